Background: an optimization exercise with open tools, aiming at small area. Do not read the settings as production practice. RTL that was checked went through simulation tests only; none was proved equivalent to the original. Order is by start time. A run may have started before the one above it ended, and the first run may already hold edits. Not every run is shown, and edits may drop behaviour that the tests do not exercise. Function not checked in runs 3, 4 and 6: the RTL went through the layout flow alone.

$ cat config.mk
export PLATFORM = sky130hd
export DESIGN_NAME = inp_handler
export DESIGN_NICKNAME = inp_handler
export VERILOG_FILES = /design/flow/design.v
export SDC_FILE = /design/flow/constraint.sdc
export NUM_CORES = 8
export LEC_CHECK = 0
export CAP_MARGIN = 20
export CORE_MARGIN = 2
export CORE_UTILIZATION = 40
export SLEW_MARGIN = 20
$ cat constraint.sdc
create_clock -name core_clock -period 80.0 [get_ports {clk}]
set_input_delay 16.0000 -clock core_clock [delete_from_list [all_inputs] [get_ports {clk}]]
set_output_delay 16.0000 -clock core_clock [all_outputs]
set_load 0.01 [all_outputs]
$ cat design.v
`timescale 1ns / 1ps
module hvsync(clk, reset, data_enable, hsync, vsync, hpos, vpos);
input clk;
input reset;
output data_enable;
output reg hsync;
output reg vsync;
output reg [11:0] hpos;
output reg [11:0] vpos;
parameter HDISPLAY = 800;
parameter HFRONT = 210;
parameter HSPULSE = 23;
parameter HTOTAL = 1056;
parameter HBACK = HTOTAL - HDISPLAY - HFRONT - HSPULSE;  
parameter VDISPLAY = 480;
parameter VBOTTOM = 22;
parameter VSPULSE = 5;
parameter VTOTAL = 525;
parameter VTOP =  VTOTAL - VSPULSE - VBOTTOM - VDISPLAY;  
parameter HA_END = HDISPLAY - 1;
parameter HS_STA = HA_END + HFRONT;  
parameter HS_END = HS_STA + HSPULSE;  
parameter LINE = HTOTAL - 1;
parameter VA_END = VDISPLAY - 1;
parameter VS_STA = VA_END + VBOTTOM;  
parameter VS_END = VS_STA + VSPULSE;  
parameter SCREEN = VTOTAL - 1; 
always @(posedge clk)
begin
	hsync <= (hpos>= HS_STA && hpos< HS_END) ? 0 : 1;
	vsync <= (vpos>= VS_STA && vpos< VS_END) ? 0 : 1;
if(hpos >= LINE)
begin
	hpos<= 12'd0;
	vpos<= (vpos == SCREEN) ? 12'd0 : vpos + 12'd1;
end
else 
begin
	hpos <= hpos + 12'd1;
end
if(reset) begin
	hpos <= 12'd0;
	vpos <= 12'd0;
	hsync <= 1'b1;
	vsync <= 1'b1;
end
end
	assign data_enable = (hpos<= HA_END && vpos<= VA_END) ? 1 : 0;
endmodule
module PushButton_Debouncer(
    input clk,
    input reset,  
    input PB,   
    output reg PB_state,   
    output PB_down,   
    output PB_up    
);
parameter CNT_W = 8;
reg PB_sync_0;  always @(posedge clk) PB_sync_0 <= reset ? 1'b0 : ~PB;   
reg PB_sync_1;  always @(posedge clk) PB_sync_1 <= reset ? 1'b0 : PB_sync_0;
reg [CNT_W-1:0] PB_cnt;
wire PB_idle = (PB_state==PB_sync_1);
wire PB_cnt_max = &PB_cnt;	 
always @(posedge clk)
if(reset)
begin
    PB_cnt <= 0;
    PB_state <= 1'b0;
end
else if(PB_idle)
    PB_cnt <= 0;   
else
begin
    PB_cnt <= PB_cnt + 1'b1;   
    if(PB_cnt_max) PB_state <= ~PB_state;   
end
assign PB_down = ~PB_idle & PB_cnt_max & ~PB_state;
assign PB_up   = ~PB_idle & PB_cnt_max &  PB_state;
endmodule
module dec_to_7seg (out, in);
output [6:0] out;
input [11:0] in;
reg [6:0] out;
always @(*)
	case (in)
		0: out = 7'b1000000;
		1: out = 7'b1111001;
		2: out = 7'b0100100;
		3: out = 7'b0110000;
		4: out = 7'b0011001;
		5: out = 7'b0010010;
		6: out = 7'b0000010;
		7: out = 7'b1111000;
		8: out = 7'b0000000;
		9: out = 7'b0011000;
		default: out = 7'b1111111;
	endcase
endmodule
module sign_to_7seg (out, in);
output [6:0] out;
input [7:0] in;
reg [6:0] out;
always @(*)
	case (in)
		0: out = 7'b0111111;
		1: out = 7'b1111111;
		default: out = 7'b1111111;
	endcase
endmodule
module inp_handler(SW, GPIO_0, HEX0, HEX1, HEX2, HEX3, HEX4, HEX5, clk, reset, MTL2_R, MTL2_G, MTL2_B, MTL2_HSD,
MTL2_VSD);
input [3:0] SW;
input [35:0] GPIO_0;
output [6:0] HEX0;
output [6:0] HEX1;
output [6:0] HEX2;
output [6:0] HEX3;
output [6:0] HEX4;
output [6:0] HEX5;
input clk;
input reset;
output [7:0] MTL2_R;
output [7:0] MTL2_G;
output [7:0] MTL2_B;
output MTL2_HSD;
output MTL2_VSD;
reg [7:0] red, green, blue;
wire res=~reset;  
wire display_on;
wire [11:0] hpos;
wire [11:0] vpos;
wire clk25 = clk;
hvsync test(
	.clk(clk25),
	.reset(res),
	.data_enable(display_on),
	.hsync(MTL2_HSD),
	.vsync(MTL2_VSD),
	.hpos(hpos),
	.vpos(vpos)
);
reg graph;
integer curCoef;
integer shiftX;
localparam integer shiftY = 240;
localparam [11:0] t = 500;
reg signed [16:0] x;
reg signed [36:0] y;
reg signed [16:0] coefs [4:0];
integer i, j;
reg [11:0] nums [0:4];
wire pressed [35:0];
genvar gen;
reg signed [4:0] zoom;
reg [7:0] plus;  
generate
   for (gen = 0; gen < 36; gen = gen + 1) begin : debounce_loop
      PushButton_Debouncer dber(
			.clk(clk25),
			.reset(res),
			.PB(GPIO_0[gen]),
			.PB_up(pressed[gen])
		);
   end
	dec_to_7seg conv0 (
		.out(HEX0), 
		.in(nums[0])
	);
	dec_to_7seg conv1 (
		.out(HEX1), 
		.in(nums[1])
	);
	dec_to_7seg conv2 (
		.out(HEX2), 
		.in(nums[2])
	);
	dec_to_7seg conv3 (
		.out(HEX3), 
		.in(nums[3])
	);
	dec_to_7seg conv4 (
		.out(HEX4), 
		.in(nums[4])
	);
	sign_to_7seg sign_conv (
		.out(HEX5),
		.in(plus)
	);
endgenerate
reg signed [16:0] buff;
function reg signed [36:0] poly(input reg signed [16:0] x, a4, a3, a2, a1, a0);
    begin
        poly = ((((a4 * x + a3) * x) + a2) * x + a1)*x + a0; 
    end
endfunction
always @(posedge clk25) begin
	if (res) begin
	graph = 0;
	curCoef = 0;
	shiftX = 400;
	zoom = 1;
	plus <= 1;
	for (j = 0; j < 5; j=j+1) begin
		coefs[j] = 0;
		nums[j] = 0;
	end
	buff = 0;
	x <= 0;
	y <= 0;
	red <= 8'h00;
	green <= 8'h00;
	blue <= 8'h00;
	end
	else begin
	x <= (hpos - shiftX) / zoom;
	y <= shiftY - vpos;
	red <= 8'hcc;
	green <= 8'hcc;
	blue <= 8'hcc;
	if (pressed[33]) begin  
		coefs[curCoef] = nums[0] + nums[1] * 10 + nums[2] * 100 + nums[3] * 1000 + nums[4] * 10000;
		if (plus == 0) coefs[curCoef] = coefs[curCoef] * -1;
		graph = ~graph;
	end
	if (graph) begin
		if (pressed[34])  
			shiftX = shiftX + 10;
		if (pressed[35])  
			shiftX = shiftX - 10;	
		if ((x === 0 || y === 0) && display_on) begin
			red <= 8'h00;
			green <= 8'h00;
			blue <= 8'h00;
		end
		if (pressed[29] && zoom < 5)
			zoom = zoom * 2;
		else if (pressed[31] && zoom > 1)
			zoom = zoom / 2;
		if ((x % 10 === 0 && y > -4 && 4 > y))begin
			red <= 8'h00;
			green <= 8'h00;
			blue <= 8'h00;
		end
		if ((x % 100 === 0 && y > -10 && 10 > y))begin
			red <= 8'h00;
			green <= 8'h00;
			blue <= 8'h00;
		end
		if ((y % 10 === 0 && x > -4 && 4 > x))begin
			red <= 8'h00;
			green <= 8'h00;
			blue <= 8'h00;
		end
		if ((y % 100 === 0 && x > -10 && 10 > x))begin
			red <= 8'h00;
			green <= 8'h00;
			blue <= 8'h00;
		end
		if ((y >= poly(x, coefs[4], coefs[3], coefs[2], coefs[1], coefs[0]) 
				&& poly(x + 1, coefs[4], coefs[3], coefs[2], coefs[1], coefs[0]) >= y)
				||	 (poly(x, coefs[4], coefs[3], coefs[2], coefs[1], coefs[0]) >= y 
				&& y >= poly(x + 1, coefs[4], coefs[3], coefs[2], coefs[1], coefs[0]))) begin
					red <= 8'hcc;
					green <= 8'h00;
					blue <= 8'h00;
		end
	end
	else begin
		if (pressed[30]) begin  
			if (plus == 0) begin plus <= 1; end
			else begin plus <= 0; end
		end
		if (pressed[34] && curCoef > 0) begin  
			coefs[curCoef] = nums[0] + nums[1] * 10 + nums[2] * 100 + nums[3] * 1000 + nums[4] * 10000;  
			if (plus == 0) coefs[curCoef] = coefs[curCoef] * -1;  
			curCoef = curCoef - 1;  
			buff = coefs[curCoef];
			if (buff < 0) begin
				plus <= 0;
				buff = buff * -1;
			end
			else begin  
				plus <= 1;
			end
			nums[0] = buff % 10;
			buff = buff / 10;
			nums[1] = buff % 10;
			buff = buff / 10;
			nums[2] = buff % 10;
			buff = buff / 10;
			nums[3] = buff % 10;
			buff = buff / 10;
			nums[4] = buff % 10;
		end
		else if (pressed[35] && curCoef < 4) begin  
			coefs[curCoef] = nums[0] + nums[1] * 10 + nums[2] * 100 + nums[3] * 1000 + nums[4] * 10000;
			if (plus == 0) coefs[curCoef] = coefs[curCoef] * -1;
			curCoef = curCoef + 1;
			buff = coefs[curCoef];
			if (buff < 0) begin
				plus <= 0;
				buff = buff * -1;
			end
			else begin  
				plus <= 1;
			end
			nums[0] = buff % 10;
			buff = buff / 10;
			nums[1] = buff % 10;
			buff = buff / 10;
			nums[2] = buff % 10;
			buff = buff / 10;
			nums[3] = buff % 10;
			buff = buff / 10;
			nums[4] = buff % 10;
		end
		else if (hpos < t) begin
			red <= 8'h00;
			green <= 8'hcc;
			blue <= 8'h00;
		end
		else begin
			red <= 8'hcc;
			green <= 8'hcc;
			blue <= 8'hcc;
		end
		for (i = 0; i < 5; i=i+1) begin  
			if (hpos >= 20 + i*80 && vpos >= 20 &&
				56 + i*80 >= hpos && 80 >= vpos && display_on) begin
				red <= 8'h00;
				green <= 8'h00;
				blue <= 8'h00;
			end
		end
		if (hpos >= 20 + curCoef*80 && vpos >= 20 &&  
			56 + curCoef*80 >= hpos && 80 >= vpos && display_on) begin
			red <= 8'hcc;
			green <= 8'h00;
			blue <= 8'h00;
		end
		for (i = 0; i < 5; i=i+1) begin  
			if (i == 0) begin  
				if (hpos >= 32 + i*80 && vpos >= 32 &&
					44 + i*80 >= hpos && 68 >= vpos && display_on) begin
					red <= 8'h00;
					green <= 8'hcc;
					blue <= 8'h00;
				end
			end
			if (i == 1) begin  
				if (hpos >= 20 + i*80 && vpos >= 20 &&
					32 + i*80 >= hpos && 80 >= vpos && display_on) begin
					red <= 8'h00;
					green <= 8'hcc;
					blue <= 8'h00;
				end
				if (hpos >= 44 + i*80 && vpos >= 20 &&
					56 + i*80 >= hpos && 80 >= vpos && display_on) begin
					red <= 8'h00;
					green <= 8'hcc;
					blue <= 8'h00;
				end
			end
			if (i == 2) begin  
				if (hpos >= 20 + i*80 && vpos >= 32 &&
					44 + i*80 >= hpos && 44 >= vpos && display_on) begin
					red <= 8'h00;
					green <= 8'hcc;
					blue <= 8'h00;
				end
				if (hpos >= 32 + i*80 && vpos >= 56 &&
					68 + i*80 >= hpos && 68 >= vpos && display_on) begin
					red <= 8'h00;
					green <= 8'hcc;
					blue <= 8'h00;
				end
			end
			if (i == 3) begin  
				if (hpos >= 20 + i*80 && vpos >= 32 &&
					44 + i*80 >= hpos && 44 >= vpos && display_on) begin
					red <= 8'h00;
					green <= 8'hcc;
					blue <= 8'h00;
				end
				if (hpos >= 20 + i*80 && vpos >= 56 &&
					44 + i*80 >= hpos && 68 >= vpos && display_on) begin
					red <= 8'h00;
					green <= 8'hcc;
					blue <= 8'h00;
				end
			end
			if (i == 4) begin  
				if (hpos >= 32 + i*80 && vpos >= 20 &&
					44 + i*80 >= hpos && 44 >= vpos && display_on) begin
					red <= 8'h00;
					green <= 8'hcc;
					blue <= 8'h00;
				end
				if (hpos >= 20 + i*80 && vpos >= 56 &&
					44 + i*80 >= hpos && 80 >= vpos && display_on) begin
					red <= 8'h00;
					green <= 8'hcc;
					blue <= 8'h00;
				end
			end
		end
		if (pressed[32]) begin  
			nums[0] = nums[1];
			nums[1] = nums[2];
			nums[2] = nums[3];
			nums[3] = nums[4];
			nums[4] = 0;
		end
		if (nums[4] != 0) begin
		end
		else begin  
			if (pressed[0]) begin
				nums[4] = nums[3];
				nums[3] = nums[2];
				nums[2] = nums[1];
				nums[1] = nums[0];
				nums[0] = 0;
			end
			else if (pressed[1]) begin
				nums[4] = nums[3];
				nums[3] = nums[2];
				nums[2] = nums[1];
				nums[1] = nums[0];
				nums[0] = 1;
			end
			else if (pressed[2]) begin
				nums[4] = nums[3];
				nums[3] = nums[2];
				nums[2] = nums[1];
				nums[1] = nums[0];
				nums[0] = 2;
			end
			else if (pressed[3]) begin
				nums[4] = nums[3];
				nums[3] = nums[2];
				nums[2] = nums[1];
				nums[1] = nums[0];
				nums[0] = 3;
			end
			else if (pressed[4]) begin
				nums[4] = nums[3];
				nums[3] = nums[2];
				nums[2] = nums[1];
				nums[1] = nums[0];
				nums[0] = 4;
			end
			else if (pressed[5]) begin
				nums[4] = nums[3];
				nums[3] = nums[2];
				nums[2] = nums[1];
				nums[1] = nums[0];
				nums[0] = 5;
			end
			else if (pressed[6]) begin
				nums[4] = nums[3];
				nums[3] = nums[2];
				nums[2] = nums[1];
				nums[1] = nums[0];
				nums[0] = 6;
			end
			else if (pressed[7]) begin
				nums[4] = nums[3];
				nums[3] = nums[2];
				nums[2] = nums[1];
				nums[1] = nums[0];
				nums[0] = 7;
			end
			else if (pressed[8]) begin
				nums[4] = nums[3];
				nums[3] = nums[2];
				nums[2] = nums[1];
				nums[1] = nums[0];
				nums[0] = 8;
			end
			else if (pressed[9]) begin
				nums[4] = nums[3];
				nums[3] = nums[2];
				nums[2] = nums[1];
				nums[1] = nums[0];
				nums[0] = 9;
			end
		end
	end
	end
end
assign MTL2_R=red;
assign MTL2_G=green;
assign MTL2_B=blue;
endmodule
$ cat run.sh
#!/bin/bash
# synth_recipe.tcl (not shown) runs the flow's synth.tcl, then flattens the netlist and writes it again
# the make line also repeats each setting of config.mk as NAME=value (left out here)
make -C /OpenROAD-flow-scripts/flow DESIGN_CONFIG=/design/flow/config.mk WORK_HOME=/design/flow/orfs CLKGATE_MAP_FILE= SYNTH_SCRIPT=/design/flow/synth_recipe.tcl finish
==> metrics.csv, run 1 <==
metric;value;unit
r2r setup slk;6580;ps
Worst Path Class, Setup;reg -> reg;
mean routed wirelength per cell;19.7;µm
Cell Area, Synth;190000;µm²
Worst Setup End Kind;flip-flop;
routability cong.;0.941;
crit path max fanout;17;
Primary FF master, synth;dfxtp_1;
area share of the largest cell type after synthesis;0.347;
number of remaining DRC errors;0;
WP buf/inv;15;
Max-cap violations;0;
Die Y;693;µm
CTS root buf;clkbuf_16;
CTS Buf Count;67;
RR Endpoint;x[0];
die width;693;µm
WP depth;343;
WP data arrival;73980;ps
slew of the pin with the lowest slew margin;1240;ps
initial antenna violation count;23;
Area contributors post-synth;fa_1, ha_1, inv_1, dfxtp_1, and2_1;
total length of routed wires;580000;µm
worst setup path start;test.hpos[1];
Core Area;474000;µm²
Fin Clk Skew;44.7;ps
Tcrit/Tclk final;0.918;
CTS tree;done;
CP dominant cell by count;o21a_1;
post-placement cell area;199000;µm²
first drt pass iteration count;9;
Syn Inst Count;23597;
post-route cell area;202000;µm²
final core utilization;0.426;
cts hold-fix bufs;0;
EDFF count, synth;0;
remaining antenna violation count;0;
final setup fails;0;
row count;253;
worst reg2reg path depth;343;
Congestion Overflow GR;0;
vias in the first global route;161610;
Syn-to-layout area delta;6.29;%
layout cells sized above 1;0.0491;
Rel. slew slack;0.170;
Final Hold Viols;0;
synth cell count leaders;inv_1, fa_1, nand2_1;
CP required;80560;ps
count leader, synth;inv_1;
H-Tree Depth;3;
largest net degree at the start of global routing;106;
crit path max-delay cell type;or4_4;
final net count;27955;
port bufs;68;
Via density;5.41;
Initial Util;0.401;
Synth Warn #;9;
GRT Util Overall;0.241;
Synth area leader;fa_1;
CTS Buffer Depth;3;
Worst path top cell family by delay;compound AO/OA/AOI/OAI gates;
Hold Crit Class;reg -> reg;
DR iter-0 viols;11479;
crit start category;flip-flop;
I/O pins;110;
Pins Over Slew Limit;0;
DIE AREA;481000;µm²
clock latency (worst-skew pair);720;ps
CP max stage delay;620;ps
dpl hpwl;460000;µm
syn_area_per_cell;8.05;µm²
r2r startpoint;test.hpos[1];
Clk pin slew, worst setup/hold paths;80;ps
Yosys cell types;136;
Min Clock Period, post-route;73420;ps
Synth async-reset ratio;0;
first-pass GRT wire length;924000;µm
vias;159732;
Fmax;0.0136;GHz
flop and latch count out of synthesis;496;
CTS sink count;496;
sequential element share of the synthesized area;0.0522;
status;complete, no violations;
worst setup path endpoint;x[0];
[layout make-up]
cell class / count / area, µm²
Fill cell: 47752 / 272000
Multi-Input combinational cell: 17829 / 161000
Inverter: 4239 / 15900
Sequential cell: 496 / 9990
Tap cell: 6247 / 7820
Timing Repair Buffer: 572 / 4480
Clock buffer: 85 / 1800
Clock inverter: 37 / 504
Antenna cell: 4 / 10.0
[sequential cells by signal, indices dropped and copies added, names as in the netlist, named ones only]
register and flops:
debounce_loop.dber.PB_state 17, test.hsync 1, y 13, test.vsync 1
red 1, green 1, coefs 85, debounce_loop.dber.PB_sync_1 17
x 17, curCoef 32, test.vpos 12, graph 1
debounce_loop.dber.PB_cnt 136, plus 1, debounce_loop.dber.PB_sync_0 17, blue 1
test.hpos 12, nums 60, shiftX 31, zoom 5
[worst min-delay path by stage]
stage / from / end / slack (ps) / cells past startpoint
CTS: debounce_loop[1].dber.PB_sync_0 / debounce_loop[1].dber.PB_sync_1 / 430 / 1
floorplan: debounce_loop[0].dber.PB_sync_0 / debounce_loop[0].dber.PB_sync_1 / 410 / 1
detailed placement: debounce_loop[1].dber.PB_sync_0 / debounce_loop[1].dber.PB_sync_1 / 420 / 1
global route: debounce_loop[32].dber.PB_sync_0 / debounce_loop[32].dber.PB_sync_1 / 450 / 1
finish: debounce_loop[1].dber.PB_sync_0 / debounce_loop[1].dber.PB_sync_1 / 430 / 1
global placement: debounce_loop[2].dber.PB_sync_0 / debounce_loop[2].dber.PB_sync_1 / 420 / 1
[metal layers]
| layer | part of all wire | vias to the layer above | global-route usage |
|---|---|---|---|
| met2 | 0.47 | 4396 | 0.400 |
| met4 | 0.043 | 4 | 0.0888 |
| li1 | - | 74215 | - |
| met1 | 0.43 | 80233 | 0.324 |
| met5 | 0.000038 | - | 0 |
| met3 | 0.059 | 884 | 0.0281 |
[cell families (layout without fill, tap and decap cells)]
kind of cell,Yosys count,in the layout,synth area share
xor gates and xnor gates,1306,1306,0.0603
and+or+nand+nor,7836,7836,0.199
DFF,496,496,0.0522
buffers and inverters,5289,4933,0.105
muxes,299,299,0.0165
adders and majority gates,4732,4732,0.441
other,2,23,0.0000395
AOI/OAI and AO/OA,3637,3637,0.126
[placed cells by master, fill, tap and decap left out, drive strengths merged, types with 40 or more instances in the layout]
| cell type | count |
|---|---|
| a21oi | 1052 |
| clkbuf | 86 |
| fa | 3298 |
| or4 | 57 |
| nand2 | 2231 |
| nor2 | 2209 |
| or3 | 147 |
| and2 | 1407 |
| a221oi | 40 |
| and4 | 49 |
| o21ai | 683 |
| a2111oi | 47 |
| ha | 1410 |
| o21bai | 280 |
| a211oi | 153 |
| and3 | 142 |
| inv | 4232 |
| nand4 | 141 |
| nor2b | 199 |
| mux2 | 104 |
| nor3 | 334 |
| xnor2 | 966 |
| nor4 | 117 |
| o21a | 174 |
| a31oi | 159 |
| nand3 | 398 |
| o22ai | 81 |
| a22oi | 61 |
| mux2i | 195 |
| clkdlybuf4s50 | 67 |
| o31ai | 104 |
| o211ai | 149 |
| buf | 504 |
| a21o | 124 |
| xor2 | 339 |
| or2 | 117 |
| dfxtp | 496 |
| nand2b | 181 |
[metrics by stage]
step | instances | TNS, ps | hold slack [ps] | setup WS (ps)
final | 29509 | 0 | 430 | 6580
after global routing | 29506 | -180 | 446 | -180
after CTS | 29479 | 0 | 432 | 1140
after detailed placement | 29357 | 0 | 421 | 1570
after global placement | 29355 | 0 | 415 | 2020
after floorplan | 23614 | 0 | 412 | 9060
[repair_timing]
action                                  CTS  global route
endpoints found under the hold margin     0             0
resized for setup                         0            66
endpoints found under the setup margin    0             3
setup buffers                             0            25
Power of run 1 is left out: the tool's default activity adds up to more than one toggle a clock period on the data nets, which glitch-free logic cannot reach.
## Run 2: large edit since run 1, in outline
design.v: 494 -> 5586 lines; modules unchanged: 0
  hvsync: edited, 48 -> 24 lines
  PushButton_Debouncer: edited, 30 -> 20 lines
  dec_to_7seg: edited, 19 -> 19 lines
  sign_to_7seg: edited, 11 -> 5 lines
  inp_handler: edited, 385 -> 241 lines
  polyeval: new, 5277 lines, shown in part
  code outside the modules changed too, not shown
==> module hvsync as of run 2 <==
module hvsync(
    input clk,
    input rst,
    output reg [10:0] hpos,
    output reg [9:0] vd,
    output [9:0] vpos,
    output hsync,
    output vsync
);
wire hz = (hpos == 11'd0);
wire [9:0] vinc = (vd == 10'd524) ? 10'd0 : vd + 10'd1;
assign vpos = hz ? vinc : vd;
always @(posedge clk) begin
    if (rst) begin
        hpos <= 11'd0;
        vd <= 10'd524;
    end else begin
        hpos <= (hpos == 11'd1055) ? 11'd0 : hpos + 11'd1;
        vd <= vpos;
    end
end
assign hsync = ~(hpos >= 11'd1010 && hpos < 11'd1033);
assign vsync = ~(vd >= 10'd501 && vd < 10'd506);
endmodule
==> module PushButton_Debouncer as of run 2 <==
module PushButton_Debouncer(
    input clk,
    input rst,       
    input PB,        
    output PB_up     
);
reg s0, s1, st;
reg [7:0] q;
wire idle = (st == s1);
wire last = (q == 8'h80);
wire fb = q[7] ^ q[5] ^ q[4] ^ q[3] ^ ~|q[6:0];
always @(posedge clk) begin
    s0 <= ~(rst | PB);
    s1 <= ~rst & s0;
    q <= (rst | idle) ? 8'd0 : {q[6:0], fb};
    if (rst) st <= 1'b0;
    else if (~idle & last) st <= ~st;
end
assign PB_up = ~idle & last & st;
endmodule
==> module dec_to_7seg, changes in run 2 <==
@@ -1,6 +1,6 @@
 module dec_to_7seg (out, in);
 output [6:0] out;
-input [11:0] in;
+input [3:0] in;
 reg [6:0] out;
 always @(*)
 	case (in)
==> module sign_to_7seg as of run 2 <==
module sign_to_7seg (out, in);
output [6:0] out;
input in;
assign out = {in, 6'b111111};
endmodule
==> module inp_handler as of run 2 <==
module inp_handler(SW, GPIO_0, HEX0, HEX1, HEX2, HEX3, HEX4, HEX5, clk, reset, MTL2_R, MTL2_G, MTL2_B, MTL2_HSD,
MTL2_VSD);
input [3:0] SW;
input [35:0] GPIO_0;
output [6:0] HEX0;
output [6:0] HEX1;
output [6:0] HEX2;
output [6:0] HEX3;
output [6:0] HEX4;
output [6:0] HEX5;
input clk;
input reset;
output [7:0] MTL2_R;
output [7:0] MTL2_G;
output [7:0] MTL2_B;
output MTL2_HSD;
output MTL2_VSD;
wire rst = ~reset;  
wire [10:0] hpos;
wire [9:0] vd, vpos;
hvsync raster(.clk(clk), .rst(rst), .hpos(hpos), .vd(vd), .vpos(vpos),
	.hsync(MTL2_HSD), .vsync(MTL2_VSD));
wire display_on = (hpos <= 11'd799) && (vpos <= 10'd479);
wire [35:0] pressed;
genvar gk;
generate
	for (gk = 0; gk < 36; gk = gk + 1) begin : debounce_loop
		if (gk <= 9 || gk >= 29) begin : used
			PushButton_Debouncer dber(.clk(clk), .rst(rst), .PB(GPIO_0[gk]), .PB_up(pressed[gk]));
		end else begin : unused
			assign pressed[gk] = 1'b0;
		end
	end
endgenerate
reg graph;
reg [2:0] cur;
reg plus;
reg [3:0] n0, n1, n2, n3, n4;         
reg [16:0] C0, C1, C2, C3, C4;         
reg [1:0] zs;                          
reg [1:0] zsd;                         
reg [19:0] dd;                         
reg evL, evR;                          
reg rr, gg;                            
function [4:0] sdig(input [3:0] c);
	sdig = (c[3] & (c[2] | c[1])) ? {1'b1, c} : {1'b0, c};
endfunction
function ext(input [3:0] c);
	ext = c[3] & (c[2] | c[1]);
endfunction
function [16:0] storeval(input [3:0] c0, input [3:0] c1, input [3:0] c2, input [3:0] c3,
	input [3:0] c4, input p);
	reg [16:0] s, v0, v1, v2, v3, v4;
	reg [4:0] e;
	begin
		e = {4'd0, ext(c0)} + (ext(c1) ? 5'd10 : 5'd0) + (ext(c2) ? 5'd4 : 5'd0)
			+ (ext(c3) ? 5'd8 : 5'd0) + (ext(c4) ? 5'd16 : 5'd0);
		v0 = {{12{ext(c0)}}, sdig(c0)};
		v1 = {{12{ext(c1)}}, sdig(c1)};
		v2 = {{12{ext(c2)}}, sdig(c2)};
		v3 = {{12{ext(c3)}}, sdig(c3)};
		v4 = {{12{ext(c4)}}, sdig(c4)};
		s = v0 + v1 * 17'd10 + v2 * 17'd100 + v3 * 17'd1000 + v4 * 17'd10000 + {e, 12'd0};
		storeval = p ? s : 17'd0 - s;
	end
endfunction
wire gp = graph ^ pressed[33];         
wire mvL = ~gp & pressed[34] & (cur != 3'd0);
wire mvR = ~gp & ~mvL & pressed[35] & (cur != 3'd4);
wire mv = mvL | mvR;
wire [2:0] curN = mvL ? cur - 3'd1 : mvR ? cur + 3'd1 : cur;
reg [16:0] rc;
always @(*)
	case (curN)
		3'd0: rc = C0;
		3'd1: rc = C1;
		3'd2: rc = C2;
		3'd3: rc = C3;
		default: rc = C4;
	endcase
wire rneg = rc[16];
wire [16:0] rabs = rneg ? 17'd0 - rc : rc;
reg [3:0] b0, b1, b2, b3, b4;
reg [35:0] dab;
integer k;
always @(*) begin
	dab = {20'd0, rabs[15:0]};
	for (k = 0; k < 16; k = k + 1) begin
		if (dab[19:16] >= 5) dab[19:16] = dab[19:16] + 4'd3;
		if (dab[23:20] >= 5) dab[23:20] = dab[23:20] + 4'd3;
		if (dab[27:24] >= 5) dab[27:24] = dab[27:24] + 4'd3;
		if (dab[31:28] >= 5) dab[31:28] = dab[31:28] + 4'd3;
		dab = dab << 1;
	end
	if (rc == 17'h10000) begin
		b0 = 4'd10; b1 = 4'd13; b2 = 4'd11; b3 = 4'd11; b4 = 4'd10;
	end else begin
		b0 = dab[19:16]; b1 = dab[23:20]; b2 = dab[27:24]; b3 = dab[31:28]; b4 = dab[35:32];
	end
end
reg plusN;
reg [3:0] d0, d1, d2, d3, d4;
always @(*) begin
	if (gp) begin
		plusN = plus;
		{d4, d3, d2, d1, d0} = {n4, n3, n2, n1, n0};
	end else begin
		if (mv) begin
			plusN = ~rneg;
			{d4, d3, d2, d1, d0} = {b4, b3, b2, b1, b0};
		end else begin
			plusN = pressed[30] ? ~plus : plus;
			{d4, d3, d2, d1, d0} = {n4, n3, n2, n1, n0};
		end
		if (pressed[32])
			{d4, d3, d2, d1, d0} = {4'd0, d4, d3, d2, d1};
		if (d4 == 4'd0) begin
			if (pressed[0]) {d4, d3, d2, d1, d0} = {d3, d2, d1, d0, 4'd0};
			else if (pressed[1]) {d4, d3, d2, d1, d0} = {d3, d2, d1, d0, 4'd1};
			else if (pressed[2]) {d4, d3, d2, d1, d0} = {d3, d2, d1, d0, 4'd2};
			else if (pressed[3]) {d4, d3, d2, d1, d0} = {d3, d2, d1, d0, 4'd3};
			else if (pressed[4]) {d4, d3, d2, d1, d0} = {d3, d2, d1, d0, 4'd4};
			else if (pressed[5]) {d4, d3, d2, d1, d0} = {d3, d2, d1, d0, 4'd5};
			else if (pressed[6]) {d4, d3, d2, d1, d0} = {d3, d2, d1, d0, 4'd6};
			else if (pressed[7]) {d4, d3, d2, d1, d0} = {d3, d2, d1, d0, 4'd7};
			else if (pressed[8]) {d4, d3, d2, d1, d0} = {d3, d2, d1, d0, 4'd8};
			else if (pressed[9]) {d4, d3, d2, d1, d0} = {d3, d2, d1, d0, 4'd9};
		end
	end
end
wire [16:0] sv = storeval(d0, d1, d2, d3, d4, plusN);
always @(posedge clk) begin
	if (rst) begin
		graph <= 1'b0;
		cur <= 3'd0;
		plus <= 1'b1;
		{n4, n3, n2, n1, n0} <= 20'd0;
		C0 <= 17'd0; C1 <= 17'd0; C2 <= 17'd0; C3 <= 17'd0; C4 <= 17'd0;
	end else begin
		graph <= gp;
		cur <= curN;
		plus <= plusN;
		{n4, n3, n2, n1, n0} <= {d4, d3, d2, d1, d0};
		if (curN == 3'd0) C0 <= sv;
		if (curN == 3'd1) C1 <= sv;
		if (curN == 3'd2) C2 <= sv;
		if (curN == 3'd3) C3 <= sv;
		if (curN == 3'd4) C4 <= sv;
	end
end
always @(posedge clk) begin
	if (rst) begin
		zs <= 2'd0;
		dd <= 20'd655;    
		evL <= 1'b0;
		evR <= 1'b0;
	end else begin
		if (gp) begin
			if (pressed[29] && zs != 2'd3) zs <= zs + 2'd1;
			else if (pressed[31] && zs != 2'd0) zs <= zs - 2'd1;
		end
		dd <= dd + ((hpos == 11'd0) ? -20'd1055 : 20'd1) + (evR ? 20'd10 : 20'd0) - (evL ? 20'd10 : 20'd0);
		evL <= gp & pressed[34];
		evR <= gp & pressed[35];
	end
	zsd <= zs;
end
wire [16:0] x = (zsd == 2'd0) ? dd[16:0] : (zsd == 2'd1) ? dd[17:1] : (zsd == 2'd2) ? dd[18:2] : dd[19:3];
wire [9:0] y = 10'd240 - vd;
wire [36:0] P, Q;
polyeval poly(.x(x), .a0(C0), .a1(C1), .a2(C2), .a3(C3), .a4(C4), .P(P), .Q(Q));
function [1:0] cmpy(input [36:0] p, input [9:0] yy);   
	reg inr;
	begin
		inr = (p[36:9] == 28'd0) || (p[36:9] == {28{1'b1}});
		if (inr) cmpy = {{~p[9], p[8:0]} > {~yy[9], yy[8:0]}, {~p[9], p[8:0]} < {~yy[9], yy[8:0]}};
		else cmpy = {~p[36], p[36]};
	end
endfunction
wire [1:0] cp = cmpy(P, y);
wire [1:0] cq = cmpy(Q, y);
wire curve = ~(cp[1] & cq[1]) & ~(cp[0] & cq[0]);
wire signed [16:0] xs = x;
wire [7:0] xr = (x[0] ? 8'd1 : 8'd0) + (x[1] ? 8'd2 : 8'd0) + (x[2] ? 8'd4 : 8'd0) + (x[3] ? 8'd8 : 8'd0)
	+ (x[4] ? 8'd16 : 8'd0) + (x[5] ? 8'd7 : 8'd0) + (x[6] ? 8'd14 : 8'd0) + (x[7] ? 8'd3 : 8'd0)
	+ (x[8] ? 8'd6 : 8'd0) + (x[9] ? 8'd12 : 8'd0) + (x[10] ? 8'd24 : 8'd0) + (x[11] ? 8'd23 : 8'd0)
	+ (x[12] ? 8'd21 : 8'd0) + (x[13] ? 8'd17 : 8'd0) + (x[14] ? 8'd9 : 8'd0) + (x[15] ? 8'd18 : 8'd0)
	+ (x[16] ? 8'd14 : 8'd0);    
wire x25 = (xr % 25) == 0;
wire x5 = (xr % 5) == 0;
wire xm10 = ~x[0] & x5;
wire xm100 = (x[1:0] == 2'b00) & x25;
wire xa4 = (xs > -17'sd4) && (xs < 17'sd4);
wire xa10 = (xs > -17'sd10) && (xs < 17'sd10);
wire [5:0] vr = (vd[0] ? 6'd1 : 6'd0) + (vd[1] ? 6'd2 : 6'd0) + (vd[2] ? 6'd4 : 6'd0) + (vd[3] ? 6'd3 : 6'd0)
	+ (vd[4] ? 6'd1 : 6'd0) + (vd[5] ? 6'd2 : 6'd0) + (vd[6] ? 6'd4 : 6'd0) + (vd[7] ? 6'd3 : 6'd0)
	+ (vd[8] ? 6'd1 : 6'd0) + (vd[9] ? 6'd2 : 6'd0);    
wire ym10 = ~vd[0] & ((vr % 5) == 0);      
wire ym100 = (vd == 10'd40) || (vd == 10'd140) || (vd == 10'd240) || (vd == 10'd340) || (vd == 10'd440);
wire ya4 = (vd >= 10'd237) && (vd <= 10'd243);
wire ya10 = (vd >= 10'd231) && (vd <= 10'd249);
wire axis = ((x == 17'd0) || (vd == 10'd240)) && display_on;
wire tick = (xm10 & ya4) | (xm100 & ya10) | (ym10 & xa4) | (ym100 & xa10);
wire blk = axis | tick;
function inr(input [10:0] v, input [10:0] lo, input [10:0] hi);
	inr = (v >= lo) && (v <= hi);
endfunction
wire [10:0] vv = {1'b0, vd};    
wire vb = inr(vv, 20, 80);
wire box_any = vb & (inr(hpos, 20, 56) | inr(hpos, 100, 136) | inr(hpos, 180, 216)
	| inr(hpos, 260, 296) | inr(hpos, 340, 376));
wire box_cur = vb & inr(hpos, 11'd20 + {curN, 4'd0} * 5, 11'd56 + {curN, 4'd0} * 5);
wire glyph = (inr(hpos, 32, 44) & inr(vv, 32, 68))
	| (inr(hpos, 100, 112) & vb) | (inr(hpos, 124, 136) & vb)
	| (inr(hpos, 180, 204) & inr(vv, 32, 44)) | (inr(hpos, 192, 228) & inr(vv, 56, 68))
	| (inr(hpos, 260, 284) & inr(vv, 32, 44)) | (inr(hpos, 260, 284) & inr(vv, 56, 68))
	| (inr(hpos, 352, 364) & inr(vv, 20, 44)) | (inr(hpos, 340, 364) & inr(vv, 56, 80));
wire base_r = mv | (hpos >= 11'd500);
always @(posedge clk) begin
	if (rst) begin
		rr <= 1'b0;
		gg <= 1'b0;
	end else if (gp) begin
		rr <= curve | ~blk;
		gg <= ~curve & ~blk;
	end else begin
		rr <= ~glyph & (box_cur | (~box_any & base_r));
		gg <= glyph | (~box_cur & ~box_any);
	end
end
wire bb = rr & gg;
assign MTL2_R = {rr, rr, 2'b00, rr, rr, 2'b00};
assign MTL2_G = {gg, gg, 2'b00, gg, gg, 2'b00};
assign MTL2_B = {bb, bb, 2'b00, bb, bb, 2'b00};
dec_to_7seg conv0(.out(HEX0), .in(n0));
dec_to_7seg conv1(.out(HEX1), .in(n1));
dec_to_7seg conv2(.out(HEX2), .in(n2));
dec_to_7seg conv3(.out(HEX3), .in(n3));
dec_to_7seg conv4(.out(HEX4), .in(n4));
sign_to_7seg sign_conv(.out(HEX5), .in(plus));
endmodule
==> module polyeval as of run 2, first 51 of 5277 lines <==
module polyeval(input [16:0] x, input [16:0] a0, input [16:0] a1, input [16:0] a2,
  input [16:0] a3, input [16:0] a4, output [36:0] P, output [36:0] Q);
  wire xp1 = ~x[0];
  wire xp2 = x[1] ^ x[0];
  wire xpc3 = x[1] & x[0];
  wire xp4 = x[2] ^ xpc3;
  wire xpc5 = x[2] & xpc3;
  wire xp6 = x[3] ^ xpc5;
  wire xpc7 = x[3] & xpc5;
  wire xp8 = x[4] ^ xpc7;
  wire xpc9 = x[4] & xpc7;
  wire xp10 = x[5] ^ xpc9;
  wire xpc11 = x[5] & xpc9;
  wire xp12 = x[6] ^ xpc11;
  wire xpc13 = x[6] & xpc11;
  wire xp14 = x[7] ^ xpc13;
  wire xpc15 = x[7] & xpc13;
  wire xp16 = x[8] ^ xpc15;
  wire xpc17 = x[8] & xpc15;
  wire xp18 = x[9] ^ xpc17;
  wire xpc19 = x[9] & xpc17;
  wire xp20 = x[10] ^ xpc19;
  wire xpc21 = x[10] & xpc19;
  wire xp22 = x[11] ^ xpc21;
  wire xpc23 = x[11] & xpc21;
  wire xp24 = x[12] ^ xpc23;
  wire xpc25 = x[12] & xpc23;
  wire xp26 = x[13] ^ xpc25;
  wire xpc27 = x[13] & xpc25;
  wire xp28 = x[14] ^ xpc27;
  wire xpc29 = x[14] & xpc27;
  wire xp30 = x[15] ^ xpc29;
  wire xpc31 = x[15] & xpc29;
  wire xp32 = x[16] ^ xpc31;
  wire xpc33 = x[16] & xpc31;
  wire xp34 = x[16] ^ xpc33;
  wire bxone35 = 1'b0 ^ x[0];
  wire bxtwo36 = (x[1] & ~x[0] & ~1'b0) | (~x[1] & x[0] & 1'b0);
  wire bxneg37 = x[1] & ~(x[0] & 1'b0);
  wire bxone38 = x[1] ^ x[2];
  wire bxtwo39 = (x[3] & ~x[2] & ~x[1]) | (~x[3] & x[2] & x[1]);
  wire bxneg40 = x[3] & ~(x[2] & x[1]);
  wire bxone41 = x[3] ^ x[4];
  wire bxtwo42 = (x[5] & ~x[4] & ~x[3]) | (~x[5] & x[4] & x[3]);
  wire bxneg43 = x[5] & ~(x[4] & x[3]);
  wire bxone44 = x[5] ^ x[6];
  wire bxtwo45 = (x[7] & ~x[6] & ~x[5]) | (~x[7] & x[6] & x[5]);
  wire bxneg46 = x[7] & ~(x[6] & x[5]);
  wire bxone47 = x[7] ^ x[8];
  wire bxtwo48 = (x[9] & ~x[8] & ~x[7]) | (~x[9] & x[8] & x[7]);
  wire bxneg49 = x[9] & ~(x[8] & x[7]);
==> run 2 against run 1 <==
  * Still clean
  * Area after synthesis decreased by 47%
  * Global-route usage increased by 2.6 points
  * Setup slack improved by 38000 ps
  * Utilization decreased by 0.17 points
  * Design area decreased by 48%
  * Clock skew decreased by 9.6 ps
  * Synthesized cell count decreased by 51%
  * Sequential share of layout area increased by 2.3 points
  * Clock-buffer cell count decreased by 31
  * Routed wire length decreased by 40%
  * Non-clock buffer count decreased by 214
  * Die area decreased by 47%
  * Highest routed layer unchanged
==> metrics.csv, run 2 <==
metric;value;unit
Worst Setup End Kind;flip-flop;
I/O pins;110;
Area contributors post-synth;fa_1, xnor2_1, a22oi_1, inv_1, ha_1;
Via density;5.81;
number of remaining DRC errors;0;
r2r setup slk;44600;ps
multi-input logic area;81000;µm²
Die Y;504;µm
EDFF count, synth;0;
row count;183;
area share of the largest cell type after synthesis;0.307;
syn_area_per_cell;8.65;µm²
register area;7630;µm²
sequential element share of the synthesized area;0.0762;
Max-cap violations;0;
vias;83966;
crit path max-delay cell type;fa_1;
GRT Util Overall;0.267;
Final Hold Viols;0;
Fmax;0.0283;GHz
status;complete, no violations;
Filler Cell Count;24410;
synth cell count leaders;inv_1, fa_1, xnor2_1;
Top reg by flops;debounce_loop.used.dber.q;
CTS Buffer Depth;3;
Congestion Overflow GR;0;
remaining antenna violation count;0;
flop and latch count out of synthesis;381;
Cell Area, Synth;100000;µm²
routability cong.;0.954;
CTS root buf;clkbuf_16;
CP max stage delay;1280;ps
Clk pin slew, worst setup/hold paths;60;ps
Initial Util;0.402;
Hold Crit Class;reg -> reg;
CTS sink count;381;
first drt pass iteration count;9;
Syn-to-layout area delta;5.54;%
final setup fails;0;
Worst Path Class, Setup;reg -> reg;
Synth Warn #;4;
Primary FF master, synth;dfxtp_1;
Syn Inst Count;11571;
port bufs;68;
mean routed wirelength per cell;24.2;µm
vias in the first global route;87880;
WP data arrival;35840;ps
crit start category;flip-flop;
dpl hpwl;254000;µm
CP required;80440;ps
Post-CTS Resized;0;
CTS Buf Count;41;
Min Clock Period, post-route;35400;ps
Tcrit/Tclk final;0.442;
clock latency (worst-skew pair);600;ps
# Post-CTS Setup Buffers;0;
Synth area leader;fa_1;
Yosys cell types;120;
cts hold-fix bufs;0;
first-pass GRT wire length;532000;µm
CP dominant cell by count;fa_1;
leading cell types in the layout, fill and taps excluded;inv_1, fa_1, xnor2_1;
slew of the pin with the lowest slew margin;1290;ps
die width;504;µm
Rel. slew slack;0.136;
total length of routed wires;349000;µm
count leader, synth;inv_1;
CTS tree;done;
H-Tree Depth;2;
DR iter-0 viols;9405;
most common cell after layout, fill and taps aside;inv_1;
Synth async-reset ratio;0;
setup TNS;0;ps
final net count;13305;
Core Area;249000;µm²
DIE AREA;254000;µm²
initial antenna violation count;5;
crit path max fanout;33;
RSZ-0062 raised after global routing;false;
layout cells sized above 1;0.0524;
max reg flops;136;
Fin Clk Skew;35.1;ps
largest net degree at the start of global routing;94;
Pins Over Slew Limit;0;
==> run 2: changes by cell type after synthesis, sizes merged, moves of 811 or more <==
cell,delta
a22oi,+1088
nor2,-1844
fa,-1762
nand2,-1765
inv,-1991
and2,-1333
a21oi,-811
==> run 2: cells by family (layout without fill, tap and decap cells) <==
family / count (synthesis) / count (layout) / share of synthesized area
buffers and inverters: 3156 / 2686 / 0.121
muxes: 145 / 145 / 0.0153
DFF: 381 / 381 / 0.0762
other: 2 / 20 / 0.0000750
and+or+nand+nor: 1582 / 1582 / 0.0789
xor gates and xnor gates: 1818 / 1818 / 0.160
AOI/OAI and AO/OA: 2307 / 2307 / 0.162
adders and majority gates: 2180 / 2180 / 0.388
==> run 2: final cells by class <==
class / count / area share
multi-input cells: 8050 / 0.766
inverters: 2252 / 0.0802
flip-flops and latches: 381 / 0.0722
well taps: 3330 / 0.0394
repair buffers: 358 / 0.0276
clock buffers: 54 / 0.0109
clock inverters: 22 / 0.00360
diodes: 2 / 0.0000474
==> run 2: metrics by stage <==
| step | std cells | hold slack, ps | utilization | worst slack, ps | instance area [µm²] |
|---|---|---|---|---|---|
| final | 14449 | 417 | 0.425 | 44600 | 106000 |
| after detailed placement | 14371 | 410 | 0.418 | 45150 | 104000 |
| after floorplan | 11587 | 364 | - | 47600 | 100000 |
| after global placement | 14371 | 398 | 0.418 | 45330 | 104000 |
| after global routing | 14447 | 410 | 0.425 | 43650 | 106000 |
| after CTS | 14447 | 404 | 0.425 | 45100 | 106000 |
==> run 2: metal layers <==
metal / wire length (µm) / part of all wire / track usage / up-vias
met5: 27 / 0.000077 / 0 / -
met4: 19300 / 0.055 / 0.127 / 4
met3: 37300 / 0.11 / 0.0528 / 1129
met2: 156000 / 0.45 / 0.430 / 4863
met1: 136000 / 0.39 / 0.344 / 41746
li1: - / - / - / 36224
==> run 2: critical path: cells and delay by family (launching register included) <==
family,cells,cell delay [ps]
buf+inv,15,1910
xor+xnor,11,3240
compound gates,9,2430
simple gates,3,530
fa+ha+maj,56,26020
flops,1,1020
==> run 2: path summary, 6_finish.rpt <==
check,start,end,depth (start not counted)
hold / removal,zs[0],zsd[0],0
hold reg to reg,zs[0],zsd[0],0
setup / recovery,zsd[0],gg,94
setup reg to reg,zsd[0],gg,94
Power of run 2 is left out for the same reason.
## Run 3: large edit since run 2, in outline
design.v: 5586 -> 10516 lines; modules unchanged: 4
  inp_handler: edited, 241 -> 226 lines
  polyeval: edited, 5277 -> 9832 lines, shown in part
  storeval: new, 284 lines, not shown
  xres: new, 80 lines
  cfa: new, 4 lines
  cha: new, 4 lines
  caoi22: new, 3 lines
  cxnor2: new, 3 lines
  cxor2: new, 3 lines
  cnand2: new, 3 lines
  cor2: new, 3 lines
  cinv: new, 3 lines
==> module inp_handler, changes in run 3 <==
@@ -42,27 +42,11 @@
 reg [19:0] dd;                         
 reg evL, evR;                          
 reg rr, gg;                            
-function [4:0] sdig(input [3:0] c);
-	sdig = (c[3] & (c[2] | c[1])) ? {1'b1, c} : {1'b0, c};
-endfunction
-function ext(input [3:0] c);
-	ext = c[3] & (c[2] | c[1]);
-endfunction
-function [16:0] storeval(input [3:0] c0, input [3:0] c1, input [3:0] c2, input [3:0] c3,
-	input [3:0] c4, input p);
-	reg [16:0] s, v0, v1, v2, v3, v4;
-	reg [4:0] e;
-	begin
-		e = {4'd0, ext(c0)} + (ext(c1) ? 5'd10 : 5'd0) + (ext(c2) ? 5'd4 : 5'd0)
-			+ (ext(c3) ? 5'd8 : 5'd0) + (ext(c4) ? 5'd16 : 5'd0);
-		v0 = {{12{ext(c0)}}, sdig(c0)};
-		v1 = {{12{ext(c1)}}, sdig(c1)};
-		v2 = {{12{ext(c2)}}, sdig(c2)};
-		v3 = {{12{ext(c3)}}, sdig(c3)};
-		v4 = {{12{ext(c4)}}, sdig(c4)};
-		s = v0 + v1 * 17'd10 + v2 * 17'd100 + v3 * 17'd1000 + v4 * 17'd10000 + {e, 12'd0};
-		storeval = p ? s : 17'd0 - s;
-	end
+function [3:0] add3(input [3:0] d);
+	add3 = {d[3] | (d[2] & d[0]) | (d[2] & d[1]),
+		(d[3] & d[0]) | (d[2] & ~d[1] & ~d[0]),
+		(d[3] & ~d[0]) | (~d[2] & d[1]) | (d[1] & d[0]),
+		(d[3] & ~d[0]) | (~d[3] & ~d[2] & d[0]) | (d[2] & d[1] & ~d[0])};
 endfunction
 wire gp = graph ^ pressed[33];         
 wire mvL = ~gp & pressed[34] & (cur != 3'd0);
@@ -86,10 +70,10 @@
 always @(*) begin
 	dab = {20'd0, rabs[15:0]};
 	for (k = 0; k < 16; k = k + 1) begin
-		if (dab[19:16] >= 5) dab[19:16] = dab[19:16] + 4'd3;
-		if (dab[23:20] >= 5) dab[23:20] = dab[23:20] + 4'd3;
-		if (dab[27:24] >= 5) dab[27:24] = dab[27:24] + 4'd3;
-		if (dab[31:28] >= 5) dab[31:28] = dab[31:28] + 4'd3;
+		dab[19:16] = add3(dab[19:16]);
+		dab[23:20] = add3(dab[23:20]);
+		dab[27:24] = add3(dab[27:24]);
+		dab[31:28] = add3(dab[31:28]);
 		dab = dab << 1;
 	end
 	if (rc == 17'h10000) begin
@@ -128,7 +112,8 @@
 		end
 	end
 end
-wire [16:0] sv = storeval(d0, d1, d2, d3, d4, plusN);
+wire [16:0] sv;
+storeval store(.c0(d0), .c1(d1), .c2(d2), .c3(d3), .c4(d4), .p(plusN), .sv(sv));
 always @(posedge clk) begin
 	if (rst) begin
 		graph <= 1'b0;
@@ -181,13 +166,13 @@
 wire [1:0] cq = cmpy(Q, y);
 wire curve = ~(cp[1] & cq[1]) & ~(cp[0] & cq[0]);
 wire signed [16:0] xs = x;
-wire [7:0] xr = (x[0] ? 8'd1 : 8'd0) + (x[1] ? 8'd2 : 8'd0) + (x[2] ? 8'd4 : 8'd0) + (x[3] ? 8'd8 : 8'd0)
-	+ (x[4] ? 8'd16 : 8'd0) + (x[5] ? 8'd7 : 8'd0) + (x[6] ? 8'd14 : 8'd0) + (x[7] ? 8'd3 : 8'd0)
-	+ (x[8] ? 8'd6 : 8'd0) + (x[9] ? 8'd12 : 8'd0) + (x[10] ? 8'd24 : 8'd0) + (x[11] ? 8'd23 : 8'd0)
-	+ (x[12] ? 8'd21 : 8'd0) + (x[13] ? 8'd17 : 8'd0) + (x[14] ? 8'd9 : 8'd0) + (x[15] ? 8'd18 : 8'd0)
-	+ (x[16] ? 8'd14 : 8'd0);    
-wire x25 = (xr % 25) == 0;
-wire x5 = (xr % 5) == 0;
+wire [7:0] xr;       
+xres xmod(.x(x), .s(xr));
+wire x25 = (xr == 8'd0) || (xr == 8'd25) || (xr == 8'd50) || (xr == 8'd75) || (xr == 8'd100)
+	|| (xr == 8'd125) || (xr == 8'd150) || (xr == 8'd175);
+wire [4:0] xr5 = {4'd0, xr[0]} + {3'd0, xr[1], 1'b0} + {2'd0, xr[2], 2'b0} + {3'd0, xr[3], xr[3]}
+	+ {4'd0, xr[4]} + {3'd0, xr[5], 1'b0} + {2'd0, xr[6], 2'b0} + {3'd0, xr[7], xr[7]};
+wire x5 = (xr5 == 5'd0) || (xr5 == 5'd5) || (xr5 == 5'd10) || (xr5 == 5'd15) || (xr5 == 5'd20);
 wire xm10 = ~x[0] & x5;
 wire xm100 = (x[1:0] == 2'b00) & x25;
 wire xa4 = (xs > -17'sd4) && (xs < 17'sd4);
@@ -195,7 +180,7 @@
 wire [5:0] vr = (vd[0] ? 6'd1 : 6'd0) + (vd[1] ? 6'd2 : 6'd0) + (vd[2] ? 6'd4 : 6'd0) + (vd[3] ? 6'd3 : 6'd0)
 	+ (vd[4] ? 6'd1 : 6'd0) + (vd[5] ? 6'd2 : 6'd0) + (vd[6] ? 6'd4 : 6'd0) + (vd[7] ? 6'd3 : 6'd0)
 	+ (vd[8] ? 6'd1 : 6'd0) + (vd[9] ? 6'd2 : 6'd0);    
-wire ym10 = ~vd[0] & ((vr % 5) == 0);      
+wire ym10 = ~vd[0] & ((vr == 6'd0) || (vr == 6'd5) || (vr == 6'd10) || (vr == 6'd15) || (vr == 6'd20));      
 wire ym100 = (vd == 10'd40) || (vd == 10'd140) || (vd == 10'd240) || (vd == 10'd340) || (vd == 10'd440);
 wire ya4 = (vd >= 10'd237) && (vd <= 10'd243);
 wire ya10 = (vd >= 10'd231) && (vd <= 10'd249);
==> module polyeval as of run 3, first 51 of 9832 lines <==
module polyeval(input [16:0] x, input [16:0] a0, input [16:0] a1, input [16:0] a2,
  input [16:0] a3, input [16:0] a4, output [36:0] P, output [36:0] Q);
  wire xp1 = ~x[0];
  wire xp2 = x[1] ^ x[0];
  wire xpc3 = x[1] & x[0];
  wire xp4 = x[2] ^ xpc3;
  wire xpc5 = x[2] & xpc3;
  wire xp6 = x[3] ^ xpc5;
  wire xpc7 = x[3] & xpc5;
  wire xp8 = x[4] ^ xpc7;
  wire xpc9 = x[4] & xpc7;
  wire xp10 = x[5] ^ xpc9;
  wire xpc11 = x[5] & xpc9;
  wire xp12 = x[6] ^ xpc11;
  wire xpc13 = x[6] & xpc11;
  wire xp14 = x[7] ^ xpc13;
  wire xpc15 = x[7] & xpc13;
  wire xp16 = x[8] ^ xpc15;
  wire xpc17 = x[8] & xpc15;
  wire xp18 = x[9] ^ xpc17;
  wire xpc19 = x[9] & xpc17;
  wire xp20 = x[10] ^ xpc19;
  wire xpc21 = x[10] & xpc19;
  wire xp22 = x[11] ^ xpc21;
  wire xpc23 = x[11] & xpc21;
  wire xp24 = x[12] ^ xpc23;
  wire xpc25 = x[12] & xpc23;
  wire xp26 = x[13] ^ xpc25;
  wire xpc27 = x[13] & xpc25;
  wire xp28 = x[14] ^ xpc27;
  wire xpc29 = x[14] & xpc27;
  wire xp30 = x[15] ^ xpc29;
  wire xpc31 = x[15] & xpc29;
  wire xp32 = x[16] ^ xpc31;
  wire xpc33 = x[16] & xpc31;
  wire xp34 = x[16] ^ xpc33;
  wire bxone35 = 1'b0 ^ x[0];
  wire bxtwo36 = (x[1] & ~x[0] & ~1'b0) | (~x[1] & x[0] & 1'b0);
  wire bxneg37 = x[1] & ~(x[0] & 1'b0);
  wire bxone38 = x[1] ^ x[2];
  wire bxtwo39 = (x[3] & ~x[2] & ~x[1]) | (~x[3] & x[2] & x[1]);
  wire bxneg40 = x[3] & ~(x[2] & x[1]);
  wire bxone41 = x[3] ^ x[4];
  wire bxtwo42 = (x[5] & ~x[4] & ~x[3]) | (~x[5] & x[4] & x[3]);
  wire bxneg43 = x[5] & ~(x[4] & x[3]);
  wire bxone44 = x[5] ^ x[6];
  wire bxtwo45 = (x[7] & ~x[6] & ~x[5]) | (~x[7] & x[6] & x[5]);
  wire bxneg46 = x[7] & ~(x[6] & x[5]);
  wire bxone47 = x[7] ^ x[8];
  wire bxtwo48 = (x[9] & ~x[8] & ~x[7]) | (~x[9] & x[8] & x[7]);
  wire bxneg49 = x[9] & ~(x[8] & x[7]);
==> module xres as of run 3 <==
module xres(input [16:0] x, output [7:0] s);
  wire n6836, n6837;
  cha cn6836 (.A(x[0]), .B(x[5]), .COUT(n6836), .SUM(n6837));
  wire n6838, n6839;
  cfa cn6838 (.A(x[1]), .B(x[5]), .CIN(x[6]), .COUT(n6838), .SUM(n6839));
  wire n6840, n6841;
  cha cn6840 (.A(x[7]), .B(x[8]), .COUT(n6840), .SUM(n6841));
  wire n6842, n6843;
  cfa cn6842 (.A(x[2]), .B(x[5]), .CIN(x[6]), .COUT(n6842), .SUM(n6843));
  wire n6844, n6845;
  cfa cn6844 (.A(x[8]), .B(x[9]), .CIN(x[11]), .COUT(n6844), .SUM(n6845));
  wire n6846, n6847;
  cfa cn6846 (.A(x[3]), .B(x[6]), .CIN(x[9]), .COUT(n6846), .SUM(n6847));
  wire n6848, n6849;
  cha cn6848 (.A(x[4]), .B(x[10]), .COUT(n6848), .SUM(n6849));
  wire n6850, n6851;
  cfa cn6850 (.A(x[7]), .B(x[11]), .CIN(x[12]), .COUT(n6850), .SUM(n6851));
  wire n6852, n6853;
  cfa cn6852 (.A(x[11]), .B(x[15]), .CIN(x[16]), .COUT(n6852), .SUM(n6853));
  wire n6854, n6855;
  cha cn6854 (.A(n6836), .B(n6839), .COUT(n6854), .SUM(n6855));
  wire n6856, n6857;
  cfa cn6856 (.A(x[12]), .B(x[16]), .CIN(n6838), .COUT(n6856), .SUM(n6857));
  wire n6858, n6859;
  cfa cn6858 (.A(n6840), .B(n6843), .CIN(n6845), .COUT(n6858), .SUM(n6859));
  wire n6860, n6861;
  cfa cn6860 (.A(x[10]), .B(x[14]), .CIN(x[16]), .COUT(n6860), .SUM(n6861));
  wire n6862, n6863;
  cfa cn6862 (.A(n6842), .B(n6844), .CIN(n6847), .COUT(n6862), .SUM(n6863));
  wire n6864, n6865;
  cfa cn6864 (.A(x[11]), .B(x[12]), .CIN(x[13]), .COUT(n6864), .SUM(n6865));
  wire n6866, n6867;
  cfa cn6866 (.A(x[15]), .B(n6846), .CIN(n6849), .COUT(n6866), .SUM(n6867));
  wire n6868, n6869;
  cha cn6868 (.A(x[13]), .B(x[14]), .COUT(n6868), .SUM(n6869));
  wire n6870, n6871;
  cfa cn6870 (.A(n6841), .B(n6850), .CIN(n6853), .COUT(n6870), .SUM(n6871));
  wire n6872, n6873;
  cfa cn6872 (.A(n6852), .B(n6854), .CIN(n6857), .COUT(n6872), .SUM(n6873));
  wire n6874, n6875;
  cfa cn6874 (.A(n6856), .B(n6858), .CIN(n6861), .COUT(n6874), .SUM(n6875));
  wire n6876, n6877;
  cfa cn6876 (.A(n6860), .B(n6862), .CIN(n6865), .COUT(n6876), .SUM(n6877));
  wire n6878, n6879;
  cha cn6878 (.A(n6848), .B(n6864), .COUT(n6878), .SUM(n6879));
  wire n6880, n6881;
  cha cn6880 (.A(n6837), .B(n6851), .COUT(n6880), .SUM(n6881));
  wire n6882, n6883;
  cfa cn6882 (.A(n6855), .B(n6868), .CIN(n6871), .COUT(n6882), .SUM(n6883));
  wire n6884, n6885;
  cfa cn6884 (.A(n6859), .B(n6870), .CIN(n6873), .COUT(n6884), .SUM(n6885));
  wire n6886, n6887;
  cfa cn6886 (.A(n6863), .B(n6872), .CIN(n6875), .COUT(n6886), .SUM(n6887));
  wire n6888, n6889;
  cfa cn6888 (.A(n6867), .B(n6874), .CIN(n6877), .COUT(n6888), .SUM(n6889));
  wire n6890, n6891;
  cfa cn6890 (.A(n6866), .B(n6876), .CIN(n6879), .COUT(n6890), .SUM(n6891));
  wire n6892, n6893;
  cha cn6892 (.A(n6869), .B(n6881), .COUT(n6892), .SUM(n6893));
  wire n6894, n6895;
  cfa cn6894 (.A(n6880), .B(n6883), .CIN(n6892), .COUT(n6894), .SUM(n6895));
  wire n6896, n6897;
  cfa cn6896 (.A(n6882), .B(n6885), .CIN(n6894), .COUT(n6896), .SUM(n6897));
  wire n6898, n6899;
  cfa cn6898 (.A(n6884), .B(n6887), .CIN(n6896), .COUT(n6898), .SUM(n6899));
  wire n6900, n6901;
  cfa cn6900 (.A(n6886), .B(n6889), .CIN(n6898), .COUT(n6900), .SUM(n6901));
  wire n6902, n6903;
  cfa cn6902 (.A(n6888), .B(n6891), .CIN(n6900), .COUT(n6902), .SUM(n6903));
  wire n6904, n6905;
  cfa cn6904 (.A(n6878), .B(n6890), .CIN(n6902), .COUT(n6904), .SUM(n6905));
  assign s[0] = n6893;
  assign s[1] = n6895;
  assign s[2] = n6897;
  assign s[3] = n6899;
  assign s[4] = n6901;
  assign s[5] = n6903;
  assign s[6] = n6905;
  assign s[7] = n6904;
endmodule
==> module cfa as of run 3 <==
module cfa(input A, input B, input CIN, output COUT, output SUM);
	assign SUM = A ^ B ^ CIN;
	assign COUT = (A & B) | (A & CIN) | (B & CIN);
endmodule
==> module cha as of run 3 <==
module cha(input A, input B, output COUT, output SUM);
	assign SUM = A ^ B;
	assign COUT = A & B;
endmodule
==> module caoi22 as of run 3 <==
module caoi22(input A1, input A2, input B1, input B2, output Y);
	assign Y = ~((A1 & A2) | (B1 & B2));
endmodule
==> module cxnor2 as of run 3 <==
module cxnor2(input A, input B, output Y);
	assign Y = ~(A ^ B);
endmodule
==> module cxor2 as of run 3 <==
module cxor2(input A, input B, output X);
	assign X = A ^ B;
endmodule
==> module cnand2 as of run 3 <==
module cnand2(input A, input B, output Y);
	assign Y = ~(A & B);
endmodule
==> module cor2 as of run 3 <==
module cor2(input A, input B, output X);
	assign X = A | B;
endmodule
==> module cinv as of run 3 <==
module cinv(input A, output Y);
	assign Y = ~A;
endmodule
removed: run.sh
==> flow/run.sh (new file) <==
#!/bin/bash
# Layout flow: the standard layout (standard.sh), run on the design with
# the stand-in cell modules of the RTL (cfa, cha, ...) replaced by the
# sky130_fd_sc_hd cells they model (flow/cells.py), so that synthesis keeps
# the hand-built arithmetic instead of restructuring it. Everything else
# (synthesis script, settings, floorplan, placement, CTS, routing) is the
# standard flow's.
set -euo pipefail
here=$(pwd)
python3 flow/cells.py design.v design_cells.v > cells.log 2>&1
sed "s#^export VERILOG_FILES = .*#export VERILOG_FILES = $here/design_cells.v#" config.mk > config_cells.mk
grep -q "design_cells.v" config_cells.mk
sed "s#$here/config.mk#$here/config_cells.mk#g" standard.sh > standard_cells.sh
grep -q "config_cells.mk" standard_cells.sh
bash standard_cells.sh > flow.log 2>&1
==> flow/cells.py (new file) <==
#!/usr/bin/env python3
"""Map the RTL's stand-in cell modules to the sky130_fd_sc_hd cells they model.

The RTL builds its arithmetic from small modules (cfa, cha, ...), each the
exact function of one library cell with the same port names. This drops
their definitions and instantiates the library cells instead, so synthesis
keeps that structure. Usage: cells.py IN.v OUT.v"""
import re
import sys

CELLS = {'cfa': 'fa_1', 'cha': 'ha_1', 'caoi22': 'a22oi_1', 'cxnor2': 'xnor2_1',
         'cxor2': 'xor2_1', 'cnand2': 'nand2_1', 'cor2': 'or2_1', 'cinv': 'inv_1'}

src = open(sys.argv[1]).read()
names = '|'.join(CELLS)
defs = re.compile(r'^\s*module\s+(' + names + r')\b.*?^\s*endmodule\b[^\n]*\n', re.S | re.M)
src, ndef = defs.subn('', src)
inst = re.compile(r'^(\s*)(' + names + r')(\s+\w+\s*\()', re.M)
counts = {}
def ren(m):
    counts[m.group(2)] = counts.get(m.group(2), 0) + 1
    return m.group(1) + 'sky130_fd_sc_hd__' + CELLS[m.group(2)] + m.group(3)
src = inst.sub(ren, src)
open(sys.argv[2], 'w').write(src)
print(f'removed {ndef} stand-in module definitions')
for k, v in sorted(counts.items()):
    print(f'{k} -> sky130_fd_sc_hd__{CELLS[k]}: {v} instances')
==> standard.sh (new file) <==
#!/bin/bash
# synth_recipe.tcl (not shown) runs the flow's synth.tcl, then flattens the netlist and writes it again
# the make line also repeats each setting of config.mk as NAME=value (left out here)
make -C /OpenROAD-flow-scripts/flow DESIGN_CONFIG=/design/flow/config.mk WORK_HOME=/design/flow/orfs CLKGATE_MAP_FILE= SYNTH_SCRIPT=/design/flow/synth_recipe.tcl "${@:-finish}"
--- a/config.mk
+++ b/config.mk
@@ -5,6 +5,7 @@
 export SDC_FILE = /design/flow/constraint.sdc
 export NUM_CORES = 8
 export LEC_CHECK = 0
+export ABC_AREA = 1
 export CAP_MARGIN = 20
 export CORE_MARGIN = 2
 export CORE_UTILIZATION = 40
==> run 3 against run 2 <==
  * Register-to-register slack better by 390 ps
  * Largest cell class unchanged
  * Flip-flop and latch count stayed put
  * Hold slack got worse by 20 ps
  * Utilization rose by 1.5 points
  * Die area down 16%
  * Non-clock buffer count fell by 42
  * Still clean
==> metrics.csv, run 3 <==
metric;value;unit
status;complete, no violations;
routability cong.;0.931;
I/O pins;110;
count leader, synth;xnor2_1;
crit path max-delay cell type;fa_1;
metal2 WL;138000;µm
final setup fails;0;
vias in the first global route;76594;
Fin Clk Skew;36.8;ps
Min Clock Period, post-route;35010;ps
Syn Inst Count;8691;
number of remaining DRC errors;0;
max layer used;met5;
Syn-to-layout area delta;9.17;%
Top reg by flops;debounce_loop.used.dber.q;
vias;72261;
flop and latch count out of synthesis;381;
cts hold-fix bufs;0;
Worst Path Class, Setup;reg -> reg;
Die Y;463;µm
CTS tree;done;
Worst Setup End Kind;flip-flop;
Primary FF master, synth;dfxtp_1;
routed length on met3;33100;µm
first drt pass iteration count;9;
most common cell after layout, fill and taps aside;xnor2_1;
Synth area leader;fa_1;
max reg flops;136;
Tcrit/Tclk final;0.438;
dpl hpwl;205000;µm
total length of routed wires;300000;µm
CP max stage delay;1310;ps
Hold Crit Class;reg -> reg;
CTS sink count;381;
slew of the pin with the lowest slew margin;1240;ps
area share of the largest cell type after synthesis;0.374;
final net count;11036;
CTS Buffer Depth;3;
syn_area_per_cell;9.71;µm²
Max-cap violations;0;
row count;168;
sequential element share of the synthesized area;0.0904;
initial antenna violation count;7;
leading cell types in the layout, fill and taps excluded;xnor2_1, fa_1, a22oi_1;
Fmax;0.0286;GHz
Initial Util;0.403;
synth cell count leaders;xnor2_1, fa_1, a22oi_1;
clock latency (worst-skew pair);600;ps
GRT Util Overall;0.273;
Congestion Overflow GR;0;
setup TNS;0;ps
Synth async-reset ratio;0;
Core Area;210000;µm²
Clk pin slew, worst setup/hold paths;60;ps
CP dominant cell by count;fa_1;
Synth Warn #;4;
EDFF count, synth;0;
die width;463;µm
crit start category;flip-flop;
Final Hold Viols;0;
Yosys cell types;74;
Rel. slew slack;0.174;
DR iter-0 viols;8015;
mean routed wirelength per cell;25.3;µm
Via density;6.09;
Area contributors post-synth;fa_1, xnor2_1, a22oi_1, dfxtp_1, ha_1;
CP required;80420;ps
diodes inserted;0;
r2r setup slk;44990;ps
# Post-CTS Setup Buffers;0;
remaining antenna violation count;0;
crit path max fanout;41;
largest net degree at the start of global routing;93;
Cell Area, Synth;84400;µm²
CTS root buf;clkbuf_16;
met1 wire length;119000;µm
layout cells sized above 1;0.0635;
H-Tree Depth;2;
DIE AREA;215000;µm²
CTS Buf Count;43;
Pins Over Slew Limit;0;
first-pass GRT wire length;460000;µm
port bufs;68;
RSZ-0062 raised after global routing;false;
Post-CTS Resized;0;
WP data arrival;35430;ps
run 3: metrics by stage:
step           instances  area, µm²  hold slack, ps   util  setup WS [ps]
2_1_floorplan       8784      84700             361      -          29460
3_3_place_gp       11790      90600             369  0.432          45040
3_5_place_dp       11790      90600             386  0.432          45150
4_1_cts            11865      92100             395  0.439          45020
5_1_grt            11865      92100             410  0.439          43840
6_report           11865      92100             396  0.439          44990
run 3: worst paths after layout:
path | from | end | cells after the start
max reg2reg | zsd[1] | gg | 86
min reg2reg | zs[1] | zsd[1] | 0
min | zs[1] | zsd[1] | 0
max | zsd[1] | gg | 86
run 3: cells by family after synthesis:
logic type / count (synthesis) / share of synthesized area
adder cells (fa/ha/maj): 1964 / 0.431
buffers and inverters: 792 / 0.0381
AND/OR/NAND/NOR: 1938 / 0.103
AO/OA/AOI/OAI: 1929 / 0.162
other: 2 / 0.0000890
XOR/XNOR: 1685 / 0.175
flip-flops: 381 / 0.0904
run 3: worst max-delay path: cells and delay by family (launching register included):
family                   cells  cell delay (ps)
AND/OR/NAND/NOR              8             1340
AO/OA/AOI/OAI               12             3460
flip-flops                   1              680
buffers and inverters        6             2050
adder cells (fa/ha/maj)     54            25540
XOR/XNOR                     6             1630
run 3: cell type report:
type                            instances  area (µm²)
Multi-Input combinational cell       7611       74300
Tap cell                             2805        3510
Clock inverter                         18         267
Sequential cell                       381        7630
Inverter                              677        2550
Timing Repair Buffer                  316        2580
Fill cell                           20023      117000
Clock buffer                           57        1220
run 3: routing by layer:
metal | vias to the layer above | track usage
met4 | 8 | 0.0969
met3 | 809 | 0.0630
li1 | 30352 | -
met5 | - | 0
met1 | 36733 | 0.355
met2 | 4359 | 0.442
Power of run 3 is left out for the same reason.
--- run 4: outline of the changes from run 3 ---
design.v: 10516 -> 10510 lines; modules unchanged: 12
  dec_to_7seg: edited, 19 -> 14 lines
  polyeval: edited, 9832 -> 9831 lines, shown in part
  storeval: edited, 284 -> 284 lines, not shown
  xres: edited, 80 -> 80 lines
==> module dec_to_7seg as of run 4 <==
module dec_to_7seg (out, in);
output [6:0] out;
input [3:0] in;
assign out = (in == 4'd0) ? 7'b1000000 :
	(in == 4'd1) ? 7'b1111001 :
	(in == 4'd2) ? 7'b0100100 :
	(in == 4'd3) ? 7'b0110000 :
	(in == 4'd4) ? 7'b0011001 :
	(in == 4'd5) ? 7'b0010010 :
	(in == 4'd6) ? 7'b0000010 :
	(in == 4'd7) ? 7'b1111000 :
	(in == 4'd8) ? 7'b0000000 :
	(in == 4'd9) ? 7'b0011000 : 7'b1111111;
endmodule
==> module polyeval, changes in run 4, first 39 of 16445 lines <==
@@ -59,9061 +59,9062 @@
   wire bxtwo57 = (x[15] & ~x[14] & ~x[13]) | (~x[15] & x[14] & x[13]);
   wire bxneg58 = x[15] & ~(x[14] & x[13]);
   wire bxone59 = x[15] ^ x[16];
-  wire bxtwo60 = (x[16] & ~x[16] & ~x[15]) | (~x[16] & x[16] & x[15]);
-  wire bxneg61 = x[16] & ~(x[16] & x[15]);
-  wire bpone62 = 1'b0 ^ xp1;
-  wire bptwo63 = (xp2 & ~xp1 & ~1'b0) | (~xp2 & xp1 & 1'b0);
-  wire bpneg64 = xp2 & ~(xp1 & 1'b0);
-  wire bpone65 = xp2 ^ xp4;
-  wire bptwo66 = (xp6 & ~xp4 & ~xp2) | (~xp6 & xp4 & xp2);
-  wire bpneg67 = xp6 & ~(xp4 & xp2);
-  wire bpone68 = xp6 ^ xp8;
-  wire bptwo69 = (xp10 & ~xp8 & ~xp6) | (~xp10 & xp8 & xp6);
-  wire bpneg70 = xp10 & ~(xp8 & xp6);
-  wire bpone71 = xp10 ^ xp12;
-  wire bptwo72 = (xp14 & ~xp12 & ~xp10) | (~xp14 & xp12 & xp10);
-  wire bpneg73 = xp14 & ~(xp12 & xp10);
-  wire bpone74 = xp14 ^ xp16;
-  wire bptwo75 = (xp18 & ~xp16 & ~xp14) | (~xp18 & xp16 & xp14);
-  wire bpneg76 = xp18 & ~(xp16 & xp14);
-  wire bpone77 = xp18 ^ xp20;
-  wire bptwo78 = (xp22 & ~xp20 & ~xp18) | (~xp22 & xp20 & xp18);
-  wire bpneg79 = xp22 & ~(xp20 & xp18);
-  wire bpone80 = xp22 ^ xp24;
-  wire bptwo81 = (xp26 & ~xp24 & ~xp22) | (~xp26 & xp24 & xp22);
-  wire bpneg82 = xp26 & ~(xp24 & xp22);
-  wire bpone83 = xp26 ^ xp28;
-  wire bptwo84 = (xp30 & ~xp28 & ~xp26) | (~xp30 & xp28 & xp26);
-  wire bpneg85 = xp30 & ~(xp28 & xp26);
-  wire bpone86 = xp30 ^ xp32;
-  wire bptwo87 = (xp34 & ~xp32 & ~xp30) | (~xp34 & xp32 & xp30);
-  wire bpneg88 = xp34 & ~(xp32 & xp30);
+  wire bxneg60 = x[16] & ~(x[16] & x[15]);
+  wire bpone61 = 1'b0 ^ xp1;
+  wire bptwo62 = (xp2 & ~xp1 & ~1'b0) | (~xp2 & xp1 & 1'b0);
+  wire bpneg63 = xp2 & ~(xp1 & 1'b0);
+  wire bpone64 = xp2 ^ xp4;
+  wire bptwo65 = (xp6 & ~xp4 & ~xp2) | (~xp6 & xp4 & xp2);
==> module xres as of run 4 <==
module xres(input [16:0] x, output [7:0] s);
  wire n6835, n6836;
  cha cn6835 (.A(x[0]), .B(x[5]), .COUT(n6835), .SUM(n6836));
  wire n6837, n6838;
  cfa cn6837 (.A(x[1]), .B(x[5]), .CIN(x[6]), .COUT(n6837), .SUM(n6838));
  wire n6839, n6840;
  cha cn6839 (.A(x[7]), .B(x[8]), .COUT(n6839), .SUM(n6840));
  wire n6841, n6842;
  cfa cn6841 (.A(x[2]), .B(x[5]), .CIN(x[6]), .COUT(n6841), .SUM(n6842));
  wire n6843, n6844;
  cfa cn6843 (.A(x[8]), .B(x[9]), .CIN(x[11]), .COUT(n6843), .SUM(n6844));
  wire n6845, n6846;
  cfa cn6845 (.A(x[3]), .B(x[6]), .CIN(x[9]), .COUT(n6845), .SUM(n6846));
  wire n6847, n6848;
  cha cn6847 (.A(x[4]), .B(x[10]), .COUT(n6847), .SUM(n6848));
  wire n6849, n6850;
  cfa cn6849 (.A(x[7]), .B(x[11]), .CIN(x[12]), .COUT(n6849), .SUM(n6850));
  wire n6851, n6852;
  cfa cn6851 (.A(x[11]), .B(x[15]), .CIN(x[16]), .COUT(n6851), .SUM(n6852));
  wire n6853, n6854;
  cha cn6853 (.A(n6835), .B(n6838), .COUT(n6853), .SUM(n6854));
  wire n6855, n6856;
  cfa cn6855 (.A(x[12]), .B(x[16]), .CIN(n6837), .COUT(n6855), .SUM(n6856));
  wire n6857, n6858;
  cfa cn6857 (.A(n6839), .B(n6842), .CIN(n6844), .COUT(n6857), .SUM(n6858));
  wire n6859, n6860;
  cfa cn6859 (.A(x[10]), .B(x[14]), .CIN(x[16]), .COUT(n6859), .SUM(n6860));
  wire n6861, n6862;
  cfa cn6861 (.A(n6841), .B(n6843), .CIN(n6846), .COUT(n6861), .SUM(n6862));
  wire n6863, n6864;
  cfa cn6863 (.A(x[11]), .B(x[12]), .CIN(x[13]), .COUT(n6863), .SUM(n6864));
  wire n6865, n6866;
  cfa cn6865 (.A(x[15]), .B(n6845), .CIN(n6848), .COUT(n6865), .SUM(n6866));
  wire n6867, n6868;
  cha cn6867 (.A(x[13]), .B(x[14]), .COUT(n6867), .SUM(n6868));
  wire n6869, n6870;
  cfa cn6869 (.A(n6840), .B(n6849), .CIN(n6852), .COUT(n6869), .SUM(n6870));
  wire n6871, n6872;
  cfa cn6871 (.A(n6851), .B(n6853), .CIN(n6856), .COUT(n6871), .SUM(n6872));
  wire n6873, n6874;
  cfa cn6873 (.A(n6855), .B(n6857), .CIN(n6860), .COUT(n6873), .SUM(n6874));
  wire n6875, n6876;
  cfa cn6875 (.A(n6859), .B(n6861), .CIN(n6864), .COUT(n6875), .SUM(n6876));
  wire n6877, n6878;
  cha cn6877 (.A(n6847), .B(n6863), .COUT(n6877), .SUM(n6878));
  wire n6879, n6880;
  cha cn6879 (.A(n6836), .B(n6850), .COUT(n6879), .SUM(n6880));
  wire n6881, n6882;
  cfa cn6881 (.A(n6854), .B(n6867), .CIN(n6870), .COUT(n6881), .SUM(n6882));
  wire n6883, n6884;
  cfa cn6883 (.A(n6858), .B(n6869), .CIN(n6872), .COUT(n6883), .SUM(n6884));
  wire n6885, n6886;
  cfa cn6885 (.A(n6862), .B(n6871), .CIN(n6874), .COUT(n6885), .SUM(n6886));
  wire n6887, n6888;
  cfa cn6887 (.A(n6866), .B(n6873), .CIN(n6876), .COUT(n6887), .SUM(n6888));
  wire n6889, n6890;
  cfa cn6889 (.A(n6865), .B(n6875), .CIN(n6878), .COUT(n6889), .SUM(n6890));
  wire n6891, n6892;
  cha cn6891 (.A(n6868), .B(n6880), .COUT(n6891), .SUM(n6892));
  wire n6893, n6894;
  cfa cn6893 (.A(n6879), .B(n6882), .CIN(n6891), .COUT(n6893), .SUM(n6894));
  wire n6895, n6896;
  cfa cn6895 (.A(n6881), .B(n6884), .CIN(n6893), .COUT(n6895), .SUM(n6896));
  wire n6897, n6898;
  cfa cn6897 (.A(n6883), .B(n6886), .CIN(n6895), .COUT(n6897), .SUM(n6898));
  wire n6899, n6900;
  cfa cn6899 (.A(n6885), .B(n6888), .CIN(n6897), .COUT(n6899), .SUM(n6900));
  wire n6901, n6902;
  cfa cn6901 (.A(n6887), .B(n6890), .CIN(n6899), .COUT(n6901), .SUM(n6902));
  wire n6903, n6904;
  cfa cn6903 (.A(n6877), .B(n6889), .CIN(n6901), .COUT(n6903), .SUM(n6904));
  assign s[0] = n6892;
  assign s[1] = n6894;
  assign s[2] = n6896;
  assign s[3] = n6898;
  assign s[4] = n6900;
  assign s[5] = n6902;
  assign s[6] = n6904;
  assign s[7] = n6903;
endmodule
--- a/config.mk
+++ b/config.mk
@@ -9,4 +9,5 @@
 export CAP_MARGIN = 20
 export CORE_MARGIN = 2
 export CORE_UTILIZATION = 40
+export CTS_BUF_LIST = sky130_fd_sc_hd__clkbuf_4 sky130_fd_sc_hd__clkbuf_8
 export SLEW_MARGIN = 20
==> run 4 against run 3 <==
  * Still clean on timing, DRC and antenna
  * Register-to-register slack improved by 310 ps
  * Flip-flop and latch count is 35 lower
  * Design area decreased by 2.1%
  * Global-route usage grew 0.62 points
  * Routed wire length up 0.14%
  * Area after synthesis fell by 1.6%
  * Largest cell class unchanged
==> metrics.csv, run 4 <==
metric;value;unit
first drt pass iteration count;7;
Primary FF master, synth;dfxtp_1;
status;complete, no violations;
Clk pin slew, worst setup/hold paths;70;ps
Fmax;0.0288;GHz
EDFF count, synth;0;
I/O pins;110;
vias in the first global route;75146;
crit path max-delay cell type;fa_1;
row count;167;
crit start category;flip-flop;
CTS root buf;clkbuf_8;
Synth area leader;fa_1;
routability cong.;0.940;
crit path max fanout;78;
post-route cell area;90100;µm²
first-pass GRT wire length;458000;µm
port bufs;68;
Hold Path Cell Cnt;0;
Syn-to-layout area delta;8.52;%
Pins Over Slew Limit;0;
mean routed wirelength per cell;25.7;µm
Area contributors post-synth;fa_1, xnor2_1, a22oi_1, dfxtp_1, ha_1;
post-placement cell area;88900;µm²
area share of the largest cell type after synthesis;0.380;
CP max stage delay;1160;ps
Hold Path Sink;zsd[1];
# Post-CTS Setup Buffers;0;
dpl hpwl;208000;µm
Fin Clk Skew;58.2;ps
CTS Buffer Depth;3;
Min Clock Period, post-route;34700;ps
synth cell count leaders;xnor2_1, fa_1, a22oi_1;
die width;460;µm
cts hold-fix bufs;0;
number of remaining DRC errors;0;
max reg flops;136;
Synth async-reset ratio;0;
RR Endpoint;gg;
DR iter-0 viols;8856;
GRT Util Overall;0.279;
largest net degree at the start of global routing;99;
CP required;80500;ps
initial antenna violation count;10;
Filler Cell Count;19744;
final core utilization;0.436;
Die Y;460;µm
CTS sink count;346;
count leader, synth;xnor2_1;
Hold WS;407;ps
Worst path top cell family by delay;adder cells;
Worst Path Class, Setup;reg -> reg;
Via density;6.10;
Tcrit/Tclk final;0.434;
CTS Buf Count;58;
worst reg2reg path depth;82;
RSZ-0062 raised after global routing;false;
Top reg by flops;debounce_loop.used.dber.q;
WP data arrival;35200;ps
final setup fails;0;
most common cell after layout, fill and taps aside;xnor2_1;
Syn Inst Count;8675;
r2r setup slk;45300;ps
Initial Util;0.402;
r2r startpoint;zsd[1];
register area;6930;µm²
CTS tree;done;
Worst Setup End Kind;flip-flop;
Yosys cell types;72;
H-Tree Depth;2;
sequential element share of the synthesized area;0.0834;
CP dominant cell by count;fa_1;
Rel. slew slack;0.209;
Post-CTS Resized;0;
Max-cap violations;0;
Final Hold Viols;0;
layout cells sized above 1;0.0607;
flop and latch count out of synthesis;346;
Cell Area, Synth;83000;µm²
multi-input logic area;73400;µm²
Core Area;207000;µm²
syn_area_per_cell;9.57;µm²
WP buf/inv;5;
DIE AREA;211000;µm²
Synth Warn #;3;
Congestion Overflow GR;0;
remaining antenna violation count;0;
leading cell types in the layout, fill and taps excluded;xnor2_1, fa_1, a22oi_1;
clock latency (worst-skew pair);700;ps
Hold Crit Class;reg -> reg;
total length of routed wires;300000;µm
slew of the pin with the lowest slew margin;1190;ps
setup TNS;0;ps
vias;71319;
final net count;10931;
hold_sp;zs[1];
==> run 4: cell types whose count changed in the layout (fill, tap and decap cells not counted), sizes merged, moves of 31 or more <==
cell / previous run / this run
a21oi: 145 / 204
a22oi: 1417 / 1345
clkbuf: 57 / 88
conb: 95 / 18
dfxtp: 381 / 346
nand2: 819 / 891
nor2: 587 / 618
==> run 4: worst max path at each step <==
stage	slack, ps	cells past startpoint	from	endpoint
2_1_floorplan	30610	81	zsd[1]	rr
3_3_place_gp	45700	82	zsd[1]	gg
3_5_place_dp	45520	82	zsd[1]	gg
4_1_cts	45460	82	zsd[1]	gg
5_1_grt	44270	82	zsd[1]	gg
6_report	45300	82	zsd[1]	gg
==> run 4: cell type report <==
cell class              instances  area share
diodes                          2   0.0000555
multi-input cells            7550       0.815
clock buffers                  88      0.0120
flip-flops and latches        346      0.0769
well taps                    2704      0.0375
inverters                     670      0.0279
clock inverters                12     0.00139
repair buffers                324      0.0295
==> run 4: cells by family after synthesis <==
| logic type | Yosys count | share of synthesized area |
|---|---|---|
| and+or+nand+nor | 2008 | 0.105 |
| adders and majority gates | 1939 | 0.435 |
| AOI/OAI and AO/OA | 1896 | 0.160 |
| xor gates and xnor gates | 1687 | 0.178 |
| buffers and inverters | 795 | 0.0386 |
| DFF | 346 | 0.0834 |
| other | 2 | 0.0000904 |
| muxes | 2 | 0.000256 |
==> run 4: routing by layer <==
metal  track usage  vias up  routed length, µm
met1         0.371    36117             121000
met4         0.108       14              11600
met2         0.437     4323             134000
met3        0.0672      769              33400
met5             0        -                 98
li1              -    30096                  -
==> run 4: metrics by stage <==
stage	setup slack, ps	instances
2_1_floorplan	30610	8691
3_3_place_gp	45700	11594
3_5_place_dp	45520	11594
4_1_cts	45460	11694
5_1_grt	44270	11694
6_report	45300	11696
Power of run 4 is left out for the same reason.
--- run 5: outline of the changes from run 4 ---
design.v: 10510 -> 11747 lines; modules unchanged: 12
  inp_handler: edited, 226 -> 210 lines
  polyeval: edited, 9831 -> 10888 lines, shown in part
  storeval: edited, 284 -> 284 lines, not shown
  xres: edited, 80 -> 80 lines
  bin2bcd: new, 162 lines, not shown
  cand2: new, 3 lines
  ca222oi: new, 3 lines
  co21ai: new, 3 lines
  cnand2b: new, 3 lines
  ca22o: new, 3 lines
  ca21oi: new, 3 lines
  co21a: new, 3 lines
  cadd3: new, 13 lines
==> module inp_handler, changes in run 5 <==
@@ -42,12 +42,6 @@
 reg [19:0] dd;                         
 reg evL, evR;                          
 reg rr, gg;                            
-function [3:0] add3(input [3:0] d);
-	add3 = {d[3] | (d[2] & d[0]) | (d[2] & d[1]),
-		(d[3] & d[0]) | (d[2] & ~d[1] & ~d[0]),
-		(d[3] & ~d[0]) | (~d[2] & d[1]) | (d[1] & d[0]),
-		(d[3] & ~d[0]) | (~d[3] & ~d[2] & d[0]) | (d[2] & d[1] & ~d[0])};
-endfunction
 wire gp = graph ^ pressed[33];         
 wire mvL = ~gp & pressed[34] & (cur != 3'd0);
 wire mvR = ~gp & ~mvL & pressed[35] & (cur != 3'd4);
@@ -63,25 +57,14 @@
 		default: rc = C4;
 	endcase
 wire rneg = rc[16];
-wire [16:0] rabs = rneg ? 17'd0 - rc : rc;
-reg [3:0] b0, b1, b2, b3, b4;
-reg [35:0] dab;
-integer k;
-always @(*) begin
-	dab = {20'd0, rabs[15:0]};
-	for (k = 0; k < 16; k = k + 1) begin
-		dab[19:16] = add3(dab[19:16]);
-		dab[23:20] = add3(dab[23:20]);
-		dab[27:24] = add3(dab[27:24]);
-		dab[31:28] = add3(dab[31:28]);
-		dab = dab << 1;
-	end
-	if (rc == 17'h10000) begin
-		b0 = 4'd10; b1 = 4'd13; b2 = 4'd11; b3 = 4'd11; b4 = 4'd10;
-	end else begin
-		b0 = dab[19:16]; b1 = dab[23:20]; b2 = dab[27:24]; b3 = dab[31:28]; b4 = dab[35:32];
-	end
-end
+wire [19:0] rdig;       
+bin2bcd recall_digits(.r(rc), .d(rdig));
+wire rmin = (rc == 17'h10000);
+wire [3:0] b0 = rmin ? 4'd10 : rdig[3:0];
+wire [3:0] b1 = rmin ? 4'd13 : rdig[7:4];
+wire [3:0] b2 = rmin ? 4'd11 : rdig[11:8];
+wire [3:0] b3 = rmin ? 4'd11 : rdig[15:12];
+wire [3:0] b4 = rmin ? 4'd10 : rdig[19:16];
 reg plusN;
 reg [3:0] d0, d1, d2, d3, d4;
 always @(*) begin
@@ -192,9 +175,10 @@
 endfunction
 wire [10:0] vv = {1'b0, vd};    
 wire vb = inr(vv, 20, 80);
-wire box_any = vb & (inr(hpos, 20, 56) | inr(hpos, 100, 136) | inr(hpos, 180, 216)
-	| inr(hpos, 260, 296) | inr(hpos, 340, 376));
-wire box_cur = vb & inr(hpos, 11'd20 + {curN, 4'd0} * 5, 11'd56 + {curN, 4'd0} * 5);
+wire [4:0] boxh = {inr(hpos, 340, 376), inr(hpos, 260, 296), inr(hpos, 180, 216),
+	inr(hpos, 100, 136), inr(hpos, 20, 56)};
+wire box_any = vb & (|boxh);
+wire box_cur = vb & boxh[curN];
 wire glyph = (inr(hpos, 32, 44) & inr(vv, 32, 68))
 	| (inr(hpos, 100, 112) & vb) | (inr(hpos, 124, 136) & vb)
 	| (inr(hpos, 180, 204) & inr(vv, 32, 44)) | (inr(hpos, 192, 228) & inr(vv, 56, 68))
==> module polyeval as of run 5, first 54 of 10888 lines <==
module polyeval(input [16:0] x, input [16:0] a0, input [16:0] a1, input [16:0] a2,
  input [16:0] a3, input [16:0] a4, output [36:0] P, output [36:0] Q);
  wire xp1 = ~x[0];
  wire xp2 = x[1] ^ x[0];
  wire xpc3 = x[1] & x[0];
  wire xp4 = x[2] ^ xpc3;
  wire xpc5 = x[2] & xpc3;
  wire xp6 = x[3] ^ xpc5;
  wire xpc7 = x[3] & xpc5;
  wire xp8 = x[4] ^ xpc7;
  wire xpc9 = x[4] & xpc7;
  wire xp10 = x[5] ^ xpc9;
  wire xpc11 = x[5] & xpc9;
  wire xp12 = x[6] ^ xpc11;
  wire xpc13 = x[6] & xpc11;
  wire xp14 = x[7] ^ xpc13;
  wire xpc15 = x[7] & xpc13;
  wire xp16 = x[8] ^ xpc15;
  wire xpc17 = x[8] & xpc15;
  wire xp18 = x[9] ^ xpc17;
  wire xpc19 = x[9] & xpc17;
  wire xp20 = x[10] ^ xpc19;
  wire xpc21 = x[10] & xpc19;
  wire xp22 = x[11] ^ xpc21;
  wire xpc23 = x[11] & xpc21;
  wire xp24 = x[12] ^ xpc23;
  wire xpc25 = x[12] & xpc23;
  wire xp26 = x[13] ^ xpc25;
  wire xpc27 = x[13] & xpc25;
  wire xp28 = x[14] ^ xpc27;
  wire xpc29 = x[14] & xpc27;
  wire xp30 = x[15] ^ xpc29;
  wire xpc31 = x[15] & xpc29;
  wire xp32 = x[16] ^ xpc31;
  wire xpc33 = x[16] & xpc31;
  wire xp34 = x[16] ^ xpc33;
  wire bxbc35 = x[0] ^ 1'b0;
  wire bxas36 = x[1] ^ x[2];
  wire bxone37 = bxbc35 & ~bxas36;
  wire bxthr38 = bxbc35 & bxas36;
  wire bxtwo39 = ~bxbc35 & (x[1] ^ x[0]);
  wire bxfour40 = ~bxbc35 & ~(x[1] ^ x[0]) & bxas36;
  wire bxneg41 = x[2] & ~(x[1] & x[0] & 1'b0);
  wire bxbc42 = x[3] ^ x[2];
  wire bxas43 = x[4] ^ x[5];
  wire bxone44 = bxbc42 & ~bxas43;
  wire bxthr45 = bxbc42 & bxas43;
  wire bxtwo46 = ~bxbc42 & (x[4] ^ x[3]);
  wire bxfour47 = ~bxbc42 & ~(x[4] ^ x[3]) & bxas43;
  wire bxneg48 = x[5] & ~(x[4] & x[3] & x[2]);
  wire bxbc49 = x[6] ^ x[5];
  wire bxas50 = x[7] ^ x[8];
  wire bxone51 = bxbc49 & ~bxas50;
  wire bxthr52 = bxbc49 & bxas50;
==> module xres as of run 5 <==
module xres(input [16:0] x, output [7:0] s);
  wire n7108, n7109;
  cha cn7108 (.A(x[0]), .B(x[5]), .COUT(n7108), .SUM(n7109));
  wire n7110, n7111;
  cfa cn7110 (.A(x[1]), .B(x[5]), .CIN(x[6]), .COUT(n7110), .SUM(n7111));
  wire n7112, n7113;
  cha cn7112 (.A(x[7]), .B(x[8]), .COUT(n7112), .SUM(n7113));
  wire n7114, n7115;
  cfa cn7114 (.A(x[2]), .B(x[5]), .CIN(x[6]), .COUT(n7114), .SUM(n7115));
  wire n7116, n7117;
  cfa cn7116 (.A(x[8]), .B(x[9]), .CIN(x[11]), .COUT(n7116), .SUM(n7117));
  wire n7118, n7119;
  cfa cn7118 (.A(x[3]), .B(x[6]), .CIN(x[9]), .COUT(n7118), .SUM(n7119));
  wire n7120, n7121;
  cha cn7120 (.A(x[4]), .B(x[10]), .COUT(n7120), .SUM(n7121));
  wire n7122, n7123;
  cfa cn7122 (.A(x[7]), .B(x[11]), .CIN(x[12]), .COUT(n7122), .SUM(n7123));
  wire n7124, n7125;
  cfa cn7124 (.A(x[11]), .B(x[15]), .CIN(x[16]), .COUT(n7124), .SUM(n7125));
  wire n7126, n7127;
  cha cn7126 (.A(n7108), .B(n7111), .COUT(n7126), .SUM(n7127));
  wire n7128, n7129;
  cfa cn7128 (.A(x[12]), .B(x[16]), .CIN(n7110), .COUT(n7128), .SUM(n7129));
  wire n7130, n7131;
  cfa cn7130 (.A(n7112), .B(n7115), .CIN(n7117), .COUT(n7130), .SUM(n7131));
  wire n7132, n7133;
  cfa cn7132 (.A(x[10]), .B(x[14]), .CIN(x[16]), .COUT(n7132), .SUM(n7133));
  wire n7134, n7135;
  cfa cn7134 (.A(n7114), .B(n7116), .CIN(n7119), .COUT(n7134), .SUM(n7135));
  wire n7136, n7137;
  cfa cn7136 (.A(x[11]), .B(x[12]), .CIN(x[13]), .COUT(n7136), .SUM(n7137));
  wire n7138, n7139;
  cfa cn7138 (.A(x[15]), .B(n7118), .CIN(n7121), .COUT(n7138), .SUM(n7139));
  wire n7140, n7141;
  cha cn7140 (.A(x[13]), .B(x[14]), .COUT(n7140), .SUM(n7141));
  wire n7142, n7143;
  cfa cn7142 (.A(n7113), .B(n7122), .CIN(n7125), .COUT(n7142), .SUM(n7143));
  wire n7144, n7145;
  cfa cn7144 (.A(n7124), .B(n7126), .CIN(n7129), .COUT(n7144), .SUM(n7145));
  wire n7146, n7147;
  cfa cn7146 (.A(n7128), .B(n7130), .CIN(n7133), .COUT(n7146), .SUM(n7147));
  wire n7148, n7149;
  cfa cn7148 (.A(n7132), .B(n7134), .CIN(n7137), .COUT(n7148), .SUM(n7149));
  wire n7150, n7151;
  cha cn7150 (.A(n7120), .B(n7136), .COUT(n7150), .SUM(n7151));
  wire n7152, n7153;
  cha cn7152 (.A(n7109), .B(n7123), .COUT(n7152), .SUM(n7153));
  wire n7154, n7155;
  cfa cn7154 (.A(n7127), .B(n7140), .CIN(n7143), .COUT(n7154), .SUM(n7155));
  wire n7156, n7157;
  cfa cn7156 (.A(n7131), .B(n7142), .CIN(n7145), .COUT(n7156), .SUM(n7157));
  wire n7158, n7159;
  cfa cn7158 (.A(n7135), .B(n7144), .CIN(n7147), .COUT(n7158), .SUM(n7159));
  wire n7160, n7161;
  cfa cn7160 (.A(n7139), .B(n7146), .CIN(n7149), .COUT(n7160), .SUM(n7161));
  wire n7162, n7163;
  cfa cn7162 (.A(n7138), .B(n7148), .CIN(n7151), .COUT(n7162), .SUM(n7163));
  wire n7164, n7165;
  cha cn7164 (.A(n7141), .B(n7153), .COUT(n7164), .SUM(n7165));
  wire n7166, n7167;
  cfa cn7166 (.A(n7152), .B(n7155), .CIN(n7164), .COUT(n7166), .SUM(n7167));
  wire n7168, n7169;
  cfa cn7168 (.A(n7154), .B(n7157), .CIN(n7166), .COUT(n7168), .SUM(n7169));
  wire n7170, n7171;
  cfa cn7170 (.A(n7156), .B(n7159), .CIN(n7168), .COUT(n7170), .SUM(n7171));
  wire n7172, n7173;
  cfa cn7172 (.A(n7158), .B(n7161), .CIN(n7170), .COUT(n7172), .SUM(n7173));
  wire n7174, n7175;
  cfa cn7174 (.A(n7160), .B(n7163), .CIN(n7172), .COUT(n7174), .SUM(n7175));
  wire n7176, n7177;
  cfa cn7176 (.A(n7150), .B(n7162), .CIN(n7174), .COUT(n7176), .SUM(n7177));
  assign s[0] = n7165;
  assign s[1] = n7167;
  assign s[2] = n7169;
  assign s[3] = n7171;
  assign s[4] = n7173;
  assign s[5] = n7175;
  assign s[6] = n7177;
  assign s[7] = n7176;
endmodule
==> module cand2 as of run 5 <==
module cand2(input A, input B, output X);
	assign X = A & B;
endmodule
==> module ca222oi as of run 5 <==
module ca222oi(input A1, input A2, input B1, input B2, input C1, input C2, output Y);
	assign Y = ~((A1 & A2) | (B1 & B2) | (C1 & C2));
endmodule
==> module co21ai as of run 5 <==
module co21ai(input A1, input A2, input B1, output Y);
	assign Y = ~((A1 | A2) & B1);
endmodule
==> module cnand2b as of run 5 <==
module cnand2b(input A_N, input B, output Y);
	assign Y = ~(~A_N & B);
endmodule
==> module ca22o as of run 5 <==
module ca22o(input A1, input A2, input B1, input B2, output X);
	assign X = (A1 & A2) | (B1 & B2);
endmodule
==> module ca21oi as of run 5 <==
module ca21oi(input A1, input A2, input B1, output Y);
	assign Y = ~((A1 & A2) | B1);
endmodule
==> module co21a as of run 5 <==
module co21a(input A1, input A2, input B1, output X);
	assign X = (A1 | A2) & B1;
endmodule
==> module cadd3 as of run 5 <==
module cadd3(input [3:0] d, output [3:0] o);
	wire t5, t0, t1, nd0, t3, t4;
	co21ai u0 (.A1(d[0]), .A2(d[1]), .B1(d[2]), .Y(t5));
	cnand2b u1 (.A_N(d[3]), .B(t5), .Y(o[3]));
	cnand2b u2 (.A_N(d[0]), .B(d[2]), .Y(t0));
	cnand2 u3 (.A(d[0]), .B(d[3]), .Y(t1));
	co21ai u4 (.A1(d[1]), .A2(t0), .B1(t1), .Y(o[2]));
	cinv u5 (.A(d[0]), .Y(nd0));
	ca22o u6 (.A1(nd0), .A2(d[3]), .B1(t0), .B2(d[1]), .X(o[1]));
	ca21oi u7 (.A1(d[2]), .A2(d[1]), .B1(d[3]), .Y(t3));
	co21a u8 (.A1(d[2]), .A2(d[3]), .B1(d[0]), .X(t4));
	ca21oi u9 (.A1(nd0), .A2(t3), .B1(t4), .Y(o[0]));
endmodule
--- a/flow/cells.py
+++ b/flow/cells.py
@@ -8,7 +8,8 @@
 import re
 import sys
 
-CELLS = {'cfa': 'fa_1', 'cha': 'ha_1', 'caoi22': 'a22oi_1', 'cxnor2': 'xnor2_1',
+CELLS = {'co21ai': 'o21ai_0', 'cnand2b': 'nand2b_1', 'ca22o': 'a22o_1', 'ca21oi': 'a21oi_1',
+         'co21a': 'o21a_1', 'ca222oi': 'a222oi_1', 'cand2': 'and2_1', 'cfa': 'fa_1', 'cha': 'ha_1', 'caoi22': 'a22oi_1', 'cxnor2': 'xnor2_1',
          'cxor2': 'xor2_1', 'cnand2': 'nand2_1', 'cor2': 'or2_1', 'cinv': 'inv_1'}
 
 src = open(sys.argv[1]).read()
--- a/config.mk
+++ b/config.mk
@@ -9,5 +9,4 @@
 export CAP_MARGIN = 20
 export CORE_MARGIN = 2
 export CORE_UTILIZATION = 40
-export CTS_BUF_LIST = sky130_fd_sc_hd__clkbuf_4 sky130_fd_sc_hd__clkbuf_8
 export SLEW_MARGIN = 20
==> run 5 against run 4 <==
  * Routed wire length is 3.0% lower
  * Sequential share of layout area is 0.46 points higher
  * Setup slack worse by 2000 ps
  * Design area is 5.6% lower
  * Maximum frequency is 5.4% lower
  * Die area is 6.1% lower
  * Critical path type unchanged
  * Hold slack hardly changed
  * Utilization is 0.15 points higher
  * Area after synthesis is 6.1% lower
  * Flip-flop and latch count stayed put
==> metrics.csv, run 5 <==
metric;value;unit
H-Tree Depth;2;
WP buf/inv;6;
multi-input logic area;68400;µm²
GR Util met1;0.374;
I/O pins;110;
status;complete, no violations;
Worst path top cell family by delay;adder cells;
area share of the largest cell type after synthesis;0.330;
Clk pin slew, worst setup/hold paths;60;ps
dpl hpwl;201000;µm
max reg flops;136;
synth cell count leaders;nand2_1, fa_1, xor2_1;
count leader, synth;nand2_1;
Hold Crit Class;reg -> reg;
routability cong.;0.917;
Syn-to-layout area delta;9.12;%
Syn Inst Count;8850;
CP required;80440;ps
# Post-CTS Setup Buffers;0;
crit start category;flip-flop;
remaining antenna violation count;0;
Synth Warn #;3;
GRT Max-Usage Layer;met2;
Tcrit/Tclk final;0.459;
initial antenna violation count;5;
Via density;6.36;
CTS Buffer Depth;3;
RSZ-0062 raised after global routing;false;
cts hold-fix bufs;0;
first-pass GRT wire length;444000;µm
most common cell after layout, fill and taps aside;nand2_1;
sequential element share of the synthesized area;0.0889;
register area;6930;µm²
Pins Over Slew Limit;0;
syn_area_per_cell;8.81;µm²
final net count;10826;
CTS Buf Count;42;
CP max stage delay;1140;ps
Primary FF master, synth;dfxtp_1;
Core Area;194000;µm²
Cell Area, Synth;78000;µm²
Fmax;0.0273;GHz
port bufs;68;
Fin Clk Skew;58.8;ps
Min Clock Period, post-route;36700;ps
final setup fails;0;
layout cells sized above 1;0.0479;
Initial Util;0.401;
clock latency (worst-skew pair);600;ps
first drt pass iteration count;17;
Yosys cell types;68;
Synth area leader;fa_1;
number of remaining DRC errors;0;
Post-CTS Resized;0;
Worst Setup End Kind;flip-flop;
largest net degree at the start of global routing;107;
setup TNS;0;ps
vias in the first global route;74820;
met2 global-route usage;0.456;
flop and latch count out of synthesis;346;
Filler Cell Count;18888;
leading cell types in the layout, fill and taps excluded;nand2_1, fa_1, xor2_1;
WP data arrival;37130;ps
Rel. slew slack;0.230;
GRT Util Overall;0.284;
EDFF count, synth;0;
Area contributors post-synth;fa_1, a222oi_1, nand2_1, xor2_1, dfxtp_1;
CP dominant cell by count;fa_1;
Congestion Overflow GR;0;
r2r setup slk;43300;ps
CTS root buf;clkbuf_16;
Top reg by flops;debounce_loop.used.dber.q;
row count;162;
crit path max fanout;50;
DIE AREA;198000;µm²
Worst Path Class, Setup;reg -> reg;
met3 GRT Util;0.0647;
Synth async-reset ratio;0;
slew of the pin with the lowest slew margin;1150;ps
Final Hold Viols;0;
die width;445;µm
vias;74242;
crit path max-delay cell type;fa_1;
Die Y;445;µm
mean routed wirelength per cell;24.9;µm
CTS sink count;346;
total length of routed wires;291000;µm
CTS tree;done;
DR iter-0 viols;14050;
Max-cap violations;0;
==> run 5: cell count changes in the layout (fill, tap and decap cells not counted), sizes merged, moves of 33 or more <==
cell,delta
fa,-288
xor2,+829
o21a,+33
a222oi,+881
nand2b,+60
nand3,-95
a22oi,-1218
o21ai,+52
clkbuf,-34
nor2,-82
xnor2,-1283
nand2,+1271
==> run 5: worst paths after layout <==
check,start,to,cells past startpoint
max reg2reg,zsd[1],rr,88
min,debounce_loop[6].used.dber.s0,debounce_loop[6].used.dber.s1,2
max,zsd[1],rr,88
min reg2reg,debounce_loop[6].used.dber.s0,debounce_loop[6].used.dber.s1,2
==> run 5: cell type report <==
class / instances / area share
Sequential cell: 346 / 0.0814
Multi-Input combinational cell: 7750 / 0.805
Clock inverter: 18 / 0.00337
Antenna cell: 1 / 0.0000294
Timing Repair Buffer: 314 / 0.0304
Tap cell: 2542 / 0.0374
Inverter: 654 / 0.0291
Clock buffer: 54 / 0.0137
==> run 5: through the flow <==
| step | cells | hold WS (ps) | area (µm²) | utilization | setup WS (ps) |
|---|---|---|---|---|---|
| after floorplan | 8866 | 385 | 78000 | - | 40880 |
| after global placement | 11606 | 400 | 83600 | 0.430 | 43700 |
| after detailed placement | 11606 | 397 | 83600 | 0.430 | 43510 |
| after CTS | 11678 | 410 | 85100 | 0.438 | 43480 |
| after global routing | 11678 | 432 | 85100 | 0.438 | 42050 |
| final | 11679 | 407 | 85100 | 0.438 | 43300 |
==> run 5: cells by family after synthesis <==
logic type / after synthesis / synth area share
AND/OR/NAND/NOR: 3127 / 0.163
AO/OA/AOI/OAI: 1695 / 0.177
adder cells (fa/ha/maj): 1676 / 0.393
XOR/XNOR: 1233 / 0.139
buffers and inverters: 770 / 0.0393
flip-flops: 346 / 0.0889
other: 2 / 0.0000963
multiplexers: 1 / 0.000144
==> run 5: per-layer routing <==
| layer | up-vias | part of all wire |
|---|---|---|
| met2 | 5040 | 0.45 |
| met5 | - | 0.00014 |
| li1 | 31767 | - |
| met4 | 6 | 0.034 |
| met1 | 36686 | 0.39 |
| met3 | 743 | 0.13 |
==> run 5: worst register-to-register path, delay by kind of cell, from the launching register on <==
family | cells | cell delay, ps
buf+inv | 6 | 2420
simple gates | 8 | 1550
xor+xnor | 6 | 1250
flops | 1 | 400
fa+ha+maj | 57 | 27190
compound gates | 10 | 3420
mux | 1 | 320
Power of run 5 is left out for the same reason.
==> run 6: too many edits to list; what changed since run 5 <==
design.v: 11747 -> 11104 lines; modules unchanged: 21
  polyeval: edited, 10888 -> 10255 lines, shown in part
  storeval: edited, 284 -> 284 lines, not shown
  xres: edited, 80 -> 70 lines
  bin2bcd: edited, 162 -> 162 lines
==> module polyeval as of run 6, first 53 of 10255 lines <==
module polyeval(input [16:0] x, input [16:0] a0, input [16:0] a1, input [16:0] a2,
  input [16:0] a3, input [16:0] a4, output [36:0] P, output [36:0] Q);
  wire xp1 = ~x[0];
  wire xp2 = x[1] ^ x[0];
  wire xpc3 = x[1] & x[0];
  wire xp4 = x[2] ^ xpc3;
  wire xpc5 = x[2] & xpc3;
  wire xp6 = x[3] ^ xpc5;
  wire xpc7 = x[3] & xpc5;
  wire xp8 = x[4] ^ xpc7;
  wire xpc9 = x[4] & xpc7;
  wire xp10 = x[5] ^ xpc9;
  wire xpc11 = x[5] & xpc9;
  wire xp12 = x[6] ^ xpc11;
  wire xpc13 = x[6] & xpc11;
  wire xp14 = x[7] ^ xpc13;
  wire xpc15 = x[7] & xpc13;
  wire xp16 = x[8] ^ xpc15;
  wire xpc17 = x[8] & xpc15;
  wire xp18 = x[9] ^ xpc17;
  wire xpc19 = x[9] & xpc17;
  wire xp20 = x[10] ^ xpc19;
  wire xpc21 = x[10] & xpc19;
  wire xp22 = x[11] ^ xpc21;
  wire xpc23 = x[11] & xpc21;
  wire xp24 = x[12] ^ xpc23;
  wire xpc25 = x[12] & xpc23;
  wire xp26 = x[13] ^ xpc25;
  wire xpc27 = x[13] & xpc25;
  wire xp28 = x[14] ^ xpc27;
  wire xpc29 = x[14] & xpc27;
  wire xp30 = x[15] ^ xpc29;
  wire xpc31 = x[15] & xpc29;
  wire xp32 = x[16] ^ xpc31;
  wire xpc33 = x[16] & xpc31;
  wire xp34 = x[16] ^ xpc33;
  wire b1xbc35 = x[0] ^ 1'b0;
  wire b1xas36 = x[1] ^ x[2];
  wire b1xone37 = b1xbc35 & ~b1xas36;
  wire b1xthr38 = b1xbc35 & b1xas36;
  wire b1xtwo39 = ~b1xbc35 & (x[1] ^ x[0]);
  wire b1xfour40 = ~b1xbc35 & ~(x[1] ^ x[0]) & b1xas36;
  wire b1xneg41 = x[2] & ~(x[1] & x[0] & 1'b0);
  wire b1xbc42 = x[3] ^ x[2];
  wire b1xas43 = x[4] ^ x[5];
  wire b1xone44 = b1xbc42 & ~b1xas43;
  wire b1xthr45 = b1xbc42 & b1xas43;
  wire b1xtwo46 = ~b1xbc42 & (x[4] ^ x[3]);
  wire b1xfour47 = ~b1xbc42 & ~(x[4] ^ x[3]) & b1xas43;
  wire b1xneg48 = x[5] & ~(x[4] & x[3] & x[2]);
  wire b1xbc49 = x[6] ^ x[5];
  wire b1xas50 = x[7] ^ x[8];
  wire b1xone51 = b1xbc49 & ~b1xas50;
==> module xres as of run 6 <==
module xres(input [16:0] x, output [7:0] s);
  wire n6720, n6721;
  cfa cn6720 (.A(x[0]), .B(x[5]), .CIN(x[7]), .COUT(n6720), .SUM(n6721));
  wire n6722, n6723;
  cfa cn6722 (.A(x[11]), .B(x[12]), .CIN(x[13]), .COUT(n6722), .SUM(n6723));
  wire n6724, n6725;
  cfa cn6724 (.A(x[1]), .B(x[5]), .CIN(x[6]), .COUT(n6724), .SUM(n6725));
  wire n6726, n6727;
  cfa cn6726 (.A(x[7]), .B(x[8]), .CIN(x[11]), .COUT(n6726), .SUM(n6727));
  wire n6728, n6729;
  cfa cn6728 (.A(x[2]), .B(x[5]), .CIN(x[6]), .COUT(n6728), .SUM(n6729));
  wire n6730, n6731;
  cfa cn6730 (.A(x[8]), .B(x[9]), .CIN(x[11]), .COUT(n6730), .SUM(n6731));
  wire n6732, n6733;
  cfa cn6732 (.A(x[3]), .B(x[6]), .CIN(x[9]), .COUT(n6732), .SUM(n6733));
  wire n6734, n6735;
  cfa cn6734 (.A(x[10]), .B(x[14]), .CIN(x[16]), .COUT(n6734), .SUM(n6735));
  wire n6736, n6737;
  cfa cn6736 (.A(x[4]), .B(x[10]), .CIN(x[11]), .COUT(n6736), .SUM(n6737));
  wire n6738, n6739;
  cfa cn6738 (.A(x[12]), .B(x[13]), .CIN(x[15]), .COUT(n6738), .SUM(n6739));
  wire n6740, n6741;
  cfa cn6740 (.A(n6721), .B(n6723), .CIN(x[14]), .COUT(n6740), .SUM(n6741));
  wire n6742, n6743;
  cfa cn6742 (.A(n6720), .B(n6722), .CIN(n6725), .COUT(n6742), .SUM(n6743));
  wire n6744, n6745;
  cfa cn6744 (.A(n6727), .B(x[15]), .CIN(x[16]), .COUT(n6744), .SUM(n6745));
  wire n6746, n6747;
  cfa cn6746 (.A(n6724), .B(n6726), .CIN(n6729), .COUT(n6746), .SUM(n6747));
  wire n6748, n6749;
  cfa cn6748 (.A(n6731), .B(x[12]), .CIN(x[16]), .COUT(n6748), .SUM(n6749));
  wire n6750, n6751;
  cfa cn6750 (.A(n6728), .B(n6730), .CIN(n6733), .COUT(n6750), .SUM(n6751));
  wire n6752, n6753;
  cfa cn6752 (.A(n6732), .B(n6734), .CIN(n6737), .COUT(n6752), .SUM(n6753));
  wire n6754, n6755;
  cfa cn6754 (.A(n6740), .B(n6743), .CIN(n6745), .COUT(n6754), .SUM(n6755));
  wire n6756, n6757;
  cfa cn6756 (.A(n6742), .B(n6744), .CIN(n6747), .COUT(n6756), .SUM(n6757));
  wire n6758, n6759;
  cfa cn6758 (.A(n6746), .B(n6748), .CIN(n6751), .COUT(n6758), .SUM(n6759));
  wire n6760, n6761;
  cfa cn6760 (.A(n6750), .B(n6753), .CIN(n6739), .COUT(n6760), .SUM(n6761));
  wire n6762, n6763;
  cfa cn6762 (.A(n6752), .B(n6736), .CIN(n6738), .COUT(n6762), .SUM(n6763));
  wire n6764, n6765;
  cfa cn6764 (.A(n6754), .B(n6757), .CIN(n6749), .COUT(n6764), .SUM(n6765));
  wire n6766, n6767;
  cfa cn6766 (.A(n6756), .B(n6759), .CIN(n6735), .COUT(n6766), .SUM(n6767));
  wire n6768, n6769;
  cfa cn6768 (.A(n6766), .B(n6758), .CIN(n6761), .COUT(n6768), .SUM(n6769));
  wire n6770, n6771;
  cfa cn6770 (.A(n6768), .B(n6760), .CIN(n6763), .COUT(n6770), .SUM(n6771));
  wire n6772, n6773;
  cha cn6772 (.A(n6764), .B(n6767), .COUT(n6772), .SUM(n6773));
  wire n6774, n6775;
  cha cn6774 (.A(n6769), .B(n6772), .COUT(n6774), .SUM(n6775));
  wire n6776, n6777;
  cha cn6776 (.A(n6771), .B(n6774), .COUT(n6776), .SUM(n6777));
  wire n6778, n6779;
  cfa cn6778 (.A(n6770), .B(n6762), .CIN(n6776), .COUT(n6778), .SUM(n6779));
  assign s[0] = n6741;
  assign s[1] = n6755;
  assign s[2] = n6765;
  assign s[3] = n6773;
  assign s[4] = n6775;
  assign s[5] = n6777;
  assign s[6] = n6779;
  assign s[7] = n6778;
endmodule
==> module bin2bcd as of run 6 <==
module bin2bcd(input [16:0] r, output [19:0] d);
  wire n6780;
  cxor2 cn6780 (.A(r[0]), .B(r[16]), .X(n6780));
  wire n6781;
  cxor2 cn6781 (.A(r[1]), .B(r[16]), .X(n6781));
  wire n6782;
  cxor2 cn6782 (.A(r[2]), .B(r[16]), .X(n6782));
  wire n6783;
  cxor2 cn6783 (.A(r[3]), .B(r[16]), .X(n6783));
  wire n6784;
  cxor2 cn6784 (.A(r[4]), .B(r[16]), .X(n6784));
  wire n6785;
  cxor2 cn6785 (.A(r[5]), .B(r[16]), .X(n6785));
  wire n6786;
  cxor2 cn6786 (.A(r[6]), .B(r[16]), .X(n6786));
  wire n6787;
  cxor2 cn6787 (.A(r[7]), .B(r[16]), .X(n6787));
  wire n6788;
  cxor2 cn6788 (.A(r[8]), .B(r[16]), .X(n6788));
  wire n6789;
  cxor2 cn6789 (.A(r[9]), .B(r[16]), .X(n6789));
  wire n6790;
  cxor2 cn6790 (.A(r[10]), .B(r[16]), .X(n6790));
  wire n6791;
  cxor2 cn6791 (.A(r[11]), .B(r[16]), .X(n6791));
  wire n6792;
  cxor2 cn6792 (.A(r[12]), .B(r[16]), .X(n6792));
  wire n6793;
  cxor2 cn6793 (.A(r[13]), .B(r[16]), .X(n6793));
  wire n6794;
  cxor2 cn6794 (.A(r[14]), .B(r[16]), .X(n6794));
  wire n6795;
  cxor2 cn6795 (.A(r[15]), .B(r[16]), .X(n6795));
  wire n6796, n6797;
  cha cn6796 (.A(n6780), .B(r[16]), .COUT(n6796), .SUM(n6797));
  wire n6798, n6799;
  cha cn6798 (.A(n6781), .B(n6796), .COUT(n6798), .SUM(n6799));
  wire n6800, n6801;
  cha cn6800 (.A(n6782), .B(n6798), .COUT(n6800), .SUM(n6801));
  wire n6802, n6803;
  cha cn6802 (.A(n6783), .B(n6800), .COUT(n6802), .SUM(n6803));
  wire n6804, n6805;
  cha cn6804 (.A(n6784), .B(n6802), .COUT(n6804), .SUM(n6805));
  wire n6806, n6807;
  cha cn6806 (.A(n6785), .B(n6804), .COUT(n6806), .SUM(n6807));
  wire n6808, n6809;
  cha cn6808 (.A(n6786), .B(n6806), .COUT(n6808), .SUM(n6809));
  wire n6810, n6811;
  cha cn6810 (.A(n6787), .B(n6808), .COUT(n6810), .SUM(n6811));
  wire n6812, n6813;
  cha cn6812 (.A(n6788), .B(n6810), .COUT(n6812), .SUM(n6813));
  wire n6814, n6815;
  cha cn6814 (.A(n6789), .B(n6812), .COUT(n6814), .SUM(n6815));
  wire n6816, n6817;
  cha cn6816 (.A(n6790), .B(n6814), .COUT(n6816), .SUM(n6817));
  wire n6818, n6819;
  cha cn6818 (.A(n6791), .B(n6816), .COUT(n6818), .SUM(n6819));
  wire n6820, n6821;
  cha cn6820 (.A(n6792), .B(n6818), .COUT(n6820), .SUM(n6821));
  wire n6822, n6823;
  cha cn6822 (.A(n6793), .B(n6820), .COUT(n6822), .SUM(n6823));
  wire n6824, n6825;
  cha cn6824 (.A(n6794), .B(n6822), .COUT(n6824), .SUM(n6825));
  wire n6826;
  cxor2 cn6826 (.A(n6795), .B(n6824), .X(n6826));
  wire bc6827 = n6826 & (n6825 | n6823);
  wire bc6828 = n6826 & ~n6825 & ~n6823;
  wire bc6829 = n6825 & (~n6826 | n6823);
  wire bc6830 = (~n6826 & n6823) | (n6826 & n6825 & ~n6823);
  wire n6831, n6832, n6833, n6834;
  cadd3 an6831 (.d({bc6828, bc6829, bc6830, n6821}), .o({n6834, n6833, n6832, n6831}));
  wire n6835, n6836, n6837, n6838;
  cadd3 an6835 (.d({n6833, n6832, n6831, n6819}), .o({n6838, n6837, n6836, n6835}));
  wire n6839, n6840, n6841, n6842;
  cadd3 an6839 (.d({n6837, n6836, n6835, n6817}), .o({n6842, n6841, n6840, n6839}));
  wire bc6843 = bc6827 & (n6834 | n6838);
  wire bc6844 = bc6827 & ~n6834 & ~n6838;
  wire bc6845 = n6834 & (~bc6827 | n6838);
  wire bc6846 = (~bc6827 & n6838) | (bc6827 & n6834 & ~n6838);
  wire n6847, n6848, n6849, n6850;
  cadd3 an6847 (.d({n6841, n6840, n6839, n6815}), .o({n6850, n6849, n6848, n6847}));
  wire n6851, n6852, n6853, n6854;
  cadd3 an6851 (.d({bc6844, bc6845, bc6846, n6842}), .o({n6854, n6853, n6852, n6851}));
  wire n6855, n6856, n6857, n6858;
  cadd3 an6855 (.d({n6849, n6848, n6847, n6813}), .o({n6858, n6857, n6856, n6855}));
  wire n6859, n6860, n6861, n6862;
  cadd3 an6859 (.d({n6853, n6852, n6851, n6850}), .o({n6862, n6861, n6860, n6859}));
  wire n6863, n6864, n6865, n6866;
  cadd3 an6863 (.d({n6857, n6856, n6855, n6811}), .o({n6866, n6865, n6864, n6863}));
  wire n6867, n6868, n6869, n6870;
  cadd3 an6867 (.d({n6861, n6860, n6859, n6858}), .o({n6870, n6869, n6868, n6867}));
  wire bc6871 = bc6843 & (n6854 | n6862);
  wire bc6872 = bc6843 & ~n6854 & ~n6862;
  wire bc6873 = n6854 & (~bc6843 | n6862);
  wire bc6874 = (~bc6843 & n6862) | (bc6843 & n6854 & ~n6862);
  wire n6875, n6876, n6877, n6878;
  cadd3 an6875 (.d({n6865, n6864, n6863, n6809}), .o({n6878, n6877, n6876, n6875}));
  wire n6879, n6880, n6881, n6882;
  cadd3 an6879 (.d({n6869, n6868, n6867, n6866}), .o({n6882, n6881, n6880, n6879}));
  wire n6883, n6884, n6885, n6886;
  cadd3 an6883 (.d({bc6872, bc6873, bc6874, n6870}), .o({n6886, n6885, n6884, n6883}));
  wire n6887, n6888, n6889, n6890;
  cadd3 an6887 (.d({n6877, n6876, n6875, n6807}), .o({n6890, n6889, n6888, n6887}));
  wire n6891, n6892, n6893, n6894;
  cadd3 an6891 (.d({n6881, n6880, n6879, n6878}), .o({n6894, n6893, n6892, n6891}));
  wire n6895, n6896, n6897, n6898;
  cadd3 an6895 (.d({n6885, n6884, n6883, n6882}), .o({n6898, n6897, n6896, n6895}));
  wire n6899, n6900, n6901, n6902;
  cadd3 an6899 (.d({n6889, n6888, n6887, n6805}), .o({n6902, n6901, n6900, n6899}));
  wire n6903, n6904, n6905, n6906;
  cadd3 an6903 (.d({n6893, n6892, n6891, n6890}), .o({n6906, n6905, n6904, n6903}));
  wire n6907, n6908, n6909, n6910;
  cadd3 an6907 (.d({n6897, n6896, n6895, n6894}), .o({n6910, n6909, n6908, n6907}));
  wire bc6911 = bc6871 & (n6886 | n6898);
  wire bc6912 = bc6871 & ~n6886 & ~n6898;
  wire bc6913 = n6886 & (~bc6871 | n6898);
  wire bc6914 = (~bc6871 & n6898) | (bc6871 & n6886 & ~n6898);
  wire n6915, n6916, n6917, n6918;
  cadd3 an6915 (.d({n6901, n6900, n6899, n6803}), .o({n6918, n6917, n6916, n6915}));
  wire n6919, n6920, n6921, n6922;
  cadd3 an6919 (.d({n6905, n6904, n6903, n6902}), .o({n6922, n6921, n6920, n6919}));
  wire n6923, n6924, n6925, n6926;
  cadd3 an6923 (.d({n6909, n6908, n6907, n6906}), .o({n6926, n6925, n6924, n6923}));
  wire n6927, n6928, n6929, n6930;
  cadd3 an6927 (.d({bc6912, bc6913, bc6914, n6910}), .o({n6930, n6929, n6928, n6927}));
  wire n6931, n6932, n6933, n6934;
  cadd3 an6931 (.d({n6917, n6916, n6915, n6801}), .o({n6934, n6933, n6932, n6931}));
  wire n6935, n6936, n6937, n6938;
  cadd3 an6935 (.d({n6921, n6920, n6919, n6918}), .o({n6938, n6937, n6936, n6935}));
  wire n6939, n6940, n6941, n6942;
  cadd3 an6939 (.d({n6925, n6924, n6923, n6922}), .o({n6942, n6941, n6940, n6939}));
  wire n6943, n6944, n6945, n6946;
  cadd3 an6943 (.d({n6929, n6928, n6927, n6926}), .o({n6946, n6945, n6944, n6943}));
  wire n6947, n6948, n6949, n6950;
  cadd3 an6947 (.d({n6933, n6932, n6931, n6799}), .o({n6950, n6949, n6948, n6947}));
  wire n6951, n6952, n6953, n6954;
  cadd3 an6951 (.d({n6937, n6936, n6935, n6934}), .o({n6954, n6953, n6952, n6951}));
  wire n6955, n6956, n6957, n6958;
  cadd3 an6955 (.d({n6941, n6940, n6939, n6938}), .o({n6958, n6957, n6956, n6955}));
  wire n6959, n6960, n6961, n6962;
  cadd3 an6959 (.d({n6945, n6944, n6943, n6942}), .o({n6962, n6961, n6960, n6959}));
  assign d[0] = n6797;
  assign d[1] = n6947;
  assign d[2] = n6948;
  assign d[3] = n6949;
  assign d[4] = n6950;
  assign d[5] = n6951;
  assign d[6] = n6952;
  assign d[7] = n6953;
  assign d[8] = n6954;
  assign d[9] = n6955;
  assign d[10] = n6956;
  assign d[11] = n6957;
  assign d[12] = n6958;
  assign d[13] = n6959;
  assign d[14] = n6960;
  assign d[15] = n6961;
  assign d[16] = n6962;
  assign d[17] = n6946;
  assign d[18] = n6930;
  assign d[19] = bc6911;
endmodule
--- a/flow/run.sh
+++ b/flow/run.sh
@@ -10,6 +10,8 @@
 python3 flow/cells.py design.v design_cells.v > cells.log 2>&1
 sed "s#^export VERILOG_FILES = .*#export VERILOG_FILES = $here/design_cells.v#" config.mk > config_cells.mk
 grep -q "design_cells.v" config_cells.mk
+# port buffers: the smallest buffer cell (the ports drive or see light loads)
+echo "export BUFFER_PORTS_ARGS = -buffer_cell sky130_fd_sc_hd__buf_1" >> config_cells.mk
 sed "s#$here/config.mk#$here/config_cells.mk#g" standard.sh > standard_cells.sh
 grep -q "config_cells.mk" standard_cells.sh
 bash standard_cells.sh > flow.log 2>&1
--- a/config.mk
+++ b/config.mk
@@ -8,5 +8,7 @@
 export ABC_AREA = 1
 export CAP_MARGIN = 20
 export CORE_MARGIN = 2
-export CORE_UTILIZATION = 40
+export CORE_UTILIZATION = 60
+export CTS_BUF_LIST = sky130_fd_sc_hd__clkbuf_4 sky130_fd_sc_hd__clkbuf_8
+export PLACE_DENSITY = 0.7
 export SLEW_MARGIN = 20
==> run 6 against run 5 <==
  * Design area decreased by 6.4%
  * Routed wire length decreased by 6.4%
  * Clock-buffer cell count increased by 32
  * Clock skew decreased by 4.2 ps
  * Area after synthesis decreased by 4.6%
  * Die area decreased by 36%
==> metrics.csv, run 6 <==
metric;value;unit
dpl hpwl;189000;µm
Synth async-reset ratio;0;
die width;356;µm
EDFF count, synth;0;
status;complete, no violations;
syn_area_per_cell;8.76;µm²
CTS tree;done;
leading cell types in the layout, fill and taps excluded;nand2_1, fa_1, xor2_1;
CTS Buffer Depth;3;
Clk pin slew, worst setup/hold paths;60;ps
worst setup path start;zsd[1];
first drt pass iteration count;23;
Top reg by flops;debounce_loop.used.dber.q;
WP data arrival;39790;ps
Filler Cell Count;10629;
flop and latch count out of synthesis;346;
row count;129;
CP max stage delay;900;ps
crit path max-delay cell type;o21ai_0;
sequential element share of the synthesized area;0.0931;
post-route cell area;79600;µm²
Yosys cell types;69;
# Post-CTS Setup Buffers;0;
Core Area;123000;µm²
H-Tree Depth;2;
RSZ-0062 raised after global routing;false;
CTS root buf;clkbuf_8;
Min Clock Period, post-route;39290;ps
vias in the first global route;71812;
DIE AREA;127000;µm²
max reg flops;136;
Fmax;0.0255;GHz
CP required;80510;ps
vias;71963;
Syn Inst Count;8491;
Area contributors post-synth;fa_1, a222oi_1, nand2_1, xor2_1, dfxtp_1;
Primary FF master, synth;dfxtp_1;
slew of the pin with the lowest slew margin;1280;ps
Max-cap violations;0;
count leader, synth;nand2_1;
I/O pins;110;
remaining antenna violation count;0;
initial antenna violation count;2;
Initial Util;0.603;
Worst path top cell family by delay;adder cells;
Pins Over Slew Limit;0;
largest net degree at the start of global routing;148;
dpl cells;10306;
crit path max fanout;147;
Rel. slew slack;0.141;
WP buf/inv;6;
Post-CTS Resized;0;
DR iter-0 viols;14590;
post-placement cell area;78200;µm²
Via density;6.91;
routability cong.;0.975;
Synth area leader;fa_1;
Finished Layout Cells;10412;
synth cell count leaders;nand2_1, fa_1, xor2_1;
Cell Area, Synth;74400;µm²
Final Hold Viols;0;
most common cell after layout, fill and taps aside;nand2_1;
number of remaining DRC errors;0;
Fin Clk Skew;54.7;ps
Die Y;356;µm
r2r startpoint;zsd[1];
final net count;10294;
Congestion Overflow GR;0;
port bufs;68;
cts hold-fix bufs;0;
Tcrit/Tclk final;0.491;
CTS Buf Count;56;
total length of routed wires;273000;µm
first-pass GRT wire length;422000;µm
area share of the largest cell type after synthesis;0.336;
Synth Warn #;3;
setup TNS;0;ps
crit start category;flip-flop;
CTS sink count;346;
layout cells sized above 1;0.0492;
Worst Setup End Kind;flip-flop;
GRT Util Overall;0.426;
clock latency (worst-skew pair);700;ps
Worst Path Class, Setup;reg -> reg;
mean routed wirelength per cell;26.2;µm
Hold Crit Class;reg -> reg;
hold_sp;debounce_loop[6].used.dber.s0;
CP dominant cell by count;fa_1;
Syn-to-layout area delta;6.99;%
final setup fails;0;
run 6: changes by cell type in the layout (fill, tap and decap cells not counted), moves of 40 or more:
cell and change:
nand2_1 -138, ha_1 -113, a222oi_1 -81, xor2_1 -77, clkbuf_8 +70, buf_1 +67, clkdlybuf4s50_1 -67, clkbuf_16 -42
fa_1 -40
run 6: worst min-delay path, delay by kind of cell, from the launching register on:
kind,cells,cell delay [ps]
DFF,1,300
and+or+nand+nor,1,40
buffers and inverters,1,40
run 6: kinds of logic (layout without fill, tap and decap cells):
group | count (synthesis) | in the layout | share of synthesized area
flip-flops | 346 | 346 | 0.0931
buffers and inverters | 773 | 1039 | 0.0416
other | 2 | 20 | 0.000101
multiplexers | 2 | 2 | 0.000269
adder cells (fa/ha/maj) | 1525 | 1525 | 0.383
AO/OA/AOI/OAI | 1609 | 1609 | 0.174
XOR/XNOR | 1188 | 1188 | 0.140
AND/OR/NAND/NOR | 3046 | 3046 | 0.169
run 6: area by class of cell:
| cell class | instances | area [µm²] | share of cell area |
|---|---|---|---|
| tap | 1637 | 2050 | 0.0257 |
| timing repair buffer | 284 | 1940 | 0.0244 |
| sequential | 346 | 6930 | 0.0870 |
| clock buffer | 86 | 1130 | 0.0142 |
| clock inverter | 18 | 294 | 0.00369 |
| antenna | 2 | 5.00 | 0.0000629 |
| inverter | 651 | 2460 | 0.0310 |
| multi-input combinational | 7388 | 64800 | 0.814 |
run 6: worst paths after layout:
check                                        to  slack, ps  depth (start not counted)
setup / recovery                             gg      40710                         91
hold / removal    debounce_loop[6].used.dber.s1        410                          2
setup reg to reg                             gg      40710                         91
hold reg to reg   debounce_loop[6].used.dber.s1        410                          2
run 6: per-stage QoR:
| step | setup WS [ps] | hold slack, ps | utilization |
|---|---|---|---|
| floorplan | 31500 | 356 | - |
| global placement | 41370 | 396 | 0.634 |
| detailed placement | 41220 | 396 | 0.634 |
| CTS | 41120 | 408 | 0.645 |
| global route | 39780 | 425 | 0.645 |
| finish | 40710 | 409 | 0.645 |
run 6: per-layer routing:
| layer | vias up | GRT usage | share of wire |
|---|---|---|---|
| met5 | - | 0 | 0.00077 |
| met4 | 2 | 0.264 | 0.075 |
| met3 | 1201 | 0.113 | 0.14 |
| met2 | 5817 | 0.646 | 0.43 |
| met1 | 34667 | 0.545 | 0.35 |
| li1 | 30276 | - | - |
Power of run 6 is left out for the same reason.
==> inputs of run 7 (changes only) <==
--- a/design.v
+++ b/design.v
@@ -28,19 +28,43 @@
     input PB,        
     output PB_up     
 );
-reg s0, s1, st;
-reg [7:0] q;
-wire idle = (st == s1);
-wire last = (q == 8'h80);
-wire fb = q[7] ^ q[5] ^ q[4] ^ q[3] ^ ~|q[6:0];
+reg s0n, s1, st;     
+reg q0, qn1, q2, qn3, q4, qn5, q6, qn7;    
+wire s0n_d, s1_d, idle, go, ngo, n02, n46, z4, z3, z, last, t1, t2, t3, fbn, f, gn, st_d;
+wire q0_d, qn1_d, q2_d, qn3_d, q4_d, qn5_d, q6_d, qn7_d;
+cor2 u0 (.A(rst), .B(PB), .X(s0n_d));
+cnor2 u1 (.A(rst), .B(s0n), .Y(s1_d));
+cxnor2 u2 (.A(st), .B(s1), .Y(idle));
+cnor2 u3 (.A(rst), .B(idle), .Y(go));                 
+cinv u4 (.A(go), .Y(ngo));
+cnor2 u5 (.A(ngo), .B(fbn), .Y(q0_d));
+cnand2 u6 (.A(go), .B(q0), .Y(qn1_d));
+cnor2 u7 (.A(ngo), .B(qn1), .Y(q2_d));
+cnand2 u8 (.A(go), .B(q2), .Y(qn3_d));
+cnor2 u9 (.A(ngo), .B(qn3), .Y(q4_d));
+cnand2 u10 (.A(go), .B(q4), .Y(qn5_d));
+cnor2 u11 (.A(ngo), .B(qn5), .Y(q6_d));
+cnand2 u12 (.A(go), .B(q6), .Y(qn7_d));
+cnor2 u13 (.A(q0), .B(q2), .Y(n02));
+cand3 u14 (.A(n02), .B(qn1), .C(qn3), .X(z4));       
+cnor2 u25 (.A(q4), .B(q6), .Y(n46));
+cand2 u26 (.A(n46), .B(qn5), .X(z3));                
+cand2 u15 (.A(z4), .B(z3), .X(z));
+cand3b u16 (.A_N(qn7), .B(z4), .C(z3), .X(last));
+cxor2 u17 (.A(qn7), .B(qn5), .X(t1));
+cxor2 u18 (.A(q4), .B(qn3), .X(t2));
+cxor2 u19 (.A(t1), .B(t2), .X(t3));
+cxor2 u20 (.A(t3), .B(z), .X(fbn));                   
+cand2 u21 (.A(go), .B(last), .X(f));                  
+cxnor2 u22 (.A(st), .B(f), .Y(gn));
+cnor2 u23 (.A(rst), .B(gn), .Y(st_d));
+cand2 u24 (.A(f), .B(st), .X(PB_up));
 always @(posedge clk) begin
-    s0 <= ~(rst | PB);
-    s1 <= ~rst & s0;
-    q <= (rst | idle) ? 8'd0 : {q[6:0], fb};
-    if (rst) st <= 1'b0;
-    else if (~idle & last) st <= ~st;
+    s0n <= s0n_d;
+    s1 <= s1_d;
+    {qn7, q6, qn5, q4, qn3, q2, qn1, q0} <= {qn7_d, q6_d, qn5_d, q4_d, qn3_d, q2_d, qn1_d, q0_d};
+    st <= st_d;
 end
-assign PB_up = ~idle & last & st;
 endmodule
 module dec_to_7seg (out, in);
 output [6:0] out;
@@ -389,9 +413,9 @@
   cfa cn109 (.A(n76), .B(n74), .CIN(n107), .COUT(n109), .SUM(n110));
   wire n111 = ~n109;
   wire n112;
-  caoi22 cn112 (.A1(b1xone37), .A2(a4[0]), .B1(b1xthr38), .B2(a4[0]), .Y(n112));
+  ca22o cn112 (.A1(b1xone37), .A2(a4[0]), .B1(b1xthr38), .B2(a4[0]), .X(n112));
   wire n113;
-  cxnor2 cn113 (.A(n112), .B(b1xneg41), .Y(n113));
+  cxor2 cn113 (.A(n112), .B(b1xneg41), .X(n113));
   wire n114;
   ca222oi cn114 (.A1(b1xone37), .A2(a4[1]), .B1(b1xtwo39), .B2(a4[0]), .C1(b1xthr38), .C2(n78), .Y(n114));
   wire n115;
@@ -533,9 +557,9 @@
   wire n183;
   cxnor2 cn183 (.A(n182), .B(b1xneg41), .Y(n183));
   wire n184;
-  caoi22 cn184 (.A1(b1xone44), .A2(a4[0]), .B1(b1xthr45), .B2(a4[0]), .Y(n184));
+  ca22o cn184 (.A1(b1xone44), .A2(a4[0]), .B1(b1xthr45), .B2(a4[0]), .X(n184));
   wire n185;
-  cxnor2 cn185 (.A(n184), .B(b1xneg48), .Y(n185));
+  cxor2 cn185 (.A(n184), .B(b1xneg48), .X(n185));
   wire n186;
   ca222oi cn186 (.A1(b1xone44), .A2(a4[1]), .B1(b1xtwo46), .B2(a4[0]), .C1(b1xthr45), .C2(n78), .Y(n186));
   wire n187;
@@ -677,9 +701,9 @@
   wire n255;
   cxnor2 cn255 (.A(n254), .B(b1xneg48), .Y(n255));
   wire n256;
-  caoi22 cn256 (.A1(b1xone51), .A2(a4[0]), .B1(b1xthr52), .B2(a4[0]), .Y(n256));
+  ca22o cn256 (.A1(b1xone51), .A2(a4[0]), .B1(b1xthr52), .B2(a4[0]), .X(n256));
   wire n257;
-  cxnor2 cn257 (.A(n256), .B(b1xneg55), .Y(n257));
+  cxor2 cn257 (.A(n256), .B(b1xneg55), .X(n257));
   wire n258;
   ca222oi cn258 (.A1(b1xone51), .A2(a4[1]), .B1(b1xtwo53), .B2(a4[0]), .C1(b1xthr52), .C2(n78), .Y(n258));
   wire n259;
@@ -821,9 +845,9 @@
   wire n327;
   cxnor2 cn327 (.A(n326), .B(b1xneg55), .Y(n327));
   wire n328;
-  caoi22 cn328 (.A1(b1xone58), .A2(a4[0]), .B1(b1xthr59), .B2(a4[0]), .Y(n328));
+  ca22o cn328 (.A1(b1xone58), .A2(a4[0]), .B1(b1xthr59), .B2(a4[0]), .X(n328));
   wire n329;
-  cxnor2 cn329 (.A(n328), .B(b1xneg62), .Y(n329));
+  cxor2 cn329 (.A(n328), .B(b1xneg62), .X(n329));
   wire n330;
   ca222oi cn330 (.A1(b1xone58), .A2(a4[1]), .B1(b1xtwo60), .B2(a4[0]), .C1(b1xthr59), .C2(n78), .Y(n330));
   wire n331;
@@ -965,9 +989,9 @@
   wire n399;
   cxnor2 cn399 (.A(n398), .B(b1xneg62), .Y(n399));
   wire n400;
-  caoi22 cn400 (.A1(b1xone65), .A2(a4[0]), .B1(b1xthr66), .B2(a4[0]), .Y(n400));
+  ca22o cn400 (.A1(b1xone65), .A2(a4[0]), .B1(b1xthr66), .B2(a4[0]), .X(n400));
   wire n401;
-  cxnor2 cn401 (.A(n400), .B(b1xneg69), .Y(n401));
+  cxor2 cn401 (.A(n400), .B(b1xneg69), .X(n401));
   wire n402;
   ca222oi cn402 (.A1(b1xone65), .A2(a4[1]), .B1(b1xtwo67), .B2(a4[0]), .C1(b1xthr66), .C2(n78), .Y(n402));
   wire n403;
@@ -1113,77 +1137,77 @@
   wire n473;
   cxnor2 cn473 (.A(n472), .B(b1xneg72), .Y(n473));
   wire n474;
-  caoi22 cn474 (.A1(b1xbc70), .A2(a4[1]), .B1(b1xtwo71), .B2(a4[0]), .Y(n474));
+  ca22o cn474 (.A1(b1xbc70), .A2(a4[1]), .B1(b1xtwo71), .B2(a4[0]), .X(n474));
   wire n475;
-  cxnor2 cn475 (.A(n474), .B(b1xneg72), .Y(n475));
+  cxor2 cn475 (.A(n474), .B(b1xneg72), .X(n475));
   wire n476;
-  caoi22 cn476 (.A1(b1xbc70), .A2(a4[2]), .B1(b1xtwo71), .B2(a4[1]), .Y(n476));
+  ca22o cn476 (.A1(b1xbc70), .A2(a4[2]), .B1(b1xtwo71), .B2(a4[1]), .X(n476));
   wire n477;
-  cxnor2 cn477 (.A(n476), .B(b1xneg72), .Y(n477));
+  cxor2 cn477 (.A(n476), .B(b1xneg72), .X(n477));
   wire n478;
-  caoi22 cn478 (.A1(b1xbc70), .A2(a4[3]), .B1(b1xtwo71), .B2(a4[2]), .Y(n478));
+  ca22o cn478 (.A1(b1xbc70), .A2(a4[3]), .B1(b1xtwo71), .B2(a4[2]), .X(n478));
   wire n479;
-  cxnor2 cn479 (.A(n478), .B(b1xneg72), .Y(n479));
+  cxor2 cn479 (.A(n478), .B(b1xneg72), .X(n479));
   wire n480;
-  caoi22 cn480 (.A1(b1xbc70), .A2(a4[4]), .B1(b1xtwo71), .B2(a4[3]), .Y(n480));
+  ca22o cn480 (.A1(b1xbc70), .A2(a4[4]), .B1(b1xtwo71), .B2(a4[3]), .X(n480));
   wire n481;
-  cxnor2 cn481 (.A(n480), .B(b1xneg72), .Y(n481));
+  cxor2 cn481 (.A(n480), .B(b1xneg72), .X(n481));
   wire n482;
-  caoi22 cn482 (.A1(b1xbc70), .A2(a4[5]), .B1(b1xtwo71), .B2(a4[4]), .Y(n482));
+  ca22o cn482 (.A1(b1xbc70), .A2(a4[5]), .B1(b1xtwo71), .B2(a4[4]), .X(n482));
   wire n483;
-  cxnor2 cn483 (.A(n482), .B(b1xneg72), .Y(n483));
+  cxor2 cn483 (.A(n482), .B(b1xneg72), .X(n483));
   wire n484;
-  caoi22 cn484 (.A1(b1xbc70), .A2(a4[6]), .B1(b1xtwo71), .B2(a4[5]), .Y(n484));
+  ca22o cn484 (.A1(b1xbc70), .A2(a4[6]), .B1(b1xtwo71), .B2(a4[5]), .X(n484));
   wire n485;
-  cxnor2 cn485 (.A(n484), .B(b1xneg72), .Y(n485));
+  cxor2 cn485 (.A(n484), .B(b1xneg72), .X(n485));
   wire n486;
-  caoi22 cn486 (.A1(b1xbc70), .A2(a4[7]), .B1(b1xtwo71), .B2(a4[6]), .Y(n486));
+  ca22o cn486 (.A1(b1xbc70), .A2(a4[7]), .B1(b1xtwo71), .B2(a4[6]), .X(n486));
   wire n487;
-  cxnor2 cn487 (.A(n486), .B(b1xneg72), .Y(n487));
+  cxor2 cn487 (.A(n486), .B(b1xneg72), .X(n487));
   wire n488;
-  caoi22 cn488 (.A1(b1xbc70), .A2(a4[8]), .B1(b1xtwo71), .B2(a4[7]), .Y(n488));
+  ca22o cn488 (.A1(b1xbc70), .A2(a4[8]), .B1(b1xtwo71), .B2(a4[7]), .X(n488));
   wire n489;
-  cxnor2 cn489 (.A(n488), .B(b1xneg72), .Y(n489));
+  cxor2 cn489 (.A(n488), .B(b1xneg72), .X(n489));
   wire n490;
-  caoi22 cn490 (.A1(b1xbc70), .A2(a4[9]), .B1(b1xtwo71), .B2(a4[8]), .Y(n490));
+  ca22o cn490 (.A1(b1xbc70), .A2(a4[9]), .B1(b1xtwo71), .B2(a4[8]), .X(n490));
   wire n491;
-  cxnor2 cn491 (.A(n490), .B(b1xneg72), .Y(n491));
+  cxor2 cn491 (.A(n490), .B(b1xneg72), .X(n491));
   wire n492;
-  caoi22 cn492 (.A1(b1xbc70), .A2(a4[10]), .B1(b1xtwo71), .B2(a4[9]), .Y(n492));
+  ca22o cn492 (.A1(b1xbc70), .A2(a4[10]), .B1(b1xtwo71), .B2(a4[9]), .X(n492));
   wire n493;
-  cxnor2 cn493 (.A(n492), .B(b1xneg72), .Y(n493));
+  cxor2 cn493 (.A(n492), .B(b1xneg72), .X(n493));
   wire n494;
-  caoi22 cn494 (.A1(b1xbc70), .A2(a4[11]), .B1(b1xtwo71), .B2(a4[10]), .Y(n494));
+  ca22o cn494 (.A1(b1xbc70), .A2(a4[11]), .B1(b1xtwo71), .B2(a4[10]), .X(n494));
   wire n495;
-  cxnor2 cn495 (.A(n494), .B(b1xneg72), .Y(n495));
+  cxor2 cn495 (.A(n494), .B(b1xneg72), .X(n495));
   wire n496;
-  caoi22 cn496 (.A1(b1xbc70), .A2(a4[12]), .B1(b1xtwo71), .B2(a4[11]), .Y(n496));
+  ca22o cn496 (.A1(b1xbc70), .A2(a4[12]), .B1(b1xtwo71), .B2(a4[11]), .X(n496));
   wire n497;
-  cxnor2 cn497 (.A(n496), .B(b1xneg72), .Y(n497));
+  cxor2 cn497 (.A(n496), .B(b1xneg72), .X(n497));
   wire n498;
-  caoi22 cn498 (.A1(b1xbc70), .A2(a4[13]), .B1(b1xtwo71), .B2(a4[12]), .Y(n498));
+  ca22o cn498 (.A1(b1xbc70), .A2(a4[13]), .B1(b1xtwo71), .B2(a4[12]), .X(n498));
   wire n499;
-  cxnor2 cn499 (.A(n498), .B(b1xneg72), .Y(n499));
+  cxor2 cn499 (.A(n498), .B(b1xneg72), .X(n499));
   wire n500;
-  caoi22 cn500 (.A1(b1xbc70), .A2(a4[14]), .B1(b1xtwo71), .B2(a4[13]), .Y(n500));
+  ca22o cn500 (.A1(b1xbc70), .A2(a4[14]), .B1(b1xtwo71), .B2(a4[13]), .X(n500));
   wire n501;
-  cxnor2 cn501 (.A(n500), .B(b1xneg72), .Y(n501));
+  cxor2 cn501 (.A(n500), .B(b1xneg72), .X(n501));
   wire n502;
-  caoi22 cn502 (.A1(b1xbc70), .A2(a4[15]), .B1(b1xtwo71), .B2(a4[14]), .Y(n502));
+  ca22o cn502 (.A1(b1xbc70), .A2(a4[15]), .B1(b1xtwo71), .B2(a4[14]), .X(n502));
   wire n503;
-  cxnor2 cn503 (.A(n502), .B(b1xneg72), .Y(n503));
+  cxor2 cn503 (.A(n502), .B(b1xneg72), .X(n503));
   wire n504;
-  caoi22 cn504 (.A1(b1xbc70), .A2(a4[16]), .B1(b1xtwo71), .B2(a4[15]), .Y(n504));
+  ca22o cn504 (.A1(b1xbc70), .A2(a4[16]), .B1(b1xtwo71), .B2(a4[15]), .X(n504));
   wire n505;
-  cxnor2 cn505 (.A(n504), .B(b1xneg72), .Y(n505));
+  cxor2 cn505 (.A(n504), .B(b1xneg72), .X(n505));
   wire n506;
-  caoi22 cn506 (.A1(b1xbc70), .A2(a4[16]), .B1(b1xtwo71), .B2(a4[16]), .Y(n506));
+  ca22o cn506 (.A1(b1xbc70), .A2(a4[16]), .B1(b1xtwo71), .B2(a4[16]), .X(n506));
   wire n507;
-  cxnor2 cn507 (.A(n506), .B(b1xneg72), .Y(n507));
+  cxor2 cn507 (.A(n506), .B(b1xneg72), .X(n507));
   wire n508;
-  caoi22 cn508 (.A1(b1xbc70), .A2(a4[16]), .B1(b1xtwo71), .B2(a4[16]), .Y(n508));
+  ca22o cn508 (.A1(b1xbc70), .A2(a4[16]), .B1(b1xtwo71), .B2(a4[16]), .X(n508));
   wire n509;
-  cxor2 cn509 (.A(n508), .B(b1xneg72), .X(n509));
+  cxnor2 cn509 (.A(n508), .B(b1xneg72), .Y(n509));
   wire n510;
   cinv cn510 (.A(a3[16]), .Y(n510));
   wire n511, n512;
@@ -1577,9 +1601,9 @@
   wire b2xtwo871 = ~b2xbc870 & (x[16] ^ x[15]);
   wire b2xneg872 = x[16] & ~(x[16] & x[15] & x[14]);
   wire n873;
-  caoi22 cn873 (.A1(b2xone837), .A2(n512), .B1(b2xthr838), .B2(n512), .Y(n873));
+  ca22o cn873 (.A1(b2xone837), .A2(n512), .B1(b2xthr838), .B2(n512), .X(n873));
   wire n874;
-  cxnor2 cn874 (.A(n873), .B(b2xneg841), .Y(n874));
+  cxor2 cn874 (.A(n873), .B(b2xneg841), .X(n874));
   wire n875;
   ca222oi cn875 (.A1(b2xone837), .A2(n588), .B1(b2xtwo839), .B2(n512), .C1(b2xthr838), .C2(n767), .Y(n875));
   wire n876;
@@ -1857,9 +1881,9 @@
   wire n1012;
   cxnor2 cn1012 (.A(n1011), .B(b2xneg841), .Y(n1012));
   wire n1013;
-  caoi22 cn1013 (.A1(b2xone844), .A2(n512), .B1(b2xthr845), .B2(n512), .Y(n1013));
+  ca22o cn1013 (.A1(b2xone844), .A2(n512), .B1(b2xthr845), .B2(n512), .X(n1013));
   wire n1014;
-  cxnor2 cn1014 (.A(n1013), .B(b2xneg848), .Y(n1014));
+  cxor2 cn1014 (.A(n1013), .B(b2xneg848), .X(n1014));
   wire n1015;
   ca222oi cn1015 (.A1(b2xone844), .A2(n588), .B1(b2xtwo846), .B2(n512), .C1(b2xthr845), .C2(n767), .Y(n1015));
   wire n1016;
@@ -2121,9 +2145,9 @@
   wire n1144;
   cxor2 cn1144 (.A(n1143), .B(b2xneg848), .X(n1144));
   wire n1145;
-  caoi22 cn1145 (.A1(b2xone851), .A2(n512), .B1(b2xthr852), .B2(n512), .Y(n1145));
+  ca22o cn1145 (.A1(b2xone851), .A2(n512), .B1(b2xthr852), .B2(n512), .X(n1145));
   wire n1146;
-  cxnor2 cn1146 (.A(n1145), .B(b2xneg855), .Y(n1146));
+  cxor2 cn1146 (.A(n1145), .B(b2xneg855), .X(n1146));
   wire n1147;
   ca222oi cn1147 (.A1(b2xone851), .A2(n588), .B1(b2xtwo853), .B2(n512), .C1(b2xthr852), .C2(n767), .Y(n1147));
   wire n1148;
@@ -2361,9 +2385,9 @@
   wire n1264;
   cxor2 cn1264 (.A(n1263), .B(b2xneg855), .X(n1264));
   wire n1265;
-  caoi22 cn1265 (.A1(b2xone858), .A2(n512), .B1(b2xthr859), .B2(n512), .Y(n1265));
+  ca22o cn1265 (.A1(b2xone858), .A2(n512), .B1(b2xthr859), .B2(n512), .X(n1265));
   wire n1266;
-  cxnor2 cn1266 (.A(n1265), .B(b2xneg862), .Y(n1266));
+  cxor2 cn1266 (.A(n1265), .B(b2xneg862), .X(n1266));
   wire n1267;
   ca222oi cn1267 (.A1(b2xone858), .A2(n588), .B1(b2xtwo860), .B2(n512), .C1(b2xthr859), .C2(n767), .Y(n1267));
   wire n1268;
@@ -2577,9 +2601,9 @@
   wire n1372;
   cxor2 cn1372 (.A(n1371), .B(b2xneg862), .X(n1372));
   wire n1373;
-  caoi22 cn1373 (.A1(b2xone865), .A2(n512), .B1(b2xthr866), .B2(n512), .Y(n1373));
+  ca22o cn1373 (.A1(b2xone865), .A2(n512), .B1(b2xthr866), .B2(n512), .X(n1373));
   wire n1374;
-  cxnor2 cn1374 (.A(n1373), .B(b2xneg869), .Y(n1374));
+  cxor2 cn1374 (.A(n1373), .B(b2xneg869), .X(n1374));
   wire n1375;
   ca222oi cn1375 (.A1(b2xone865), .A2(n588), .B1(b2xtwo867), .B2(n512), .C1(b2xthr866), .C2(n767), .Y(n1375));
   wire n1376;
@@ -2773,89 +2797,89 @@
   wire n1470;
   cxnor2 cn1470 (.A(n1469), .B(b2xneg872), .Y(n1470));
   wire n1471;
-  caoi22 cn1471 (.A1(b2xbc870), .A2(n588), .B1(b2xtwo871), .B2(n512), .Y(n1471));
+  ca22o cn1471 (.A1(b2xbc870), .A2(n588), .B1(b2xtwo871), .B2(n512), .X(n1471));
   wire n1472;
-  cxnor2 cn1472 (.A(n1471), .B(b2xneg872), .Y(n1472));
+  cxor2 cn1472 (.A(n1471), .B(b2xneg872), .X(n1472));
   wire n1473;
-  caoi22 cn1473 (.A1(b2xbc870), .A2(n638), .B1(b2xtwo871), .B2(n588), .Y(n1473));
+  ca22o cn1473 (.A1(b2xbc870), .A2(n638), .B1(b2xtwo871), .B2(n588), .X(n1473));
   wire n1474;
-  cxnor2 cn1474 (.A(n1473), .B(b2xneg872), .Y(n1474));
+  cxor2 cn1474 (.A(n1473), .B(b2xneg872), .X(n1474));
   wire n1475;
-  caoi22 cn1475 (.A1(b2xbc870), .A2(n672), .B1(b2xtwo871), .B2(n638), .Y(n1475));
+  ca22o cn1475 (.A1(b2xbc870), .A2(n672), .B1(b2xtwo871), .B2(n638), .X(n1475));
   wire n1476;
-  cxnor2 cn1476 (.A(n1475), .B(b2xneg872), .Y(n1476));
+  cxor2 cn1476 (.A(n1475), .B(b2xneg872), .X(n1476));
   wire n1477;
-  caoi22 cn1477 (.A1(b2xbc870), .A2(n686), .B1(b2xtwo871), .B2(n672), .Y(n1477));
+  ca22o cn1477 (.A1(b2xbc870), .A2(n686), .B1(b2xtwo871), .B2(n672), .X(n1477));
   wire n1478;
-  cxnor2 cn1478 (.A(n1477), .B(b2xneg872), .Y(n1478));
+  cxor2 cn1478 (.A(n1477), .B(b2xneg872), .X(n1478));
   wire n1479;
-  caoi22 cn1479 (.A1(b2xbc870), .A2(n698), .B1(b2xtwo871), .B2(n686), .Y(n1479));
+  ca22o cn1479 (.A1(b2xbc870), .A2(n698), .B1(b2xtwo871), .B2(n686), .X(n1479));
   wire n1480;
-  cxnor2 cn1480 (.A(n1479), .B(b2xneg872), .Y(n1480));
+  cxor2 cn1480 (.A(n1479), .B(b2xneg872), .X(n1480));
   wire n1481;
-  caoi22 cn1481 (.A1(b2xbc870), .A2(n706), .B1(b2xtwo871), .B2(n698), .Y(n1481));
+  ca22o cn1481 (.A1(b2xbc870), .A2(n706), .B1(b2xtwo871), .B2(n698), .X(n1481));
   wire n1482;
-  cxnor2 cn1482 (.A(n1481), .B(b2xneg872), .Y(n1482));
+  cxor2 cn1482 (.A(n1481), .B(b2xneg872), .X(n1482));
   wire n1483;
-  caoi22 cn1483 (.A1(b2xbc870), .A2(n710), .B1(b2xtwo871), .B2(n706), .Y(n1483));
+  ca22o cn1483 (.A1(b2xbc870), .A2(n710), .B1(b2xtwo871), .B2(n706), .X(n1483));
   wire n1484;
-  cxnor2 cn1484 (.A(n1483), .B(b2xneg872), .Y(n1484));
+  cxor2 cn1484 (.A(n1483), .B(b2xneg872), .X(n1484));
   wire n1485;
-  caoi22 cn1485 (.A1(b2xbc870), .A2(n712), .B1(b2xtwo871), .B2(n710), .Y(n1485));
+  ca22o cn1485 (.A1(b2xbc870), .A2(n712), .B1(b2xtwo871), .B2(n710), .X(n1485));
   wire n1486;
-  cxnor2 cn1486 (.A(n1485), .B(b2xneg872), .Y(n1486));
+  cxor2 cn1486 (.A(n1485), .B(b2xneg872), .X(n1486));
   wire n1487;
-  caoi22 cn1487 (.A1(b2xbc870), .A2(n714), .B1(b2xtwo871), .B2(n712), .Y(n1487));
+  ca22o cn1487 (.A1(b2xbc870), .A2(n714), .B1(b2xtwo871), .B2(n712), .X(n1487));
   wire n1488;
-  cxnor2 cn1488 (.A(n1487), .B(b2xneg872), .Y(n1488));
+  cxor2 cn1488 (.A(n1487), .B(b2xneg872), .X(n1488));
   wire n1489;
-  caoi22 cn1489 (.A1(b2xbc870), .A2(n716), .B1(b2xtwo871), .B2(n714), .Y(n1489));
+  ca22o cn1489 (.A1(b2xbc870), .A2(n716), .B1(b2xtwo871), .B2(n714), .X(n1489));
   wire n1490;
-  cxnor2 cn1490 (.A(n1489), .B(b2xneg872), .Y(n1490));
+  cxor2 cn1490 (.A(n1489), .B(b2xneg872), .X(n1490));
   wire n1491;
-  caoi22 cn1491 (.A1(b2xbc870), .A2(n718), .B1(b2xtwo871), .B2(n716), .Y(n1491));
+  ca22o cn1491 (.A1(b2xbc870), .A2(n718), .B1(b2xtwo871), .B2(n716), .X(n1491));
   wire n1492;
-  cxnor2 cn1492 (.A(n1491), .B(b2xneg872), .Y(n1492));
+  cxor2 cn1492 (.A(n1491), .B(b2xneg872), .X(n1492));
   wire n1493;
-  caoi22 cn1493 (.A1(b2xbc870), .A2(n720), .B1(b2xtwo871), .B2(n718), .Y(n1493));
+  ca22o cn1493 (.A1(b2xbc870), .A2(n720), .B1(b2xtwo871), .B2(n718), .X(n1493));
   wire n1494;
-  cxnor2 cn1494 (.A(n1493), .B(b2xneg872), .Y(n1494));
+  cxor2 cn1494 (.A(n1493), .B(b2xneg872), .X(n1494));
   wire n1495;
-  caoi22 cn1495 (.A1(b2xbc870), .A2(n722), .B1(b2xtwo871), .B2(n720), .Y(n1495));
+  ca22o cn1495 (.A1(b2xbc870), .A2(n722), .B1(b2xtwo871), .B2(n720), .X(n1495));
   wire n1496;
-  cxnor2 cn1496 (.A(n1495), .B(b2xneg872), .Y(n1496));
+  cxor2 cn1496 (.A(n1495), .B(b2xneg872), .X(n1496));
   wire n1497;
-  caoi22 cn1497 (.A1(b2xbc870), .A2(n724), .B1(b2xtwo871), .B2(n722), .Y(n1497));
+  ca22o cn1497 (.A1(b2xbc870), .A2(n724), .B1(b2xtwo871), .B2(n722), .X(n1497));
   wire n1498;
-  cxnor2 cn1498 (.A(n1497), .B(b2xneg872), .Y(n1498));
+  cxor2 cn1498 (.A(n1497), .B(b2xneg872), .X(n1498));
   wire n1499;
-  caoi22 cn1499 (.A1(b2xbc870), .A2(n726), .B1(b2xtwo871), .B2(n724), .Y(n1499));
+  ca22o cn1499 (.A1(b2xbc870), .A2(n726), .B1(b2xtwo871), .B2(n724), .X(n1499));
   wire n1500;
-  cxnor2 cn1500 (.A(n1499), .B(b2xneg872), .Y(n1500));
+  cxor2 cn1500 (.A(n1499), .B(b2xneg872), .X(n1500));
   wire n1501;
-  caoi22 cn1501 (.A1(b2xbc870), .A2(n728), .B1(b2xtwo871), .B2(n726), .Y(n1501));
+  ca22o cn1501 (.A1(b2xbc870), .A2(n728), .B1(b2xtwo871), .B2(n726), .X(n1501));
   wire n1502;
-  cxnor2 cn1502 (.A(n1501), .B(b2xneg872), .Y(n1502));
+  cxor2 cn1502 (.A(n1501), .B(b2xneg872), .X(n1502));
   wire n1503;
-  caoi22 cn1503 (.A1(b2xbc870), .A2(n730), .B1(b2xtwo871), .B2(n728), .Y(n1503));
+  ca22o cn1503 (.A1(b2xbc870), .A2(n730), .B1(b2xtwo871), .B2(n728), .X(n1503));
   wire n1504;
-  cxnor2 cn1504 (.A(n1503), .B(b2xneg872), .Y(n1504));
+  cxor2 cn1504 (.A(n1503), .B(b2xneg872), .X(n1504));
   wire n1505;
-  caoi22 cn1505 (.A1(b2xbc870), .A2(n732), .B1(b2xtwo871), .B2(n730), .Y(n1505));
+  ca22o cn1505 (.A1(b2xbc870), .A2(n732), .B1(b2xtwo871), .B2(n730), .X(n1505));
   wire n1506;
-  cxnor2 cn1506 (.A(n1505), .B(b2xneg872), .Y(n1506));
+  cxor2 cn1506 (.A(n1505), .B(b2xneg872), .X(n1506));
   wire n1507;
-  caoi22 cn1507 (.A1(b2xbc870), .A2(n734), .B1(b2xtwo871), .B2(n732), .Y(n1507));
+  ca22o cn1507 (.A1(b2xbc870), .A2(n734), .B1(b2xtwo871), .B2(n732), .X(n1507));
   wire n1508;
-  cxnor2 cn1508 (.A(n1507), .B(b2xneg872), .Y(n1508));
+  cxor2 cn1508 (.A(n1507), .B(b2xneg872), .X(n1508));
   wire n1509;
-  caoi22 cn1509 (.A1(b2xbc870), .A2(n736), .B1(b2xtwo871), .B2(n734), .Y(n1509));
+  ca22o cn1509 (.A1(b2xbc870), .A2(n736), .B1(b2xtwo871), .B2(n734), .X(n1509));
   wire n1510;
-  cxnor2 cn1510 (.A(n1509), .B(b2xneg872), .Y(n1510));
+  cxor2 cn1510 (.A(n1509), .B(b2xneg872), .X(n1510));
   wire n1511;
-  caoi22 cn1511 (.A1(b2xbc870), .A2(n738), .B1(b2xtwo871), .B2(n736), .Y(n1511));
+  ca22o cn1511 (.A1(b2xbc870), .A2(n738), .B1(b2xtwo871), .B2(n736), .X(n1511));
   wire n1512;
-  cxnor2 cn1512 (.A(n1511), .B(b2xneg872), .Y(n1512));
+  cxor2 cn1512 (.A(n1511), .B(b2xneg872), .X(n1512));
   wire n1513;
   cinv cn1513 (.A(a2[16]), .Y(n1513));
   wire n1514, n1515;
@@ -3405,9 +3429,9 @@
   wire b3xtwo2015 = ~b3xbc2014 & (x[16] ^ x[15]);
   wire b3xneg2016 = x[16] & ~(x[16] & x[15] & x[14]);
   wire n2017;
-  caoi22 cn2017 (.A1(b3xone1981), .A2(n1515), .B1(b3xthr1982), .B2(n1515), .Y(n2017));
+  ca22o cn2017 (.A1(b3xone1981), .A2(n1515), .B1(b3xthr1982), .B2(n1515), .X(n2017));
   wire n2018;
-  cxnor2 cn2018 (.A(n2017), .B(b3xneg1985), .Y(n2018));
+  cxor2 cn2018 (.A(n2017), .B(b3xneg1985), .X(n2018));
   wire n2019;
   ca222oi cn2019 (.A1(b3xone1981), .A2(n1637), .B1(b3xtwo1983), .B2(n1515), .C1(b3xthr1982), .C2(n1909), .Y(n2019));
   wire n2020;
@@ -3693,9 +3717,9 @@
   wire n2160;
   cxor2 cn2160 (.A(n2159), .B(b3xneg1985), .X(n2160));
   wire n2161;
-  caoi22 cn2161 (.A1(b3xone1988), .A2(n1515), .B1(b3xthr1989), .B2(n1515), .Y(n2161));
+  ca22o cn2161 (.A1(b3xone1988), .A2(n1515), .B1(b3xthr1989), .B2(n1515), .X(n2161));
   wire n2162;
-  cxnor2 cn2162 (.A(n2161), .B(b3xneg1992), .Y(n2162));
+  cxor2 cn2162 (.A(n2161), .B(b3xneg1992), .X(n2162));
   wire n2163;
   ca222oi cn2163 (.A1(b3xone1988), .A2(n1637), .B1(b3xtwo1990), .B2(n1515), .C1(b3xthr1989), .C2(n1909), .Y(n2163));
   wire n2164;
@@ -3957,9 +3981,9 @@
   wire n2292;
   cxor2 cn2292 (.A(n2291), .B(b3xneg1992), .X(n2292));
   wire n2293;
-  caoi22 cn2293 (.A1(b3xone1995), .A2(n1515), .B1(b3xthr1996), .B2(n1515), .Y(n2293));
+  ca22o cn2293 (.A1(b3xone1995), .A2(n1515), .B1(b3xthr1996), .B2(n1515), .X(n2293));
   wire n2294;
-  cxnor2 cn2294 (.A(n2293), .B(b3xneg1999), .Y(n2294));
+  cxor2 cn2294 (.A(n2293), .B(b3xneg1999), .X(n2294));
   wire n2295;
   ca222oi cn2295 (.A1(b3xone1995), .A2(n1637), .B1(b3xtwo1997), .B2(n1515), .C1(b3xthr1996), .C2(n1909), .Y(n2295));
   wire n2296;
@@ -4197,9 +4221,9 @@
   wire n2412;
   cxor2 cn2412 (.A(n2411), .B(b3xneg1999), .X(n2412));
   wire n2413;
-  caoi22 cn2413 (.A1(b3xone2002), .A2(n1515), .B1(b3xthr2003), .B2(n1515), .Y(n2413));
+  ca22o cn2413 (.A1(b3xone2002), .A2(n1515), .B1(b3xthr2003), .B2(n1515), .X(n2413));
   wire n2414;
-  cxnor2 cn2414 (.A(n2413), .B(b3xneg2006), .Y(n2414));
+  cxor2 cn2414 (.A(n2413), .B(b3xneg2006), .X(n2414));
   wire n2415;
   ca222oi cn2415 (.A1(b3xone2002), .A2(n1637), .B1(b3xtwo2004), .B2(n1515), .C1(b3xthr2003), .C2(n1909), .Y(n2415));
   wire n2416;
@@ -4413,9 +4437,9 @@
   wire n2520;
   cxor2 cn2520 (.A(n2519), .B(b3xneg2006), .X(n2520));
   wire n2521;
-  caoi22 cn2521 (.A1(b3xone2009), .A2(n1515), .B1(b3xthr2010), .B2(n1515), .Y(n2521));
+  ca22o cn2521 (.A1(b3xone2009), .A2(n1515), .B1(b3xthr2010), .B2(n1515), .X(n2521));
   wire n2522;
-  cxnor2 cn2522 (.A(n2521), .B(b3xneg2013), .Y(n2522));
+  cxor2 cn2522 (.A(n2521), .B(b3xneg2013), .X(n2522));
   wire n2523;
   ca222oi cn2523 (.A1(b3xone2009), .A2(n1637), .B1(b3xtwo2011), .B2(n1515), .C1(b3xthr2010), .C2(n1909), .Y(n2523));
   wire n2524;
@@ -4609,89 +4633,89 @@
   wire n2618;
   cxnor2 cn2618 (.A(n2617), .B(b3xneg2016), .Y(n2618));
   wire n2619;
-  caoi22 cn2619 (.A1(b3xbc2014), .A2(n1637), .B1(b3xtwo2015), .B2(n1515), .Y(n2619));
+  ca22o cn2619 (.A1(b3xbc2014), .A2(n1637), .B1(b3xtwo2015), .B2(n1515), .X(n2619));
   wire n2620;
-  cxnor2 cn2620 (.A(n2619), .B(b3xneg2016), .Y(n2620));
+  cxor2 cn2620 (.A(n2619), .B(b3xneg2016), .X(n2620));
   wire n2621;
-  caoi22 cn2621 (.A1(b3xbc2014), .A2(n1705), .B1(b3xtwo2015), .B2(n1637), .Y(n2621));
+  ca22o cn2621 (.A1(b3xbc2014), .A2(n1705), .B1(b3xtwo2015), .B2(n1637), .X(n2621));
   wire n2622;
-  cxnor2 cn2622 (.A(n2621), .B(b3xneg2016), .Y(n2622));
+  cxor2 cn2622 (.A(n2621), .B(b3xneg2016), .X(n2622));
   wire n2623;
-  caoi22 cn2623 (.A1(b3xbc2014), .A2(n1761), .B1(b3xtwo2015), .B2(n1705), .Y(n2623));
+  ca22o cn2623 (.A1(b3xbc2014), .A2(n1761), .B1(b3xtwo2015), .B2(n1705), .X(n2623));
   wire n2624;
-  cxnor2 cn2624 (.A(n2623), .B(b3xneg2016), .Y(n2624));
+  cxor2 cn2624 (.A(n2623), .B(b3xneg2016), .X(n2624));
   wire n2625;
-  caoi22 cn2625 (.A1(b3xbc2014), .A2(n1801), .B1(b3xtwo2015), .B2(n1761), .Y(n2625));
+  ca22o cn2625 (.A1(b3xbc2014), .A2(n1801), .B1(b3xtwo2015), .B2(n1761), .X(n2625));
   wire n2626;
-  cxnor2 cn2626 (.A(n2625), .B(b3xneg2016), .Y(n2626));
+  cxor2 cn2626 (.A(n2625), .B(b3xneg2016), .X(n2626));
   wire n2627;
-  caoi22 cn2627 (.A1(b3xbc2014), .A2(n1807), .B1(b3xtwo2015), .B2(n1801), .Y(n2627));
+  ca22o cn2627 (.A1(b3xbc2014), .A2(n1807), .B1(b3xtwo2015), .B2(n1801), .X(n2627));
   wire n2628;
-  cxnor2 cn2628 (.A(n2627), .B(b3xneg2016), .Y(n2628));
+  cxor2 cn2628 (.A(n2627), .B(b3xneg2016), .X(n2628));
   wire n2629;
-  caoi22 cn2629 (.A1(b3xbc2014), .A2(n1813), .B1(b3xtwo2015), .B2(n1807), .Y(n2629));
+  ca22o cn2629 (.A1(b3xbc2014), .A2(n1813), .B1(b3xtwo2015), .B2(n1807), .X(n2629));
   wire n2630;
-  cxnor2 cn2630 (.A(n2629), .B(b3xneg2016), .Y(n2630));
+  cxor2 cn2630 (.A(n2629), .B(b3xneg2016), .X(n2630));
   wire n2631;
-  caoi22 cn2631 (.A1(b3xbc2014), .A2(n1817), .B1(b3xtwo2015), .B2(n1813), .Y(n2631));
+  ca22o cn2631 (.A1(b3xbc2014), .A2(n1817), .B1(b3xtwo2015), .B2(n1813), .X(n2631));
   wire n2632;
-  cxnor2 cn2632 (.A(n2631), .B(b3xneg2016), .Y(n2632));
+  cxor2 cn2632 (.A(n2631), .B(b3xneg2016), .X(n2632));
   wire n2633;
-  caoi22 cn2633 (.A1(b3xbc2014), .A2(n1821), .B1(b3xtwo2015), .B2(n1817), .Y(n2633));
+  ca22o cn2633 (.A1(b3xbc2014), .A2(n1821), .B1(b3xtwo2015), .B2(n1817), .X(n2633));
   wire n2634;
-  cxnor2 cn2634 (.A(n2633), .B(b3xneg2016), .Y(n2634));
+  cxor2 cn2634 (.A(n2633), .B(b3xneg2016), .X(n2634));
   wire n2635;
-  caoi22 cn2635 (.A1(b3xbc2014), .A2(n1825), .B1(b3xtwo2015), .B2(n1821), .Y(n2635));
+  ca22o cn2635 (.A1(b3xbc2014), .A2(n1825), .B1(b3xtwo2015), .B2(n1821), .X(n2635));
   wire n2636;
-  cxnor2 cn2636 (.A(n2635), .B(b3xneg2016), .Y(n2636));
+  cxor2 cn2636 (.A(n2635), .B(b3xneg2016), .X(n2636));
   wire n2637;
-  caoi22 cn2637 (.A1(b3xbc2014), .A2(n1829), .B1(b3xtwo2015), .B2(n1825), .Y(n2637));
+  ca22o cn2637 (.A1(b3xbc2014), .A2(n1829), .B1(b3xtwo2015), .B2(n1825), .X(n2637));
   wire n2638;
-  cxnor2 cn2638 (.A(n2637), .B(b3xneg2016), .Y(n2638));
+  cxor2 cn2638 (.A(n2637), .B(b3xneg2016), .X(n2638));
   wire n2639;
-  caoi22 cn2639 (.A1(b3xbc2014), .A2(n1833), .B1(b3xtwo2015), .B2(n1829), .Y(n2639));
+  ca22o cn2639 (.A1(b3xbc2014), .A2(n1833), .B1(b3xtwo2015), .B2(n1829), .X(n2639));
   wire n2640;
-  cxnor2 cn2640 (.A(n2639), .B(b3xneg2016), .Y(n2640));
+  cxor2 cn2640 (.A(n2639), .B(b3xneg2016), .X(n2640));
   wire n2641;
-  caoi22 cn2641 (.A1(b3xbc2014), .A2(n1837), .B1(b3xtwo2015), .B2(n1833), .Y(n2641));
+  ca22o cn2641 (.A1(b3xbc2014), .A2(n1837), .B1(b3xtwo2015), .B2(n1833), .X(n2641));
   wire n2642;
-  cxnor2 cn2642 (.A(n2641), .B(b3xneg2016), .Y(n2642));
+  cxor2 cn2642 (.A(n2641), .B(b3xneg2016), .X(n2642));
   wire n2643;
-  caoi22 cn2643 (.A1(b3xbc2014), .A2(n1841), .B1(b3xtwo2015), .B2(n1837), .Y(n2643));
+  ca22o cn2643 (.A1(b3xbc2014), .A2(n1841), .B1(b3xtwo2015), .B2(n1837), .X(n2643));
   wire n2644;
-  cxnor2 cn2644 (.A(n2643), .B(b3xneg2016), .Y(n2644));
+  cxor2 cn2644 (.A(n2643), .B(b3xneg2016), .X(n2644));
   wire n2645;
-  caoi22 cn2645 (.A1(b3xbc2014), .A2(n1845), .B1(b3xtwo2015), .B2(n1841), .Y(n2645));
+  ca22o cn2645 (.A1(b3xbc2014), .A2(n1845), .B1(b3xtwo2015), .B2(n1841), .X(n2645));
   wire n2646;
-  cxnor2 cn2646 (.A(n2645), .B(b3xneg2016), .Y(n2646));
+  cxor2 cn2646 (.A(n2645), .B(b3xneg2016), .X(n2646));
   wire n2647;
-  caoi22 cn2647 (.A1(b3xbc2014), .A2(n1849), .B1(b3xtwo2015), .B2(n1845), .Y(n2647));
+  ca22o cn2647 (.A1(b3xbc2014), .A2(n1849), .B1(b3xtwo2015), .B2(n1845), .X(n2647));
   wire n2648;
-  cxnor2 cn2648 (.A(n2647), .B(b3xneg2016), .Y(n2648));
+  cxor2 cn2648 (.A(n2647), .B(b3xneg2016), .X(n2648));
   wire n2649;
-  caoi22 cn2649 (.A1(b3xbc2014), .A2(n1865), .B1(b3xtwo2015), .B2(n1849), .Y(n2649));
+  ca22o cn2649 (.A1(b3xbc2014), .A2(n1865), .B1(b3xtwo2015), .B2(n1849), .X(n2649));
   wire n2650;
-  cxnor2 cn2650 (.A(n2649), .B(b3xneg2016), .Y(n2650));
+  cxor2 cn2650 (.A(n2649), .B(b3xneg2016), .X(n2650));
   wire n2651;
-  caoi22 cn2651 (.A1(b3xbc2014), .A2(n1867), .B1(b3xtwo2015), .B2(n1865), .Y(n2651));
+  ca22o cn2651 (.A1(b3xbc2014), .A2(n1867), .B1(b3xtwo2015), .B2(n1865), .X(n2651));
   wire n2652;
-  cxnor2 cn2652 (.A(n2651), .B(b3xneg2016), .Y(n2652));
+  cxor2 cn2652 (.A(n2651), .B(b3xneg2016), .X(n2652));
   wire n2653;
-  caoi22 cn2653 (.A1(b3xbc2014), .A2(n1869), .B1(b3xtwo2015), .B2(n1867), .Y(n2653));
+  ca22o cn2653 (.A1(b3xbc2014), .A2(n1869), .B1(b3xtwo2015), .B2(n1867), .X(n2653));
   wire n2654;
-  cxnor2 cn2654 (.A(n2653), .B(b3xneg2016), .Y(n2654));
+  cxor2 cn2654 (.A(n2653), .B(b3xneg2016), .X(n2654));
   wire n2655;
-  caoi22 cn2655 (.A1(b3xbc2014), .A2(n1871), .B1(b3xtwo2015), .B2(n1869), .Y(n2655));
+  ca22o cn2655 (.A1(b3xbc2014), .A2(n1871), .B1(b3xtwo2015), .B2(n1869), .X(n2655));
   wire n2656;
-  cxnor2 cn2656 (.A(n2655), .B(b3xneg2016), .Y(n2656));
+  cxor2 cn2656 (.A(n2655), .B(b3xneg2016), .X(n2656));
   wire n2657;
-  caoi22 cn2657 (.A1(b3xbc2014), .A2(n1873), .B1(b3xtwo2015), .B2(n1871), .Y(n2657));
+  ca22o cn2657 (.A1(b3xbc2014), .A2(n1873), .B1(b3xtwo2015), .B2(n1871), .X(n2657));
   wire n2658;
-  cxnor2 cn2658 (.A(n2657), .B(b3xneg2016), .Y(n2658));
+  cxor2 cn2658 (.A(n2657), .B(b3xneg2016), .X(n2658));
   wire n2659;
-  caoi22 cn2659 (.A1(b3xbc2014), .A2(n1875), .B1(b3xtwo2015), .B2(n1873), .Y(n2659));
+  ca22o cn2659 (.A1(b3xbc2014), .A2(n1875), .B1(b3xtwo2015), .B2(n1873), .X(n2659));
   wire n2660;
-  cxnor2 cn2660 (.A(n2659), .B(b3xneg2016), .Y(n2660));
+  cxor2 cn2660 (.A(n2659), .B(b3xneg2016), .X(n2660));
   wire n2661;
   cinv cn2661 (.A(a1[16]), .Y(n2661));
   wire n2662, n2663;
@@ -5247,9 +5271,9 @@
   cfa cn3166 (.A(n3055), .B(n3053), .CIN(n3164), .COUT(n3166), .SUM(n3167));
   wire n3168 = n3096 ^ n3166;
   wire n3169;
-  caoi22 cn3169 (.A1(b4xone3059), .A2(n2663), .B1(b4xthr3060), .B2(n2663), .Y(n3169));
+  ca22o cn3169 (.A1(b4xone3059), .A2(n2663), .B1(b4xthr3060), .B2(n2663), .X(n3169));
   wire n3170;
-  cxnor2 cn3170 (.A(n3169), .B(b4xneg3063), .Y(n3170));
+  cxor2 cn3170 (.A(n3169), .B(b4xneg3063), .X(n3170));
   wire n3171;
   ca222oi cn3171 (.A1(b4xone3059), .A2(n2785), .B1(b4xtwo3061), .B2(n2663), .C1(b4xthr3060), .C2(n3099), .Y(n3171));
   wire n3172;
@@ -5535,9 +5559,9 @@
   wire n3312;
   cxor2 cn3312 (.A(n3311), .B(b4xneg3063), .X(n3312));
   wire n3313;
-  caoi22 cn3313 (.A1(b4xone3066), .A2(n2663), .B1(b4xthr3067), .B2(n2663), .Y(n3313));
+  ca22o cn3313 (.A1(b4xone3066), .A2(n2663), .B1(b4xthr3067), .B2(n2663), .X(n3313));
   wire n3314;
-  cxnor2 cn3314 (.A(n3313), .B(b4xneg3070), .Y(n3314));
+  cxor2 cn3314 (.A(n3313), .B(b4xneg3070), .X(n3314));
   wire n3315;
   ca222oi cn3315 (.A1(b4xone3066), .A2(n2785), .B1(b4xtwo3068), .B2(n2663), .C1(b4xthr3067), .C2(n3099), .Y(n3315));
   wire n3316;
@@ -5799,9 +5823,9 @@
   wire n3444;
   cxor2 cn3444 (.A(n3443), .B(b4xneg3070), .X(n3444));
   wire n3445;
-  caoi22 cn3445 (.A1(b4xone3073), .A2(n2663), .B1(b4xthr3074), .B2(n2663), .Y(n3445));
+  ca22o cn3445 (.A1(b4xone3073), .A2(n2663), .B1(b4xthr3074), .B2(n2663), .X(n3445));
   wire n3446;
-  cxnor2 cn3446 (.A(n3445), .B(b4xneg3077), .Y(n3446));
+  cxor2 cn3446 (.A(n3445), .B(b4xneg3077), .X(n3446));
   wire n3447;
   ca222oi cn3447 (.A1(b4xone3073), .A2(n2785), .B1(b4xtwo3075), .B2(n2663), .C1(b4xthr3074), .C2(n3099), .Y(n3447));
   wire n3448;
@@ -6039,9 +6063,9 @@
   wire n3564;
   cxor2 cn3564 (.A(n3563), .B(b4xneg3077), .X(n3564));
   wire n3565;
-  caoi22 cn3565 (.A1(b4xone3080), .A2(n2663), .B1(b4xthr3081), .B2(n2663), .Y(n3565));
+  ca22o cn3565 (.A1(b4xone3080), .A2(n2663), .B1(b4xthr3081), .B2(n2663), .X(n3565));
   wire n3566;
-  cxnor2 cn3566 (.A(n3565), .B(b4xneg3084), .Y(n3566));
+  cxor2 cn3566 (.A(n3565), .B(b4xneg3084), .X(n3566));
   wire n3567;
   ca222oi cn3567 (.A1(b4xone3080), .A2(n2785), .B1(b4xtwo3082), .B2(n2663), .C1(b4xthr3081), .C2(n3099), .Y(n3567));
   wire n3568;
@@ -6255,9 +6279,9 @@
   wire n3672;
   cxor2 cn3672 (.A(n3671), .B(b4xneg3084), .X(n3672));
   wire n3673;
-  caoi22 cn3673 (.A1(b4xone3087), .A2(n2663), .B1(b4xthr3088), .B2(n2663), .Y(n3673));
+  ca22o cn3673 (.A1(b4xone3087), .A2(n2663), .B1(b4xthr3088), .B2(n2663), .X(n3673));
   wire n3674;
-  cxnor2 cn3674 (.A(n3673), .B(b4xneg3091), .Y(n3674));
+  cxor2 cn3674 (.A(n3673), .B(b4xneg3091), .X(n3674));
   wire n3675;
   ca222oi cn3675 (.A1(b4xone3087), .A2(n2785), .B1(b4xtwo3089), .B2(n2663), .C1(b4xthr3088), .C2(n3099), .Y(n3675));
   wire n3676;
@@ -6451,89 +6475,89 @@
   wire n3770;
   cxnor2 cn3770 (.A(n3769), .B(b4xneg3094), .Y(n3770));
   wire n3771;
-  caoi22 cn3771 (.A1(b4xbc3092), .A2(n2785), .B1(b4xtwo3093), .B2(n2663), .Y(n3771));
+  ca22o cn3771 (.A1(b4xbc3092), .A2(n2785), .B1(b4xtwo3093), .B2(n2663), .X(n3771));
   wire n3772;
-  cxnor2 cn3772 (.A(n3771), .B(b4xneg3094), .Y(n3772));
+  cxor2 cn3772 (.A(n3771), .B(b4xneg3094), .X(n3772));
   wire n3773;
-  caoi22 cn3773 (.A1(b4xbc3092), .A2(n2853), .B1(b4xtwo3093), .B2(n2785), .Y(n3773));
+  ca22o cn3773 (.A1(b4xbc3092), .A2(n2853), .B1(b4xtwo3093), .B2(n2785), .X(n3773));
   wire n3774;
-  cxnor2 cn3774 (.A(n3773), .B(b4xneg3094), .Y(n3774));
+  cxor2 cn3774 (.A(n3773), .B(b4xneg3094), .X(n3774));
   wire n3775;
-  caoi22 cn3775 (.A1(b4xbc3092), .A2(n2909), .B1(b4xtwo3093), .B2(n2853), .Y(n3775));
+  ca22o cn3775 (.A1(b4xbc3092), .A2(n2909), .B1(b4xtwo3093), .B2(n2853), .X(n3775));
   wire n3776;
-  cxnor2 cn3776 (.A(n3775), .B(b4xneg3094), .Y(n3776));
+  cxor2 cn3776 (.A(n3775), .B(b4xneg3094), .X(n3776));
   wire n3777;
-  caoi22 cn3777 (.A1(b4xbc3092), .A2(n2953), .B1(b4xtwo3093), .B2(n2909), .Y(n3777));
+  ca22o cn3777 (.A1(b4xbc3092), .A2(n2953), .B1(b4xtwo3093), .B2(n2909), .X(n3777));
   wire n3778;
-  cxnor2 cn3778 (.A(n3777), .B(b4xneg3094), .Y(n3778));
+  cxor2 cn3778 (.A(n3777), .B(b4xneg3094), .X(n3778));
   wire n3779;
-  caoi22 cn3779 (.A1(b4xbc3092), .A2(n2957), .B1(b4xtwo3093), .B2(n2953), .Y(n3779));
+  ca22o cn3779 (.A1(b4xbc3092), .A2(n2957), .B1(b4xtwo3093), .B2(n2953), .X(n3779));
   wire n3780;
-  cxnor2 cn3780 (.A(n3779), .B(b4xneg3094), .Y(n3780));
+  cxor2 cn3780 (.A(n3779), .B(b4xneg3094), .X(n3780));
   wire n3781;
-  caoi22 cn3781 (.A1(b4xbc3092), .A2(n2961), .B1(b4xtwo3093), .B2(n2957), .Y(n3781));
+  ca22o cn3781 (.A1(b4xbc3092), .A2(n2961), .B1(b4xtwo3093), .B2(n2957), .X(n3781));
   wire n3782;
-  cxnor2 cn3782 (.A(n3781), .B(b4xneg3094), .Y(n3782));
+  cxor2 cn3782 (.A(n3781), .B(b4xneg3094), .X(n3782));
   wire n3783;
-  caoi22 cn3783 (.A1(b4xbc3092), .A2(n2965), .B1(b4xtwo3093), .B2(n2961), .Y(n3783));
+  ca22o cn3783 (.A1(b4xbc3092), .A2(n2965), .B1(b4xtwo3093), .B2(n2961), .X(n3783));
   wire n3784;
-  cxnor2 cn3784 (.A(n3783), .B(b4xneg3094), .Y(n3784));
+  cxor2 cn3784 (.A(n3783), .B(b4xneg3094), .X(n3784));
   wire n3785;
-  caoi22 cn3785 (.A1(b4xbc3092), .A2(n2969), .B1(b4xtwo3093), .B2(n2965), .Y(n3785));
+  ca22o cn3785 (.A1(b4xbc3092), .A2(n2969), .B1(b4xtwo3093), .B2(n2965), .X(n3785));
   wire n3786;
-  cxnor2 cn3786 (.A(n3785), .B(b4xneg3094), .Y(n3786));
+  cxor2 cn3786 (.A(n3785), .B(b4xneg3094), .X(n3786));
   wire n3787;
-  caoi22 cn3787 (.A1(b4xbc3092), .A2(n2973), .B1(b4xtwo3093), .B2(n2969), .Y(n3787));
+  ca22o cn3787 (.A1(b4xbc3092), .A2(n2973), .B1(b4xtwo3093), .B2(n2969), .X(n3787));
   wire n3788;
-  cxnor2 cn3788 (.A(n3787), .B(b4xneg3094), .Y(n3788));
+  cxor2 cn3788 (.A(n3787), .B(b4xneg3094), .X(n3788));
   wire n3789;
-  caoi22 cn3789 (.A1(b4xbc3092), .A2(n2977), .B1(b4xtwo3093), .B2(n2973), .Y(n3789));
+  ca22o cn3789 (.A1(b4xbc3092), .A2(n2977), .B1(b4xtwo3093), .B2(n2973), .X(n3789));
   wire n3790;
-  cxnor2 cn3790 (.A(n3789), .B(b4xneg3094), .Y(n3790));
+  cxor2 cn3790 (.A(n3789), .B(b4xneg3094), .X(n3790));
   wire n3791;
-  caoi22 cn3791 (.A1(b4xbc3092), .A2(n2981), .B1(b4xtwo3093), .B2(n2977), .Y(n3791));
+  ca22o cn3791 (.A1(b4xbc3092), .A2(n2981), .B1(b4xtwo3093), .B2(n2977), .X(n3791));
   wire n3792;
-  cxnor2 cn3792 (.A(n3791), .B(b4xneg3094), .Y(n3792));
+  cxor2 cn3792 (.A(n3791), .B(b4xneg3094), .X(n3792));
   wire n3793;
-  caoi22 cn3793 (.A1(b4xbc3092), .A2(n2985), .B1(b4xtwo3093), .B2(n2981), .Y(n3793));
+  ca22o cn3793 (.A1(b4xbc3092), .A2(n2985), .B1(b4xtwo3093), .B2(n2981), .X(n3793));
   wire n3794;
-  cxnor2 cn3794 (.A(n3793), .B(b4xneg3094), .Y(n3794));
+  cxor2 cn3794 (.A(n3793), .B(b4xneg3094), .X(n3794));
   wire n3795;
-  caoi22 cn3795 (.A1(b4xbc3092), .A2(n2989), .B1(b4xtwo3093), .B2(n2985), .Y(n3795));
+  ca22o cn3795 (.A1(b4xbc3092), .A2(n2989), .B1(b4xtwo3093), .B2(n2985), .X(n3795));
   wire n3796;
-  cxnor2 cn3796 (.A(n3795), .B(b4xneg3094), .Y(n3796));
+  cxor2 cn3796 (.A(n3795), .B(b4xneg3094), .X(n3796));
   wire n3797;
-  caoi22 cn3797 (.A1(b4xbc3092), .A2(n2993), .B1(b4xtwo3093), .B2(n2989), .Y(n3797));
+  ca22o cn3797 (.A1(b4xbc3092), .A2(n2993), .B1(b4xtwo3093), .B2(n2989), .X(n3797));
   wire n3798;
-  cxnor2 cn3798 (.A(n3797), .B(b4xneg3094), .Y(n3798));
+  cxor2 cn3798 (.A(n3797), .B(b4xneg3094), .X(n3798));
   wire n3799;
-  caoi22 cn3799 (.A1(b4xbc3092), .A2(n2997), .B1(b4xtwo3093), .B2(n2993), .Y(n3799));
+  ca22o cn3799 (.A1(b4xbc3092), .A2(n2997), .B1(b4xtwo3093), .B2(n2993), .X(n3799));
   wire n3800;
-  cxnor2 cn3800 (.A(n3799), .B(b4xneg3094), .Y(n3800));
+  cxor2 cn3800 (.A(n3799), .B(b4xneg3094), .X(n3800));
   wire n3801;
-  caoi22 cn3801 (.A1(b4xbc3092), .A2(n3017), .B1(b4xtwo3093), .B2(n2997), .Y(n3801));
+  ca22o cn3801 (.A1(b4xbc3092), .A2(n3017), .B1(b4xtwo3093), .B2(n2997), .X(n3801));
   wire n3802;
-  cxnor2 cn3802 (.A(n3801), .B(b4xneg3094), .Y(n3802));
+  cxor2 cn3802 (.A(n3801), .B(b4xneg3094), .X(n3802));
   wire n3803;
-  caoi22 cn3803 (.A1(b4xbc3092), .A2(n3019), .B1(b4xtwo3093), .B2(n3017), .Y(n3803));
+  ca22o cn3803 (.A1(b4xbc3092), .A2(n3019), .B1(b4xtwo3093), .B2(n3017), .X(n3803));
   wire n3804;
-  cxnor2 cn3804 (.A(n3803), .B(b4xneg3094), .Y(n3804));
+  cxor2 cn3804 (.A(n3803), .B(b4xneg3094), .X(n3804));
   wire n3805;
-  caoi22 cn3805 (.A1(b4xbc3092), .A2(n3021), .B1(b4xtwo3093), .B2(n3019), .Y(n3805));
+  ca22o cn3805 (.A1(b4xbc3092), .A2(n3021), .B1(b4xtwo3093), .B2(n3019), .X(n3805));
   wire n3806;
-  cxnor2 cn3806 (.A(n3805), .B(b4xneg3094), .Y(n3806));
+  cxor2 cn3806 (.A(n3805), .B(b4xneg3094), .X(n3806));
   wire n3807;
-  caoi22 cn3807 (.A1(b4xbc3092), .A2(n3023), .B1(b4xtwo3093), .B2(n3021), .Y(n3807));
+  ca22o cn3807 (.A1(b4xbc3092), .A2(n3023), .B1(b4xtwo3093), .B2(n3021), .X(n3807));
   wire n3808;
-  cxnor2 cn3808 (.A(n3807), .B(b4xneg3094), .Y(n3808));
+  cxor2 cn3808 (.A(n3807), .B(b4xneg3094), .X(n3808));
   wire n3809;
-  caoi22 cn3809 (.A1(b4xbc3092), .A2(n3025), .B1(b4xtwo3093), .B2(n3023), .Y(n3809));
+  ca22o cn3809 (.A1(b4xbc3092), .A2(n3025), .B1(b4xtwo3093), .B2(n3023), .X(n3809));
   wire n3810;
-  cxnor2 cn3810 (.A(n3809), .B(b4xneg3094), .Y(n3810));
+  cxor2 cn3810 (.A(n3809), .B(b4xneg3094), .X(n3810));
   wire n3811;
-  caoi22 cn3811 (.A1(b4xbc3092), .A2(n3027), .B1(b4xtwo3093), .B2(n3025), .Y(n3811));
+  ca22o cn3811 (.A1(b4xbc3092), .A2(n3027), .B1(b4xtwo3093), .B2(n3025), .X(n3811));
   wire n3812;
-  cxnor2 cn3812 (.A(n3811), .B(b4xneg3094), .Y(n3812));
+  cxor2 cn3812 (.A(n3811), .B(b4xneg3094), .X(n3812));
   wire n3813;
   cinv cn3813 (.A(a0[16]), .Y(n3813));
   wire n3814, n3815;
@@ -7055,9 +7079,9 @@
   cfa cn4283 (.A(n4250), .B(n4248), .CIN(n4281), .COUT(n4283), .SUM(n4284));
   wire n4285 = ~n4283;
   wire n4286;
-  caoi22 cn4286 (.A1(b6xone4211), .A2(a3[0]), .B1(b6xthr4212), .B2(a3[0]), .Y(n4286));
+  ca22o cn4286 (.A1(b6xone4211), .A2(a3[0]), .B1(b6xthr4212), .B2(a3[0]), .X(n4286));
   wire n4287;
-  cxnor2 cn4287 (.A(n4286), .B(b6xneg4215), .Y(n4287));
+  cxor2 cn4287 (.A(n4286), .B(b6xneg4215), .X(n4287));
   wire n4288;
   ca222oi cn4288 (.A1(b6xone4211), .A2(a3[1]), .B1(b6xtwo4213), .B2(a3[0]), .C1(b6xthr4212), .C2(n4252), .Y(n4288));
   wire n4289;
@@ -7199,9 +7223,9 @@
   wire n4357;
   cxnor2 cn4357 (.A(n4356), .B(b6xneg4215), .Y(n4357));
   wire n4358;
-  caoi22 cn4358 (.A1(b6xone4218), .A2(a3[0]), .B1(b6xthr4219), .B2(a3[0]), .Y(n4358));
+  ca22o cn4358 (.A1(b6xone4218), .A2(a3[0]), .B1(b6xthr4219), .B2(a3[0]), .X(n4358));
   wire n4359;
-  cxnor2 cn4359 (.A(n4358), .B(b6xneg4222), .Y(n4359));
+  cxor2 cn4359 (.A(n4358), .B(b6xneg4222), .X(n4359));
   wire n4360;
   ca222oi cn4360 (.A1(b6xone4218), .A2(a3[1]), .B1(b6xtwo4220), .B2(a3[0]), .C1(b6xthr4219), .C2(n4252), .Y(n4360));
   wire n4361;
@@ -7343,9 +7367,9 @@
   wire n4429;
   cxnor2 cn4429 (.A(n4428), .B(b6xneg4222), .Y(n4429));
   wire n4430;
-  caoi22 cn4430 (.A1(b6xone4225), .A2(a3[0]), .B1(b6xthr4226), .B2(a3[0]), .Y(n4430));
+  ca22o cn4430 (.A1(b6xone4225), .A2(a3[0]), .B1(b6xthr4226), .B2(a3[0]), .X(n4430));
   wire n4431;
-  cxnor2 cn4431 (.A(n4430), .B(b6xneg4229), .Y(n4431));
+  cxor2 cn4431 (.A(n4430), .B(b6xneg4229), .X(n4431));
   wire n4432;
   ca222oi cn4432 (.A1(b6xone4225), .A2(a3[1]), .B1(b6xtwo4227), .B2(a3[0]), .C1(b6xthr4226), .C2(n4252), .Y(n4432));
   wire n4433;
@@ -7487,9 +7511,9 @@
   wire n4501;
   cxnor2 cn4501 (.A(n4500), .B(b6xneg4229), .Y(n4501));
   wire n4502;
-  caoi22 cn4502 (.A1(b6xone4232), .A2(a3[0]), .B1(b6xthr4233), .B2(a3[0]), .Y(n4502));
+  ca22o cn4502 (.A1(b6xone4232), .A2(a3[0]), .B1(b6xthr4233), .B2(a3[0]), .X(n4502));
   wire n4503;
-  cxnor2 cn4503 (.A(n4502), .B(b6xneg4236), .Y(n4503));
+  cxor2 cn4503 (.A(n4502), .B(b6xneg4236), .X(n4503));
   wire n4504;
   ca222oi cn4504 (.A1(b6xone4232), .A2(a3[1]), .B1(b6xtwo4234), .B2(a3[0]), .C1(b6xthr4233), .C2(n4252), .Y(n4504));
   wire n4505;
@@ -7631,9 +7655,9 @@
   wire n4573;
   cxnor2 cn4573 (.A(n4572), .B(b6xneg4236), .Y(n4573));
   wire n4574;
-  caoi22 cn4574 (.A1(b6xone4239), .A2(a3[0]), .B1(b6xthr4240), .B2(a3[0]), .Y(n4574));
+  ca22o cn4574 (.A1(b6xone4239), .A2(a3[0]), .B1(b6xthr4240), .B2(a3[0]), .X(n4574));
   wire n4575;
-  cxnor2 cn4575 (.A(n4574), .B(b6xneg4243), .Y(n4575));
+  cxor2 cn4575 (.A(n4574), .B(b6xneg4243), .X(n4575));
   wire n4576;
   ca222oi cn4576 (.A1(b6xone4239), .A2(a3[1]), .B1(b6xtwo4241), .B2(a3[0]), .C1(b6xthr4240), .C2(n4252), .Y(n4576));
   wire n4577;
@@ -7779,77 +7803,77 @@
   wire n4647;
   cxnor2 cn4647 (.A(n4646), .B(b6xneg4246), .Y(n4647));
   wire n4648;
-  caoi22 cn4648 (.A1(b6xbc4244), .A2(a3[1]), .B1(b6xtwo4245), .B2(a3[0]), .Y(n4648));
+  ca22o cn4648 (.A1(b6xbc4244), .A2(a3[1]), .B1(b6xtwo4245), .B2(a3[0]), .X(n4648));
   wire n4649;
-  cxnor2 cn4649 (.A(n4648), .B(b6xneg4246), .Y(n4649));
+  cxor2 cn4649 (.A(n4648), .B(b6xneg4246), .X(n4649));
   wire n4650;
-  caoi22 cn4650 (.A1(b6xbc4244), .A2(a3[2]), .B1(b6xtwo4245), .B2(a3[1]), .Y(n4650));
+  ca22o cn4650 (.A1(b6xbc4244), .A2(a3[2]), .B1(b6xtwo4245), .B2(a3[1]), .X(n4650));
   wire n4651;
-  cxnor2 cn4651 (.A(n4650), .B(b6xneg4246), .Y(n4651));
+  cxor2 cn4651 (.A(n4650), .B(b6xneg4246), .X(n4651));
   wire n4652;
-  caoi22 cn4652 (.A1(b6xbc4244), .A2(a3[3]), .B1(b6xtwo4245), .B2(a3[2]), .Y(n4652));
+  ca22o cn4652 (.A1(b6xbc4244), .A2(a3[3]), .B1(b6xtwo4245), .B2(a3[2]), .X(n4652));
   wire n4653;
-  cxnor2 cn4653 (.A(n4652), .B(b6xneg4246), .Y(n4653));
+  cxor2 cn4653 (.A(n4652), .B(b6xneg4246), .X(n4653));
   wire n4654;
-  caoi22 cn4654 (.A1(b6xbc4244), .A2(a3[4]), .B1(b6xtwo4245), .B2(a3[3]), .Y(n4654));
+  ca22o cn4654 (.A1(b6xbc4244), .A2(a3[4]), .B1(b6xtwo4245), .B2(a3[3]), .X(n4654));
   wire n4655;
-  cxnor2 cn4655 (.A(n4654), .B(b6xneg4246), .Y(n4655));
+  cxor2 cn4655 (.A(n4654), .B(b6xneg4246), .X(n4655));
   wire n4656;
-  caoi22 cn4656 (.A1(b6xbc4244), .A2(a3[5]), .B1(b6xtwo4245), .B2(a3[4]), .Y(n4656));
+  ca22o cn4656 (.A1(b6xbc4244), .A2(a3[5]), .B1(b6xtwo4245), .B2(a3[4]), .X(n4656));
   wire n4657;
-  cxnor2 cn4657 (.A(n4656), .B(b6xneg4246), .Y(n4657));
+  cxor2 cn4657 (.A(n4656), .B(b6xneg4246), .X(n4657));
   wire n4658;
-  caoi22 cn4658 (.A1(b6xbc4244), .A2(a3[6]), .B1(b6xtwo4245), .B2(a3[5]), .Y(n4658));
+  ca22o cn4658 (.A1(b6xbc4244), .A2(a3[6]), .B1(b6xtwo4245), .B2(a3[5]), .X(n4658));
   wire n4659;
-  cxnor2 cn4659 (.A(n4658), .B(b6xneg4246), .Y(n4659));
+  cxor2 cn4659 (.A(n4658), .B(b6xneg4246), .X(n4659));
   wire n4660;
-  caoi22 cn4660 (.A1(b6xbc4244), .A2(a3[7]), .B1(b6xtwo4245), .B2(a3[6]), .Y(n4660));
+  ca22o cn4660 (.A1(b6xbc4244), .A2(a3[7]), .B1(b6xtwo4245), .B2(a3[6]), .X(n4660));
   wire n4661;
-  cxnor2 cn4661 (.A(n4660), .B(b6xneg4246), .Y(n4661));
+  cxor2 cn4661 (.A(n4660), .B(b6xneg4246), .X(n4661));
   wire n4662;
-  caoi22 cn4662 (.A1(b6xbc4244), .A2(a3[8]), .B1(b6xtwo4245), .B2(a3[7]), .Y(n4662));
+  ca22o cn4662 (.A1(b6xbc4244), .A2(a3[8]), .B1(b6xtwo4245), .B2(a3[7]), .X(n4662));
   wire n4663;
-  cxnor2 cn4663 (.A(n4662), .B(b6xneg4246), .Y(n4663));
+  cxor2 cn4663 (.A(n4662), .B(b6xneg4246), .X(n4663));
   wire n4664;
-  caoi22 cn4664 (.A1(b6xbc4244), .A2(a3[9]), .B1(b6xtwo4245), .B2(a3[8]), .Y(n4664));
+  ca22o cn4664 (.A1(b6xbc4244), .A2(a3[9]), .B1(b6xtwo4245), .B2(a3[8]), .X(n4664));
   wire n4665;
-  cxnor2 cn4665 (.A(n4664), .B(b6xneg4246), .Y(n4665));
+  cxor2 cn4665 (.A(n4664), .B(b6xneg4246), .X(n4665));
   wire n4666;
-  caoi22 cn4666 (.A1(b6xbc4244), .A2(a3[10]), .B1(b6xtwo4245), .B2(a3[9]), .Y(n4666));
+  ca22o cn4666 (.A1(b6xbc4244), .A2(a3[10]), .B1(b6xtwo4245), .B2(a3[9]), .X(n4666));
   wire n4667;
-  cxnor2 cn4667 (.A(n4666), .B(b6xneg4246), .Y(n4667));
+  cxor2 cn4667 (.A(n4666), .B(b6xneg4246), .X(n4667));
   wire n4668;
-  caoi22 cn4668 (.A1(b6xbc4244), .A2(a3[11]), .B1(b6xtwo4245), .B2(a3[10]), .Y(n4668));
+  ca22o cn4668 (.A1(b6xbc4244), .A2(a3[11]), .B1(b6xtwo4245), .B2(a3[10]), .X(n4668));
   wire n4669;
-  cxnor2 cn4669 (.A(n4668), .B(b6xneg4246), .Y(n4669));
+  cxor2 cn4669 (.A(n4668), .B(b6xneg4246), .X(n4669));
   wire n4670;
-  caoi22 cn4670 (.A1(b6xbc4244), .A2(a3[12]), .B1(b6xtwo4245), .B2(a3[11]), .Y(n4670));
+  ca22o cn4670 (.A1(b6xbc4244), .A2(a3[12]), .B1(b6xtwo4245), .B2(a3[11]), .X(n4670));
   wire n4671;
-  cxnor2 cn4671 (.A(n4670), .B(b6xneg4246), .Y(n4671));
+  cxor2 cn4671 (.A(n4670), .B(b6xneg4246), .X(n4671));
   wire n4672;
-  caoi22 cn4672 (.A1(b6xbc4244), .A2(a3[13]), .B1(b6xtwo4245), .B2(a3[12]), .Y(n4672));
+  ca22o cn4672 (.A1(b6xbc4244), .A2(a3[13]), .B1(b6xtwo4245), .B2(a3[12]), .X(n4672));
   wire n4673;
-  cxnor2 cn4673 (.A(n4672), .B(b6xneg4246), .Y(n4673));
+  cxor2 cn4673 (.A(n4672), .B(b6xneg4246), .X(n4673));
   wire n4674;
-  caoi22 cn4674 (.A1(b6xbc4244), .A2(a3[14]), .B1(b6xtwo4245), .B2(a3[13]), .Y(n4674));
+  ca22o cn4674 (.A1(b6xbc4244), .A2(a3[14]), .B1(b6xtwo4245), .B2(a3[13]), .X(n4674));
   wire n4675;
-  cxnor2 cn4675 (.A(n4674), .B(b6xneg4246), .Y(n4675));
+  cxor2 cn4675 (.A(n4674), .B(b6xneg4246), .X(n4675));
   wire n4676;
-  caoi22 cn4676 (.A1(b6xbc4244), .A2(a3[15]), .B1(b6xtwo4245), .B2(a3[14]), .Y(n4676));
+  ca22o cn4676 (.A1(b6xbc4244), .A2(a3[15]), .B1(b6xtwo4245), .B2(a3[14]), .X(n4676));
   wire n4677;
-  cxnor2 cn4677 (.A(n4676), .B(b6xneg4246), .Y(n4677));
+  cxor2 cn4677 (.A(n4676), .B(b6xneg4246), .X(n4677));
   wire n4678;
-  caoi22 cn4678 (.A1(b6xbc4244), .A2(a3[16]), .B1(b6xtwo4245), .B2(a3[15]), .Y(n4678));
+  ca22o cn4678 (.A1(b6xbc4244), .A2(a3[16]), .B1(b6xtwo4245), .B2(a3[15]), .X(n4678));
   wire n4679;
-  cxnor2 cn4679 (.A(n4678), .B(b6xneg4246), .Y(n4679));
+  cxor2 cn4679 (.A(n4678), .B(b6xneg4246), .X(n4679));
   wire n4680;
-  caoi22 cn4680 (.A1(b6xbc4244), .A2(a3[16]), .B1(b6xtwo4245), .B2(a3[16]), .Y(n4680));
+  ca22o cn4680 (.A1(b6xbc4244), .A2(a3[16]), .B1(b6xtwo4245), .B2(a3[16]), .X(n4680));
   wire n4681;
-  cxnor2 cn4681 (.A(n4680), .B(b6xneg4246), .Y(n4681));
+  cxor2 cn4681 (.A(n4680), .B(b6xneg4246), .X(n4681));
   wire n4682;
-  caoi22 cn4682 (.A1(b6xbc4244), .A2(a3[16]), .B1(b6xtwo4245), .B2(a3[16]), .Y(n4682));
+  ca22o cn4682 (.A1(b6xbc4244), .A2(a3[16]), .B1(b6xtwo4245), .B2(a3[16]), .X(n4682));
   wire n4683;
-  cxor2 cn4683 (.A(n4682), .B(b6xneg4246), .X(n4683));
+  cxnor2 cn4683 (.A(n4682), .B(b6xneg4246), .Y(n4683));
   wire n4684;
   cinv cn4684 (.A(n3056), .Y(n4684));
   wire n4685;
@@ -8623,9 +8647,9 @@
   cfa cn5380 (.A(n5265), .B(n5263), .CIN(n5378), .COUT(n5380), .SUM(n5381));
   wire n5382 = n5310 ^ n5380;
   wire n5383;
-  caoi22 cn5383 (.A1(b7pone5269), .A2(n5195), .B1(b7pthr5270), .B2(n5195), .Y(n5383));
+  ca22o cn5383 (.A1(b7pone5269), .A2(n5195), .B1(b7pthr5270), .B2(n5195), .X(n5383));
   wire n5384;
-  cxnor2 cn5384 (.A(n5383), .B(b7pneg5273), .Y(n5384));
+  cxor2 cn5384 (.A(n5383), .B(b7pneg5273), .X(n5384));
   wire n5385;
   ca222oi cn5385 (.A1(b7pone5269), .A2(n5197), .B1(b7ptwo5271), .B2(n5195), .C1(b7pthr5270), .C2(n5313), .Y(n5385));
   wire n5386;
@@ -8911,9 +8935,9 @@
   wire n5526;
   cxor2 cn5526 (.A(n5525), .B(b7pneg5273), .X(n5526));
   wire n5527;
-  caoi22 cn5527 (.A1(b7pone5276), .A2(n5195), .B1(b7pthr5277), .B2(n5195), .Y(n5527));
+  ca22o cn5527 (.A1(b7pone5276), .A2(n5195), .B1(b7pthr5277), .B2(n5195), .X(n5527));
   wire n5528;
-  cxnor2 cn5528 (.A(n5527), .B(b7pneg5280), .Y(n5528));
+  cxor2 cn5528 (.A(n5527), .B(b7pneg5280), .X(n5528));
   wire n5529;
   ca222oi cn5529 (.A1(b7pone5276), .A2(n5197), .B1(b7ptwo5278), .B2(n5195), .C1(b7pthr5277), .C2(n5313), .Y(n5529));
   wire n5530;
@@ -9175,9 +9199,9 @@
   wire n5658;
   cxor2 cn5658 (.A(n5657), .B(b7pneg5280), .X(n5658));
   wire n5659;
-  caoi22 cn5659 (.A1(b7pone5283), .A2(n5195), .B1(b7pthr5284), .B2(n5195), .Y(n5659));
+  ca22o cn5659 (.A1(b7pone5283), .A2(n5195), .B1(b7pthr5284), .B2(n5195), .X(n5659));
   wire n5660;
-  cxnor2 cn5660 (.A(n5659), .B(b7pneg5287), .Y(n5660));
+  cxor2 cn5660 (.A(n5659), .B(b7pneg5287), .X(n5660));
   wire n5661;
   ca222oi cn5661 (.A1(b7pone5283), .A2(n5197), .B1(b7ptwo5285), .B2(n5195), .C1(b7pthr5284), .C2(n5313), .Y(n5661));
   wire n5662;
@@ -9415,9 +9439,9 @@
   wire n5778;
   cxor2 cn5778 (.A(n5777), .B(b7pneg5287), .X(n5778));
   wire n5779;
-  caoi22 cn5779 (.A1(b7pone5290), .A2(n5195), .B1(b7pthr5291), .B2(n5195), .Y(n5779));
+  ca22o cn5779 (.A1(b7pone5290), .A2(n5195), .B1(b7pthr5291), .B2(n5195), .X(n5779));
   wire n5780;
-  cxnor2 cn5780 (.A(n5779), .B(b7pneg5294), .Y(n5780));
+  cxor2 cn5780 (.A(n5779), .B(b7pneg5294), .X(n5780));
   wire n5781;
   ca222oi cn5781 (.A1(b7pone5290), .A2(n5197), .B1(b7ptwo5292), .B2(n5195), .C1(b7pthr5291), .C2(n5313), .Y(n5781));
   wire n5782;
@@ -9631,9 +9655,9 @@
   wire n5886;
   cxor2 cn5886 (.A(n5885), .B(b7pneg5294), .X(n5886));
   wire n5887;
-  caoi22 cn5887 (.A1(b7pone5297), .A2(n5195), .B1(b7pthr5298), .B2(n5195), .Y(n5887));
+  ca22o cn5887 (.A1(b7pone5297), .A2(n5195), .B1(b7pthr5298), .B2(n5195), .X(n5887));
   wire n5888;
-  cxnor2 cn5888 (.A(n5887), .B(b7pneg5301), .Y(n5888));
+  cxor2 cn5888 (.A(n5887), .B(b7pneg5301), .X(n5888));
   wire n5889;
   ca222oi cn5889 (.A1(b7pone5297), .A2(n5197), .B1(b7ptwo5299), .B2(n5195), .C1(b7pthr5298), .C2(n5313), .Y(n5889));
   wire n5890;
@@ -9823,9 +9847,9 @@
   wire n5982;
   cxor2 cn5982 (.A(n5981), .B(b7pneg5301), .X(n5982));
   wire n5983;
-  caoi22 cn5983 (.A1(b7pone5304), .A2(n5195), .B1(b7pthr5305), .B2(n5195), .Y(n5983));
+  ca22o cn5983 (.A1(b7pone5304), .A2(n5195), .B1(b7pthr5305), .B2(n5195), .X(n5983));
   wire n5984;
-  cxnor2 cn5984 (.A(n5983), .B(b7pneg5308), .Y(n5984));
+  cxor2 cn5984 (.A(n5983), .B(b7pneg5308), .X(n5984));
   wire n5985;
   ca222oi cn5985 (.A1(b7pone5304), .A2(n5197), .B1(b7ptwo5306), .B2(n5195), .C1(b7pthr5305), .C2(n5313), .Y(n5985));
   wire n5986;
@@ -11090,15 +11114,17 @@
 	assign X = (A1 | A2) & B1;
 endmodule
 module cadd3(input [3:0] d, output [3:0] o);
-	wire t5, t0, t1, nd0, t3, t4;
-	co21ai u0 (.A1(d[0]), .A2(d[1]), .B1(d[2]), .Y(t5));
-	cnand2b u1 (.A_N(d[3]), .B(t5), .Y(o[3]));
-	cnand2b u2 (.A_N(d[0]), .B(d[2]), .Y(t0));
-	cnand2 u3 (.A(d[0]), .B(d[3]), .Y(t1));
-	co21ai u4 (.A1(d[1]), .A2(t0), .B1(t1), .Y(o[2]));
-	cinv u5 (.A(d[0]), .Y(nd0));
-	ca22o u6 (.A1(nd0), .A2(d[3]), .B1(t0), .B2(d[1]), .X(o[1]));
-	ca21oi u7 (.A1(d[2]), .A2(d[1]), .B1(d[3]), .Y(t3));
-	co21a u8 (.A1(d[2]), .A2(d[3]), .B1(d[0]), .X(t4));
-	ca21oi u9 (.A1(nd0), .A2(t3), .B1(t4), .Y(o[0]));
+	assign o = {d[3] | (d[2] & d[0]) | (d[2] & d[1]),
+		(d[3] & d[0]) | (d[2] & ~d[1] & ~d[0]),
+		(d[3] & ~d[0]) | (~d[2] & d[1]) | (d[1] & d[0]),
+		(d[3] & ~d[0]) | (~d[3] & ~d[2] & d[0]) | (d[2] & d[1] & ~d[0])};
+endmodule
+module cnor2(input A, input B, output Y);
+	assign Y = ~(A | B);
+endmodule
+module cand3b(input A_N, input B, input C, output X);
+	assign X = ~A_N & B & C;
+endmodule
+module cand3(input A, input B, input C, output X);
+	assign X = A & B & C;
 endmodule
==> run.sh (new file) <==
#!/bin/bash
# synth_recipe.tcl (not shown) runs the flow's synth.tcl, then flattens the netlist and writes it again
# the make line also repeats each setting of config.mk as NAME=value (left out here)
make -C /OpenROAD-flow-scripts/flow DESIGN_CONFIG=/design/flow/config.mk WORK_HOME=/design/flow/orfs CLKGATE_MAP_FILE= SYNTH_SCRIPT=/design/flow/synth_recipe.tcl finish
--- a/config.mk
+++ b/config.mk
@@ -5,10 +5,10 @@
 export SDC_FILE = /design/flow/constraint.sdc
 export NUM_CORES = 8
 export LEC_CHECK = 0
-export ABC_AREA = 1
 export CAP_MARGIN = 20
 export CORE_MARGIN = 2
-export CORE_UTILIZATION = 60
+export CORE_UTILIZATION = 40
 export CTS_BUF_LIST = sky130_fd_sc_hd__clkbuf_4 sky130_fd_sc_hd__clkbuf_8
-export PLACE_DENSITY = 0.7
 export SLEW_MARGIN = 20
+export SYNTH_HIERARCHICAL = 1
+export SYNTH_MINIMUM_KEEP_SIZE = 0
removed: flow/run.sh
removed: flow/cells.py
removed: standard.sh
==> run 7 against run 6 <==
  * Area after synthesis is 1.3% higher
  * Flip-flop and latch count stayed put
  * Clock skew down 18 ps
  * Global-route usage shrank 16 points
  * Setup slack better by 370 ps
  * Critical path type is now in -> reg
  * Non-clock buffer count grew 3
  * Final cell count rose by 3.3%
  * Via count down 5.3%
  * Largest cell class unchanged
==> metrics.csv, run 7 <==
metric;value;unit
Clk pin slew, worst setup/hold paths;60;ps
# Post-CTS Setup Buffers;0;
largest net degree at the start of global routing;131;
first-pass GRT wire length;411000;µm
final setup fails;0;
Fmax;0.0257;GHz
Worst Path Class, Setup;in -> reg;
Max-cap violations;0;
Worst Setup End Kind;flip-flop;
Via density;6.33;
clock latency (worst-skew pair);660;ps
Cell Area, Synth;75400;µm²
remaining antenna violation count;0;
crit path max-delay cell type;xor2_1;
Min Clock Period, post-route;38920;ps
Post-CTS Resized;0;
Synth Warn #;9;
CP required;80550;ps
port bufs;68;
syn_area_per_cell;9.31;µm²
Tcrit/Tclk final;0.487;
vias;68133;
Core Area;188000;µm²
Fin Clk Skew;37.1;ps
routed length on met3;32800;µm
Top reg by flops;dd;
CTS Buffer Depth;3;
multi-input logic area;66300;µm²
final net count;9772;
mean routed wirelength per cell;25.0;µm
status;complete, no violations;
cts hold-fix bufs;0;
Die Y;438;µm
Syn Inst Count;8093;
DR iter-0 viols;12758;
initial antenna violation count;5;
GRT Util Overall;0.271;
metal2 WL;119000;µm
number of remaining DRC errors;0;
WP data arrival;39470;ps
routability cong.;0.945;
met1 wire length;106000;µm
row count;159;
Congestion Overflow GR;0;
register area;6930;µm²
layout cells sized above 1;0.0555;
CTS tree;done;
max reg flops;20;
I/O pins;110;
Rel. slew slack;0.199;
setup TNS;0;ps
RSZ-0062 raised after global routing;false;
Initial Util;0.402;
dpl hpwl;186000;µm
CP dominant cell by count;ha_1;
Final Hold Viols;0;
CTS Buf Count;53;
leading cell types in the layout, fill and taps excluded;nand2_1, fa_1, xor2_1;
Hold Crit Class;reg -> reg;
Syn-to-layout area delta;7.52;%
max layer used;met5;
crit start category;input port;
slew of the pin with the lowest slew margin;1200;ps
first drt pass iteration count;19;
Pins Over Slew Limit;0;
H-Tree Depth;2;
most common cell after layout, fill and taps aside;nand2_1;
CTS sink count;346;
DIE AREA;192000;µm²
Filler Cell Count;18203;
Hold WS;374;ps
crit path max fanout;63;
total length of routed wires;268000;µm
CTS root buf;clkbuf_8;
vias in the first global route;67284;
CP max stage delay;770;ps
die width;438;µm
-- run 7: routing by layer --
metal  GRT usage  vias up
met3      0.0628      625
met2       0.418     4479
li1            -    29229
met5           0        -
met4       0.101        4
met1       0.369    33796
-- run 7: critical path, delay by kind of cell --
family / cells / cell delay, ps
adder cells (fa/ha/maj): 28 / 8070
AO/OA/AOI/OAI: 21 / 5270
multiplexers: 2 / 430
buffers and inverters: 6 / 2130
AND/OR/NAND/NOR: 19 / 5280
XOR/XNOR: 5 / 2170
-- run 7: final timing paths --
path,startpoint,to,slack (ps),depth (start not counted)
setup / recovery,reset,C3[16],41080,81
hold / removal,zs[0],zsd[0],370,0
setup reg to reg,zsd[1],rr,41710,84
hold reg to reg,zs[0],zsd[0],370,0
-- run 7: area by class of cell --
| class | instances | share of cell area |
|---|---|---|
| clock inverters | 10 | 0.00131 |
| diodes | 3 | 0.0000926 |
| repair buffers | 287 | 0.0298 |
| well taps | 2495 | 0.0385 |
| inverters | 297 | 0.0139 |
| flip-flops and latches | 346 | 0.0855 |
| clock buffers | 82 | 0.0127 |
| multi-input cells | 7236 | 0.818 |
-- run 7: stage by stage --
| stage | worst slack, ps | instance area [µm²] | util | cells |
|---|---|---|---|---|
| global route | 39740 | 81000 | 0.432 | 10754 |
| finish | 41080 | 81000 | 0.432 | 10756 |
| detailed placement | 40880 | 79900 | 0.426 | 10661 |
| floorplan | 33030 | 75400 | - | 8109 |
| CTS | 41440 | 81000 | 0.432 | 10753 |
| global placement | 41440 | 79900 | 0.426 | 10661 |
Power of run 7 is left out for the same reason.
## Run 8: large edit since run 7, in outline
design.v: 11130 -> 11108 lines; modules unchanged: 20
  inp_handler: edited, 210 -> 10486 lines, shown in part
  storeval: edited, 284 -> 284 lines, not shown
  xres: edited, 70 -> 70 lines
  bin2bcd: edited, 162 -> 162 lines, not shown
  removed: hvsync, dec_to_7seg, sign_to_7seg, polyeval
==> module inp_handler, changes in run 8, first 55 of 10317 lines <==
@@ -16,10 +16,22 @@
 output MTL2_HSD;
 output MTL2_VSD;
 wire rst = ~reset;  
-wire [10:0] hpos;
-wire [9:0] vd, vpos;
-hvsync raster(.clk(clk), .rst(rst), .hpos(hpos), .vd(vd), .vpos(vpos),
-	.hsync(MTL2_HSD), .vsync(MTL2_VSD));
+reg [10:0] hpos;
+reg [9:0] vd;
+wire hz = (hpos == 11'd0);
+wire [9:0] vinc = (vd == 10'd524) ? 10'd0 : vd + 10'd1;
+wire [9:0] vpos = hz ? vinc : vd;
+always @(posedge clk) begin
+	if (rst) begin
+		hpos <= 11'd0;
+		vd <= 10'd524;
+	end else begin
+		hpos <= (hpos == 11'd1055) ? 11'd0 : hpos + 11'd1;
+		vd <= vpos;
+	end
+end
+assign MTL2_HSD = ~(hpos >= 11'd1010 && hpos < 11'd1033);
+assign MTL2_VSD = ~(vd >= 10'd501 && vd < 10'd506);
 wire display_on = (hpos <= 11'd799) && (vpos <= 10'd479);
 wire [35:0] pressed;
 genvar gk;
@@ -136,7 +148,10259 @@
 wire [16:0] x = (zsd == 2'd0) ? dd[16:0] : (zsd == 2'd1) ? dd[17:1] : (zsd == 2'd2) ? dd[18:2] : dd[19:3];
 wire [9:0] y = 10'd240 - vd;
 wire [36:0] P, Q;
-polyeval poly(.x(x), .a0(C0), .a1(C1), .a2(C2), .a3(C3), .a4(C4), .P(P), .Q(Q));
+wire [16:0] a0 = C0, a1 = C1, a2 = C2, a3 = C3, a4 = C4;
+  wire g_xp1 = ~x[0];
+  wire g_xp2 = x[1] ^ x[0];
+  wire g_xpc3 = x[1] & x[0];
+  wire g_xp4 = x[2] ^ g_xpc3;
+  wire g_xpc5 = x[2] & g_xpc3;
+  wire g_xp6 = x[3] ^ g_xpc5;
+  wire g_xpc7 = x[3] & g_xpc5;
+  wire g_xp8 = x[4] ^ g_xpc7;
+  wire g_xpc9 = x[4] & g_xpc7;
+  wire g_xp10 = x[5] ^ g_xpc9;
+  wire g_xpc11 = x[5] & g_xpc9;
+  wire g_xp12 = x[6] ^ g_xpc11;
+  wire g_xpc13 = x[6] & g_xpc11;
+  wire g_xp14 = x[7] ^ g_xpc13;
+  wire g_xpc15 = x[7] & g_xpc13;
+  wire g_xp16 = x[8] ^ g_xpc15;
+  wire g_xpc17 = x[8] & g_xpc15;
+  wire g_xp18 = x[9] ^ g_xpc17;
+  wire g_xpc19 = x[9] & g_xpc17;
+  wire g_xp20 = x[10] ^ g_xpc19;
+  wire g_xpc21 = x[10] & g_xpc19;
+  wire g_xp22 = x[11] ^ g_xpc21;
==> module xres as of run 8 <==
module xres(input [16:0] x, output [7:0] s);
  wire g_n6720, g_n6721;
  cfa cg_n6720 (.A(x[0]), .B(x[5]), .CIN(x[7]), .COUT(g_n6720), .SUM(g_n6721));
  wire g_n6722, g_n6723;
  cfa cg_n6722 (.A(x[11]), .B(x[12]), .CIN(x[13]), .COUT(g_n6722), .SUM(g_n6723));
  wire g_n6724, g_n6725;
  cfa cg_n6724 (.A(x[1]), .B(x[5]), .CIN(x[6]), .COUT(g_n6724), .SUM(g_n6725));
  wire g_n6726, g_n6727;
  cfa cg_n6726 (.A(x[7]), .B(x[8]), .CIN(x[11]), .COUT(g_n6726), .SUM(g_n6727));
  wire g_n6728, g_n6729;
  cfa cg_n6728 (.A(x[2]), .B(x[5]), .CIN(x[6]), .COUT(g_n6728), .SUM(g_n6729));
  wire g_n6730, g_n6731;
  cfa cg_n6730 (.A(x[8]), .B(x[9]), .CIN(x[11]), .COUT(g_n6730), .SUM(g_n6731));
  wire g_n6732, g_n6733;
  cfa cg_n6732 (.A(x[3]), .B(x[6]), .CIN(x[9]), .COUT(g_n6732), .SUM(g_n6733));
  wire g_n6734, g_n6735;
  cfa cg_n6734 (.A(x[10]), .B(x[14]), .CIN(x[16]), .COUT(g_n6734), .SUM(g_n6735));
  wire g_n6736, g_n6737;
  cfa cg_n6736 (.A(x[4]), .B(x[10]), .CIN(x[11]), .COUT(g_n6736), .SUM(g_n6737));
  wire g_n6738, g_n6739;
  cfa cg_n6738 (.A(x[12]), .B(x[13]), .CIN(x[15]), .COUT(g_n6738), .SUM(g_n6739));
  wire g_n6740, g_n6741;
  cfa cg_n6740 (.A(g_n6721), .B(g_n6723), .CIN(x[14]), .COUT(g_n6740), .SUM(g_n6741));
  wire g_n6742, g_n6743;
  cfa cg_n6742 (.A(g_n6720), .B(g_n6722), .CIN(g_n6725), .COUT(g_n6742), .SUM(g_n6743));
  wire g_n6744, g_n6745;
  cfa cg_n6744 (.A(g_n6727), .B(x[15]), .CIN(x[16]), .COUT(g_n6744), .SUM(g_n6745));
  wire g_n6746, g_n6747;
  cfa cg_n6746 (.A(g_n6724), .B(g_n6726), .CIN(g_n6729), .COUT(g_n6746), .SUM(g_n6747));
  wire g_n6748, g_n6749;
  cfa cg_n6748 (.A(g_n6731), .B(x[12]), .CIN(x[16]), .COUT(g_n6748), .SUM(g_n6749));
  wire g_n6750, g_n6751;
  cfa cg_n6750 (.A(g_n6728), .B(g_n6730), .CIN(g_n6733), .COUT(g_n6750), .SUM(g_n6751));
  wire g_n6752, g_n6753;
  cfa cg_n6752 (.A(g_n6732), .B(g_n6734), .CIN(g_n6737), .COUT(g_n6752), .SUM(g_n6753));
  wire g_n6754, g_n6755;
  cfa cg_n6754 (.A(g_n6740), .B(g_n6743), .CIN(g_n6745), .COUT(g_n6754), .SUM(g_n6755));
  wire g_n6756, g_n6757;
  cfa cg_n6756 (.A(g_n6742), .B(g_n6744), .CIN(g_n6747), .COUT(g_n6756), .SUM(g_n6757));
  wire g_n6758, g_n6759;
  cfa cg_n6758 (.A(g_n6746), .B(g_n6748), .CIN(g_n6751), .COUT(g_n6758), .SUM(g_n6759));
  wire g_n6760, g_n6761;
  cfa cg_n6760 (.A(g_n6750), .B(g_n6753), .CIN(g_n6739), .COUT(g_n6760), .SUM(g_n6761));
  wire g_n6762, g_n6763;
  cfa cg_n6762 (.A(g_n6752), .B(g_n6736), .CIN(g_n6738), .COUT(g_n6762), .SUM(g_n6763));
  wire g_n6764, g_n6765;
  cfa cg_n6764 (.A(g_n6754), .B(g_n6757), .CIN(g_n6749), .COUT(g_n6764), .SUM(g_n6765));
  wire g_n6766, g_n6767;
  cfa cg_n6766 (.A(g_n6756), .B(g_n6759), .CIN(g_n6735), .COUT(g_n6766), .SUM(g_n6767));
  wire g_n6768, g_n6769;
  cfa cg_n6768 (.A(g_n6766), .B(g_n6758), .CIN(g_n6761), .COUT(g_n6768), .SUM(g_n6769));
  wire g_n6770, g_n6771;
  cfa cg_n6770 (.A(g_n6768), .B(g_n6760), .CIN(g_n6763), .COUT(g_n6770), .SUM(g_n6771));
  wire g_n6772, g_n6773;
  cha cg_n6772 (.A(g_n6764), .B(g_n6767), .COUT(g_n6772), .SUM(g_n6773));
  wire g_n6774, g_n6775;
  cha cg_n6774 (.A(g_n6769), .B(g_n6772), .COUT(g_n6774), .SUM(g_n6775));
  wire g_n6776, g_n6777;
  cha cg_n6776 (.A(g_n6771), .B(g_n6774), .COUT(g_n6776), .SUM(g_n6777));
  wire g_n6778, g_n6779;
  cfa cg_n6778 (.A(g_n6770), .B(g_n6762), .CIN(g_n6776), .COUT(g_n6778), .SUM(g_n6779));
  assign s[0] = g_n6741;
  assign s[1] = g_n6755;
  assign s[2] = g_n6765;
  assign s[3] = g_n6773;
  assign s[4] = g_n6775;
  assign s[5] = g_n6777;
  assign s[6] = g_n6779;
  assign s[7] = g_n6778;
endmodule
==> run 8 against run 7 <==
  * Final cell count increased by 0.37%
  * Die area decreased by 0.70%
  * Design area about the same
  * Via count decreased by 0.23%
  * Largest cell class unchanged
  * Hold slack better by 0.79 ps
  * First-iteration DRC count is 1.4% lower
  * Still clean
  * Routed wire length shrank 1.5%
==> metrics.csv, run 8 <==
metric;value;unit
status;complete, no violations;
mean routed wirelength per cell;24.5;µm
hold_sp;debounce_loop[34].used.dber.q0;
first drt pass iteration count;15;
Top reg by flops;dd;
CTS Buffer Depth;3;
flop and latch count out of synthesis;346;
slew of the pin with the lowest slew margin;1200;ps
worst reg2reg path depth;85;
first-pass GRT wire length;413000;µm
Worst Setup End Kind;flip-flop;
routability cong.;0.923;
row count;158;
Area contributors post-synth;fa_1, xor2_1, a222oi_1, nand2_1, dfxtp_1;
Syn Inst Count;8112;
H-Tree Depth;2;
Primary FF master, synth;dfxtp_1;
crit path max-delay cell type;dfxtp_1;
Via density;6.30;
Max-cap violations;0;
leading cell types in the layout, fill and taps excluded;nand2_1, fa_1, xor2_1;
register area;6930;µm²
dpl hpwl;188000;µm
GRT Util Overall;0.272;
Hold Path Cell Cnt;1;
multi-input logic area;66400;µm²
vias;67973;
r2r startpoint;zsd[0];
count leader, synth;nand2_1;
CTS root buf;clkbuf_8;
cts hold-fix bufs;0;
I/O pins;110;
Fin Clk Skew;28.0;ps
CP max stage delay;1010;ps
Min Clock Period, post-route;39460;ps
Worst Path Class, Setup;reg -> reg;
Synth area leader;fa_1;
Pins Over Slew Limit;0;
layout cells sized above 1;0.0487;
EDFF count, synth;0;
crit start category;flip-flop;
DR iter-0 viols;12584;
Die Y;437;µm
number of remaining DRC errors;0;
Post-CTS Resized;0;
CP dominant cell by count;fa_1;
Core Area;186000;µm²
CTS sink count;346;
Fmax;0.0253;GHz
largest net degree at the start of global routing;148;
RR Endpoint;rr;
final setup fails;0;
DIE AREA;191000;µm²
Tcrit/Tclk final;0.493;
# Post-CTS Setup Buffers;0;
syn_area_per_cell;9.23;µm²
setup TNS;0;ps
Cell Area, Synth;74800;µm²
Syn-to-layout area delta;8.20;%
Hold Crit Class;reg -> reg;
sequential element share of the synthesized area;0.0925;
CTS tree;done;
Congestion Overflow GR;0;
worst setup path start;zsd[0];
area share of the largest cell type after synthesis;0.334;
final net count;9844;
Hold Path Sink;debounce_loop[34].used.dber.qn1;
vias in the first global route;69426;
Synth Warn #;8;
Initial Util;0.403;
remaining antenna violation count;0;
RSZ-0062 raised after global routing;false;
Yosys cell types;92;
die width;437;µm
Final Hold Viols;0;
Synth async-reset ratio;0;
Filler Cell Count;17907;
max reg flops;20;
synth cell count leaders;nand2_1, fa_1, xor2_1;
r2r setup slk;40540;ps
clock latency (worst-skew pair);640;ps
total length of routed wires;265000;µm
port bufs;68;
Rel. slew slack;0.198;
CP required;80480;ps
Clk pin slew, worst setup/hold paths;70;ps
CTS Buf Count;52;
initial antenna violation count;6;
crit path max fanout;48;
most common cell after layout, fill and taps aside;nand2_1;
WP data arrival;39930;ps
## run 8: cell types whose count changed in the layout (fill, tap and decap cells not counted), moves of 12 or more
cell | before | now
nand2_1 | 1880 | 1912
nor3_1 | 41 | 54
o21ai_1 | 15 | 3
buf_4 | 212 | 188
o21a_1 | 38 | 51
a21oi_1 | 193 | 243
o21ai_0 | 129 | 143
ha_1 | 257 | 275
and2_1 | 87 | 109
## run 8: worst max path at each step
| stage | slack, ps | end |
|---|---|---|
| after floorplan | 32200 | gg |
| after global placement | 40420 | rr |
| after detailed placement | 40540 | C4[16] |
| after CTS | 40540 | rr |
| after global routing | 39150 | rr |
| final | 40540 | rr |
## run 8: metrics by stage
stage                     hold slack, ps  area, µm²   util  worst slack [ps]  instances
after floorplan                      358      74900      -             32200       8128
after global placement               359      79800  0.430             40420      10699
after detailed placement             366      79800  0.430             40540      10699
after CTS                            369      80900  0.436             40540      10793
after global routing                 391      81000  0.436             39150      10795
final                                374      81000  0.436             40540      10796
## run 8: final cells by class
cell class,instances,area share
inverters,289,0.0135
clock buffers,71,0.0117
flip-flops and latches,346,0.0855
well taps,2480,0.0383
multi-input cells,7319,0.820
clock inverters,23,0.00232
repair buffers,267,0.0286
diodes,1,0.0000309
## run 8: kinds of logic (layout without fill, tap and decap cells)
family | after synthesis | after routing | synth area share
fa+ha+maj | 1528 | 1528 | 0.381
xor+xnor | 1257 | 1257 | 0.148
simple gates | 2846 | 2846 | 0.163
buf+inv | 463 | 650 | 0.0269
flops | 346 | 346 | 0.0925
mux | 81 | 81 | 0.0122
compound gates | 1589 | 1589 | 0.177
other cells | 2 | 19 | 0.000100
## run 8: per-module statistics from Yosys, one instance, submodules excluded, excerpt
module	cells	times used
cand2	1	68
xres	8	1
cinv	1	116
bin2bcd	26	1
cnor2	1	153
ca22o	1	130
cor2	1	116
cfa	1	1235
storeval	52	1
cand3b	1	17
PushButton_Debouncer	11	17
inp_handler	1973	1
cnand2	1	1611
cha	1	141
cadd3	10	30
ca222oi	1	800
## run 8: critical path: cells and delay by family, from the launching register on
family	cells	cell delay (ps)
adder cells (fa/ha/maj)	62	31240
AND/OR/NAND/NOR	9	2780
AO/OA/AOI/OAI	9	3390
flip-flops	1	1010
XOR/XNOR	5	820
## run 8: routing by layer
| layer | up-vias | track usage | part of all wire |
|---|---|---|---|
| li1 | 29371 | - | - |
| met1 | 33599 | 0.366 | 0.39 |
| met2 | 4396 | 0.430 | 0.45 |
| met3 | 599 | 0.0609 | 0.12 |
| met4 | 8 | 0.0942 | 0.032 |
| met5 | - | 0.000252 | 0.00018 |
Power of run 8 is left out for the same reason.
==> inputs of run 9 (changes only) <==
--- a/config.mk
+++ b/config.mk
@@ -9,6 +9,8 @@
 export CORE_MARGIN = 2
 export CORE_UTILIZATION = 40
 export CTS_BUF_LIST = sky130_fd_sc_hd__clkbuf_4 sky130_fd_sc_hd__clkbuf_8
+export CTS_CLUSTER_DIAMETER = 80
+export CTS_CLUSTER_SIZE = 14
 export SLEW_MARGIN = 20
 export SYNTH_HIERARCHICAL = 1
 export SYNTH_MINIMUM_KEEP_SIZE = 0
==> run 9 against run 8 <==
  * Area after synthesis unchanged
  * Critical path type unchanged
  * Still clean on timing, DRC and antenna
  * Maximum frequency grew 0.23%
  * Synthesized cell count did not move
==> metrics.csv, run 9 <==
metric;value;unit
synth cell count leaders;nand2_1, fa_1, xor2_1;
Synth Area in Adders;0.381;
die width;437;µm
layout cells sized above 1;0.0413;
max reg flops;20;
Area contributors post-synth;fa_1, xor2_1, a222oi_1, nand2_1, dfxtp_1;
Yosys cell types;92;
r2r setup slk;40630;ps
most common cell after layout, fill and taps aside;nand2_1;
worst setup path start;zsd[0];
post-route cell area;80300;µm²
CP dominant cell by count;fa_1;
Primary FF master, synth;dfxtp_1;
setup TNS;0;ps
CTS root buf;clkbuf_8;
cts hold-fix bufs;0;
post-placement cell area;79800;µm²
area share of the largest cell type after synthesis;0.334;
multi-input logic area;66400;µm²
routability cong.;0.923;
Initial Util;0.403;
Synth Area in Compound Gates;0.177;
Filler Cell Count;17956;
vias in the first global route;69140;
Syn Inst Count;8112;
Die Y;437;µm
Min Clock Period, post-route;39370;ps
syn_area_per_cell;9.23;µm²
crit path max-delay cell type;dfxtp_1;
Congestion Overflow GR;0;
Post-CTS Resized;0;
sequential element share of the synthesized area;0.0925;
worst reg2reg path depth;85;
largest net degree at the start of global routing;148;
first drt pass iteration count;22;
H-Tree Depth;1;
Pins Over Slew Limit;0;
register area;6930;µm²
Synth area leader;fa_1;
Clk pin slew, worst setup/hold paths;120;ps
Hold WS;367;ps
RR Endpoint;rr;
WP data arrival;39870;ps
crit path max fanout;48;
count leader, synth;nand2_1;
mux cell area share after synthesis;0.0122;
CTS Buf Count;28;
main combinational cell family by area after synthesis;adder cells;
Synth async-reset ratio;0;
Max-cap violations;0;
Via density;6.32;
initial antenna violation count;7;
I/O pins;110;
Core Area;186000;µm²
EDFF count, synth;0;
r2r startpoint;zsd[0];
Rel. slew slack;0.216;
Final Hold Viols;0;
CTS sink count;346;
dpl hpwl;188000;µm
Fmax;0.0254;GHz
clock latency (worst-skew pair);660;ps
Top reg by flops;dd;
DIE AREA;191000;µm²
Hold Crit Class;reg -> reg;
Fin Clk Skew;49.0;ps
synthesized-area fraction occupied by and/or/nand/nor cells;0.163;
# Post-CTS Setup Buffers;0;
flop and latch count out of synthesis;346;
CTS tree;done;
number of remaining DRC errors;0;
leading cell types in the layout, fill and taps excluded;nand2_1, fa_1, xor2_1;
worst setup path endpoint;rr;
Post-Synth XOR/XNOR Area;0.148;
final setup fails;0;
final net count;9820;
mean routed wirelength per cell;24.7;µm
crit start category;flip-flop;
Syn-to-layout area delta;7.26;%
DR iter-0 viols;12909;
status;complete, no violations;
slew of the pin with the lowest slew margin;1180;ps
Worst Setup End Kind;flip-flop;
first-pass GRT wire length;412000;µm
total length of routed wires;265000;µm
row count;158;
CP required;80510;ps
GRT Util Overall;0.272;
Synth Warn #;8;
Tcrit/Tclk final;0.492;
Cell Area, Synth;74800;µm²
RSZ-0062 raised after global routing;false;
remaining antenna violation count;0;
CTS Buffer Depth;3;
Worst Path Class, Setup;reg -> reg;
port bufs;68;
CP max stage delay;1010;ps
vias;67823;
## run 9: cell counts after synthesis
No cell type changed its count.
## run 9: logic make-up (layout without fill, tap and decap cells)
kind of cell	count (synthesis)	in the layout
flip-flops	346	346
AO/OA/AOI/OAI	1589	1589
XOR/XNOR	1257	1257
adder cells (fa/ha/maj)	1528	1528
buffers and inverters	463	586
other	2	20
multiplexers	81	81
AND/OR/NAND/NOR	2846	2846
## run 9: through the flow
stage / utilization / instances / setup WS [ps]
CTS: 0.432 / 10729 / 40540
floorplan: - / 8128 / 32200
detailed placement: 0.430 / 10699 / 40540
global placement: 0.430 / 10699 / 40420
global route: 0.432 / 10731 / 39160
finish: 0.432 / 10733 / 40630
## run 9: worst min path at each step
| stage | to | start | slack (ps) | cells past startpoint |
|---|---|---|---|---|
| after detailed placement | debounce_loop[31].used.dber.qn7 | debounce_loop[31].used.dber.q6 | 370 | 1 |
| final | debounce_loop[7].used.dber.qn3 | debounce_loop[7].used.dber.q2 | 370 | 1 |
| after global routing | debounce_loop[7].used.dber.qn3 | debounce_loop[7].used.dber.q2 | 390 | 1 |
| after floorplan | debounce_loop[0].used.dber.qn1 | debounce_loop[0].used.dber.q0 | 360 | 1 |
| after global placement | debounce_loop[3].used.dber.qn7 | debounce_loop[3].used.dber.q6 | 360 | 1 |
| after CTS | debounce_loop[8].used.dber.qn7 | debounce_loop[8].used.dber.q6 | 380 | 1 |
## run 9: worst max-delay path, delay by kind of cell (launching register included)
kind                     cells  cell delay (ps)
AND/OR/NAND/NOR              9             2750
XOR/XNOR                     5              780
AO/OA/AOI/OAI                9             3370
flip-flops                   1             1010
adder cells (fa/ha/maj)     62            31240
## run 9: Yosys stat by module, one instance, submodules excluded, a selection
module | times used | flops+latches
cand3b | 17 | 0
xres | 1 | 0
PushButton_Debouncer | 17 | 11
cxor2 | 971 | 0
ca22o | 130 | 0
cnor2 | 153 | 0
cnand2 | 1611 | 0
cand3 | 17 | 0
cxnor2 | 191 | 0
cor2 | 116 | 0
cinv | 116 | 0
storeval | 1 | 0
ca222oi | 800 | 0
cand2 | 68 | 0
## run 9: layer usage
metal | GRT usage | up-vias | share of wire
li1 | - | 29267 | -
met2 | 0.431 | 4325 | 0.45
met1 | 0.368 | 33643 | 0.39
met5 | 0.000252 | - | 0.00024
met4 | 0.0912 | 10 | 0.032
met3 | 0.0572 | 578 | 0.12
## run 9: final cells by class
class	count	area share
diodes	2	0.0000623
flip-flops and latches	346	0.0863
well taps	2480	0.0387
clock inverters	1	0.000374
multi-input cells	7319	0.827
inverters	289	0.0136
clock buffers	29	0.00497
repair buffers	267	0.0288
Power of run 9 is left out for the same reason.
==> inputs of run 10 (changes only) <==
--- a/config.mk
+++ b/config.mk
@@ -8,9 +8,9 @@
 export CAP_MARGIN = 20
 export CORE_MARGIN = 2
 export CORE_UTILIZATION = 40
-export CTS_BUF_LIST = sky130_fd_sc_hd__clkbuf_4 sky130_fd_sc_hd__clkbuf_8
-export CTS_CLUSTER_DIAMETER = 80
-export CTS_CLUSTER_SIZE = 14
+export CTS_BUF_LIST = sky130_fd_sc_hd__clkbuf_8
+export CTS_CLUSTER_DIAMETER = 70
+export CTS_CLUSTER_SIZE = 16
 export SLEW_MARGIN = 20
 export SYNTH_HIERARCHICAL = 1
 export SYNTH_MINIMUM_KEEP_SIZE = 0
==> run 10 against run 9 <==
  * Routed wire length down 0.12%
  * First-iteration DRC count rose by 2.5%
  * Final cell count barely moved
  * Still clean
  * Die area unchanged
  * Clock-buffer cell count did not move
  * Design area hardly changed
  * Non-clock buffer count did not move
  * Flip-flop and latch count unchanged
==> metrics.csv, run 10 <==
metric;value;unit
post-route cell area;80300;µm²
r2r setup slk;40520;ps
flop and latch count out of synthesis;346;
row count;158;
syn_area_per_cell;9.23;µm²
Core Area;186000;µm²
Cell Area, Synth;74800;µm²
CP max stage delay;1010;ps
synth cell count leaders;nand2_1, fa_1, xor2_1;
setup TNS;0;ps
Yosys cell types;92;
CP required;80510;ps
dpl hpwl;188000;µm
RR Endpoint;rr;
number of remaining DRC errors;0;
layout cells sized above 1;0.0420;
mean routed wirelength per cell;24.6;µm
Hold Path Sink;debounce_loop[35].used.dber.qn3;
Fin Clk Skew;47.5;ps
H-Tree Depth;1;
WP data arrival;39990;ps
port bufs;68;
vias;67755;
Tcrit/Tclk final;0.493;
hold_sp;debounce_loop[35].used.dber.q2;
Worst Setup End Kind;flip-flop;
I/O pins;110;
Post-CTS Resized;0;
most common cell after layout, fill and taps aside;nand2_1;
register area;6930;µm²
crit start category;flip-flop;
worst setup path start;zsd[0];
Initial Util;0.403;
CTS sink count;346;
Worst Path Class, Setup;reg -> reg;
Via density;6.31;
Clk pin slew, worst setup/hold paths;100;ps
multi-input logic area;66400;µm²
count leader, synth;nand2_1;
first drt pass iteration count;14;
Pins Over Slew Limit;0;
final net count;9820;
leading cell types in the layout, fill and taps excluded;nand2_1, fa_1, xor2_1;
largest net degree at the start of global routing;148;
Syn Inst Count;8112;
# Post-CTS Setup Buffers;0;
sequential element share of the synthesized area;0.0925;
r2r startpoint;zsd[0];
worst reg2reg path depth;85;
Top reg by flops;dd;
cts hold-fix bufs;0;
area share of the largest cell type after synthesis;0.334;
DR iter-0 viols;13230;
status;complete, no violations;
DIE AREA;191000;µm²
GRT Util Overall;0.272;
Hold Crit Class;reg -> reg;
Hold Path Cell Cnt;1;
Hold WS;386;ps
final setup fails;0;
Fmax;0.0253;GHz
Synth area leader;fa_1;
Min Clock Period, post-route;39480;ps
initial antenna violation count;7;
Synth Warn #;8;
vias in the first global route;69216;
Primary FF master, synth;dfxtp_1;
Area contributors post-synth;fa_1, xor2_1, a222oi_1, nand2_1, dfxtp_1;
Filler Cell Count;17947;
Synth async-reset ratio;0;
Syn-to-layout area delta;7.34;%
CTS root buf;clkbuf_8;
CTS Buffer Depth;3;
max reg flops;20;
total length of routed wires;264000;µm
EDFF count, synth;0;
clock latency (worst-skew pair);670;ps
Max-cap violations;0;
crit path max fanout;48;
first-pass GRT wire length;412000;µm
Die Y;437;µm
RSZ-0062 raised after global routing;false;
CTS Buf Count;28;
crit path max-delay cell type;dfxtp_1;
Congestion Overflow GR;0;
CP dominant cell by count;fa_1;
Final Hold Viols;0;
slew of the pin with the lowest slew margin;1170;ps
die width;437;µm
Rel. slew slack;0.219;
routability cong.;0.923;
remaining antenna violation count;0;
post-placement cell area;79800;µm²
CTS tree;done;
==> run 10: changes by cell type in the layout (fill, tap and decap cells not counted) <==
cell	change
clkinv_8	+1
inv_8	+1
inv_6	+3
clkinvlp_4	+1
diode_2	+1
==> run 10: kinds of logic after synthesis <==
| family | synth area share |
|---|---|
| compound gates | 0.177 |
| xor+xnor | 0.148 |
| fa+ha+maj | 0.381 |
| buf+inv | 0.0269 |
| flops | 0.0925 |
| mux | 0.0122 |
| other cells | 0.000100 |
| simple gates | 0.163 |
==> run 10: worst max path at each step <==
stage              to  cells past startpoint
2_1_floorplan      gg                     85
3_3_place_gp       rr                     85
3_5_place_dp   C4[16]                     81
4_1_cts            rr                     85
5_1_grt            rr                     85
6_report           rr                     85
==> run 10: through the flow <==
step	worst slack, ps	util	std cells
2_1_floorplan	32200	-	8128
3_3_place_gp	40420	0.430	10699
3_5_place_dp	40540	0.430	10699
4_1_cts	40540	0.432	10735
5_1_grt	39160	0.433	10737
6_report	40520	0.433	10740
==> run 10: modules after synthesis (local to each module, per instance), a selection <==
module | times used | cells | flip-flops and latches | area, µm²
PushButton_Debouncer | 17 | 11 | 11 | 220
bin2bcd | 1 | 26 | 0 | 180
xres | 1 | 8 | 0 | 60.1
cadd3 | 30 | 10 | 0 | 56.3
cha | 141 | 1 | 0 | 12.5
ca22o | 130 | 1 | 0 | 8.76
cxor2 | 971 | 1 | 0 | 8.76
cand3b | 17 | 1 | 0 | 8.76
cxnor2 | 191 | 1 | 0 | 8.76
cand2 | 68 | 1 | 0 | 6.26
cnand2 | 1611 | 1 | 0 | 3.75
cinv | 116 | 1 | 0 | 3.75
==> run 10: layout make-up <==
cell class | count | area share
multi-input combinational | 7319 | 0.827
sequential | 346 | 0.0862
tap | 2480 | 0.0386
timing repair buffer | 267 | 0.0288
inverter | 289 | 0.0136
clock buffer | 29 | 0.00497
clock inverter | 7 | 0.00114
antenna | 3 | 0.0000934
==> run 10: worst max-delay path: cells and delay by family (launching register included) <==
| kind | cells | cell delay (ps) |
|---|---|---|
| xor+xnor | 5 | 840 |
| compound gates | 9 | 3430 |
| simple gates | 9 | 2790 |
| fa+ha+maj | 62 | 31180 |
| flops | 1 | 1010 |
==> run 10: routing by layer <==
layer	GRT usage	share of wire
met1	0.367	0.39
met2	0.430	0.45
met3	0.0589	0.12
met4	0.0922	0.032
met5	0.000252	0.00019
Power of run 10 is left out for the same reason.
==> inputs of run 11 (changes only) <==
==> flow/run.sh (new file) <==
#!/bin/bash
# Layout flow: the standard layout (standard.sh) with the standard
# synthesis, changed only in two layout settings: the port buffers use the
# smallest buffer cell (the ports drive or see only light loads), and clock
# tree synthesis adds no dummy loads (the clock buffers the flow asks for are
# kept). Every other step is the standard flow's.
set -euo pipefail
here=$(pwd)
cp config.mk config_layout.mk
echo "export BUFFER_PORTS_ARGS = -buffer_cell sky130_fd_sc_hd__buf_1" >> config_layout.mk
echo "export CTS_ARGS = -sink_clustering_enable -repair_clock_nets -buf_list {sky130_fd_sc_hd__clkbuf_4 sky130_fd_sc_hd__clkbuf_8} -dont_use_dummy_load" >> config_layout.mk
sed "s#$here/config.mk#$here/config_layout.mk#g" standard.sh > standard_layout.sh
grep -q "config_layout.mk" standard_layout.sh
bash standard_layout.sh > flow.log 2>&1
==> standard.sh (new file) <==
#!/bin/bash
# synth_recipe.tcl (not shown) runs the flow's synth.tcl, then flattens the netlist and writes it again
# the make line also repeats each setting of config.mk as NAME=value (left out here)
make -C /OpenROAD-flow-scripts/flow DESIGN_CONFIG=/design/flow/config.mk WORK_HOME=/design/flow/orfs CLKGATE_MAP_FILE= SYNTH_SCRIPT=/design/flow/synth_recipe.tcl "${@:-finish}"
--- a/config.mk
+++ b/config.mk
@@ -8,9 +8,7 @@
 export CAP_MARGIN = 20
 export CORE_MARGIN = 2
 export CORE_UTILIZATION = 40
-export CTS_BUF_LIST = sky130_fd_sc_hd__clkbuf_8
-export CTS_CLUSTER_DIAMETER = 70
-export CTS_CLUSTER_SIZE = 16
+export CTS_BUF_LIST = sky130_fd_sc_hd__clkbuf_4 sky130_fd_sc_hd__clkbuf_8
 export SLEW_MARGIN = 20
 export SYNTH_HIERARCHICAL = 1
 export SYNTH_MINIMUM_KEEP_SIZE = 0
removed: run.sh
==> run 11 against run 10 <==
  * Flip-flop and latch count unchanged
  * Critical path type unchanged
  * Setup slack improved by 770 ps
  * Synthesized cell count stayed put
  * Global-route usage increased by 0.063 points
  * Die area unchanged
  * First-iteration DRC count is 1.7% lower
  * Non-clock buffer count is 4 lower
  * Clock-buffer cell count is 23 higher
  * Routed wire length rose by 0.23%
  * Maximum frequency increased by 2.0%
  * Clock skew increased by 48 ps
  * Utilization is 0.15 points lower
==> metrics.csv, run 11 <==
metric;value;unit
port bufs;68;
crit path max fanout;22;
die width;437;µm
Die Y;437;µm
first drt pass iteration count;17;
Synth async-reset ratio;0;
crit start category;flip-flop;
setup TNS;0;ps
Worst path top cell family by delay;adder cells;
routability cong.;0.919;
Pins Over Slew Limit;0;
CTS Buf Count;52;
synth cell count leaders;nand2_1, fa_1, xor2_1;
first-pass GRT wire length;412000;µm
CP dominant cell by count;fa_1;
largest net degree at the start of global routing;128;
setup ws final;41290;ps
dpl cells;10695;
total length of routed wires;265000;µm
final net count;9840;
Hold Crit Class;reg -> reg;
Area contributors post-synth;fa_1, xor2_1, a222oi_1, nand2_1, dfxtp_1;
vias in the first global route;68558;
Max-cap violations;0;
pre-CTS setup slack;41110;ps
row count;158;
Top reg by flops;dd;
CP required;80460;ps
Finished Layout Cells;10749;
Core Area;186000;µm²
Filler Cell Count;17904;
cts hold-fix bufs;0;
Rel. slew slack;0.218;
Worst Setup End Kind;flip-flop;
CTS tree;done;
CTS Buffer Depth;3;
Syn Inst Count;8112;
clock latency (worst-skew pair);650;ps
Yosys cell types;92;
Clk pin slew, worst setup/hold paths;60;ps
crit path max-delay cell type;fa_1;
Cell Area, Synth;74800;µm²
Syn-to-layout area delta;6.96;%
RSZ-0062 raised after global routing;false;
Congestion Overflow GR;0;
leading cell types in the layout, fill and taps excluded;nand2_1, fa_1, xor2_1;
Post-CTS Resized;0;
status;complete, no violations;
dpl hpwl;189000;µm
vias;67962;
# Post-CTS Setup Buffers;0;
Primary FF master, synth;dfxtp_1;
remaining antenna violation count;0;
layout cells sized above 1;0.0433;
Initial Util;0.403;
number of remaining DRC errors;0;
Fin Clk Skew;95.9;ps
DR iter-0 viols;13007;
Final Hold Viols;0;
count leader, synth;nand2_1;
CP max stage delay;1170;ps
max reg flops;20;
Worst Path Class, Setup;reg -> reg;
sequential element share of the synthesized area;0.0925;
Min Clock Period, post-route;38710;ps
area share of the largest cell type after synthesis;0.334;
I/O pins;110;
Tcrit/Tclk final;0.484;
WP buf/inv;1;
H-Tree Depth;2;
EDFF count, synth;0;
Fmax;0.0258;GHz
CTS sink count;346;
DIE AREA;191000;µm²
mean routed wirelength per cell;24.6;µm
final setup fails;0;
flop and latch count out of synthesis;346;
WP data arrival;39170;ps
syn_area_per_cell;9.23;µm²
GRT Util Overall;0.272;
CTS root buf;clkbuf_8;
most common cell after layout, fill and taps aside;nand2_1;
Synth area leader;fa_1;
diodes inserted;0;
Via density;6.32;
Synth Warn #;8;
slew of the pin with the lowest slew margin;1170;ps
initial antenna violation count;0;
## run 11: cell counts after synthesis
No cell type changed its count.
## run 11: final timing paths
kind	from	slack [ps]	cells after the start	to
setup / recovery	zsd[1]	41290	84	rr
setup reg to reg	zsd[1]	41290	84	rr
hold reg to reg	debounce_loop[34].used.dber.q0	370	1	debounce_loop[34].used.dber.qn1
hold / removal	debounce_loop[34].used.dber.q0	370	1	debounce_loop[34].used.dber.qn1
## run 11: final cells by class
type                       instances  area (µm²)  area share
inverter                         289        1090      0.0136
multi-input combinational       7319       66400       0.829
sequential                       346        6930      0.0865
clock buffer                      52         716     0.00894
timing repair buffer             263        1830      0.0228
tap                             2480        3100      0.0388
## run 11: cells by family (layout without fill, tap and decap cells)
group | after synthesis | in the layout | synth area share
adders and majority gates | 1528 | 1528 | 0.381
muxes | 81 | 81 | 0.0122
AOI/OAI and AO/OA | 1589 | 1589 | 0.177
other | 2 | 18 | 0.000100
xor gates and xnor gates | 1257 | 1257 | 0.148
and+or+nand+nor | 2846 | 2846 | 0.163
DFF | 346 | 346 | 0.0925
buffers and inverters | 463 | 604 | 0.0269
## run 11: per-module statistics from Yosys (local to each module, per instance), a selection
module                cells inside  cell area, µm²  flip-flops and latches
PushButton_Debouncer            11             220                      11
cor2                             1            6.26                       0
storeval                        52             475                       0
cand3                            1            6.26                       0
xres                             8            60.1                       0
cadd3                           10            56.3                       0
cnand2                           1            3.75                       0
## run 11: worst register-to-register path, delay by kind of cell (launching register included)
family / cells / cell delay, ps
AO/OA/AOI/OAI: 8 / 2870
buffers and inverters: 1 / 360
AND/OR/NAND/NOR: 10 / 3150
flip-flops: 1 / 830
XOR/XNOR: 5 / 930
adder cells (fa/ha/maj): 60 / 30430
## run 11: metal layers
layer | part of all wire | GRT usage | vias to the layer above
met1 | 0.40 | 0.369 | 33681
li1 | - | - | 29293
met2 | 0.45 | 0.425 | 4382
met4 | 0.037 | 0.0986 | 0
met5 | 0 | 0 | -
met3 | 0.12 | 0.0605 | 606
## run 11: metrics by stage
stage	util	cell area [µm²]	hold WS, ps
2_1_floorplan	-	74900	358
3_3_place_gp	0.427	79300	361
3_5_place_dp	0.427	79300	367
4_1_cts	0.431	80000	368
5_1_grt	0.431	80100	367
6_report	0.431	80100	369
Power of run 11 is left out for the same reason.
==> inputs of run 12 (changes only) <==
==> run.sh (new file) <==
#!/bin/bash
# synth_recipe.tcl (not shown) runs the flow's synth.tcl, then flattens the netlist and writes it again
# the make line also repeats each setting of config.mk as NAME=value (left out here)
make -C /OpenROAD-flow-scripts/flow DESIGN_CONFIG=/design/flow/config.mk WORK_HOME=/design/flow/orfs CLKGATE_MAP_FILE= SYNTH_SCRIPT=/design/flow/synth_recipe.tcl finish
--- a/config.mk
+++ b/config.mk
@@ -9,6 +9,8 @@
 export CORE_MARGIN = 2
 export CORE_UTILIZATION = 40
 export CTS_BUF_LIST = sky130_fd_sc_hd__clkbuf_4 sky130_fd_sc_hd__clkbuf_8
+export CTS_CLUSTER_DIAMETER = 70
+export CTS_CLUSTER_SIZE = 11
 export SLEW_MARGIN = 20
 export SYNTH_HIERARCHICAL = 1
 export SYNTH_MINIMUM_KEEP_SIZE = 0
removed: flow/run.sh
removed: standard.sh
==> run 12 against run 11 <==
  * Still clean on timing, DRC and antenna
  * Area after synthesis unchanged
  * Register-to-register slack worse by 680 ps
  * Final cell count about the same
  * Routed wire length down 0.19%
  * Utilization up 0.20 points
  * Non-clock buffer count up 4
  * Sequential share of layout area about the same
  * Clock skew down 64 ps
  * Synthesized cell count unchanged
  * Hold slack better by 3.2 ps
  * Flip-flop and latch count unchanged
==> metrics.csv, run 12 <==
metric;value;unit
Fmax;0.0254;GHz
CTS sink count;346;
H-Tree Depth;2;
Synth area leader;fa_1;
DIE AREA;191000;µm²
Hold Crit Class;reg -> reg;
CP dominant cell by count;fa_1;
Pins Over Slew Limit;0;
sequential element share of the synthesized area;0.0925;
crit start category;flip-flop;
Top reg by flops;dd;
# Post-CTS Setup Buffers;0;
Worst Path Class, Setup;reg -> reg;
Synth async-reset ratio;0;
Final Hold Viols;0;
status;complete, no violations;
Filler Cell Count;17923;
Syn Inst Count;8112;
setup TNS;0;ps
WP data arrival;39840;ps
leading cell types in the layout, fill and taps excluded;nand2_1, fa_1, xor2_1;
Die Y;437;µm
Area contributors post-synth;fa_1, xor2_1, a222oi_1, nand2_1, dfxtp_1;
number of remaining DRC errors;0;
dpl hpwl;188000;µm
Cell Area, Synth;74800;µm²
Worst Setup End Kind;flip-flop;
cts hold-fix bufs;0;
initial antenna violation count;7;
GRT Util Overall;0.272;
Syn-to-layout area delta;7.46;%
layout cells sized above 1;0.0430;
RSZ-0062 raised after global routing;false;
CP max stage delay;1010;ps
clock latency (worst-skew pair);610;ps
count leader, synth;nand2_1;
DR iter-0 viols;12969;
Post-CTS Resized;0;
Primary FF master, synth;dfxtp_1;
Yosys cell types;92;
port bufs;68;
CTS root buf;clkbuf_8;
Core Area;186000;µm²
first-pass GRT wire length;413000;µm
first drt pass iteration count;17;
routability cong.;0.923;
crit path max fanout;48;
setup ws final;40610;ps
Initial Util;0.403;
final setup fails;0;
I/O pins;110;
Synth Warn #;8;
Tcrit/Tclk final;0.492;
dpl cells;10699;
vias in the first global route;69291;
CTS Buffer Depth;3;
pre-CTS setup slack;40540;ps
Min Clock Period, post-route;39390;ps
Finished Layout Cells;10747;
Fin Clk Skew;31.9;ps
CTS tree;done;
Clk pin slew, worst setup/hold paths;100;ps
vias;67690;
largest net degree at the start of global routing;148;
remaining antenna violation count;0;
die width;437;µm
Congestion Overflow GR;0;
slew of the pin with the lowest slew margin;1160;ps
Hold WS;372;ps
Max-cap violations;0;
area share of the largest cell type after synthesis;0.334;
syn_area_per_cell;9.23;µm²
flop and latch count out of synthesis;346;
final net count;9830;
CTS Buf Count;38;
crit path max-delay cell type;dfxtp_1;
max reg flops;20;
mean routed wirelength per cell;24.6;µm
Via density;6.30;
most common cell after layout, fill and taps aside;nand2_1;
EDFF count, synth;0;
total length of routed wires;264000;µm
synth cell count leaders;nand2_1, fa_1, xor2_1;
Rel. slew slack;0.229;
CP required;80450;ps
row count;158;
run 12: per-layer routing:
metal	routed length [µm]	share of wire	vias to the layer above	GRT usage
li1	-	-	29303	-
met1	105000	0.40	33543	0.368
met2	119000	0.45	4218	0.432
met3	31500	0.12	616	0.0581
met4	8670	0.033	10	0.0909
met5	63	0.00024	-	0.000252
run 12: final timing paths:
check | start | endpoint | slack, ps | cells after the start
worst max-delay path | zsd[0] | rr | 40610 | 85
worst min-delay path | debounce_loop[7].used.dber.q2 | debounce_loop[7].used.dber.qn3 | 370 | 1
worst max register to register | zsd[0] | rr | 40610 | 85
worst min register to register | debounce_loop[7].used.dber.q2 | debounce_loop[7].used.dber.qn3 | 370 | 1
run 12: worst max-delay path, delay by kind of cell, from the launching register on:
kind | cells | cell delay (ps)
XOR/XNOR | 5 | 820
AO/OA/AOI/OAI | 9 | 3360
adder cells (fa/ha/maj) | 62 | 31210
flip-flops | 1 | 1010
AND/OR/NAND/NOR | 9 | 2760
run 12: cell families (layout without fill, tap and decap cells):
| family | Yosys count | in the layout | share of synthesized area |
|---|---|---|---|
| AND/OR/NAND/NOR | 2846 | 2846 | 0.163 |
| AO/OA/AOI/OAI | 1589 | 1589 | 0.177 |
| adder cells (fa/ha/maj) | 1528 | 1528 | 0.381 |
| XOR/XNOR | 1257 | 1257 | 0.148 |
| buffers and inverters | 463 | 600 | 0.0269 |
| flip-flops | 346 | 346 | 0.0925 |
| multiplexers | 81 | 81 | 0.0122 |
| other | 2 | 20 | 0.000100 |
run 12: final cells by class:
class	instances	area, µm²	share of cell area
Timing Repair Buffer	267	2310	0.0288
Clock inverter	5	40.0	0.000498
Antenna cell	2	5.00	0.0000622
Sequential cell	346	6930	0.0861
Multi-Input combinational cell	7319	66400	0.826
Clock buffer	39	537	0.00667
Inverter	289	1090	0.0136
Tap cell	2480	3100	0.0386
run 12: per-module statistics from Yosys, one instance, submodules excluded, excerpt:
module,flops+latches,copies in the design
cfa,0,1235
cha,0,141
bin2bcd,0,1
cxor2,0,971
cnand2,0,1611
ca222oi,0,800
run 12: per-stage QoR:
| step | instance area, µm² | utilization |
|---|---|---|
| global route | 80400 | 0.433 |
| finish | 80400 | 0.433 |
| floorplan | 74900 | - |
| global placement | 79800 | 0.430 |
| detailed placement | 79800 | 0.430 |
| CTS | 80400 | 0.433 |
Power of run 12 is left out for the same reason.
==> inputs of run 13 (changes only) <==
==> flow/run.sh (new file) <==
#!/bin/bash
set -euo pipefail
here=$(pwd)
cp config.mk config_layout.mk
echo "export BUFFER_PORTS_ARGS = -buffer_cell sky130_fd_sc_hd__buf_1" >> config_layout.mk
echo "export CTS_ARGS = -sink_clustering_enable -repair_clock_nets -sink_clustering_size 11 -sink_clustering_max_diameter 70 -buf_list {sky130_fd_sc_hd__clkbuf_4 sky130_fd_sc_hd__clkbuf_8} -dont_use_dummy_load" >> config_layout.mk
sed "s#$here/config.mk#$here/config_layout.mk#g" standard.sh > standard_layout.sh
grep -q "config_layout.mk" standard_layout.sh
bash standard_layout.sh > flow.log 2>&1
==> standard.sh (new file) <==
#!/bin/bash
# synth_recipe.tcl (not shown) runs the flow's synth.tcl, then flattens the netlist and writes it again
# the make line also repeats each setting of config.mk as NAME=value (left out here)
make -C /OpenROAD-flow-scripts/flow DESIGN_CONFIG=/design/flow/config.mk WORK_HOME=/design/flow/orfs CLKGATE_MAP_FILE= SYNTH_SCRIPT=/design/flow/synth_recipe.tcl "${@:-finish}"
removed: run.sh
==> run 13 against run 12 <==
  * Hold slack improved by 5.2 ps
  * Area after synthesis did not move
  * Maximum frequency increased by 2.1%
  * Die area stayed put
  * Via count increased by 0.25%
  * First-iteration DRC count increased by 0.41%
  * Still clean on timing, DRC and antenna
  * Synthesized cell count is the same
  * Critical path depth shrank 1
==> metrics.csv, run 13 <==
metric;value;unit
Primary FF master, synth;dfxtp_1;
CP required;80450;ps
crit path max fanout;22;
most common cell after layout, fill and taps aside;nand2_1;
GRT Util Overall;0.272;
Post-CTS Resized;0;
Rel. slew slack;0.208;
WP data arrival;39020;ps
Synth async-reset ratio;0;
DR iter-0 viols;13022;
CP dominant cell by count;fa_1;
flop and latch count out of synthesis;346;
die width;437;µm
Core Area;186000;µm²
Die Y;437;µm
Tcrit/Tclk final;0.482;
mean routed wirelength per cell;24.7;µm
DIE AREA;191000;µm²
I/O pins;110;
H-Tree Depth;2;
diodes inserted;0;
Min Clock Period, post-route;38570;ps
Syn Inst Count;8112;
number of remaining DRC errors;0;
largest net degree at the start of global routing;128;
CP max stage delay;930;ps
row count;158;
CTS Buffer Depth;3;
total length of routed wires;265000;µm
Area contributors post-synth;fa_1, xor2_1, a222oi_1, nand2_1, dfxtp_1;
Syn-to-layout area delta;6.68;%
layout cells sized above 1;0.0416;
Worst Setup End Kind;flip-flop;
routability cong.;0.919;
area share of the largest cell type after synthesis;0.334;
cts hold-fix bufs;0;
setup TNS;0;ps
count leader, synth;nand2_1;
Synth area leader;fa_1;
crit path max-delay cell type;ha_1;
remaining antenna violation count;0;
final net count;9825;
RSZ-0062 raised after global routing;false;
first drt pass iteration count;15;
vias;67857;
multi-input logic area;66400;µm²
sequential element share of the synthesized area;0.0925;
slew of the pin with the lowest slew margin;1180;ps
Via density;6.32;
Initial Util;0.403;
EDFF count, synth;0;
status;complete, no violations;
Synth Warn #;8;
Worst Path Class, Setup;reg -> reg;
syn_area_per_cell;9.23;µm²
Clk pin slew, worst setup/hold paths;90;ps
register area;6930;µm²
CTS tree;done;
Yosys cell types;92;
leading cell types in the layout, fill and taps excluded;nand2_1, fa_1, xor2_1;
crit start category;flip-flop;
Fmax;0.0259;GHz
vias in the first global route;68419;
port bufs;68;
Hold Crit Class;reg -> reg;
Fin Clk Skew;83.1;ps
first-pass GRT wire length;412000;µm
Congestion Overflow GR;0;
initial antenna violation count;1;
Cell Area, Synth;74800;µm²
Pins Over Slew Limit;0;
Final Hold Viols;0;
dpl hpwl;189000;µm
final core utilization;0.430;
Max-cap violations;0;
CTS Buf Count;37;
max reg flops;20;
Top reg by flops;dd;
clock latency (worst-skew pair);620;ps
final setup fails;0;
CTS root buf;clkbuf_8;
synth cell count leaders;nand2_1, fa_1, xor2_1;
# Post-CTS Setup Buffers;0;
Filler Cell Count;17924;
CTS sink count;346;
[run 13: changes by cell type in the layout (fill, tap and decap cells not counted), sizes merged]
cell,previous run,this run
clkbuf,39,37
inv,292,289
clkinv,2,0
buf,199,263
clkdlybuf4s50,68,0
diode,2,0
[run 13: Yosys stat by module, one instance, submodules excluded, a selection]
module                flops+latches  cell area, µm²  cells
bin2bcd                           0             180     26
PushButton_Debouncer             11             220     11
ca22o                             0            8.76      1
cadd3                             0            56.3     10
cha                               0            12.5      1
cxnor2                            0            8.76      1
storeval                          0             475     52
cor2                              0            6.26      1
cfa                               0            20.0      1
ca222oi                           0            10.0      1
[run 13: worst max-delay path: cells and delay by family, from the launching register on]
kind                     cells  cell delay [ps]
adder cells (fa/ha/maj)     60            30390
AND/OR/NAND/NOR             10             3150
AO/OA/AOI/OAI                8             2790
XOR/XNOR                     5              920
flip-flops                   1              810
buffers and inverters        1              340
[run 13: final timing paths]
kind,cells past startpoint,slack (ps),start,end
worst max-delay path,84,41430,zsd[1],rr
worst min-delay path,1,380,debounce_loop[7].used.dber.q0,debounce_loop[7].used.dber.qn1
worst max register to register,84,41430,zsd[1],rr
worst min register to register,1,380,debounce_loop[7].used.dber.q0,debounce_loop[7].used.dber.qn1
[run 13: through the flow]
step / instance area (µm²) / instances / worst slack (ps) / hold slack, ps
after floorplan: 74900 / 8128 / 32200 / 358
final: 79800 / 10734 / 41430 / 378
after CTS: 79800 / 10732 / 40970 / 381
after detailed placement: 79300 / 10695 / 41110 / 367
after global routing: 79800 / 10734 / 40140 / 389
after global placement: 79300 / 10695 / 40910 / 361
[run 13: cell families (layout without fill, tap and decap cells)]
kind of cell / Yosys count / after routing / synth area share
AND/OR/NAND/NOR: 2846 / 2846 / 0.163
AO/OA/AOI/OAI: 1589 / 1589 / 0.177
adder cells (fa/ha/maj): 1528 / 1528 / 0.381
XOR/XNOR: 1257 / 1257 / 0.148
buffers and inverters: 463 / 589 / 0.0269
flip-flops: 346 / 346 / 0.0925
multiplexers: 81 / 81 / 0.0122
other: 2 / 18 / 0.000100
[run 13: area by class of cell]
cell class | count | area share
sequential | 346 | 0.0868
timing repair buffer | 263 | 0.0229
multi-input combinational | 7319 | 0.831
clock buffer | 37 | 0.00638
inverter | 289 | 0.0136
tap | 2480 | 0.0389
[run 13: layer usage]
| metal | GRT usage | vias to the layer above | part of all wire |
|---|---|---|---|
| li1 | - | 29271 | - |
| met3 | 0.0600 | 610 | 0.12 |
| met5 | 0 | - | 0.000049 |
| met1 | 0.370 | 33460 | 0.40 |
| met2 | 0.427 | 4514 | 0.45 |
| met4 | 0.0943 | 2 | 0.036 |
Power of run 13 is left out for the same reason.

## separate check: timing with driven ports
Ports are ideal in the flow. The routed layouts listed here were re-timed in OpenROAD.
Step 1 (the two cells are an assumption about what drives the block):
set clk [get_ports {clk}]
set_driving_cell -lib_cell sky130_fd_sc_hd__clkbuf_16 $clk
set_driving_cell -lib_cell sky130_fd_sc_hd__buf_2 [delete_from_list [all_inputs] $clk]
Step 2 also shifts input and output timing later by t, the mid clock arrival at the registers, as if the neighbouring blocks saw the same clock.
Slacks: ideal / step 1 / step 2; pairs: ideal / step 1.
| run | shift t [ns] | slack for setup (ns) | clock arrival spread, ns | cell pins on the clock port's net |
|---|---|---|---|---|
| run 1 | 0.772 | 6.581 / 6.581 / 6.581 | 0.046 / 0.046 | 1 |
| run 2 | 0.645 | 44.602 / 44.602 / 44.602 | 0.035 / 0.035 | 1 |
| run 3 | 0.647 | 44.989 / 44.989 / 44.989 | 0.037 / 0.037 | 1 |
| run 4 | 0.722 | 45.301 / 45.301 / 45.301 | 0.058 / 0.058 | 1 |
| run 5 | 0.627 | 43.304 / 43.304 / 43.304 | 0.059 / 0.059 | 1 |
| run 6 | 0.724 | 40.711 / 40.711 / 40.711 | 0.055 / 0.054 | 1 |
| run 7 | 0.702 | 41.076 / 41.106 / 40.405 | 0.037 / 0.037 | 1 |
| run 8 | 0.676 | 40.544 / 40.544 / 40.355 | 0.028 / 0.028 | 1 |
| run 9 | 0.690 | 40.634 / 40.634 / 40.362 | 0.049 / 0.049 | 1 |
| run 10 | 0.694 | 40.520 / 40.520 / 40.415 | 0.048 / 0.048 | 1 |
| run 11 | 0.652 | 41.290 / 41.290 / 41.290 | 0.096 / 0.096 | 1 |
| run 12 | 0.646 | 40.614 / 40.614 / 40.372 | 0.032 / 0.032 | 1 |
| run 13 | 0.629 | 41.430 / 41.430 / 41.382 | 0.083 / 0.083 | 1 |
After both steps setup and hold are still met in every run listed. The setup slack of run 7, which loses most, moves by +0.030 ns with the drivers and by -0.671 ns with both steps.
